Source: an optimization exercise on an open RTL-to-GDS flow (aim: small area). Production flows keep margins and buffers that such runs may drop. The RTL was checked by simulation tests, not by an equivalence proof against the original design. Order is by start time. A run may have started before the one above it ended, and the first run may already hold edits. Not every run is shown, and edits may drop behaviour that the tests do not exercise. Power figures rest on the tool's default switching activity, not on a simulated workload.

File: run.sh
#!/bin/bash
# synth_recipe.tcl (not shown) runs the flow's synth.tcl, then flattens the netlist and writes it again
# the make line also repeats each setting of config.mk as NAME=value (left out here)
make -C /OpenROAD-flow-scripts/flow DESIGN_CONFIG=/design/flow/config.mk WORK_HOME=/design/flow/orfs CLKGATE_MAP_FILE= SYNTH_SCRIPT=/design/flow/synth_recipe.tcl finish
File: config.mk
export PLATFORM = sky130hd
export DESIGN_NAME = ocx_tlx_parse_mac
export DESIGN_NICKNAME = ocx_tlx_parse_mac
export VERILOG_FILES = /design/flow/design.v
export SDC_FILE = /design/flow/constraint.sdc
export NUM_CORES = 8
export LEC_CHECK = 0
export CAP_MARGIN = 20
export CORE_MARGIN = 2
export CORE_UTILIZATION = 40
export SLEW_MARGIN = 20
File: constraint.sdc
create_clock -name core_clock -period 10.0 [get_ports {tlx_clk}]
set_input_delay 2.0000 -clock core_clock [delete_from_list [all_inputs] [get_ports {tlx_clk}]]
set_output_delay 2.0000 -clock core_clock [all_outputs]
set_load 0.01 [all_outputs]
File: design.v
`timescale 1ns / 1ps
module ocx_tlx_flit_parser(
    input tlx_clk,
    input reset_n,
    input [511:0] dlx_tlx_flit,
    input dlx_tlx_flit_valid,
    input dlx_tlx_flit_crc_err,
    output [55:0] credit_return,
    output credit_return_v,
    output [167:0] pars_ctl_info,
    output pars_ctl_valid,
    output [511:0] pars_data_flit,
    output pars_data_valid,
    output template0_slot0_v,
    output [27:0] template0_slot0,
    output parser_inprog,
    output [7:0] bad_data_indicator,
    output bookend_flit_v,
    output ctl_flit_parsed,
    output ctl_flit_parse_end,
    output [5:0] ctl_template,
    output [3:0] run_length,
    output crc_error
    );
wire [511:0] flit_din;
wire [511:0] ctl_flit_din;
wire [511:0] data_flit_din;
wire [3:0]data_cnt_din;
wire [3:0]data_cnt_unverif_din;
wire [55:0] credit_buffer_din;
wire credit_flag_din;
wire data_nctl;
wire flit_valid_s1_din;
reg flit_valid_s1_dout;
wire flit_crc_s1_din;
reg flit_crc_s1_dout;
reg [511:0] flit_dout;
reg [511:0] ctl_flit_dout;
reg [511:0] data_flit_dout;
reg [3:0]data_cnt_dout;
reg [3:0]data_cnt_unverif_dout;  
reg [55:0] credit_buffer_dout;
reg credit_flag_dout;
wire flit_valid_s2_din;
reg flit_valid_s2_dout;
reg flit_valid_s2_clone_dout;
wire flit_valid_s3_din;
reg flit_valid_s3_dout;
wire flit_valid_s4_din;
reg flit_valid_s4_dout;
wire flit_valid_s5_din;
reg flit_valid_s5_dout;
wire flit_valid_s6_din;
reg flit_valid_s6_dout;
wire flit_valid_s7_din;
reg flit_valid_s7_dout;
wire flit_valid_s8_din;
reg flit_valid_s8_dout;
wire flit_valid_s9_din;
reg flit_valid_s9_dout;
wire [167:0] pars_ctl_info_t0_din;
reg  [167:0] pars_ctl_info_t0_dout;
wire [111:0] pars_ctl_info_t1_din;
reg  [111:0] pars_ctl_info_t1_dout;
wire [55:0] pars_ctl_info_t2_din;
reg  [55:0] pars_ctl_info_t2_dout;
wire [167:0] pars_ctl_info_t3_din;
reg  [167:0] pars_ctl_info_t3_dout;
wire [5:0] ctl_info_template_din;
reg  [5:0] ctl_info_template_dout;
wire [5:0] ctl_info_template_s1_din;
reg  [5:0] ctl_info_template_s1_dout;
wire parse_inprog;
wire data_flit_valid_din;
reg data_flit_valid_dout;
wire bookend_flit_valid_din;
reg bookend_flit_valid_dout;
wire [7:0] bdi_din;
reg [7:0] bdi_dout;
wire pars_ctl_valid_din;
reg pars_ctl_valid_dout;
wire parse_block_null;
reg true_bookend_dout;
wire true_bookend_din;
reg ctl_flit_parse_dout;
wire ctl_flit_parse_din;
reg ctl_flit_parse_end_dout;
wire ctl_flit_parse_end_din;
always @(posedge tlx_clk)
    begin
    if (!reset_n)
    begin
        credit_buffer_dout[55:0]   <= 56'b0;  
        flit_dout[511:0]           <= 512'b0;
        ctl_flit_dout[511:0]       <= 512'b0;
        data_flit_dout[511:0]      <= 512'b0;
        flit_valid_s1_dout         <= 1'b0;
        flit_crc_s1_dout           <= 1'b0;
        data_cnt_dout[3:0]         <= 4'b0;
        data_cnt_unverif_dout[3:0] <= 4'b0;
        credit_flag_dout           <= 1'b0;
        flit_valid_s2_dout         <= 1'b0;
        flit_valid_s2_clone_dout   <= 1'b0;
        flit_valid_s3_dout         <= 1'b0;
        flit_valid_s4_dout         <= 1'b0;
        flit_valid_s5_dout         <= 1'b0;
        flit_valid_s6_dout         <= 1'b0;
        flit_valid_s7_dout         <= 1'b0;
        flit_valid_s8_dout         <= 1'b0;
        flit_valid_s9_dout         <= 1'b0;
        pars_ctl_info_t0_dout      <= 168'b0;
        pars_ctl_info_t1_dout      <= 112'b0;
        pars_ctl_info_t2_dout      <= 56'b0;
        pars_ctl_info_t3_dout      <= 168'b0;
        ctl_info_template_dout     <= 6'b0;
        ctl_info_template_s1_dout     <= 6'b0;
        data_flit_valid_dout       <= 1'b0;
        bookend_flit_valid_dout    <= 1'b0;
        bdi_dout    <= 8'b0;
        pars_ctl_valid_dout <= 1'b0;
        true_bookend_dout <= 1'b0;
        ctl_flit_parse_dout <= 1'b0;
        ctl_flit_parse_end_dout <= 1'b0;
    end
    else
        begin
        credit_buffer_dout[55:0] <= credit_buffer_din[55:0];  
        flit_dout[511:0] <= flit_din[511:0];
        ctl_flit_dout[511:0] <= ctl_flit_din[511:0];
        data_flit_dout[511:0] <= data_flit_din[511:0];
        flit_valid_s1_dout <= flit_valid_s1_din;
        flit_crc_s1_dout <= flit_crc_s1_din;
        data_cnt_dout[3:0] <= data_cnt_din[3:0];
        data_cnt_unverif_dout[3:0] <= data_cnt_unverif_din[3:0];
        credit_flag_dout <= credit_flag_din;
        flit_valid_s2_dout <= flit_valid_s2_din;
        flit_valid_s2_clone_dout <= flit_valid_s2_din;
        flit_valid_s3_dout <= flit_valid_s3_din;
        flit_valid_s4_dout <= flit_valid_s4_din;
        flit_valid_s5_dout <= flit_valid_s5_din;
        flit_valid_s6_dout <= flit_valid_s6_din;
        flit_valid_s7_dout <= flit_valid_s7_din;
        flit_valid_s8_dout <= flit_valid_s8_din;
        flit_valid_s9_dout <= flit_valid_s9_din;
        pars_ctl_info_t0_dout <= pars_ctl_info_t0_din;
        pars_ctl_info_t1_dout <= pars_ctl_info_t1_din;
        pars_ctl_info_t2_dout <= pars_ctl_info_t2_din;
        pars_ctl_info_t3_dout <= pars_ctl_info_t3_din;
        ctl_info_template_dout <= ctl_info_template_din;
        ctl_info_template_s1_dout <= ctl_info_template_s1_din;
        data_flit_valid_dout <= data_flit_valid_din;
        bookend_flit_valid_dout <= bookend_flit_valid_din;
        bdi_dout <= bdi_din;
        pars_ctl_valid_dout <= pars_ctl_valid_din;
        true_bookend_dout <= true_bookend_din;
        ctl_flit_parse_dout <= ctl_flit_parse_din;
        ctl_flit_parse_end_dout <= ctl_flit_parse_end_din;
        end
    end
    assign flit_valid_s1_din = dlx_tlx_flit_valid & ~dlx_tlx_flit_crc_err;  
    assign flit_valid_s2_din = flit_valid_s1_dout & ~data_nctl & ~parse_block_null & (flit_dout[451:448] <= 4'h8) ; 
    assign flit_valid_s3_din = flit_valid_s2_dout & (ctl_info_template_dout != 6'b0);  
    assign flit_valid_s4_din = flit_valid_s3_dout; 
    assign flit_valid_s5_din = flit_valid_s4_dout & (ctl_info_template_dout != 6'b000011);  
    assign flit_valid_s6_din = flit_valid_s5_dout & (ctl_info_template_dout != 6'b000001);  
    assign flit_valid_s7_din = flit_valid_s6_dout;
    assign flit_valid_s8_din = flit_valid_s7_dout;
    assign flit_valid_s9_din = flit_valid_s8_dout;
    assign ctl_flit_parse_din = flit_valid_s2_clone_dout;
    assign ctl_flit_parsed = ctl_flit_parse_dout;
    assign ctl_flit_parse_end_din = (flit_valid_s2_dout & (ctl_info_template_dout == 6'b0)) | (flit_valid_s4_dout & (ctl_info_template_dout == 6'b000011)) | (flit_valid_s5_dout & (ctl_info_template_dout == 6'b000001)) | flit_valid_s9_dout;
    assign ctl_flit_parse_end = ctl_flit_parse_end_dout;
    assign flit_crc_s1_din = dlx_tlx_flit_crc_err; 
    assign flit_din[511:0] = (dlx_tlx_flit_valid && ~dlx_tlx_flit_crc_err) ? dlx_tlx_flit[511:0] : flit_dout[511:0];
    assign data_nctl = (data_cnt_unverif_dout != 4'b0) ;  
    assign data_cnt_unverif_din[3:0] =  (flit_crc_s1_dout) ? data_cnt_dout[3:0] :  
                                        (flit_valid_s1_dout && (data_cnt_unverif_dout == 4'b0)) ? flit_dout[451:448] :
                                        (flit_valid_s1_dout && (data_cnt_unverif_dout > 4'b0)) ? (data_cnt_unverif_dout[3:0] - 4'b0001) :  
                                        data_cnt_unverif_dout[3:0];      
    assign data_cnt_din[3:0] = (flit_valid_s1_dout && (~data_nctl)) ? flit_dout[451:448] : data_cnt_dout[3:0];  
    assign true_bookend_din = (data_nctl) ? 1'b1  : 
                              (bookend_flit_valid_dout) ? 1'b0 : true_bookend_dout;
    assign bookend_flit_valid_din = flit_valid_s1_dout & ~data_nctl; 
    assign bdi_din = flit_valid_s1_dout ? flit_dout[459:452] : bdi_dout;
    assign ctl_flit_din[511:0] = (flit_valid_s2_din) ? flit_dout : ctl_flit_dout;
    assign data_flit_din[511:0] = ((data_nctl) && flit_valid_s1_dout) ? flit_dout : data_flit_dout;
    assign data_flit_valid_din = (data_nctl & flit_valid_s1_dout);
    assign run_length[3:0] = ((~data_nctl) && flit_valid_s1_dout) ? flit_dout[451:448] : 4'b0;
    assign credit_flag_din = (flit_valid_s1_dout & ~data_nctl) ;  
    assign credit_buffer_din[55:0] = (flit_valid_s1_dout && ~data_nctl) ? flit_dout[55:0] : credit_buffer_dout[55:0];
    assign bad_data_indicator[7:0] = bookend_flit_valid_dout && true_bookend_dout ? bdi_dout : 8'h00;  
    assign crc_error = (flit_crc_s1_dout & (data_nctl | true_bookend_din));  
    assign bookend_flit_v = bookend_flit_valid_dout & true_bookend_dout;  
    assign parse_block_null = flit_valid_s3_din |flit_valid_s4_din |flit_valid_s5_din |flit_valid_s6_din |flit_valid_s7_din |flit_valid_s8_din |flit_valid_s9_din;
    assign parse_inprog = flit_valid_s2_dout|flit_valid_s3_dout|flit_valid_s4_dout|flit_valid_s5_dout|flit_valid_s6_dout|flit_valid_s7_dout|flit_valid_s8_dout|flit_valid_s9_dout;
    assign pars_ctl_info_t0_din[167:0] = (flit_valid_s2_dout) ? ctl_flit_dout[279:112] : pars_ctl_info_t0_dout;
    assign pars_ctl_info_t1_din[111:0] = (flit_valid_s2_dout) ? ctl_flit_dout[111:0] :  
                                         (flit_valid_s3_dout) ? ctl_flit_dout[223:112] :
                                         (flit_valid_s4_dout) ? ctl_flit_dout[335:224] :
                                         (flit_valid_s5_dout) ? ctl_flit_dout[447:336] : pars_ctl_info_t1_dout;
    assign pars_ctl_info_t2_din[55:0]  = (flit_valid_s2_dout) ? ctl_flit_dout[55:0] :
                                         (flit_valid_s3_dout) ? ctl_flit_dout[111:56] :
                                         (flit_valid_s4_dout) ? ctl_flit_dout[167:112] :
                                         (flit_valid_s5_dout) ? ctl_flit_dout[223:168] : 
                                         (flit_valid_s6_dout) ? ctl_flit_dout[279:224] :
                                         (flit_valid_s7_dout) ? ctl_flit_dout[335:280] :
                                         (flit_valid_s8_dout) ? ctl_flit_dout[391:336] :
                                         (flit_valid_s9_dout) ? ctl_flit_dout[447:392] : pars_ctl_info_t2_dout;
    assign pars_ctl_info_t3_din[167:0] = (flit_valid_s2_dout) ? {56'b0, ctl_flit_dout[111:0]} :
                                         (flit_valid_s3_dout) ? ctl_flit_dout[279:112] :
                                         (flit_valid_s4_dout) ? ctl_flit_dout[447:280] : pars_ctl_info_t3_dout;       
    assign ctl_info_template_din[5:0] = (flit_valid_s2_din) ? flit_dout[465:460] : ctl_info_template_dout;
    assign ctl_info_template_s1_din[5:0] = ctl_info_template_dout;
    assign pars_ctl_info = (ctl_info_template_s1_dout == 6'b000000) ? pars_ctl_info_t0_dout :
                           (ctl_info_template_s1_dout == 6'b000001) ? {56'b0,pars_ctl_info_t1_dout} :
                           (ctl_info_template_s1_dout == 6'b000010) ? {112'b0,pars_ctl_info_t2_dout} :
                           (ctl_info_template_s1_dout == 6'b000011) ? pars_ctl_info_t3_dout :
                           168'b0;
    assign ctl_template = ctl_info_template_s1_dout;                           
    assign pars_ctl_valid_din = parse_inprog;
    assign pars_ctl_valid = pars_ctl_valid_dout;
    assign credit_return = credit_buffer_dout;
    assign credit_return_v = credit_flag_dout & credit_buffer_dout[7:0] == 8'h01;  
    assign pars_data_flit = data_flit_dout;
    assign pars_data_valid = data_flit_valid_dout;
    assign parser_inprog = flit_valid_s3_dout|flit_valid_s4_dout|flit_valid_s5_dout|flit_valid_s6_dout|flit_valid_s7_dout|flit_valid_s8_dout|flit_valid_s9_dout;
    assign template0_slot0_v = flit_valid_s2_dout & (ctl_info_template_dout == 6'b0);
    assign template0_slot0[27:0] = ctl_flit_dout[27:0];  
endmodule
`timescale 1ns / 1ps
module ocx_tlx_data_arb(
    input tlx_clk,
    input reset_n,
    input crc_error,
    input bookend_flit_v,     
    output dcp0_data_v,
    output dcp1_data_v,
    output [511:0] dcp0_data,
    output [511:0] dcp1_data,
    output good_crc,
    output crc_flush_done,
    output crc_flush_inprog,
    output cfg_data_v,
    output cfg_data_cnt_v,
    output [31:0] cfg_data_bus,
    input  control_parsing_end, 
    input  control_parsing_start,   
    input [511:0] pars_data_flit,
    input pars_data_valid,
    input [3:0] run_length,
    input [1:0] data_arb_vc_v,
    input data_arb_cfg_hint,
    input [3:0] data_arb_cfg_offset,
    input [1:0] data_arb_flit_cnt
    );
wire [511:0] dcp1_data_wire;
wire [1:0] data_arb_vc_v_din;
reg  [1:0] data_arb_vc_v_dout;
wire [2:0] data_arb_flit_cnt_din;
reg  [2:0] data_arb_flit_cnt_dout;
wire [2:0] data_arb_flit_cnt_dout_m1;
wire [511:0] data_pipe0_din,data_pipe1_din,data_pipe2_din,data_pipe3_din,data_pipe4_din,data_pipe5_din,data_pipe6_din,data_pipe7_din, data_pipe8_din, data_pipe9_din;
reg  [511:0] data_pipe0_dout, data_pipe1_dout, data_pipe2_dout, data_pipe3_dout, data_pipe4_dout, data_pipe5_dout, data_pipe6_dout, data_pipe7_dout, data_pipe8_dout, data_pipe9_dout;
wire [3:0] shift_reg_value;
wire data_vc_v;
wire [9:0] pipe_v_din;
reg  [9:0] pipe_v_dout;
wire rd_stg4_v_clone_dcp0,rd_stg3_v_clone_dcp0,rd_stg5_v_clone_dcp0, rd_stg6_v_clone_dcp0, rd_stg9_v_clone_dcp0;
wire rd_stg4_v_clone_dcp1,rd_stg3_v_clone_dcp1,rd_stg5_v_clone_dcp1, rd_stg6_v_clone_dcp1, rd_stg9_v_clone_dcp1;
wire rd_stg4_v_clone_cfg,rd_stg3_v_clone_cfg,rd_stg5_v_clone_cfg, rd_stg6_v_clone_cfg, rd_stg9_v_clone_cfg;
wire vc_shift_decr,vc_shift_incr;
wire [3:0] vc_shift_minus1, vc_shift_plus;
wire [3:0] vc_shift_load_ptr_din;
reg  [3:0] vc_shift_load_ptr_dout, vc_shift_load_ptr_dout_clone_dcp1, vc_shift_load_ptr_dout_clone_dcp0,vc_shift_load_ptr_dout_clone_cfg;
wire [15:0] vc_shift_din;
reg  [15:0] vc_shift_dout;
wire [15:0] vc_shift_verified_din;
reg  [15:0] vc_shift_verified_dout;
wire [15:0] cfg_shift_din;
reg  [15:0] cfg_shift_dout;
wire [15:0] cfg_shift_verified_din;
reg  [15:0] cfg_shift_verified_dout;
wire bookend_flit_din;
reg  bookend_flit_dout;
wire [8:0] good_crc_shift_din;
reg  [8:0] good_crc_shift_dout;
wire crc_flush_inprog_din;
reg  crc_flush_inprog_dout;
wire crc_flush_done_wire;
reg  [3:0] run_length_hold_dout;
wire [3:0] run_length_hold_din;
wire crc_error_din;
reg  crc_error_dout;
wire ctl_flit_parse_done_din;
reg  ctl_flit_parse_done_dout;
reg  crc_error_s2_dout;
wire crc_error_s2_din;
reg  crc_error_s3_dout;
wire crc_error_s3_din;
reg  [3:0] vc_shift_verif_ptr_dout;
wire [3:0] vc_shift_verif_ptr_din;
reg  data_arb_cfg_hint_dout;
wire data_arb_cfg_hint_din;
reg  [1:0] cfg_offset_wr_ptr_dout;
wire [1:0] cfg_offset_wr_ptr_din;
wire cfg_offset_incr;
wire cfg_offset_decr;
wire cfg_offset_hold;
reg  [31:0] cfg_data_bus_reg;
reg [3:0] cfg_offset_shift0_dout;
wire [3:0] cfg_offset_shift0_din;
reg [3:0] cfg_offset_shift1_dout;
wire [3:0] cfg_offset_shift1_din;
reg [3:0] cfg_offset_shift2_dout;
wire [3:0] cfg_offset_shift2_din;
reg [3:0] cfg_offset_shift3_dout;
wire [3:0] cfg_offset_shift3_din;
reg [3:0] cfg_offset_verif_shift0_dout;
wire [3:0] cfg_offset_verif_shift0_din;
reg [3:0] cfg_offset_verif_shift1_dout;
wire [3:0] cfg_offset_verif_shift1_din;
reg [3:0] cfg_offset_verif_shift2_dout;
wire [3:0] cfg_offset_verif_shift2_din;
reg [3:0] cfg_offset_verif_shift3_dout;
wire [3:0] cfg_offset_verif_shift3_din;
wire cfg_shift;
wire cfg_wr;
wire cfg_data_v_din;
reg  cfg_data_v_dout;
wire [511:0] cfg_data_bus_din;
reg  [511:0] cfg_data_bus_dout;
wire [3:0] data_arb_cfg_offset_din;
reg  [3:0] data_arb_cfg_offset_dout;
wire cfg_data_v_s1_din;
reg  cfg_data_v_s1_dout;
wire [1:0] cfg_offset_verif_ptr_din;
reg  [1:0] cfg_offset_verif_ptr_dout;
wire crc_reset;
reg  [9:0] pipe_v_clone_dout;
reg  [9:0] pipe_v_clone_cfg_dout;
wire [19:0]  vc_shift_verified_shifted_temp;
wire [18:0]  vc_shifted_reg_value_temp_1;
wire [19:0]  vc_shifted_reg_value_temp_0;
wire [19:0]  cfg_shifted_reg_verified_temp;
parameter [15:0] vc0_mask = 16'hFF;
always @(posedge tlx_clk)  
    begin
        if(!reset_n)
        begin
            data_arb_cfg_hint_dout            <= 1'b0;
            cfg_shift_verified_dout           <= 16'b0;
            cfg_shift_dout                    <= 16'b0;                      
            data_arb_vc_v_dout[1:0]           <= 2'b0;
            data_arb_flit_cnt_dout            <= 3'b0;
            data_pipe0_dout[511:0]            <= 512'b0;
            data_pipe1_dout[511:0]            <= 512'b0;
            data_pipe2_dout[511:0]            <= 512'b0;
            data_pipe3_dout[511:0]            <= 512'b0;
            data_pipe4_dout[511:0]            <= 512'b0;
            data_pipe5_dout[511:0]            <= 512'b0;
            data_pipe6_dout[511:0]            <= 512'b0;
            data_pipe7_dout[511:0]            <= 512'b0;
            data_pipe8_dout[511:0]            <= 512'b0;
            data_pipe9_dout[511:0]            <= 512'b0;
            vc_shift_dout[15:0]               <= 16'b0;
            vc_shift_load_ptr_dout_clone_cfg[3:0] <= 4'b0;
            vc_shift_load_ptr_dout_clone_dcp1[3:0] <= 4'b0;
            vc_shift_load_ptr_dout_clone_dcp0[3:0] <= 4'b0;
            vc_shift_verified_dout[15:0]      <= 16'b0;
            vc_shift_load_ptr_dout[3:0]       <= 4'b0;
            pipe_v_dout[9:0]                  <= 10'b0;
            pipe_v_clone_dout[9:0]            <= 10'b0;
            pipe_v_clone_cfg_dout[9:0]        <= 10'b0;
            bookend_flit_dout                 <= 1'b0;
            good_crc_shift_dout               <= 9'b0;
            crc_flush_inprog_dout             <= 1'b0;
            run_length_hold_dout              <= 4'b0;
            crc_error_dout                    <= 1'b0;
            crc_error_s2_dout                 <= 1'b0;
            crc_error_s3_dout                 <= 1'b0;
            ctl_flit_parse_done_dout          <= 1'b0;
            vc_shift_verif_ptr_dout[3:0]      <= 4'b0;
            cfg_offset_wr_ptr_dout[1:0]       <= 2'b0;
            cfg_data_bus_reg[31:0]            <= 32'b0;
            cfg_offset_shift0_dout            <= 4'b0;
            cfg_offset_shift1_dout            <= 4'b0;
            cfg_offset_shift2_dout            <= 4'b0;
            cfg_offset_shift3_dout            <= 4'b0;
            cfg_offset_verif_shift0_dout            <= 4'b0;
            cfg_offset_verif_shift1_dout            <= 4'b0;
            cfg_offset_verif_shift2_dout            <= 4'b0;
            cfg_offset_verif_shift3_dout            <= 4'b0;            
            cfg_data_v_dout                   <= 1'b0;
            cfg_data_bus_dout[511:0]          <= 512'b0;
            data_arb_cfg_offset_dout[3:0]     <= 4'b0;
            cfg_data_v_s1_dout                <= 1'b0;
            cfg_offset_verif_ptr_dout         <= 2'b0;
        end
        else
        begin
            bookend_flit_dout      <= bookend_flit_din;
            data_arb_vc_v_dout     <= data_arb_vc_v_din;
            data_arb_flit_cnt_dout <= data_arb_flit_cnt_din;
            data_pipe0_dout[511:0] <= data_pipe0_din[511:0];
            data_pipe1_dout[511:0] <= data_pipe1_din[511:0];
            data_pipe2_dout[511:0] <= data_pipe2_din[511:0];
            data_pipe3_dout[511:0] <= data_pipe3_din[511:0];
            data_pipe4_dout[511:0] <= data_pipe4_din[511:0];
            data_pipe5_dout[511:0] <= data_pipe5_din[511:0];
            data_pipe6_dout[511:0] <= data_pipe6_din[511:0];
            data_pipe7_dout[511:0] <= data_pipe7_din[511:0];
            data_pipe8_dout[511:0] <= data_pipe8_din[511:0];
            data_pipe9_dout[511:0] <= data_pipe9_din[511:0];
            vc_shift_dout[15:0] <= vc_shift_din[15:0];
            vc_shift_verified_dout[15:0] <= vc_shift_verified_din[15:0];
            vc_shift_load_ptr_dout[3:0] <= vc_shift_load_ptr_din[3:0];
            vc_shift_load_ptr_dout_clone_cfg[3:0] <= vc_shift_load_ptr_din[3:0];
            vc_shift_load_ptr_dout_clone_dcp1[3:0] <= vc_shift_load_ptr_din[3:0];
            vc_shift_load_ptr_dout_clone_dcp0[3:0] <= vc_shift_load_ptr_din[3:0];
            pipe_v_dout[9:0] <= pipe_v_din[9:0];
            pipe_v_clone_dout[9:0] <= pipe_v_din[9:0];
            pipe_v_clone_cfg_dout[9:0] <= pipe_v_din[9:0];
            good_crc_shift_dout[8:0] <= good_crc_shift_din[8:0];
            crc_flush_inprog_dout <= crc_flush_inprog_din;
            run_length_hold_dout <= run_length_hold_din;
            crc_error_dout <= crc_error_din;
            crc_error_s2_dout <= crc_error_s2_din;
            crc_error_s3_dout <= crc_error_s3_din;
            ctl_flit_parse_done_dout <= ctl_flit_parse_done_din;
            vc_shift_verif_ptr_dout[3:0]  <= vc_shift_verif_ptr_din[3:0];
            cfg_shift_verified_dout[15:0]     <= cfg_shift_verified_din[15:0];
            cfg_shift_dout[15:0]              <= cfg_shift_din[15:0]; 
            data_arb_cfg_hint_dout            <= data_arb_cfg_hint_din;  
            cfg_offset_wr_ptr_dout            <= cfg_offset_wr_ptr_din;           
            cfg_offset_shift0_dout            <= cfg_offset_shift0_din;
            cfg_offset_shift1_dout            <= cfg_offset_shift1_din;
            cfg_offset_shift2_dout            <= cfg_offset_shift2_din;
            cfg_offset_shift3_dout            <= cfg_offset_shift3_din;
            cfg_offset_verif_shift0_dout            <= cfg_offset_verif_shift0_din;
            cfg_offset_verif_shift1_dout            <= cfg_offset_verif_shift1_din;
            cfg_offset_verif_shift2_dout            <= cfg_offset_verif_shift2_din;
            cfg_offset_verif_shift3_dout            <= cfg_offset_verif_shift3_din;
            cfg_data_v_dout                   <= cfg_data_v_din;
            cfg_data_bus_dout[511:0]          <= cfg_data_bus_din[511:0];
            data_arb_cfg_offset_dout[3:0]     <= data_arb_cfg_offset_din[3:0];
            cfg_data_v_s1_dout                <= cfg_data_v_s1_din;
            cfg_offset_verif_ptr_dout         <= cfg_offset_verif_ptr_din;
          case ( cfg_offset_shift0_dout[3:0] )        
            4'b0000:  cfg_data_bus_reg <= cfg_data_bus_dout[ 31:  0];
            4'b0001:  cfg_data_bus_reg <= cfg_data_bus_dout[ 63: 32];
            4'b0010:  cfg_data_bus_reg <= cfg_data_bus_dout[ 95: 64];
            4'b0011:  cfg_data_bus_reg <= cfg_data_bus_dout[127: 96];
            4'b0100:  cfg_data_bus_reg <= cfg_data_bus_dout[159:128];
            4'b0101:  cfg_data_bus_reg <= cfg_data_bus_dout[191:160];
            4'b0110:  cfg_data_bus_reg <= cfg_data_bus_dout[223:192];
            4'b0111:  cfg_data_bus_reg <= cfg_data_bus_dout[255:224];
            4'b1000:  cfg_data_bus_reg <= cfg_data_bus_dout[287:256];
            4'b1001:  cfg_data_bus_reg <= cfg_data_bus_dout[319:288];
            4'b1010:  cfg_data_bus_reg <= cfg_data_bus_dout[351:320];
            4'b1011:  cfg_data_bus_reg <= cfg_data_bus_dout[383:352];
            4'b1100:  cfg_data_bus_reg <= cfg_data_bus_dout[415:384];
            4'b1101:  cfg_data_bus_reg <= cfg_data_bus_dout[447:416];
            4'b1110:  cfg_data_bus_reg <= cfg_data_bus_dout[479:448];
            4'b1111:  cfg_data_bus_reg <= cfg_data_bus_dout[511:480];
            default:  cfg_data_bus_reg <= 32'hBADDBADD;     
          endcase                     
        end
    end   
wire unused_intentionally;
assign unused_intentionally = (| {pipe_v_clone_dout[2:0],
vc_shift_verified_shifted_temp[19:16],
vc_shifted_reg_value_temp_1[18:16],
vc_shifted_reg_value_temp_0[19:16],
cfg_shifted_reg_verified_temp[19:16],
cfg_offset_verif_shift2_dout[3:0],
cfg_offset_verif_shift3_dout[3:0],
pipe_v_clone_cfg_dout[2:0]} );
assign crc_error_din = crc_error;
assign crc_error_s2_din = crc_error_dout;
assign crc_error_s3_din = crc_error_s2_dout;
assign ctl_flit_parse_done_din = control_parsing_end ? 1'b1 :
                                 control_parsing_start ? 1'b0 : ctl_flit_parse_done_dout;
assign good_crc_shift_din = bookend_flit_v ? 9'b111111111 : good_crc_shift_dout <<< 1;   
assign crc_flush_inprog_din = (|(good_crc_shift_dout[8:0] & pipe_v_dout[9:1])) && crc_error_dout ? 1'b1 :
                             !(|(good_crc_shift_dout[8:0] & pipe_v_dout[9:1])) ? 1'b0 : crc_flush_inprog_dout;
assign crc_flush_done_wire = ~crc_flush_inprog_din & crc_flush_inprog_dout;  
assign pipe_v_din[0] = crc_error_dout ? 1'b0 : pars_data_valid;
assign pipe_v_din[1] = crc_error_dout && ~good_crc_shift_dout[0] ? 1'b0 : pipe_v_dout[0];
assign pipe_v_din[2] = crc_error_dout && ~good_crc_shift_dout[1] ? 1'b0 : pipe_v_dout[1];
assign pipe_v_din[3] = crc_error_dout && ~good_crc_shift_dout[2] ? 1'b0 : pipe_v_dout[2];
assign pipe_v_din[4] = crc_error_dout && ~good_crc_shift_dout[3] ? 1'b0 : (pipe_v_dout[3] & ~rd_stg3_v_clone_dcp1);
assign pipe_v_din[5] = crc_error_dout && ~good_crc_shift_dout[4] ? 1'b0 : (pipe_v_dout[4] & ~rd_stg4_v_clone_dcp1);
assign pipe_v_din[6] = crc_error_dout && ~good_crc_shift_dout[5] ? 1'b0 : (pipe_v_dout[5] & ~rd_stg5_v_clone_dcp1);
assign pipe_v_din[7] = crc_error_dout && ~good_crc_shift_dout[6] ? 1'b0 : (pipe_v_dout[6] & ~rd_stg6_v_clone_dcp1);
assign pipe_v_din[8] = crc_error_dout && ~good_crc_shift_dout[7] ? 1'b0 : pipe_v_dout[7];
assign pipe_v_din[9] = crc_error_dout && ~good_crc_shift_dout[8] ? 1'b0 : pipe_v_dout[8];
assign data_pipe0_din[511:0] = pars_data_flit[511:0];
assign data_pipe1_din[511:0] = data_pipe0_dout[511:0];
assign data_pipe2_din[511:0] = data_pipe1_dout[511:0];
assign data_pipe3_din[511:0] = data_pipe2_dout[511:0];
assign data_pipe4_din[511:0] = data_pipe3_dout[511:0];
assign data_pipe5_din[511:0] = data_pipe4_dout[511:0];
assign data_pipe6_din[511:0] = data_pipe5_dout[511:0];
assign data_pipe7_din[511:0] = data_pipe6_dout[511:0];
assign data_pipe8_din[511:0] = data_pipe7_dout[511:0];
assign data_pipe9_din[511:0] = data_pipe8_dout[511:0];
assign data_arb_vc_v_din = data_arb_vc_v;
assign data_arb_flit_cnt_din[2:0] = (data_arb_flit_cnt == 2'b01) ? 3'b001 :  
                                    (data_arb_flit_cnt == 2'b10) ? 3'b010 :  
                                    (data_arb_flit_cnt == 2'b11) ? 3'b100 : 3'b000;  
assign data_vc_v = |data_arb_vc_v_dout;
assign shift_reg_value[3:0] = (data_arb_flit_cnt_dout == 3'b001) ? 4'b0001 :  
                              (data_arb_flit_cnt_dout == 3'b010) ? 4'b0011 :  
                              (data_arb_flit_cnt_dout == 3'b100) ? 4'b1111 : 4'b0000;  
assign vc_shift_minus1[3:0] = vc_shift_load_ptr_dout[3:0] - 4'b0001;
assign data_arb_flit_cnt_dout_m1[2:0] = (data_arb_flit_cnt_dout[2:0] - 3'b001);
assign vc_shift_plus[3:0] = data_vc_v && (rd_stg4_v_clone_dcp0 || rd_stg3_v_clone_dcp1 || rd_stg5_v_clone_dcp1 || rd_stg6_v_clone_dcp1 || rd_stg9_v_clone_dcp1) ? {1'b0,data_arb_flit_cnt_dout_m1[2:0]} + vc_shift_load_ptr_dout[3:0] :  
                            data_vc_v ? {1'b0,data_arb_flit_cnt_dout[2:0]} + vc_shift_load_ptr_dout[3:0] : 4'b0;
assign vc_shift_incr = data_vc_v;
assign vc_shift_decr = (rd_stg4_v_clone_dcp1 | rd_stg3_v_clone_dcp1 | rd_stg5_v_clone_dcp1 | rd_stg6_v_clone_dcp1 | rd_stg9_v_clone_dcp1);        
assign run_length_hold_din = (run_length > 4'b0) ? run_length : run_length_hold_dout;     
assign vc_shift_verif_ptr_din[3:0] = control_parsing_start && data_vc_v ? {1'b0, data_arb_flit_cnt_dout}   :
                                     control_parsing_start ? 4'b0 :
                                     data_vc_v ? vc_shift_verif_ptr_dout + {1'b0,data_arb_flit_cnt_dout} : vc_shift_verif_ptr_dout;                          
assign vc_shift_load_ptr_din[3:0] = (ctl_flit_parse_done_dout && crc_error_s3_dout && ~(control_parsing_start || bookend_flit_v || crc_flush_inprog_dout)) ? run_length_hold_dout :
                                    vc_shift_incr ? vc_shift_plus :
                                    vc_shift_decr ? vc_shift_minus1 : vc_shift_load_ptr_dout;
assign vc_shift_verified_shifted_temp[19:0] = ({16'b0, shift_reg_value[3:0]} <<< vc_shift_verif_ptr_dout[3:0]);
assign vc_shift_verified_din[15:0] = control_parsing_start && data_arb_vc_v_dout[1] ? {12'b0,shift_reg_value} :
                                     control_parsing_start && data_arb_vc_v_dout[0] ? 16'b0 :
                                     data_arb_vc_v_dout[1] ? vc_shift_verified_dout[15:0] |  (vc_shift_verified_shifted_temp[15:0]) :
                                     data_arb_vc_v_dout[0] ? vc_shift_verified_dout[15:0] & ((vc_shift_verified_shifted_temp[15:0]) ^ vc0_mask) :
                                     vc_shift_verified_dout;
assign vc_shifted_reg_value_temp_1[18:0] = ({15'b0, shift_reg_value[3:0]} <<< (vc_shift_load_ptr_dout[3:0]-4'h1));
assign vc_shifted_reg_value_temp_0[19:0] = ({16'b0, shift_reg_value[3:0]} <<< vc_shift_load_ptr_dout[3:0]);
assign vc_shift_din[15:0] = (ctl_flit_parse_done_dout && crc_error_s3_dout && ~(control_parsing_start || crc_flush_inprog_dout)) ? vc_shift_verified_dout :
                            data_arb_vc_v_dout[1] && vc_shift_decr ? (vc_shift_dout[15:0] >> 1) |  (vc_shifted_reg_value_temp_1[15:0]) :
                            data_arb_vc_v_dout[0] && vc_shift_decr ? (vc_shift_dout[15:0] >> 1) & ((vc_shifted_reg_value_temp_1[15:0]) ^ vc0_mask) : 
                            data_arb_vc_v_dout[1] ? vc_shift_dout[15:0] |  (vc_shifted_reg_value_temp_0[15:0]) :
                            data_arb_vc_v_dout[0] ? vc_shift_dout[15:0] & ((vc_shifted_reg_value_temp_0[15:0]) ^ vc0_mask) : 
                            vc_shift_decr ? vc_shift_dout >> 1 : vc_shift_dout;
assign crc_reset = (ctl_flit_parse_done_dout & crc_error_s3_dout & ~(control_parsing_start | crc_flush_inprog_dout));
assign data_arb_cfg_hint_din = data_arb_cfg_hint;
assign cfg_shift_din[15:0] = (ctl_flit_parse_done_dout && crc_error_s3_dout && ~(control_parsing_start || crc_flush_inprog_dout)) ? cfg_shift_verified_dout :                            
                            data_arb_cfg_hint_dout && vc_shift_decr ? (cfg_shift_dout[15:0] >> 1) |  (vc_shifted_reg_value_temp_1[15:0]) :                             
                            data_arb_cfg_hint_dout ? cfg_shift_dout[15:0] | (vc_shifted_reg_value_temp_0[15:0]) :
                            |data_arb_vc_v_dout && vc_shift_decr    ? (cfg_shift_dout[15:0] >> 1) & ((vc_shifted_reg_value_temp_1[15:0]) ^ vc0_mask) :
                            |data_arb_vc_v_dout    ? cfg_shift_dout[15:0] & ((vc_shifted_reg_value_temp_0[15:0]) ^ vc0_mask) : 
                            vc_shift_decr ? cfg_shift_dout >> 1 : cfg_shift_dout;
assign cfg_shifted_reg_verified_temp[19:0] = ({16'b0, shift_reg_value[3:0]} <<< vc_shift_verif_ptr_dout[3:0]);
assign cfg_shift_verified_din[15:0] = control_parsing_start && data_arb_cfg_hint_dout ? {12'b0,shift_reg_value} :
                                   control_parsing_start && |data_arb_vc_v_dout ? 16'b0 :
                                   data_arb_cfg_hint_dout ? cfg_shift_verified_dout[15:0] |  (cfg_shifted_reg_verified_temp[15:0]) :
                                   |data_arb_vc_v_dout    ? cfg_shift_verified_dout[15:0] & ((cfg_shifted_reg_verified_temp[15:0]) ^ vc0_mask) :
                                   cfg_shift_verified_dout;
assign data_arb_cfg_offset_din = data_arb_cfg_offset;
assign cfg_offset_incr = data_arb_cfg_hint_dout;
assign cfg_offset_decr = cfg_data_v_dout;
assign cfg_offset_hold = data_arb_cfg_hint_dout & cfg_data_v_dout;
assign cfg_offset_wr_ptr_din[1:0] =  crc_reset ? cfg_offset_verif_ptr_dout:
                                     cfg_offset_hold ? cfg_offset_wr_ptr_dout:
                                     cfg_offset_incr ? cfg_offset_wr_ptr_dout + 2'b01:
                                     cfg_offset_decr ? cfg_offset_wr_ptr_dout - 2'b01: cfg_offset_wr_ptr_dout;
assign cfg_offset_verif_ptr_din[1:0] = control_parsing_start && cfg_offset_incr ? 2'b01:  
                                       cfg_offset_incr ? cfg_offset_verif_ptr_dout + 2'b01: 
                                       control_parsing_start ? 2'b00 : cfg_offset_verif_ptr_dout;                                     
assign cfg_shift = cfg_data_v_dout;
assign cfg_wr = data_arb_cfg_hint_dout;                                     
assign cfg_offset_shift0_din[3:0] = crc_reset ? cfg_offset_verif_shift0_dout :
                                    cfg_offset_hold && (cfg_offset_wr_ptr_dout - 2'b01 == 2'b00) ? data_arb_cfg_offset_dout:
                                    cfg_wr && (cfg_offset_wr_ptr_dout == 2'b00) ? data_arb_cfg_offset_dout :
                                    cfg_shift ? cfg_offset_shift1_dout : cfg_offset_shift0_dout;
assign cfg_offset_shift1_din[3:0] = crc_reset ? cfg_offset_verif_shift1_dout :
                                    cfg_offset_hold && (cfg_offset_wr_ptr_dout - 2'b01 == 2'b01) ? data_arb_cfg_offset_dout:
                                    cfg_wr && (cfg_offset_wr_ptr_dout == 2'b01) ? data_arb_cfg_offset_dout :
                                    cfg_shift ? cfg_offset_shift2_dout : cfg_offset_shift1_dout; 
assign cfg_offset_shift2_din[3:0] = crc_reset ? cfg_offset_verif_shift0_dout :
                                    cfg_offset_hold && (cfg_offset_wr_ptr_dout - 2'b01 == 2'b10) ? data_arb_cfg_offset_dout:
                                    cfg_wr && (cfg_offset_wr_ptr_dout == 2'b10) ? data_arb_cfg_offset_dout :
                                    cfg_shift ? cfg_offset_shift3_dout : cfg_offset_shift2_dout;
assign cfg_offset_shift3_din[3:0] = crc_reset ? cfg_offset_verif_shift0_dout :
                                    cfg_offset_hold && (cfg_offset_wr_ptr_dout - 2'b01 == 2'b11) ? data_arb_cfg_offset_dout:
                                    cfg_wr && (cfg_offset_wr_ptr_dout == 2'b11) ? data_arb_cfg_offset_dout :
                                    cfg_shift ? 4'h0 : cfg_offset_shift3_dout; 
assign cfg_offset_verif_shift0_din[3:0] = bookend_flit_v ? 4'h0 :
                                          cfg_wr && (cfg_offset_wr_ptr_dout == 2'b00) ? data_arb_cfg_offset_dout : cfg_offset_verif_shift0_dout;
assign cfg_offset_verif_shift1_din[3:0] = bookend_flit_v ? 4'h0 :
                                          cfg_wr && (cfg_offset_wr_ptr_dout == 2'b01) ? data_arb_cfg_offset_dout : cfg_offset_verif_shift1_dout;                                           
assign cfg_offset_verif_shift2_din[3:0] = bookend_flit_v ? 4'h0 :
                                          cfg_wr && (cfg_offset_wr_ptr_dout == 2'b10) ? data_arb_cfg_offset_dout : cfg_offset_verif_shift2_dout;
assign cfg_offset_verif_shift3_din[3:0] = bookend_flit_v ? 4'h0 :
                                          cfg_wr && (cfg_offset_wr_ptr_dout == 2'b11) ? data_arb_cfg_offset_dout :cfg_offset_verif_shift3_dout;                                                                                                                                      
assign rd_stg9_v_clone_dcp0 = pipe_v_dout[9] & (vc_shift_load_ptr_dout_clone_dcp0 > 4'b0);
assign rd_stg6_v_clone_dcp0 = pipe_v_dout[6] & ~(|pipe_v_dout[9:7]) & (vc_shift_load_ptr_dout_clone_dcp0 > 4'b0);
assign rd_stg5_v_clone_dcp0 = pipe_v_dout[5] & ~(|pipe_v_dout[9:6]) & (vc_shift_load_ptr_dout_clone_dcp0 > 4'b0);
assign rd_stg4_v_clone_dcp0 = pipe_v_dout[4] & ~(|pipe_v_dout[9:5]) & (vc_shift_load_ptr_dout_clone_dcp0 > 4'b0);
assign rd_stg3_v_clone_dcp0 = pipe_v_dout[3] & ~(|pipe_v_dout[9:4]) & (vc_shift_load_ptr_dout_clone_dcp0 > 4'b0);
assign rd_stg9_v_clone_dcp1 = pipe_v_clone_dout[9] & vc_shift_load_ptr_dout_clone_dcp1 > 4'b0;
assign rd_stg6_v_clone_dcp1 = pipe_v_clone_dout[6] & ~(|pipe_v_clone_dout[9:7]) & vc_shift_load_ptr_dout_clone_dcp1 > 4'b0;
assign rd_stg5_v_clone_dcp1 = pipe_v_clone_dout[5] & ~(|pipe_v_clone_dout[9:6]) & vc_shift_load_ptr_dout_clone_dcp1 > 4'b0;
assign rd_stg4_v_clone_dcp1 = pipe_v_clone_dout[4] & ~(|pipe_v_clone_dout[9:5]) & vc_shift_load_ptr_dout_clone_dcp1 > 4'b0;
assign rd_stg3_v_clone_dcp1 = pipe_v_clone_dout[3] & ~(|pipe_v_clone_dout[9:4]) & vc_shift_load_ptr_dout_clone_dcp1 > 4'b0;
assign rd_stg9_v_clone_cfg = pipe_v_clone_cfg_dout[9] & vc_shift_load_ptr_dout_clone_cfg > 4'b0;
assign rd_stg6_v_clone_cfg = pipe_v_clone_cfg_dout[6] & ~(|pipe_v_clone_cfg_dout[9:7]) & vc_shift_load_ptr_dout_clone_cfg > 4'b0;
assign rd_stg5_v_clone_cfg = pipe_v_clone_cfg_dout[5] & ~(|pipe_v_clone_cfg_dout[9:6]) & vc_shift_load_ptr_dout_clone_cfg > 4'b0;
assign rd_stg4_v_clone_cfg = pipe_v_clone_cfg_dout[4] & ~(|pipe_v_clone_cfg_dout[9:5]) & vc_shift_load_ptr_dout_clone_cfg > 4'b0;
assign rd_stg3_v_clone_cfg = pipe_v_clone_cfg_dout[3] & ~(|pipe_v_clone_cfg_dout[9:4]) & vc_shift_load_ptr_dout_clone_cfg > 4'b0;
assign dcp0_data_v = (rd_stg4_v_clone_dcp0 | rd_stg3_v_clone_dcp0 | rd_stg5_v_clone_dcp0 | rd_stg6_v_clone_dcp0 | rd_stg9_v_clone_dcp0) & ~vc_shift_dout[0];
assign dcp1_data_v = (rd_stg4_v_clone_dcp1 | rd_stg3_v_clone_dcp1 | rd_stg5_v_clone_dcp1 | rd_stg6_v_clone_dcp1 | rd_stg9_v_clone_dcp1) & (vc_shift_dout[0] & ~cfg_shift_dout[0]);
assign dcp0_data = (rd_stg9_v_clone_dcp0) ? data_pipe9_dout :
                   (rd_stg6_v_clone_dcp0) ? data_pipe6_dout :
                   (rd_stg5_v_clone_dcp0) ? data_pipe5_dout :
                   (rd_stg3_v_clone_dcp0) ? data_pipe3_dout :
                   (rd_stg4_v_clone_dcp0) ? data_pipe4_dout : 512'b0; 
assign dcp1_data_wire = (rd_stg9_v_clone_dcp1) ? data_pipe9_dout :
                   (rd_stg6_v_clone_dcp1) ? data_pipe6_dout :
                   (rd_stg5_v_clone_dcp1) ? data_pipe5_dout :
                   (rd_stg3_v_clone_dcp1) ? data_pipe3_dout :
                   (rd_stg4_v_clone_dcp1) ? data_pipe4_dout : 512'b0;
assign dcp1_data = dcp1_data_wire;
assign bookend_flit_din = (pars_data_valid || crc_error) ? 1'b0 :
                          (bookend_flit_v) ? 1'b1 : bookend_flit_dout;                            
assign good_crc = bookend_flit_dout | (|(good_crc_shift_dout[8:0] & pipe_v_dout[9:1]));  
assign crc_flush_done = crc_flush_done_wire;
assign crc_flush_inprog = crc_flush_inprog_din;    
assign cfg_data_v_din = (rd_stg4_v_clone_cfg | rd_stg3_v_clone_cfg | rd_stg5_v_clone_cfg | rd_stg6_v_clone_cfg | rd_stg9_v_clone_cfg) & (vc_shift_dout[0] & cfg_shift_dout[0]);
assign cfg_data_v_s1_din = cfg_data_v_dout & ~crc_reset;
assign cfg_data_v = cfg_data_v_s1_dout;                                       
assign cfg_data_bus_din = dcp1_data_wire;
assign cfg_data_bus = cfg_data_bus_reg;
assign cfg_data_cnt_v = cfg_data_v_din;  
endmodule
`timescale 1ns / 1ps
module ocx_tlx_ctl_fsm(
    input tlx_clk,
    input reset_n,
    input [55:0] credit_return,
    input credit_return_v,
    input [167:0] pars_ctl_info,
    input pars_ctl_valid,
    input ctl_flit_parsed,
    input ctl_flit_parse_end,
    output [55:0] ctl_vc0_bus,
    output [167:0] ctl_vc1_bus,
    output ctl_vc0_v,
    output ctl_vc1_v,
    output [3:0] rcv_xmt_credit_vcx0,
    output [3:0] rcv_xmt_credit_vcx3,
    output [5:0] rcv_xmt_credit_dcpx0,
    output [5:0] rcv_xmt_credit_dcpx3,
    output rcv_xmt_credit_tlx_v,
    output data_arb_cfg_hint,
    output bdi_cfg_hint,
    output [3:0] data_arb_cfg_offset,
    output cmd_credit_enable,
    output [1:0] data_arb_vc_v,
    output [1:0] data_bdi_vc_V,
    output data_hold_vc0,
    output data_hold_vc1,
    output control_parsing_end,
    output control_parsing_start,
    output [1:0] data_bdi_flit_cnt,
    output [1:0] data_arb_flit_cnt
    );
wire [55:0] credit_return_din;
reg  [55:0] credit_return_dout;
wire credit_return_v_din;
reg  credit_return_v_dout;
wire [167:0] pars_ctl_info_din;
reg  [167:0] pars_ctl_info_dout;
wire pars_ctl_valid_din;
reg  pars_ctl_valid_dout;
wire ctl_flit_parsed_din;
reg  ctl_flit_parsed_dout;
wire ctl_flit_parse_end_din;
reg  ctl_flit_parse_end_dout;
wire [1:0] data_arb_flit_cnt_din;
reg  [1:0] data_arb_flit_cnt_dout;
wire [1:0] data_arb_vc_v_din;
reg  [1:0] data_arb_vc_v_dout;
wire cfg_hint_din;
reg  cfg_hint_dout;
wire ctl_vc0_valid;
wire ctl_vc1_valid;
wire data_vc0_valid;
wire data_vc1_valid;
always @(posedge tlx_clk) 
    begin
        if(!reset_n)
        begin
        credit_return_dout <= 56'b0;
        credit_return_v_dout <= 1'b0;
        pars_ctl_valid_dout <= 1'b0;
        pars_ctl_info_dout <= 168'b0;
        ctl_flit_parsed_dout <= 1'b0;
        ctl_flit_parse_end_dout <= 1'b0;
        data_arb_vc_v_dout <= 2'b0;
        data_arb_flit_cnt_dout <= 2'b0;
        cfg_hint_dout <= 1'b0;
        end
        else
        begin
        credit_return_dout <= credit_return_din;
        credit_return_v_dout <= credit_return_v_din;
        pars_ctl_valid_dout <= pars_ctl_valid_din;
        pars_ctl_info_dout <= pars_ctl_info_din;
        ctl_flit_parsed_dout <= ctl_flit_parsed_din;
        ctl_flit_parse_end_dout <= ctl_flit_parse_end_din;
        data_arb_vc_v_dout <= data_arb_vc_v_din;
        data_arb_flit_cnt_dout <= data_arb_flit_cnt_din;
        cfg_hint_dout <= cfg_hint_din;
        end
    end   
assign credit_return_din[55:0] = credit_return_v ? credit_return[55:0] : credit_return_dout;
assign credit_return_v_din = credit_return_v;
assign pars_ctl_info_din[167:0] = pars_ctl_info[167:0];
assign pars_ctl_valid_din = pars_ctl_valid;
assign ctl_vc0_valid = ~(~pars_ctl_info_dout[1] & ~pars_ctl_info_dout[2] & ~pars_ctl_info_dout[3] & ~pars_ctl_info_dout[4])  
                    & (~pars_ctl_info_dout[7] & ~pars_ctl_info_dout[6] & ~pars_ctl_info_dout[5]) & pars_ctl_valid_dout;  
assign ctl_vc0_v = ctl_vc0_valid;  
assign ctl_vc0_bus[55:0] = pars_ctl_info_dout[55:0];                  
assign ctl_vc1_valid = (pars_ctl_info_dout[5] | pars_ctl_info_dout[7] | pars_ctl_info_dout[6]) & pars_ctl_valid_dout;  
assign ctl_vc1_v = ctl_vc1_valid;
assign ctl_vc1_bus[167:0] = pars_ctl_info_dout[167:0];
assign data_vc0_valid = ~(~pars_ctl_info[1] & ~pars_ctl_info[2] & ~pars_ctl_info[3] & ~pars_ctl_info[4])  
                       & (~pars_ctl_info[7] & ~pars_ctl_info[6] & ~pars_ctl_info[5]) & pars_ctl_valid;  
assign data_vc1_valid = (pars_ctl_info[5] | pars_ctl_info[7] | pars_ctl_info[6]) & pars_ctl_valid;  
assign data_arb_vc_v_din[0] = data_vc0_valid & ((pars_ctl_info[7:0] == 8'h04) | (pars_ctl_info[7:0] == 8'h06));
assign data_arb_vc_v_din[1] = data_vc1_valid & ((pars_ctl_info[7:0] == 8'h81) |
                                           (pars_ctl_info[7:0] == 8'h82) |
                                           (pars_ctl_info[7:0] == 8'h86) |
                                           (pars_ctl_info[7:0] == 8'hE1));
assign cfg_hint_din = data_vc1_valid & pars_ctl_info[7:0] == 8'hE1;                                           
assign data_arb_cfg_hint = cfg_hint_din;    
assign data_arb_cfg_offset[3:0] = pars_ctl_info[33:30];                                      
assign data_arb_vc_v[1:0] = data_arb_vc_v_din[1:0];  
assign data_bdi_vc_V[1:0] = data_arb_vc_v_dout[1:0]; 
assign bdi_cfg_hint = cfg_hint_dout;             
assign cmd_credit_enable = ctl_vc1_valid & ((pars_ctl_info_dout[7:0] != 8'hE1) | (pars_ctl_info_dout[7:0] != 8'hE0));                                          
assign data_hold_vc0 = ctl_vc0_valid & ((pars_ctl_info_dout[7:0] == 8'h04) | (pars_ctl_info_dout[7:0] == 8'h06));                                           
assign data_hold_vc1 = ctl_vc1_valid & ((pars_ctl_info_dout[7:0] == 8'h81) |
                       (pars_ctl_info_dout[7:0] == 8'h82) |
                       (pars_ctl_info_dout[7:0] == 8'h86) |
                       (pars_ctl_info_dout[7:0] == 8'hE1));                                           
assign data_arb_flit_cnt_din[1:0] = (data_vc0_valid && (pars_ctl_info[7:0] == 8'h04 || pars_ctl_info[7:0] == 8'h06)) ? pars_ctl_info[27:26] :  
                                (data_vc1_valid && pars_ctl_info[7:0] == 8'h81) ? pars_ctl_info[111:110] :  
                                (data_vc1_valid && (pars_ctl_info[7:0] == 8'h82 || pars_ctl_info[7:0] == 8'h86 || pars_ctl_info[7:0] == 8'hE1)) ? 2'b01 :  
                                2'b00;
assign data_arb_flit_cnt = data_arb_flit_cnt_din;
assign data_bdi_flit_cnt = data_arb_flit_cnt_dout;                                
assign ctl_flit_parsed_din = ctl_flit_parsed ? 1'b1 :
                             ctl_flit_parsed_dout && (ctl_vc0_valid || ctl_vc1_valid) ? 1'b0 : ctl_flit_parsed_dout; 
assign ctl_flit_parse_end_din = ctl_flit_parse_end;                                               
assign control_parsing_start = ctl_flit_parsed_dout & (ctl_vc0_valid | ctl_vc1_valid);  
assign control_parsing_end = ctl_flit_parse_end_dout;
assign rcv_xmt_credit_vcx0 = credit_return_dout[11:8];    
assign rcv_xmt_credit_vcx3 = credit_return_dout[23:20]; 
assign rcv_xmt_credit_dcpx0 = credit_return_dout[37:32];   
assign rcv_xmt_credit_dcpx3 = credit_return_dout[55:50];   
assign rcv_xmt_credit_tlx_v = credit_return_v_dout;
endmodule
`timescale 1ns / 1ps
module ocx_tlx_parse_mac(
    output fp_rcv_cmd_valid,
    output [167:0] fp_rcv_cmd_info,
    output fp_rcv_cmd_data_v,
    output [511:0] fp_rcv_cmd_data_bus,
    output fp_rcv_resp_valid,
    output [55:0] fp_rcv_resp_info,
    output fp_rcv_resp_data_v,
    output data_hold_vc0,
    output data_hold_vc1,
    output [7:0] bad_data_indicator,
    output good_crc,
    output crc_flush_done,
    output crc_flush_inprog,
    output crc_error,
    output bookend_flit_v,
    output [3:0] run_length,
    output [1:0] data_arb_vc_v,
    output [1:0] data_arb_flit_cnt,
    output control_parsing_start,
    output control_parsing_end,
    output [511:0] fp_rcv_resp_data_bus,
    output rcv_xmt_credit_tlx_v,
    output [3:0] rcv_xmt_credit_vcx0,
    output [3:0] rcv_xmt_credit_vcx3,
    output [5:0] rcv_xmt_credit_dcpx0,
    output [5:0] rcv_xmt_credit_dcpx3,
    output ctl_flit_start,
    output template0_slot0_v,
    output [27:0] template0_slot0,
    output parser_inprog,    
    output [5:0] ctl_template,
    output [167:0] pars_ctl_info,
    output pars_ctl_valid,
    output cfg_data_v,
    output cfg_data_cnt_v,
    output [31:0] cfg_data_bus,
    output cmd_credit_enable,
    output bdi_cfg_hint,
    input [511:0] dlx_tlx_flit,
    input dlx_tlx_flit_valid,
    input dlx_tlx_flit_crc_err,
    input reset_n,
    input tlx_clk
    );   
    wire [55:0] credit_return;
    wire credit_return_v;
    wire [167:0] pars_ctl_info_wire;
    wire pars_ctl_valid_wire;
    wire ctl_flit_parsed;
    wire [1:0] data_arb_vc_v_wire;
    wire [1:0] data_arb_flit_cnt_wire;
    wire [511:0] pars_data_flit;
    wire pars_data_valid;  
    wire crc_error_int;
    wire data_arb_cfg_hint;
    wire [3:0] data_arb_cfg_offset;
    wire ctl_flit_parse_end;
    wire bookend_flit_v_wire;
    wire [3:0] run_length_wire;
    wire control_parsing_start_wire;
    wire control_parsing_end_wire;
    assign crc_error = crc_error_int;
    assign ctl_flit_start = ctl_flit_parsed;
    assign pars_ctl_info = pars_ctl_info_wire;
    assign pars_ctl_valid = pars_ctl_valid_wire;
    ocx_tlx_flit_parser flit_parser(
        .tlx_clk            (tlx_clk),                   
        .reset_n            (reset_n),                   
        .dlx_tlx_flit       (dlx_tlx_flit),              
        .dlx_tlx_flit_valid (dlx_tlx_flit_valid),        
        .dlx_tlx_flit_crc_err (dlx_tlx_flit_crc_err),        
        .pars_ctl_info      (pars_ctl_info_wire),             
        .pars_ctl_valid     (pars_ctl_valid_wire),            
        .pars_data_flit     (pars_data_flit),            
        .pars_data_valid    (pars_data_valid),           
        .bad_data_indicator (bad_data_indicator),             
        .crc_error          (crc_error_int),         
        .bookend_flit_v     (bookend_flit_v_wire),            
        .run_length         (run_length_wire),            
        .parser_inprog      (parser_inprog),
        .template0_slot0    (template0_slot0),
        .template0_slot0_v  (template0_slot0_v),
        .ctl_flit_parsed    (ctl_flit_parsed),   
        .ctl_flit_parse_end (ctl_flit_parse_end),  
        .ctl_template       (ctl_template),   
        .credit_return      (credit_return),        
        .credit_return_v    (credit_return_v)     
        );      
    assign bookend_flit_v         = bookend_flit_v_wire;
    assign run_length             = run_length_wire;
    assign control_parsing_start  = control_parsing_start_wire;
    assign control_parsing_end    = control_parsing_end_wire;
    ocx_tlx_data_arb data_arb(
        .tlx_clk            (tlx_clk),                   
        .reset_n            (reset_n),                   
        .dcp0_data_v        (fp_rcv_resp_data_v),               
        .dcp1_data_v        (fp_rcv_cmd_data_v),               
        .dcp0_data          (fp_rcv_resp_data_bus),                 
        .dcp1_data          (fp_rcv_cmd_data_bus),                 
        .good_crc           (good_crc),                 
        .crc_flush_inprog   (crc_flush_inprog),
        .crc_flush_done     (crc_flush_done),
        .control_parsing_start  (control_parsing_start_wire),
        .control_parsing_end(control_parsing_end_wire),
        .data_arb_vc_v      (data_arb_vc_v_wire),           
        .data_arb_flit_cnt  (data_arb_flit_cnt_wire),           
        .pars_data_flit     (pars_data_flit),            
        .pars_data_valid    (pars_data_valid),           
        .bookend_flit_v     (bookend_flit_v_wire),            
        .run_length         (run_length_wire),            
        .data_arb_cfg_hint  (data_arb_cfg_hint),
        .data_arb_cfg_offset(data_arb_cfg_offset),
        .cfg_data_v         (cfg_data_v),
        .cfg_data_cnt_v     (cfg_data_cnt_v),
        .cfg_data_bus       (cfg_data_bus),
        .crc_error          (crc_error_int)
        );
    ocx_tlx_ctl_fsm control_fsm(
        .tlx_clk                (tlx_clk),               
        .reset_n                (reset_n),                   
        .credit_return          (credit_return),    
        .credit_return_v        (credit_return_v),  
        .pars_ctl_info          (pars_ctl_info_wire),         
        .pars_ctl_valid         (pars_ctl_valid_wire),        
        .data_hold_vc0          (data_hold_vc0),   
        .data_hold_vc1          (data_hold_vc1),   
        .data_arb_vc_v          (data_arb_vc_v_wire),           
        .data_arb_flit_cnt      (data_arb_flit_cnt_wire),           
        .data_bdi_vc_V          (data_arb_vc_v),           
        .data_bdi_flit_cnt      (data_arb_flit_cnt),           
        .data_arb_cfg_hint      (data_arb_cfg_hint),
        .data_arb_cfg_offset    (data_arb_cfg_offset),
        .bdi_cfg_hint           (bdi_cfg_hint),  
        .cmd_credit_enable      (cmd_credit_enable),     
        .ctl_flit_parsed        (ctl_flit_parsed), 
        .ctl_flit_parse_end     (ctl_flit_parse_end),
        .control_parsing_start  (control_parsing_start_wire),
        .control_parsing_end    (control_parsing_end_wire),
        .ctl_vc0_bus            (fp_rcv_resp_info),           
        .ctl_vc1_bus            (fp_rcv_cmd_info),           
        .ctl_vc0_v              (fp_rcv_resp_valid),             
        .ctl_vc1_v              (fp_rcv_cmd_valid),             
        .rcv_xmt_credit_vcx0    (rcv_xmt_credit_vcx0),   
        .rcv_xmt_credit_vcx3    (rcv_xmt_credit_vcx3),   
        .rcv_xmt_credit_dcpx0   (rcv_xmt_credit_dcpx0),  
        .rcv_xmt_credit_dcpx3   (rcv_xmt_credit_dcpx3),  
        .rcv_xmt_credit_tlx_v   (rcv_xmt_credit_tlx_v)   
        );
endmodule
==> summary.md, run 1 <==
| Metric | Value |
|---|---|
| Initial Utilization | 0.401 |
| Prevailing post-synth register cell | dfxtp_1 |
| Share of cells above drive strength 1 | 0.0700 |
| Final Max Tran Viols | 0 |
| Row count | 302 |
| Ys async rst share | 0 |
| Largest net degree at the start of global routing | 274 |
| Sw power | 14800 uW |
| CTS tree | yes |
| Layout area overhead | 20.0% |
| Slack of the critical path | 1.40 ns |
| GP Congestion | 0.995 |
| Mean routed wirelength per cell | 32.5 um |
| Layout Nets | 28604 |
| Final setup fails | 0 |
| Clk sinks | 8043 |
| Total die area | 683000 um^2 |
| Crit path time final | 8.60 ns |
| First DRT Iteration DRCs | 24224 |
| Peak supply drop | 0.000218 V |
| Area of the multi-input gates | 96700 um^2 |
| Synthesized area | 271000 um^2 |
| Internal | 51400 uW |
| Number of gates resized after CTS | 0 |
| Hold buffers post-CTS | 0 |
| Number of flops mapped to enable cells by yosys | 0 |
| Initial DRT Pass Iterations | 6 |
| Period utilization | 0.860 |
| Number of setup buffers added after CTS | 0 |
| Remaining global-route overflow | 0 |
| Die Width | 826 um |
| Via count | 204193 |
| RSZ-0062 raised after global routing | false |
| Antenna violation net count after detailed routing | 0 |
| Post-Route Skew | 0.0539 ns |
| Final hold slack | 0.402 ns |
| Yosys cell types | 84 |
| Worst hold path cell count | 1 |
| Register Area | 161000 um^2 |
| Status | finished clean |
| Layout fillers | 63546 |
| Worst-Skew Late Latency | 1.18 ns |
| Nature of the critical path endpoint | output pin |
| Sequential share of power | 0.490 |
| Ports | 2056 |
| CP cell instances | inv_1, ha_1, or3b_1, nand2b_4, nor3b_2, buf_12, buf_4, a21oi_1, o21ai_0, clkdlybuf4s50_1 |
| Post-Syn Nets | 28021 |
| Worst Tran Pin Value | 1.33 ns |
| CP peak stage delay | 1.01 ns |
| Pleak | 0.120 uW |
| Die height | 826 um |
| Slew margin rel. | 0.112 |
| Clock transition at path regs | 0.06 ns |
| Yosys warning count | 3 |
| Crit path max-delay cell type | o21ai_0 |
| Commonest cells after routing, fill and taps aside | 8027 x dfxtp_1, 5827 x and2_1, 3553 x nand2_1, 2180 x a21oi_1, 2054 x clkdlybuf4s50_1 |
| CTS buffer count | 817 |
| Hold crit path type | flop to flop |
| Hpwl dp | 935000 um |
| Logic pwr share | 0.021 |
| Fin. Hold Viols | 0 |
| Initial antenna violation count | 410 |
| First-pass GRT wire length | 1640000 um |
| Root Buffer | clkbuf_16 |
| Setup TNS | 0 ns |
| DR vias/cell | 5.28 |
| Syn_area_per_cell | 9.84 um^2 |
| Crit path max fanout | 42 |
| Max Cap Viol | 0 |
| Number of buffers added on ports | 2055 |
| #FFs+latches synth | 8043 |
| WL final | 1260000 um |
| H-tree lvl count | 6 |
| DRC violations left | 0 |
| Core area | 675000 um^2 |
| Most common cell after layout, fill and taps aside | dfxtp_1 |
| CP Data Arrival Time | 6.60 ns |
| R2R cell count | 10 |
| Clock power frac | 0.489 |
| Total GRT Usage | 0.351 |
| Crit Path Class | flop to output pin |
| Number of global-route vias before repair | 185241 |
| Maximum clock path buffer count | 4 |
| Critical Path RT | 8.00 ns |
| Max Clk Rate | 116 MHz |
| Register area share after synthesis | 0.595 |
| Post-place setup slack | 2.71 ns |
| CP Launch Type | flop |
| Sw Ratio | 0.223 |
| Synth Instances | 27487 |
| Cell Pwr Density | 204 nW/um^2 |
## final timing paths
check                                                   from                                          to  slack (ns)
min reg2reg          data_arb.data_pipe2_dout[61]$_SDFF_PN0_     data_arb.data_pipe3_dout[61]$_SDFF_PN0_        0.40
min                  data_arb.data_pipe2_dout[61]$_SDFF_PN0_     data_arb.data_pipe3_dout[61]$_SDFF_PN0_        0.40
max          data_arb.vc_shift_load_ptr_dout[1]$_SDFFE_PN0P_                    fp_rcv_resp_data_bus[18]        1.40
max reg2reg  data_arb.vc_shift_load_ptr_dout[1]$_SDFFE_PN0P_  data_arb.cfg_data_bus_dout[298]$_SDFF_PN0_        4.36
## synthesized netlist by cell type, drive strengths merged (9+ instances only)
| cell type | number | area [um^2] |
|---|---|---|
| clkbuf | 1810 | 6790 |
| inv | 255 | 960 |
| a22o | 94 | 823 |
| dfxtp | 8043 | 161000 |
| xnor2 | 10 | 87.6 |
| a211o | 16 | 140 |
| a211oi | 20 | 155 |
| o211ai | 74 | 569 |
| a221oi | 418 | 3660 |
| mux4 | 56 | 1260 |
| a221o | 369 | 3690 |
| nor2b | 445 | 2780 |
| a31oi | 164 | 1030 |
| buf | 826 | 5480 |
| o221a | 22 | 248 |
| mux2i | 495 | 4950 |
| a222oi | 28 | 280 |
| nor3b | 9 | 67.6 |
| nor2 | 603 | 2260 |
| ha | 16 | 200 |
| nand4 | 18 | 113 |
| mux2 | 129 | 1450 |
| nor3 | 403 | 2020 |
| o21ai | 804 | 4020 |
| nand2b | 17 | 106 |
| a21oi | 2180 | 10900 |
| a22oi | 395 | 2970 |
| and3 | 143 | 895 |
| o22ai | 11 | 68.8 |
| o31ai | 9 | 67.6 |
| and2 | 5832 | 36500 |
| nand3 | 74 | 375 |
| nand2 | 3555 | 13300 |
## cell families after synthesis
group	synth area share
xor gates and xnor gates	0.000453
and+or+nand+nor	0.218
buffers and inverters	0.0489
adders and majority gates	0.000888
AOI/OAI and AO/OA	0.109
muxes	0.0283
DFF	0.595
## critical path: cells and delay by family (launching register included)
kind / cells / cell delay [ns]
adder cells (fa/ha/maj): 1 / 0.39
buffers and inverters: 4 / 1.99
AND/OR/NAND/NOR: 3 / 1.01
AO/OA/AOI/OAI: 2 / 1.16
flip-flops: 1 / 0.75
## power by group through the flow
stage                     registers, uW  clock network [uW]  logic [uW]
after floorplan                   33000                   0         741
after global placement            33100                   0        1360
after detailed placement          33100                   0        1380
after CTS                         32400               32600        1380
after global routing              32400               34000        1480
final                             32400               32400        1400
## through the flow
stage                     power (uW)  instance area, um^2  instances   util
after floorplan                33700               271000      27487      -
after global placement         34500               294000      36212  0.435
after detailed placement       34500               294000      36218  0.435
after CTS                      66400               322000      37734  0.477
after global routing           67800               324000      38411  0.480
final                          66200               325000      38637  0.481
## cell type report
type | count | share of cell area
Antenna cell | 902 | 0.00695
Clock buffer | 1182 | 0.0738
Inverter | 257 | 0.00300
Timing Repair Buffer | 2400 | 0.0737
Tap cell | 8968 | 0.0346
Clock inverter | 334 | 0.0141
Multi-Input combinational cell | 16551 | 0.298
Sequential cell | 8043 | 0.496
## layer usage
metal,vias to the layer above,track usage,share of wire
met4,106,0.301,0.096
met5,-,0,0.00056
li1,92007,-,-
met1,99887,0.454,0.40
met3,2350,0.0750,0.084
met2,9843,0.499,0.42
==> run 2: changes to the inputs <==
==> design.v (replaced) <==
`timescale 1ns / 1ps
module ocx_tlx_flit_parser(
    input tlx_clk,
    input reset_n,
    input [511:0] dlx_tlx_flit,
    input dlx_tlx_flit_valid,
    input dlx_tlx_flit_crc_err,
    output [55:0] credit_return,
    output credit_return_v,
    output [167:0] pars_ctl_info,
    output pars_ctl_valid,
    output [511:0] pars_data_flit,
    output [10*512-1:0] pars_data_pipe,
    output pars_data_valid,
    output template0_slot0_v,
    output [27:0] template0_slot0,
    output parser_inprog,
    output [7:0] bad_data_indicator,
    output bookend_flit_v,
    output ctl_flit_parsed,
    output ctl_flit_parse_end,
    output [5:0] ctl_template,
    output [3:0] run_length,
    output crc_error
    );
reg  [511:0] flit_dout;           
reg  [511:0] data_flit_dout;      
reg  [10*512-1:0] data_pipe;      
reg  [27:0] ctl_slot0_dout;
reg  [167:0] pars_ctl_info_dout;
reg  flit_valid_s1_dout;
reg  flit_crc_s1_dout;
reg  [3:0] data_cnt_dout;
reg  [3:0] data_cnt_unverif_dout;
reg  flit_valid_s2_dout, flit_valid_s3_dout, flit_valid_s4_dout, flit_valid_s5_dout;
reg  flit_valid_s6_dout, flit_valid_s7_dout, flit_valid_s8_dout, flit_valid_s9_dout;
reg  [5:0] ctl_info_template_dout;
reg  [5:0] ctl_info_template_s1_dout;
reg  data_flit_valid_dout;
reg  bookend_flit_valid_dout;
reg  pars_ctl_valid_dout;
reg  true_bookend_dout;
reg  ctl_flit_parse_dout;
reg  ctl_flit_parse_end_dout;
wire data_nctl = (data_cnt_unverif_dout != 4'b0);  
wire [3:0] flit_rl = flit_dout[451:448];
wire [5:0] tmpl = ctl_info_template_dout;
wire ctl_v = flit_valid_s1_dout & ~data_nctl;
wire flit_valid_s3_din = flit_valid_s2_dout & (tmpl != 6'b0);  
wire flit_valid_s5_din = flit_valid_s4_dout & (tmpl != 6'b000011);  
wire flit_valid_s6_din = flit_valid_s5_dout & (tmpl != 6'b000001);  
wire parse_block_null = flit_valid_s3_din | flit_valid_s3_dout | flit_valid_s5_din | flit_valid_s6_din |
                        flit_valid_s6_dout | flit_valid_s7_dout | flit_valid_s8_dout;
wire flit_valid_s2_din = ctl_v & ~parse_block_null & (flit_rl <= 4'h8);
wire true_bookend_din = data_nctl ? 1'b1 : bookend_flit_valid_dout ? 1'b0 : true_bookend_dout;
wire [3:0] data_cnt_unverif_din = flit_crc_s1_dout ? data_cnt_dout :
                                  (flit_valid_s1_dout && !data_nctl) ? flit_rl :
                                  flit_valid_s1_dout ? data_cnt_unverif_dout - 4'b0001 :
                                  data_cnt_unverif_dout;
wire [511:0] pipe0 = data_pipe[0*512 +: 512];
wire [511:0] pipe1 = data_pipe[1*512 +: 512];
wire [511:0] pipe2 = data_pipe[2*512 +: 512];
wire [511:0] pipe3 = data_pipe[3*512 +: 512];
wire [511:0] pipe4 = data_pipe[4*512 +: 512];
wire [511:0] pipe5 = data_pipe[5*512 +: 512];
wire [511:0] pipe6 = data_pipe[6*512 +: 512];
reg [167:0] pars_ctl_info_din;
always @(*)
    begin
    pars_ctl_info_din = pars_ctl_info_dout;
    if (flit_valid_s2_dout)
        case (tmpl)
        6'd0:      pars_ctl_info_din = data_flit_dout[279:112];
        6'd1,6'd3: pars_ctl_info_din = {56'b0, data_flit_dout[111:0]};
        6'd2:      pars_ctl_info_din = {112'b0, data_flit_dout[55:0]};
        default:   pars_ctl_info_din = 168'b0;
        endcase
    else
        case (tmpl)
        6'd1: pars_ctl_info_din[111:0] = flit_valid_s3_dout ? pipe0[223:112] :
                                         flit_valid_s4_dout ? pipe1[335:224] :
                                         flit_valid_s5_dout ? pipe2[447:336] : pars_ctl_info_dout[111:0];
        6'd2: pars_ctl_info_din[55:0]  = flit_valid_s3_dout ? pipe0[111:56] :
                                         flit_valid_s4_dout ? pipe1[167:112] :
                                         flit_valid_s5_dout ? pipe2[223:168] :
                                         flit_valid_s6_dout ? pipe3[279:224] :
                                         flit_valid_s7_dout ? pipe4[335:280] :
                                         flit_valid_s8_dout ? pipe5[391:336] :
                                         flit_valid_s9_dout ? pipe6[447:392] : pars_ctl_info_dout[55:0];
        6'd3: pars_ctl_info_din        = flit_valid_s3_dout ? pipe0[279:112] :
                                         flit_valid_s4_dout ? pipe1[447:280] : pars_ctl_info_dout;
        default: ;
        endcase
    end
always @(posedge tlx_clk)
    begin
    flit_dout <= dlx_tlx_flit;
    data_flit_dout <= flit_dout;
    data_pipe <= {data_pipe[9*512-1:0], data_flit_dout};
    end
always @(posedge tlx_clk)
    begin
    if (!reset_n)
    begin
        ctl_slot0_dout          <= 28'b0;
        pars_ctl_info_dout      <= 168'b0;
        flit_valid_s1_dout      <= 1'b0;
        flit_crc_s1_dout        <= 1'b0;
        data_cnt_dout           <= 4'b0;
        data_cnt_unverif_dout   <= 4'b0;
        flit_valid_s2_dout      <= 1'b0;
        flit_valid_s3_dout      <= 1'b0;
        flit_valid_s4_dout      <= 1'b0;
        flit_valid_s5_dout      <= 1'b0;
        flit_valid_s6_dout      <= 1'b0;
        flit_valid_s7_dout      <= 1'b0;
        flit_valid_s8_dout      <= 1'b0;
        flit_valid_s9_dout      <= 1'b0;
        ctl_info_template_dout  <= 6'b0;
        ctl_info_template_s1_dout <= 6'b0;
        data_flit_valid_dout    <= 1'b0;
        bookend_flit_valid_dout <= 1'b0;
        pars_ctl_valid_dout     <= 1'b0;
        true_bookend_dout       <= 1'b0;
        ctl_flit_parse_dout     <= 1'b0;
        ctl_flit_parse_end_dout <= 1'b0;
    end
    else
    begin
        if (flit_valid_s2_din)
        begin
            ctl_slot0_dout <= flit_dout[27:0];
            ctl_info_template_dout <= flit_dout[465:460];
        end
        pars_ctl_info_dout      <= pars_ctl_info_din;
        flit_valid_s1_dout      <= dlx_tlx_flit_valid & ~dlx_tlx_flit_crc_err;
        flit_crc_s1_dout        <= dlx_tlx_flit_crc_err;
        if (ctl_v)
            data_cnt_dout       <= flit_rl;
        data_cnt_unverif_dout   <= data_cnt_unverif_din;
        flit_valid_s2_dout      <= flit_valid_s2_din;
        flit_valid_s3_dout      <= flit_valid_s3_din;
        flit_valid_s4_dout      <= flit_valid_s3_dout;
        flit_valid_s5_dout      <= flit_valid_s5_din;
        flit_valid_s6_dout      <= flit_valid_s6_din;
        flit_valid_s7_dout      <= flit_valid_s6_dout;
        flit_valid_s8_dout      <= flit_valid_s7_dout;
        flit_valid_s9_dout      <= flit_valid_s8_dout;
        ctl_info_template_s1_dout <= ctl_info_template_dout;
        data_flit_valid_dout    <= data_nctl & flit_valid_s1_dout;
        bookend_flit_valid_dout <= ctl_v;
        pars_ctl_valid_dout     <= flit_valid_s2_dout | flit_valid_s3_dout | flit_valid_s4_dout | flit_valid_s5_dout |
                                   flit_valid_s6_dout | flit_valid_s7_dout | flit_valid_s8_dout | flit_valid_s9_dout;
        true_bookend_dout       <= true_bookend_din;
        ctl_flit_parse_dout     <= flit_valid_s2_dout;
        ctl_flit_parse_end_dout <= (flit_valid_s2_dout & (tmpl == 6'b0)) | (flit_valid_s4_dout & (tmpl == 6'b000011)) |
                                   (flit_valid_s5_dout & (tmpl == 6'b000001)) | flit_valid_s9_dout;
    end
    end
assign ctl_flit_parsed = ctl_flit_parse_dout;
assign ctl_flit_parse_end = ctl_flit_parse_end_dout;
assign run_length = ctl_v ? flit_rl : 4'b0;
assign bad_data_indicator = (bookend_flit_valid_dout && true_bookend_dout) ? data_flit_dout[459:452] : 8'h00;  
assign crc_error = flit_crc_s1_dout & (data_nctl | true_bookend_din);  
assign bookend_flit_v = bookend_flit_valid_dout & true_bookend_dout;  
assign pars_ctl_info = pars_ctl_info_dout;
assign ctl_template = ctl_info_template_s1_dout;
assign pars_ctl_valid = pars_ctl_valid_dout;
assign credit_return = data_flit_dout[55:0];
assign credit_return_v = bookend_flit_valid_dout & data_flit_dout[7:0] == 8'h01;  
assign pars_data_flit = data_flit_dout;
assign pars_data_pipe = data_pipe;
assign pars_data_valid = data_flit_valid_dout;
assign parser_inprog = flit_valid_s3_dout|flit_valid_s4_dout|flit_valid_s5_dout|flit_valid_s6_dout|flit_valid_s7_dout|flit_valid_s8_dout|flit_valid_s9_dout;
assign template0_slot0_v = flit_valid_s2_dout & (tmpl == 6'b0);
assign template0_slot0 = ctl_slot0_dout;
endmodule
`timescale 1ns / 1ps
module ocx_tlx_data_arb(
    input tlx_clk,
    input reset_n,
    input crc_error,
    input bookend_flit_v,     
    output dcp0_data_v,
    output dcp1_data_v,
    output [511:0] dcp0_data,
    output [511:0] dcp1_data,
    output good_crc,
    output crc_flush_done,
    output crc_flush_inprog,
    output cfg_data_v,
    output cfg_data_cnt_v,
    output [31:0] cfg_data_bus,
    input  control_parsing_end,
    input  control_parsing_start,
    input [511:0] pars_data_flit,
    input [10*512-1:0] pars_data_pipe,  
    input pars_data_valid,
    input [3:0] run_length,
    input [1:0] data_arb_vc_v,
    input data_arb_cfg_hint,
    input [3:0] data_arb_cfg_offset,
    input [1:0] data_arb_flit_cnt
    );
parameter [15:0] vc0_mask = 16'hFF;
wire [10*512-1:0] data_pipe = pars_data_pipe;  
reg  [1:0] data_arb_vc_v_dout;
reg  [2:0] data_arb_flit_cnt_dout;
reg  [9:0] pipe_v_dout;
reg  [3:0] vc_shift_load_ptr_dout;
reg  [15:0] vc_shift_dout;
reg  [15:0] vc_shift_verified_dout;
reg  [15:0] cfg_shift_dout;
reg  [15:0] cfg_shift_verified_dout;
reg  bookend_flit_dout;
reg  [8:0] good_crc_shift_dout;
reg  crc_flush_inprog_dout;
reg  [3:0] run_length_hold_dout;
reg  crc_error_dout;
reg  crc_error_s2_dout;
reg  crc_error_s3_dout;
reg  ctl_flit_parse_done_dout;
reg  [3:0] vc_shift_verif_ptr_dout;
reg  data_arb_cfg_hint_dout;
reg  [1:0] cfg_offset_wr_ptr_dout;
reg  [1:0] cfg_offset_verif_ptr_dout;
reg  [3:0] cfg_offset_shift0_dout, cfg_offset_shift1_dout, cfg_offset_shift2_dout, cfg_offset_shift3_dout;
reg  [3:0] cfg_offset_verif_shift0_dout, cfg_offset_verif_shift1_dout;
reg  cfg_data_v_dout;
reg  cfg_data_v_s1_dout;
reg  [3:0] data_arb_cfg_offset_dout;
reg  [31:0] cfg_word_dout;
reg  [31:0] cfg_data_bus_reg;
wire [1:0] data_arb_vc_v_din;
wire [2:0] data_arb_flit_cnt_din;
wire [9:0] pipe_v_din;
wire [3:0] vc_shift_load_ptr_din;
wire [15:0] vc_shift_din, vc_shift_verified_din, cfg_shift_din, cfg_shift_verified_din;
wire bookend_flit_din;
wire [8:0] good_crc_shift_din;
wire crc_flush_inprog_din;
wire [3:0] run_length_hold_din;
wire ctl_flit_parse_done_din;
wire [3:0] vc_shift_verif_ptr_din;
wire [1:0] cfg_offset_wr_ptr_din;
wire [1:0] cfg_offset_verif_ptr_din;
wire [3:0] cfg_offset_shift0_din, cfg_offset_shift1_din, cfg_offset_shift2_din, cfg_offset_shift3_din;
wire [3:0] cfg_offset_verif_shift0_din, cfg_offset_verif_shift1_din;
wire cfg_data_v_din;
wire cfg_data_v_s1_din;
wire [511:0] dcp_data;
wire [31:0] cfg_word_din;
always @(posedge tlx_clk)
    begin
        if(!reset_n)
        begin
            data_arb_cfg_hint_dout       <= 1'b0;
            cfg_shift_verified_dout      <= 16'b0;
            cfg_shift_dout               <= 16'b0;
            data_arb_vc_v_dout           <= 2'b0;
            data_arb_flit_cnt_dout       <= 3'b0;
            vc_shift_dout                <= 16'b0;
            vc_shift_verified_dout       <= 16'b0;
            vc_shift_load_ptr_dout       <= 4'b0;
            pipe_v_dout                  <= 10'b0;
            bookend_flit_dout            <= 1'b0;
            good_crc_shift_dout          <= 9'b0;
            crc_flush_inprog_dout        <= 1'b0;
            run_length_hold_dout         <= 4'b0;
            crc_error_dout               <= 1'b0;
            crc_error_s2_dout            <= 1'b0;
            crc_error_s3_dout            <= 1'b0;
            ctl_flit_parse_done_dout     <= 1'b0;
            vc_shift_verif_ptr_dout      <= 4'b0;
            cfg_offset_wr_ptr_dout       <= 2'b0;
            cfg_offset_verif_ptr_dout    <= 2'b0;
            cfg_offset_shift0_dout       <= 4'b0;
            cfg_offset_shift1_dout       <= 4'b0;
            cfg_offset_shift2_dout       <= 4'b0;
            cfg_offset_shift3_dout       <= 4'b0;
            cfg_offset_verif_shift0_dout <= 4'b0;
            cfg_offset_verif_shift1_dout <= 4'b0;
            cfg_data_v_dout              <= 1'b0;
            cfg_data_v_s1_dout           <= 1'b0;
            data_arb_cfg_offset_dout     <= 4'b0;
            cfg_word_dout                <= 32'b0;
            cfg_data_bus_reg             <= 32'b0;
        end
        else
        begin
            data_arb_cfg_hint_dout       <= data_arb_cfg_hint;
            cfg_shift_verified_dout      <= cfg_shift_verified_din;
            cfg_shift_dout               <= cfg_shift_din;
            data_arb_vc_v_dout           <= data_arb_vc_v_din;
            data_arb_flit_cnt_dout       <= data_arb_flit_cnt_din;
            vc_shift_dout                <= vc_shift_din;
            vc_shift_verified_dout       <= vc_shift_verified_din;
            vc_shift_load_ptr_dout       <= vc_shift_load_ptr_din;
            pipe_v_dout                  <= pipe_v_din;
            bookend_flit_dout            <= bookend_flit_din;
            good_crc_shift_dout          <= good_crc_shift_din;
            crc_flush_inprog_dout        <= crc_flush_inprog_din;
            run_length_hold_dout         <= run_length_hold_din;
            crc_error_dout               <= crc_error;
            crc_error_s2_dout            <= crc_error_dout;
            crc_error_s3_dout            <= crc_error_s2_dout;
            ctl_flit_parse_done_dout     <= ctl_flit_parse_done_din;
            vc_shift_verif_ptr_dout      <= vc_shift_verif_ptr_din;
            cfg_offset_wr_ptr_dout       <= cfg_offset_wr_ptr_din;
            cfg_offset_verif_ptr_dout    <= cfg_offset_verif_ptr_din;
            cfg_offset_shift0_dout       <= cfg_offset_shift0_din;
            cfg_offset_shift1_dout       <= cfg_offset_shift1_din;
            cfg_offset_shift2_dout       <= cfg_offset_shift2_din;
            cfg_offset_shift3_dout       <= cfg_offset_shift3_din;
            cfg_offset_verif_shift0_dout <= cfg_offset_verif_shift0_din;
            cfg_offset_verif_shift1_dout <= cfg_offset_verif_shift1_din;
            cfg_data_v_dout              <= cfg_data_v_din;
            cfg_data_v_s1_dout           <= cfg_data_v_s1_din;
            data_arb_cfg_offset_dout     <= data_arb_cfg_offset;
            cfg_word_dout                <= cfg_word_din;
            cfg_data_bus_reg             <= cfg_word_dout;
        end
    end
assign ctl_flit_parse_done_din = control_parsing_end ? 1'b1 :
                                 control_parsing_start ? 1'b0 : ctl_flit_parse_done_dout;
assign good_crc_shift_din = bookend_flit_v ? 9'b111111111 : good_crc_shift_dout << 1;
wire good_pending = |(good_crc_shift_dout[8:0] & pipe_v_dout[9:1]);
assign crc_flush_inprog_din = good_pending && crc_error_dout ? 1'b1 :
                             !good_pending ? 1'b0 : crc_flush_inprog_dout;
wire ptr_nz = |vc_shift_load_ptr_dout;
wire rd_stg9 = pipe_v_dout[9] & ptr_nz;
wire rd_stg6 = pipe_v_dout[6] & ~(|pipe_v_dout[9:7]) & ptr_nz;
wire rd_stg5 = pipe_v_dout[5] & ~(|pipe_v_dout[9:6]) & ptr_nz;
wire rd_stg4 = pipe_v_dout[4] & ~(|pipe_v_dout[9:5]) & ptr_nz;
wire rd_stg3 = pipe_v_dout[3] & ~(|pipe_v_dout[9:4]) & ptr_nz;
wire rd_any  = rd_stg9 | rd_stg6 | rd_stg5 | rd_stg4 | rd_stg3;
assign pipe_v_din[0] = crc_error_dout ? 1'b0 : pars_data_valid;
assign pipe_v_din[1] = crc_error_dout && ~good_crc_shift_dout[0] ? 1'b0 : pipe_v_dout[0];
assign pipe_v_din[2] = crc_error_dout && ~good_crc_shift_dout[1] ? 1'b0 : pipe_v_dout[1];
assign pipe_v_din[3] = crc_error_dout && ~good_crc_shift_dout[2] ? 1'b0 : pipe_v_dout[2];
assign pipe_v_din[4] = crc_error_dout && ~good_crc_shift_dout[3] ? 1'b0 : (pipe_v_dout[3] & ~rd_stg3);
assign pipe_v_din[5] = crc_error_dout && ~good_crc_shift_dout[4] ? 1'b0 : (pipe_v_dout[4] & ~rd_stg4);
assign pipe_v_din[6] = crc_error_dout && ~good_crc_shift_dout[5] ? 1'b0 : (pipe_v_dout[5] & ~rd_stg5);
assign pipe_v_din[7] = crc_error_dout && ~good_crc_shift_dout[6] ? 1'b0 : (pipe_v_dout[6] & ~rd_stg6);
assign pipe_v_din[8] = crc_error_dout && ~good_crc_shift_dout[7] ? 1'b0 : pipe_v_dout[7];
assign pipe_v_din[9] = crc_error_dout && ~good_crc_shift_dout[8] ? 1'b0 : pipe_v_dout[8];
assign data_arb_vc_v_din = data_arb_vc_v;
assign data_arb_flit_cnt_din[2:0] = (data_arb_flit_cnt == 2'b01) ? 3'b001 :  
                                    (data_arb_flit_cnt == 2'b10) ? 3'b010 :  
                                    (data_arb_flit_cnt == 2'b11) ? 3'b100 : 3'b000;  
wire data_vc_v = |data_arb_vc_v_dout;
wire [3:0] shift_reg_value = (data_arb_flit_cnt_dout == 3'b001) ? 4'b0001 :  
                             (data_arb_flit_cnt_dout == 3'b010) ? 4'b0011 :  
                             (data_arb_flit_cnt_dout == 3'b100) ? 4'b1111 : 4'b0000;  
wire vc_shift_decr = rd_any;
wire [3:0] vc_shift_minus1 = vc_shift_load_ptr_dout - 4'b0001;
wire [2:0] data_arb_flit_cnt_dout_m1 = data_arb_flit_cnt_dout - 3'b001;
wire [3:0] vc_shift_plus = data_vc_v && rd_any ? {1'b0,data_arb_flit_cnt_dout_m1} + vc_shift_load_ptr_dout :
                           data_vc_v ? {1'b0,data_arb_flit_cnt_dout} + vc_shift_load_ptr_dout : 4'b0;
assign run_length_hold_din = (run_length > 4'b0) ? run_length : run_length_hold_dout;
wire crc_reset = ctl_flit_parse_done_dout & crc_error_s3_dout & ~(control_parsing_start | crc_flush_inprog_dout);
assign vc_shift_verif_ptr_din = control_parsing_start && data_vc_v ? {1'b0, data_arb_flit_cnt_dout} :
                                control_parsing_start ? 4'b0 :
                                data_vc_v ? vc_shift_verif_ptr_dout + {1'b0,data_arb_flit_cnt_dout} : vc_shift_verif_ptr_dout;
assign vc_shift_load_ptr_din = (ctl_flit_parse_done_dout && crc_error_s3_dout && ~(control_parsing_start || bookend_flit_v || crc_flush_inprog_dout)) ? run_length_hold_dout :
                               data_vc_v ? vc_shift_plus :
                               vc_shift_decr ? vc_shift_minus1 : vc_shift_load_ptr_dout;
wire [19:0] verif_shifted = {16'b0, shift_reg_value} << vc_shift_verif_ptr_dout;
wire [18:0] load_shifted_m1 = {15'b0, shift_reg_value} << (vc_shift_load_ptr_dout - 4'h1);
wire [19:0] load_shifted = {16'b0, shift_reg_value} << vc_shift_load_ptr_dout;
assign vc_shift_verified_din = control_parsing_start && data_arb_vc_v_dout[1] ? {12'b0,shift_reg_value} :
                               control_parsing_start && data_arb_vc_v_dout[0] ? 16'b0 :
                               data_arb_vc_v_dout[1] ? vc_shift_verified_dout |  verif_shifted[15:0] :
                               data_arb_vc_v_dout[0] ? vc_shift_verified_dout & (verif_shifted[15:0] ^ vc0_mask) :
                               vc_shift_verified_dout;
assign vc_shift_din = crc_reset ? vc_shift_verified_dout :
                      data_arb_vc_v_dout[1] && vc_shift_decr ? (vc_shift_dout >> 1) |  load_shifted_m1[15:0] :
                      data_arb_vc_v_dout[0] && vc_shift_decr ? (vc_shift_dout >> 1) & (load_shifted_m1[15:0] ^ vc0_mask) :
                      data_arb_vc_v_dout[1] ? vc_shift_dout |  load_shifted[15:0] :
                      data_arb_vc_v_dout[0] ? vc_shift_dout & (load_shifted[15:0] ^ vc0_mask) :
                      vc_shift_decr ? vc_shift_dout >> 1 : vc_shift_dout;
assign cfg_shift_din = crc_reset ? cfg_shift_verified_dout :
                       data_arb_cfg_hint_dout && vc_shift_decr ? (cfg_shift_dout >> 1) |  load_shifted_m1[15:0] :
                       data_arb_cfg_hint_dout ? cfg_shift_dout | load_shifted[15:0] :
                       data_vc_v && vc_shift_decr ? (cfg_shift_dout >> 1) & (load_shifted_m1[15:0] ^ vc0_mask) :
                       data_vc_v ? cfg_shift_dout & (load_shifted[15:0] ^ vc0_mask) :
                       vc_shift_decr ? cfg_shift_dout >> 1 : cfg_shift_dout;
assign cfg_shift_verified_din = control_parsing_start && data_arb_cfg_hint_dout ? {12'b0,shift_reg_value} :
                                control_parsing_start && data_vc_v ? 16'b0 :
                                data_arb_cfg_hint_dout ? cfg_shift_verified_dout |  verif_shifted[15:0] :
                                data_vc_v ? cfg_shift_verified_dout & (verif_shifted[15:0] ^ vc0_mask) :
                                cfg_shift_verified_dout;
wire cfg_offset_incr = data_arb_cfg_hint_dout;
wire cfg_offset_decr = cfg_data_v_dout;
wire cfg_offset_hold = data_arb_cfg_hint_dout & cfg_data_v_dout;
assign cfg_offset_wr_ptr_din =  crc_reset ? cfg_offset_verif_ptr_dout:
                                cfg_offset_hold ? cfg_offset_wr_ptr_dout:
                                cfg_offset_incr ? cfg_offset_wr_ptr_dout + 2'b01:
                                cfg_offset_decr ? cfg_offset_wr_ptr_dout - 2'b01: cfg_offset_wr_ptr_dout;
assign cfg_offset_verif_ptr_din = control_parsing_start && cfg_offset_incr ? 2'b01:  
                                  cfg_offset_incr ? cfg_offset_verif_ptr_dout + 2'b01:
                                  control_parsing_start ? 2'b00 : cfg_offset_verif_ptr_dout;
wire cfg_shift = cfg_data_v_dout;
wire cfg_wr = data_arb_cfg_hint_dout;
wire [1:0] wr_ptr_m1 = cfg_offset_wr_ptr_dout - 2'b01;
assign cfg_offset_shift0_din = crc_reset ? cfg_offset_verif_shift0_dout :
                               cfg_offset_hold && (wr_ptr_m1 == 2'b00) ? data_arb_cfg_offset_dout:
                               cfg_wr && (cfg_offset_wr_ptr_dout == 2'b00) ? data_arb_cfg_offset_dout :
                               cfg_shift ? cfg_offset_shift1_dout : cfg_offset_shift0_dout;
assign cfg_offset_shift1_din = crc_reset ? cfg_offset_verif_shift1_dout :
                               cfg_offset_hold && (wr_ptr_m1 == 2'b01) ? data_arb_cfg_offset_dout:
                               cfg_wr && (cfg_offset_wr_ptr_dout == 2'b01) ? data_arb_cfg_offset_dout :
                               cfg_shift ? cfg_offset_shift2_dout : cfg_offset_shift1_dout;
assign cfg_offset_shift2_din = crc_reset ? cfg_offset_verif_shift0_dout :
                               cfg_offset_hold && (wr_ptr_m1 == 2'b10) ? data_arb_cfg_offset_dout:
                               cfg_wr && (cfg_offset_wr_ptr_dout == 2'b10) ? data_arb_cfg_offset_dout :
                               cfg_shift ? cfg_offset_shift3_dout : cfg_offset_shift2_dout;
assign cfg_offset_shift3_din = crc_reset ? cfg_offset_verif_shift0_dout :
                               cfg_offset_hold && (wr_ptr_m1 == 2'b11) ? data_arb_cfg_offset_dout:
                               cfg_wr && (cfg_offset_wr_ptr_dout == 2'b11) ? data_arb_cfg_offset_dout :
                               cfg_shift ? 4'h0 : cfg_offset_shift3_dout;
assign cfg_offset_verif_shift0_din = bookend_flit_v ? 4'h0 :
                                     cfg_wr && (cfg_offset_wr_ptr_dout == 2'b00) ? data_arb_cfg_offset_dout : cfg_offset_verif_shift0_dout;
assign cfg_offset_verif_shift1_din = bookend_flit_v ? 4'h0 :
                                     cfg_wr && (cfg_offset_wr_ptr_dout == 2'b01) ? data_arb_cfg_offset_dout : cfg_offset_verif_shift1_dout;
assign dcp_data = ({512{rd_stg9}} & data_pipe[9*512 +: 512]) |
                  ({512{rd_stg6}} & data_pipe[6*512 +: 512]) |
                  ({512{rd_stg5}} & data_pipe[5*512 +: 512]) |
                  ({512{rd_stg4}} & data_pipe[4*512 +: 512]) |
                  ({512{rd_stg3}} & data_pipe[3*512 +: 512]);
assign dcp0_data_v = rd_any & ~vc_shift_dout[0];
assign dcp1_data_v = rd_any & (vc_shift_dout[0] & ~cfg_shift_dout[0]);
assign dcp0_data = dcp_data;
assign dcp1_data = dcp_data;
assign bookend_flit_din = (pars_data_valid || crc_error) ? 1'b0 :
                          (bookend_flit_v) ? 1'b1 : bookend_flit_dout;
assign good_crc = bookend_flit_dout | good_pending;
assign crc_flush_done = ~crc_flush_inprog_din & crc_flush_inprog_dout;  
assign crc_flush_inprog = crc_flush_inprog_din;
assign cfg_data_v_din = rd_any & (vc_shift_dout[0] & cfg_shift_dout[0]);
assign cfg_data_v_s1_din = cfg_data_v_dout & ~crc_reset;
assign cfg_data_v = cfg_data_v_s1_dout;
assign cfg_word_din = dcp_data[cfg_offset_shift0_din*32 +: 32];
assign cfg_data_bus = cfg_data_bus_reg;
assign cfg_data_cnt_v = cfg_data_v_din;  
endmodule
`timescale 1ns / 1ps
module ocx_tlx_ctl_fsm(
    input tlx_clk,
    input reset_n,
    input [55:0] credit_return,
    input credit_return_v,
    input [167:0] pars_ctl_info,
    input pars_ctl_valid,
    input ctl_flit_parsed,
    input ctl_flit_parse_end,
    output [55:0] ctl_vc0_bus,
    output [167:0] ctl_vc1_bus,
    output ctl_vc0_v,
    output ctl_vc1_v,
    output [3:0] rcv_xmt_credit_vcx0,
    output [3:0] rcv_xmt_credit_vcx3,
    output [5:0] rcv_xmt_credit_dcpx0,
    output [5:0] rcv_xmt_credit_dcpx3,
    output rcv_xmt_credit_tlx_v,
    output data_arb_cfg_hint,
    output bdi_cfg_hint,
    output [3:0] data_arb_cfg_offset,
    output cmd_credit_enable,
    output [1:0] data_arb_vc_v,
    output [1:0] data_bdi_vc_V,
    output data_hold_vc0,
    output data_hold_vc1,
    output control_parsing_end,
    output control_parsing_start,
    output [1:0] data_bdi_flit_cnt,
    output [1:0] data_arb_flit_cnt
    );
wire [55:0] credit_return_din;
reg  [55:0] credit_return_dout;
wire credit_return_v_din;
reg  credit_return_v_dout;
wire [167:0] pars_ctl_info_din;
reg  [167:0] pars_ctl_info_dout;
wire pars_ctl_valid_din;
reg  pars_ctl_valid_dout;
wire ctl_flit_parsed_din;
reg  ctl_flit_parsed_dout;
wire ctl_flit_parse_end_din;
reg  ctl_flit_parse_end_dout;
wire [1:0] data_arb_flit_cnt_din;
reg  [1:0] data_arb_flit_cnt_dout;
wire [1:0] data_arb_vc_v_din;
reg  [1:0] data_arb_vc_v_dout;
wire cfg_hint_din;
reg  cfg_hint_dout;
wire ctl_vc0_valid;
wire ctl_vc1_valid;
wire data_vc0_valid;
wire data_vc1_valid;
always @(posedge tlx_clk) 
    begin
        if(!reset_n)
        begin
        credit_return_dout <= 56'b0;
        credit_return_v_dout <= 1'b0;
        pars_ctl_valid_dout <= 1'b0;
        pars_ctl_info_dout <= 168'b0;
        ctl_flit_parsed_dout <= 1'b0;
        ctl_flit_parse_end_dout <= 1'b0;
        data_arb_vc_v_dout <= 2'b0;
        data_arb_flit_cnt_dout <= 2'b0;
        cfg_hint_dout <= 1'b0;
        end
        else
        begin
        credit_return_dout <= credit_return_din;
        credit_return_v_dout <= credit_return_v_din;
        pars_ctl_valid_dout <= pars_ctl_valid_din;
        pars_ctl_info_dout <= pars_ctl_info_din;
        ctl_flit_parsed_dout <= ctl_flit_parsed_din;
        ctl_flit_parse_end_dout <= ctl_flit_parse_end_din;
        data_arb_vc_v_dout <= data_arb_vc_v_din;
        data_arb_flit_cnt_dout <= data_arb_flit_cnt_din;
        cfg_hint_dout <= cfg_hint_din;
        end
    end   
assign credit_return_din[55:0] = credit_return_v ? credit_return[55:0] : credit_return_dout;
assign credit_return_v_din = credit_return_v;
assign pars_ctl_info_din[167:0] = pars_ctl_info[167:0];
assign pars_ctl_valid_din = pars_ctl_valid;
assign ctl_vc0_valid = ~(~pars_ctl_info_dout[1] & ~pars_ctl_info_dout[2] & ~pars_ctl_info_dout[3] & ~pars_ctl_info_dout[4])  
                    & (~pars_ctl_info_dout[7] & ~pars_ctl_info_dout[6] & ~pars_ctl_info_dout[5]) & pars_ctl_valid_dout;  
assign ctl_vc0_v = ctl_vc0_valid;  
assign ctl_vc0_bus[55:0] = pars_ctl_info_dout[55:0];                  
assign ctl_vc1_valid = (pars_ctl_info_dout[5] | pars_ctl_info_dout[7] | pars_ctl_info_dout[6]) & pars_ctl_valid_dout;  
assign ctl_vc1_v = ctl_vc1_valid;
assign ctl_vc1_bus[167:0] = pars_ctl_info_dout[167:0];
assign data_vc0_valid = ~(~pars_ctl_info[1] & ~pars_ctl_info[2] & ~pars_ctl_info[3] & ~pars_ctl_info[4])  
                       & (~pars_ctl_info[7] & ~pars_ctl_info[6] & ~pars_ctl_info[5]) & pars_ctl_valid;  
assign data_vc1_valid = (pars_ctl_info[5] | pars_ctl_info[7] | pars_ctl_info[6]) & pars_ctl_valid;  
assign data_arb_vc_v_din[0] = data_vc0_valid & ((pars_ctl_info[7:0] == 8'h04) | (pars_ctl_info[7:0] == 8'h06));
assign data_arb_vc_v_din[1] = data_vc1_valid & ((pars_ctl_info[7:0] == 8'h81) |
                                           (pars_ctl_info[7:0] == 8'h82) |
                                           (pars_ctl_info[7:0] == 8'h86) |
                                           (pars_ctl_info[7:0] == 8'hE1));
assign cfg_hint_din = data_vc1_valid & pars_ctl_info[7:0] == 8'hE1;                                           
assign data_arb_cfg_hint = cfg_hint_din;    
assign data_arb_cfg_offset[3:0] = pars_ctl_info[33:30];                                      
assign data_arb_vc_v[1:0] = data_arb_vc_v_din[1:0];  
assign data_bdi_vc_V[1:0] = data_arb_vc_v_dout[1:0]; 
assign bdi_cfg_hint = cfg_hint_dout;             
assign cmd_credit_enable = ctl_vc1_valid & ((pars_ctl_info_dout[7:0] != 8'hE1) | (pars_ctl_info_dout[7:0] != 8'hE0));                                          
assign data_hold_vc0 = ctl_vc0_valid & ((pars_ctl_info_dout[7:0] == 8'h04) | (pars_ctl_info_dout[7:0] == 8'h06));                                           
assign data_hold_vc1 = ctl_vc1_valid & ((pars_ctl_info_dout[7:0] == 8'h81) |
                       (pars_ctl_info_dout[7:0] == 8'h82) |
                       (pars_ctl_info_dout[7:0] == 8'h86) |
                       (pars_ctl_info_dout[7:0] == 8'hE1));                                           
assign data_arb_flit_cnt_din[1:0] = (data_vc0_valid && (pars_ctl_info[7:0] == 8'h04 || pars_ctl_info[7:0] == 8'h06)) ? pars_ctl_info[27:26] :  
                                (data_vc1_valid && pars_ctl_info[7:0] == 8'h81) ? pars_ctl_info[111:110] :  
                                (data_vc1_valid && (pars_ctl_info[7:0] == 8'h82 || pars_ctl_info[7:0] == 8'h86 || pars_ctl_info[7:0] == 8'hE1)) ? 2'b01 :  
                                2'b00;
assign data_arb_flit_cnt = data_arb_flit_cnt_din;
assign data_bdi_flit_cnt = data_arb_flit_cnt_dout;                                
assign ctl_flit_parsed_din = ctl_flit_parsed ? 1'b1 :
                             ctl_flit_parsed_dout && (ctl_vc0_valid || ctl_vc1_valid) ? 1'b0 : ctl_flit_parsed_dout; 
assign ctl_flit_parse_end_din = ctl_flit_parse_end;                                               
assign control_parsing_start = ctl_flit_parsed_dout & (ctl_vc0_valid | ctl_vc1_valid);  
assign control_parsing_end = ctl_flit_parse_end_dout;
assign rcv_xmt_credit_vcx0 = credit_return_dout[11:8];    
assign rcv_xmt_credit_vcx3 = credit_return_dout[23:20]; 
assign rcv_xmt_credit_dcpx0 = credit_return_dout[37:32];   
assign rcv_xmt_credit_dcpx3 = credit_return_dout[55:50];   
assign rcv_xmt_credit_tlx_v = credit_return_v_dout;
endmodule
`timescale 1ns / 1ps
module ocx_tlx_parse_mac(
    output fp_rcv_cmd_valid,
    output [167:0] fp_rcv_cmd_info,
    output fp_rcv_cmd_data_v,
    output [511:0] fp_rcv_cmd_data_bus,
    output fp_rcv_resp_valid,
    output [55:0] fp_rcv_resp_info,
    output fp_rcv_resp_data_v,
    output data_hold_vc0,
    output data_hold_vc1,
    output [7:0] bad_data_indicator,
    output good_crc,
    output crc_flush_done,
    output crc_flush_inprog,
    output crc_error,
    output bookend_flit_v,
    output [3:0] run_length,
    output [1:0] data_arb_vc_v,
    output [1:0] data_arb_flit_cnt,
    output control_parsing_start,
    output control_parsing_end,
    output [511:0] fp_rcv_resp_data_bus,
    output rcv_xmt_credit_tlx_v,
    output [3:0] rcv_xmt_credit_vcx0,
    output [3:0] rcv_xmt_credit_vcx3,
    output [5:0] rcv_xmt_credit_dcpx0,
    output [5:0] rcv_xmt_credit_dcpx3,
    output ctl_flit_start,
    output template0_slot0_v,
    output [27:0] template0_slot0,
    output parser_inprog,    
    output [5:0] ctl_template,
    output [167:0] pars_ctl_info,
    output pars_ctl_valid,
    output cfg_data_v,
    output cfg_data_cnt_v,
    output [31:0] cfg_data_bus,
    output cmd_credit_enable,
    output bdi_cfg_hint,
    input [511:0] dlx_tlx_flit,
    input dlx_tlx_flit_valid,
    input dlx_tlx_flit_crc_err,
    input reset_n,
    input tlx_clk
    );   
    wire [55:0] credit_return;
    wire credit_return_v;
    wire [167:0] pars_ctl_info_wire;
    wire pars_ctl_valid_wire;
    wire ctl_flit_parsed;
    wire [1:0] data_arb_vc_v_wire;
    wire [1:0] data_arb_flit_cnt_wire;
    wire [511:0] pars_data_flit;
    wire [10*512-1:0] pars_data_pipe;
    wire pars_data_valid;  
    wire crc_error_int;
    wire data_arb_cfg_hint;
    wire [3:0] data_arb_cfg_offset;
    wire ctl_flit_parse_end;
    wire bookend_flit_v_wire;
    wire [3:0] run_length_wire;
    wire control_parsing_start_wire;
    wire control_parsing_end_wire;
    assign crc_error = crc_error_int;
    assign ctl_flit_start = ctl_flit_parsed;
    assign pars_ctl_info = pars_ctl_info_wire;
    assign pars_ctl_valid = pars_ctl_valid_wire;
    ocx_tlx_flit_parser flit_parser(
        .tlx_clk            (tlx_clk),                   
        .reset_n            (reset_n),                   
        .dlx_tlx_flit       (dlx_tlx_flit),              
        .dlx_tlx_flit_valid (dlx_tlx_flit_valid),        
        .dlx_tlx_flit_crc_err (dlx_tlx_flit_crc_err),        
        .pars_ctl_info      (pars_ctl_info_wire),             
        .pars_ctl_valid     (pars_ctl_valid_wire),            
        .pars_data_flit     (pars_data_flit),            
        .pars_data_pipe     (pars_data_pipe),            
        .pars_data_valid    (pars_data_valid),           
        .bad_data_indicator (bad_data_indicator),             
        .crc_error          (crc_error_int),         
        .bookend_flit_v     (bookend_flit_v_wire),            
        .run_length         (run_length_wire),            
        .parser_inprog      (parser_inprog),
        .template0_slot0    (template0_slot0),
        .template0_slot0_v  (template0_slot0_v),
        .ctl_flit_parsed    (ctl_flit_parsed),   
        .ctl_flit_parse_end (ctl_flit_parse_end),  
        .ctl_template       (ctl_template),   
        .credit_return      (credit_return),        
        .credit_return_v    (credit_return_v)     
        );      
    assign bookend_flit_v         = bookend_flit_v_wire;
    assign run_length             = run_length_wire;
    assign control_parsing_start  = control_parsing_start_wire;
    assign control_parsing_end    = control_parsing_end_wire;
    ocx_tlx_data_arb data_arb(
        .tlx_clk            (tlx_clk),                   
        .reset_n            (reset_n),                   
        .dcp0_data_v        (fp_rcv_resp_data_v),               
        .dcp1_data_v        (fp_rcv_cmd_data_v),               
        .dcp0_data          (fp_rcv_resp_data_bus),                 
        .dcp1_data          (fp_rcv_cmd_data_bus),                 
        .good_crc           (good_crc),                 
        .crc_flush_inprog   (crc_flush_inprog),
        .crc_flush_done     (crc_flush_done),
        .control_parsing_start  (control_parsing_start_wire),
        .control_parsing_end(control_parsing_end_wire),
        .data_arb_vc_v      (data_arb_vc_v_wire),           
        .data_arb_flit_cnt  (data_arb_flit_cnt_wire),           
        .pars_data_flit     (pars_data_flit),            
        .pars_data_pipe     (pars_data_pipe),            
        .pars_data_valid    (pars_data_valid),           
        .bookend_flit_v     (bookend_flit_v_wire),            
        .run_length         (run_length_wire),            
        .data_arb_cfg_hint  (data_arb_cfg_hint),
        .data_arb_cfg_offset(data_arb_cfg_offset),
        .cfg_data_v         (cfg_data_v),
        .cfg_data_cnt_v     (cfg_data_cnt_v),
        .cfg_data_bus       (cfg_data_bus),
        .crc_error          (crc_error_int)
        );
    ocx_tlx_ctl_fsm control_fsm(
        .tlx_clk                (tlx_clk),               
        .reset_n                (reset_n),                   
        .credit_return          (credit_return),    
        .credit_return_v        (credit_return_v),  
        .pars_ctl_info          (pars_ctl_info_wire),         
        .pars_ctl_valid         (pars_ctl_valid_wire),        
        .data_hold_vc0          (data_hold_vc0),   
        .data_hold_vc1          (data_hold_vc1),   
        .data_arb_vc_v          (data_arb_vc_v_wire),           
        .data_arb_flit_cnt      (data_arb_flit_cnt_wire),           
        .data_bdi_vc_V          (data_arb_vc_v),           
        .data_bdi_flit_cnt      (data_arb_flit_cnt),           
        .data_arb_cfg_hint      (data_arb_cfg_hint),
        .data_arb_cfg_offset    (data_arb_cfg_offset),
        .bdi_cfg_hint           (bdi_cfg_hint),  
        .cmd_credit_enable      (cmd_credit_enable),     
        .ctl_flit_parsed        (ctl_flit_parsed), 
        .ctl_flit_parse_end     (ctl_flit_parse_end),
        .control_parsing_start  (control_parsing_start_wire),
        .control_parsing_end    (control_parsing_end_wire),
        .ctl_vc0_bus            (fp_rcv_resp_info),           
        .ctl_vc1_bus            (fp_rcv_cmd_info),           
        .ctl_vc0_v              (fp_rcv_resp_valid),             
        .ctl_vc1_v              (fp_rcv_cmd_valid),             
        .rcv_xmt_credit_vcx0    (rcv_xmt_credit_vcx0),   
        .rcv_xmt_credit_vcx3    (rcv_xmt_credit_vcx3),   
        .rcv_xmt_credit_dcpx0   (rcv_xmt_credit_dcpx0),  
        .rcv_xmt_credit_dcpx3   (rcv_xmt_credit_dcpx3),  
        .rcv_xmt_credit_tlx_v   (rcv_xmt_credit_tlx_v)   
        );
endmodule
==> run 2 against run 1 <==
  * Clock skew down 0.0045 ns
  * Via count down 41%
  * Still clean
  * Total power down 15%
  * Critical endpoint is now fp_rcv_resp_data_bus[366]
==> summary.md, run 2 <==
| Metric | Value |
|---|---|
| Hold path endpoint | flit_parser.data_pipe[4586]$_DFF_P_ |
| CP Launch Type | flop |
| Root Buffer | clkbuf_16 |
| Worst hold path cell count | 0 (-1) |
| CTS buffer count | 662 (-19%) |
| Die height | 674 um (-18%) |
| DRC violations left | 0 (unchanged) |
| Final setup fails | 0 (unchanged) |
| Setup TNS | 0 ns (unchanged) |
| Number of gates resized after CTS | 0 (unchanged) |
| Initial antenna violation count | 288 (-30%) |
| Remaining global-route overflow | 0 (unchanged) |
| Core area | 448000 um^2 (-34%) |
| Ports | 2056 (unchanged) |
| Layout area overhead | 26.0% |
| Most common cell after layout, fill and taps aside | dfxtp_1 |
| CP Launch Point | data_arb.vc_shift_load_ptr_dout[0]$_SDFFE_PN0P_ |
| Number of flops mapped to enable cells by yosys | 0 (unchanged) |
| Syn_area_per_cell | 12.9 um^2 (+31%) |
| GP Congestion | 0.984 (-1.1%) |
| Biggest regs | flit_parser.data_pipe (5120), flit_parser.data_flit_dout (512), flit_parser.flit_dout (512) |
| Main combinational cell family by area after synthesis | compound AO/OA/AOI/OAI gates |
| Layout fillers | 38960 (-39%) |
| Simple-Gate Fraction of Synth Area | 0.0496 (-0.168) |
| Crit path max fanout | 94 (+120%) |
| H-tree lvl count | 6 (unchanged) |
| Pleak | 0.0877 uW (-27%) |
| Max Cap Viol | 0 (unchanged) |
| Yosys cell types | 91 (+8.3%) |
| Initial Utilization | 0.401 (about the same) |
| Max Clk Rate | 119 MHz (+2.4%) |
| Nature of the critical path endpoint | output pin |
| Worst-Skew Late Latency | 1.10 ns (-0.08 ns) |
| Critical Path RT | 8.00 ns (about the same) |
| Ys async rst share | 0 (unchanged) |
| Synth top area share | 0.755 (+0.159) |
| Adder-cell share of the synthesized area | 0.00134 (+0.000449) |
| Number of setup buffers added after CTS | 0 (unchanged) |
| Synthesized area | 180000 um^2 (-34%) |
| Maximum clock path buffer count | 4 (unchanged) |
| Post-synthesis mux area share | 0.0238 (-0.00459) |
| Synth Instances | 13910 (-49%) |
| Crit Reg-Reg Endpoint | data_arb.cfg_word_dout[19]$_SDFF_PN0_ |
| Antenna violation net count after detailed routing | 0 (unchanged) |
| Clock transition at path regs | 0.07 ns (about the same) |
| Leading post-synthesis cells by cell area | dfxtp_1 75%, a22oi_1 2.7%, buf_4 2.5% |
| R2R cell count | 12 (+2) |
| Final Max Tran Viols | 0 (unchanged) |
| Total die area | 455000 um^2 (-33%) |
| Post-Route Skew | 0.0494 ns (-0.00449 ns) |
| Cell Pwr Density | 249 nW/um^2 (+22%) |
| Peak supply drop | 0.000198 V (-9.5%) |
| Final hold slack | 0.297 ns (-0.105 ns) |
| Register area share after synthesis | 0.755 (+0.159) |
| Period utilization | 0.840 (-0.0200) |
| FF-to-FF Start | control_fsm.pars_ctl_info_dout[5]$_SDFF_PN0_ |
| Row count | 246 (-19%) |
| Layout Nets | 16040 (-44%) |
| Area of the multi-input gates | 36800 um^2 (-62%) |
| Share of cells above drive strength 1 | 0.0985 (+0.0285) |
| First DRT Iteration DRCs | 16861 (-30%) |
| Post-Syn Nets | 14444 (-48%) |
| Reg-to-reg setup timing slack | 3.89 ns (-0.47 ns) |
| Status | finished clean |
| Commonest cells after routing, fill and taps aside | 6759 x dfxtp_1, 2054 x clkdlybuf4s50_1, 822 x nor2_1, 670 x clkbuf_16, 636 x a22oi_1 |
| Crit path time final | 8.40 ns (-0.200 ns) |
| DR vias/cell | 5.45 (+3.0%) |
| First-pass GRT wire length | 1110000 um (-32%) |
| Number of global-route vias before repair | 110532 (-40%) |
| Die Width | 674 um (-18%) |
| Number of buffers added on ports | 2055 (unchanged) |
| Hold path startpoint | flit_parser.data_pipe[4074]$_DFF_P_ |
| Hold crit path type | flop to flop |
| Slew margin rel. | 0.162 (+0.0499) |
| Number of flip-flops in the largest register | 5120 |
| CP Data Arrival Time | 6.40 ns (-0.20 ns) |
| Synth Area in XOR/XNOR | 0.000731 (+0.000278) |
| Synth top cells by count | 6771 x dfxtp_1, 829 x nor2_1, 689 x o21ai_0, 636 x a22oi_1, 597 x buf_4 |
| Worst Tran Pin Value | 1.25 ns (-0.0780 ns) |
| Fin. Hold Viols | 0 (unchanged) |
| Biggest register | flit_parser.data_pipe |
| #FFs+latches synth | 6771 (-16%) |
| Yosys warning count | 3 (unchanged) |
| Post-synth top area cell | dfxtp_1 |
| Hpwl dp | 682000 um (-27%) |
| Largest net degree at the start of global routing | 156 (-43%) |
| Hold buffers post-CTS | 0 (unchanged) |
| Total GRT Usage | 0.372 (+0.0203) |
| Initial DRT Pass Iterations | 10 (+4) |
| CTS tree | yes |
| RSZ-0062 raised after global routing | false |
| Prevailing post-synth register cell | dfxtp_1 |
| Register Area | 136000 um^2 (-16%) |
| Crit Path Class | flop to output pin |
| Mean routed wirelength per cell | 39.7 um (+22%) |
| Via count | 120531 (-41%) |
| Clk sinks | 6771 (-16%) |
| Dominant cell by count in the synthesized netlist | dfxtp_1 |
| Compound-cell area share of the yosys netlist | 0.126 (+0.0169) |
| WL final | 878000 um (-30%) |
==> run 2: critical path: stages (launching register included) <==
cell	delay, ns
dfxtp_1	0.72
inv_1	0.29
ha_1	0.38
nor3b_1	0.25
nor4b_4	0.62
buf_4	0.66
buf_12	0.52
nand2_1	0.11
nand3_1	0.66
clkdlybuf4s50_1	0.92
==> run 2: cell type report <==
cell class	instances	share of cell area
tap	5952	0.0329
antenna	143	0.00158
multi-input combinational	5673	0.162
timing repair buffer	2335	0.102
clock inverter	268	0.0167
inverter	63	0.00108
clock buffer	929	0.0848
sequential	6771	0.599
==> run 2: how the worst max path moves through the flow <==
stage / end / slack, ns
final: fp_rcv_resp_data_bus[366] / 1.60
after global routing: fp_rcv_resp_data_bus[366] / 1.66
after CTS: fp_rcv_resp_data_bus[366] / 1.72
after detailed placement: fp_rcv_resp_data_bus[366] / 2.93
after global placement: fp_rcv_resp_data_bus[388] / 2.90
after floorplan: fp_rcv_resp_data_bus[136] / 5.17
==> run 2: logic make-up (layout without fill, tap and decap cells) <==
| logic type | Yosys count | after routing |
|---|---|---|
| flops | 6771 | 6771 |
| compound gates | 3242 | 3242 |
| simple gates | 1991 | 1991 |
| buf+inv | 1466 | 3595 |
| mux | 407 | 407 |
| fa+ha+maj | 18 | 18 |
| xor+xnor | 15 | 15 |
| other cells | 0 | 143 |
==> run 2: report_power, final <==
| part | leakage (uW) | total [uW] | internal (uW) | switching [uW] |
|---|---|---|---|---|
| clock network | 0.0113 | 26100 | 15100 | 10900 |
| logic | 0.0195 | 910 | 402 | 508 |
| registers | 0.0569 | 29500 | 28300 | 1140 |
==> run 2: layer usage <==
| metal | vias to the layer above | share of wire | GRT usage |
|---|---|---|---|
| met3 | 1591 | 0.10 | 0.108 |
| met2 | 7550 | 0.42 | 0.539 |
| li1 | 51496 | - | - |
| met1 | 59748 | 0.40 | 0.482 |
| met4 | 146 | 0.076 | 0.243 |
| met5 | - | 0.0011 | 0.00383 |
==> run 2: metrics by stage <==
stage               total power (uW)  setup WS [ns]  std cells   util  area, um^2
CTS                            56600           1.72      21991  0.504      226000
floorplan                      29600           5.17      13910      -      180000
finish                         56500           1.60      22134  0.505      226000
detailed placement             30900           2.93      20794  0.453      203000
global placement               30900           2.90      20792  0.453      203000
global route                   57800           1.66      22040  0.505      226000
==> run 3: changes to the inputs <==
--- a/design.v
+++ b/design.v
@@ -8,6 +8,7 @@
     output [55:0] credit_return,
     output credit_return_v,
     output [167:0] pars_ctl_info,
+    output [167:0] pars_ctl_info_s1,
     output pars_ctl_valid,
     output [511:0] pars_data_flit,
     output [10*512-1:0] pars_data_pipe,
@@ -27,7 +28,8 @@
 reg  [511:0] data_flit_dout;      
 reg  [10*512-1:0] data_pipe;      
 reg  [27:0] ctl_slot0_dout;
-reg  [167:0] pars_ctl_info_dout;
+reg  [167:0] pars_ctl_info_s1_dout;  
+reg  parse_s3_done, parse_s4_done, parse_s5_done, parse_s6_done, parse_s7_done, parse_s8_done, parse_s9_done;
 reg  flit_valid_s1_dout;
 reg  flit_crc_s1_dout;
 reg  [3:0] data_cnt_dout;
@@ -57,6 +59,8 @@
                                   (flit_valid_s1_dout && !data_nctl) ? flit_rl :
                                   flit_valid_s1_dout ? data_cnt_unverif_dout - 4'b0001 :
                                   data_cnt_unverif_dout;
+wire [5:0] tmpl_s1 = ctl_info_template_s1_dout;
+wire parse_s2_done = ctl_flit_parse_dout;
 wire [511:0] pipe0 = data_pipe[0*512 +: 512];
 wire [511:0] pipe1 = data_pipe[1*512 +: 512];
 wire [511:0] pipe2 = data_pipe[2*512 +: 512];
@@ -64,34 +68,59 @@
 wire [511:0] pipe4 = data_pipe[4*512 +: 512];
 wire [511:0] pipe5 = data_pipe[5*512 +: 512];
 wire [511:0] pipe6 = data_pipe[6*512 +: 512];
-reg [167:0] pars_ctl_info_din;
-always @(*)
-    begin
-    pars_ctl_info_din = pars_ctl_info_dout;
-    if (flit_valid_s2_dout)
-        case (tmpl)
-        6'd0:      pars_ctl_info_din = data_flit_dout[279:112];
-        6'd1,6'd3: pars_ctl_info_din = {56'b0, data_flit_dout[111:0]};
-        6'd2:      pars_ctl_info_din = {112'b0, data_flit_dout[55:0]};
-        default:   pars_ctl_info_din = 168'b0;
-        endcase
-    else
-        case (tmpl)
-        6'd1: pars_ctl_info_din[111:0] = flit_valid_s3_dout ? pipe0[223:112] :
-                                         flit_valid_s4_dout ? pipe1[335:224] :
-                                         flit_valid_s5_dout ? pipe2[447:336] : pars_ctl_info_dout[111:0];
-        6'd2: pars_ctl_info_din[55:0]  = flit_valid_s3_dout ? pipe0[111:56] :
-                                         flit_valid_s4_dout ? pipe1[167:112] :
-                                         flit_valid_s5_dout ? pipe2[223:168] :
-                                         flit_valid_s6_dout ? pipe3[279:224] :
-                                         flit_valid_s7_dout ? pipe4[335:280] :
-                                         flit_valid_s8_dout ? pipe5[391:336] :
-                                         flit_valid_s9_dout ? pipe6[447:392] : pars_ctl_info_dout[55:0];
-        6'd3: pars_ctl_info_din        = flit_valid_s3_dout ? pipe0[279:112] :
-                                         flit_valid_s4_dout ? pipe1[447:280] : pars_ctl_info_dout;
-        default: ;
-        endcase
-    end
+wire [511:0] pipe7 = data_pipe[7*512 +: 512];
+wire t0 = (tmpl_s1 == 6'd0);
+wire t1 = (tmpl_s1 == 6'd1);
+wire t2 = (tmpl_s1 == 6'd2);
+wire t3 = (tmpl_s1 == 6'd3);
+wire ld_t0_2  = parse_s2_done & t0;
+wire ld_t13_2 = parse_s2_done & (t1 | t3);
+wire ld_t2_2  = parse_s2_done & t2;
+wire ld_t13_3 = parse_s3_done & (t1 | t3);
+wire ld_t1_4  = parse_s4_done & t1;
+wire ld_t1_5  = parse_s5_done & t1;
+wire ld_t2_3  = parse_s3_done & t2;
+wire ld_t2_4  = parse_s4_done & t2;
+wire ld_t2_5  = parse_s5_done & t2;
+wire ld_t2_6  = parse_s6_done & t2;
+wire ld_t2_7  = parse_s7_done & t2;
+wire ld_t2_8  = parse_s8_done & t2;
+wire ld_t2_9  = parse_s9_done & t2;
+wire ld_t3_3  = parse_s3_done & t3;
+wire ld_t3_4  = parse_s4_done & t3;
+wire ld_lo  = parse_s2_done | ((t1 | t3) & (parse_s3_done | parse_s4_done)) | ld_t1_5 |
+              (t2 & (parse_s3_done | parse_s4_done | parse_s5_done | parse_s6_done | parse_s7_done | parse_s8_done | parse_s9_done));
+wire ld_mid = parse_s2_done | ((t1 | t3) & (parse_s3_done | parse_s4_done)) | ld_t1_5;
+wire ld_hi  = parse_s2_done | ld_t3_3 | ld_t3_4;
+wire [167:0] pars_ctl_info_cur;
+assign pars_ctl_info_cur[55:0] =
+    ({56{ld_t0_2}}  & pipe0[167:112]) |
+    ({56{ld_t13_2 | ld_t2_2}} & pipe0[55:0]) |
+    ({56{ld_t13_3}} & pipe1[167:112]) |
+    ({56{ld_t1_4}}  & pipe2[279:224]) |
+    ({56{ld_t1_5}}  & pipe3[391:336]) |
+    ({56{ld_t2_3}}  & pipe1[111:56]) |
+    ({56{ld_t2_4}}  & pipe2[167:112]) |
+    ({56{ld_t2_5}}  & pipe3[223:168]) |
+    ({56{ld_t2_6}}  & pipe4[279:224]) |
+    ({56{ld_t2_7}}  & pipe5[335:280]) |
+    ({56{ld_t2_8}}  & pipe6[391:336]) |
+    ({56{ld_t2_9}}  & pipe7[447:392]) |
+    ({56{ld_t3_4}}  & pipe2[335:280]) |
+    ({56{~ld_lo}}   & pars_ctl_info_s1_dout[55:0]);
+assign pars_ctl_info_cur[111:56] =
+    ({56{ld_t0_2}}  & pipe0[223:168]) |
+    ({56{ld_t13_2}} & pipe0[111:56]) |
+    ({56{ld_t13_3}} & pipe1[223:168]) |
+    ({56{ld_t1_4}}  & pipe2[335:280]) |
+    ({56{ld_t1_5}}  & pipe3[447:392]) |
+    ({56{ld_t3_4}}  & pipe2[391:336]) |
+    ({56{~ld_mid}}  & pars_ctl_info_s1_dout[111:56]);
+assign pars_ctl_info_cur[167:112] =
+    ({56{ld_t0_2}}  & pipe0[279:224]) |
+    ({56{ld_t3_3}}  & pipe1[279:224]) |
+    ({56{ld_t3_4}}  & pipe2[447:392]) |
+    ({56{~ld_hi}}   & pars_ctl_info_s1_dout[167:112]);
 always @(posedge tlx_clk)
     begin
     flit_dout <= dlx_tlx_flit;
@@ -103,7 +132,8 @@
     if (!reset_n)
     begin
         ctl_slot0_dout          <= 28'b0;
-        pars_ctl_info_dout      <= 168'b0;
+        pars_ctl_info_s1_dout   <= 168'b0;
+        {parse_s3_done, parse_s4_done, parse_s5_done, parse_s6_done, parse_s7_done, parse_s8_done, parse_s9_done} <= 7'b0;
         flit_valid_s1_dout      <= 1'b0;
         flit_crc_s1_dout        <= 1'b0;
         data_cnt_dout           <= 4'b0;
@@ -132,7 +162,9 @@
             ctl_slot0_dout <= flit_dout[27:0];
             ctl_info_template_dout <= flit_dout[465:460];
         end
-        pars_ctl_info_dout      <= pars_ctl_info_din;
+        pars_ctl_info_s1_dout   <= pars_ctl_info_cur;
+        {parse_s3_done, parse_s4_done, parse_s5_done, parse_s6_done, parse_s7_done, parse_s8_done, parse_s9_done} <=
+            {flit_valid_s3_dout, flit_valid_s4_dout, flit_valid_s5_dout, flit_valid_s6_dout, flit_valid_s7_dout, flit_valid_s8_dout, flit_valid_s9_dout};
         flit_valid_s1_dout      <= dlx_tlx_flit_valid & ~dlx_tlx_flit_crc_err;
         flit_crc_s1_dout        <= dlx_tlx_flit_crc_err;
         if (ctl_v)
@@ -163,7 +195,8 @@
 assign bad_data_indicator = (bookend_flit_valid_dout && true_bookend_dout) ? data_flit_dout[459:452] : 8'h00;  
 assign crc_error = flit_crc_s1_dout & (data_nctl | true_bookend_din);  
 assign bookend_flit_v = bookend_flit_valid_dout & true_bookend_dout;  
-assign pars_ctl_info = pars_ctl_info_dout;
+assign pars_ctl_info = pars_ctl_info_cur;
+assign pars_ctl_info_s1 = pars_ctl_info_s1_dout;
 assign ctl_template = ctl_info_template_s1_dout;
 assign pars_ctl_valid = pars_ctl_valid_dout;
 assign credit_return = data_flit_dout[55:0];
@@ -451,6 +484,7 @@
     input [55:0] credit_return,
     input credit_return_v,
     input [167:0] pars_ctl_info,
+    input [167:0] pars_ctl_info_s1,  
     input pars_ctl_valid,
     input ctl_flit_parsed,
     input ctl_flit_parse_end,
@@ -480,8 +514,7 @@
 reg  [55:0] credit_return_dout;
 wire credit_return_v_din;
 reg  credit_return_v_dout;
-wire [167:0] pars_ctl_info_din;
-reg  [167:0] pars_ctl_info_dout;
+wire [167:0] pars_ctl_info_dout;
 wire pars_ctl_valid_din;
 reg  pars_ctl_valid_dout;
 wire ctl_flit_parsed_din;
@@ -505,7 +538,6 @@
         credit_return_dout <= 56'b0;
         credit_return_v_dout <= 1'b0;
         pars_ctl_valid_dout <= 1'b0;
-        pars_ctl_info_dout <= 168'b0;
         ctl_flit_parsed_dout <= 1'b0;
         ctl_flit_parse_end_dout <= 1'b0;
         data_arb_vc_v_dout <= 2'b0;
@@ -517,7 +549,6 @@
         credit_return_dout <= credit_return_din;
         credit_return_v_dout <= credit_return_v_din;
         pars_ctl_valid_dout <= pars_ctl_valid_din;
-        pars_ctl_info_dout <= pars_ctl_info_din;
         ctl_flit_parsed_dout <= ctl_flit_parsed_din;
         ctl_flit_parse_end_dout <= ctl_flit_parse_end_din;
         data_arb_vc_v_dout <= data_arb_vc_v_din;
@@ -527,7 +558,7 @@
     end   
 assign credit_return_din[55:0] = credit_return_v ? credit_return[55:0] : credit_return_dout;
 assign credit_return_v_din = credit_return_v;
-assign pars_ctl_info_din[167:0] = pars_ctl_info[167:0];
+assign pars_ctl_info_dout = pars_ctl_info_s1;
 assign pars_ctl_valid_din = pars_ctl_valid;
 assign ctl_vc0_valid = ~(~pars_ctl_info_dout[1] & ~pars_ctl_info_dout[2] & ~pars_ctl_info_dout[3] & ~pars_ctl_info_dout[4])  
                     & (~pars_ctl_info_dout[7] & ~pars_ctl_info_dout[6] & ~pars_ctl_info_dout[5]) & pars_ctl_valid_dout;  
@@ -622,6 +653,7 @@
     wire [55:0] credit_return;
     wire credit_return_v;
     wire [167:0] pars_ctl_info_wire;
+    wire [167:0] pars_ctl_info_s1;
     wire pars_ctl_valid_wire;
     wire ctl_flit_parsed;
     wire [1:0] data_arb_vc_v_wire;
@@ -648,6 +680,7 @@
         .dlx_tlx_flit_valid (dlx_tlx_flit_valid),        
         .dlx_tlx_flit_crc_err (dlx_tlx_flit_crc_err),        
         .pars_ctl_info      (pars_ctl_info_wire),             
+        .pars_ctl_info_s1   (pars_ctl_info_s1),             
         .pars_ctl_valid     (pars_ctl_valid_wire),            
         .pars_data_flit     (pars_data_flit),            
         .pars_data_pipe     (pars_data_pipe),            
@@ -701,6 +734,7 @@
         .credit_return          (credit_return),    
         .credit_return_v        (credit_return_v),  
         .pars_ctl_info          (pars_ctl_info_wire),         
+        .pars_ctl_info_s1       (pars_ctl_info_s1),         
         .pars_ctl_valid         (pars_ctl_valid_wire),        
         .data_hold_vc0          (data_hold_vc0),   
         .data_hold_vc1          (data_hold_vc1),   
==> flow/run.sh (new file) <==
#!/bin/bash
# The standard layout (standard.sh), with two changes passed to ORFS through
# its own variables:
#  - port buffers are sky130_fd_sc_hd__buf_1 instead of the cell buffer_ports
#    picks by default (every input and output port still gets its buffer);
#  - clock tree synthesis uses clkbuf_8 leaf buffers on clusters of at most 14
#    sinks within 60 um, and inserts no dummy loads.
# Synthesis, floorplan, power grid, tap cells, placement, routing and all
# repair steps are the standard flow's. make's full output goes to flow.log
# here; ORFS writes each step's log under orfs/logs.
set -euo pipefail
export BUFFER_PORTS_ARGS="-buffer_cell sky130_fd_sc_hd__buf_1"
export CTS_ARGS="-sink_clustering_enable -repair_clock_nets -dont_use_dummy_load -sink_clustering_size 14 -sink_clustering_max_diameter 60 -buf_list sky130_fd_sc_hd__clkbuf_8"
bash standard.sh > flow.log 2>&1
==> standard.sh (new file) <==
#!/bin/bash
# synth_recipe.tcl (not shown) runs the flow's synth.tcl, then flattens the netlist and writes it again
# the make line also repeats each setting of config.mk as NAME=value (left out here)
make -C /OpenROAD-flow-scripts/flow DESIGN_CONFIG=/design/flow/config.mk WORK_HOME=/design/flow/orfs CLKGATE_MAP_FILE= SYNTH_SCRIPT=/design/flow/synth_recipe.tcl "${@:-finish}"
removed: run.sh
==> run 3 against run 2 <==
  * Still clean on timing, DRC and antenna
  * Worst setup slack improved by 0.13 ns
  * Register-to-register slack got worse by 0.13 ns
  * Utilization decreased by 6.0 points
  * Sequential share of layout area increased by 11 points
  * Critical path depth unchanged
  * Sequential power decreased by 3%
  * Clock skew increased by 0.11 ns
  * Worst hold slack got worse by 0.074 ns
  * Flip-flop and latch count decreased by 165
  * Critical endpoint is now fp_rcv_resp_data_bus[274]
  * Highest routed layer unchanged
==> summary.md, run 3 <==
| Metric | Value |
|---|---|
| Status | finished clean |
| Critical Path RT | 8.00 ns (about the same) |
| DRC violations left | 0 (unchanged) |
| Initial Utilization | 0.401 (about the same) |
| GRT busiest layer | met2 |
| Register Area | 132000 um^2 (-2.5%) |
| Sw Ratio | 0.224 (+0.000920) |
| Cell Pwr Density | 227 nW/um^2 (-9.0%) |
| Dominant cell by count in the synthesized netlist | dfxtp_1 |
| Yosys warning count | 3 (unchanged) |
| Pleak | 0.0753 uW (-14%) |
| Worst hold path cell count | 0 (unchanged) |
| Yosys cell types | 80 (-12%) |
| Remaining global-route overflow | 0 (unchanged) |
| RSZ-0062 raised after global routing | false |
| Max Cap Viol | 0 (unchanged) |
| Finished Layout Cells | 19826 (-10%) |
| Period utilization | 0.826 (-0.0132) |
| Prevailing post-synth register cell | dfxtp_1 |
| Register area share after synthesis | 0.785 (+0.0305) |
| Synth top cells by count | 6606 x dfxtp_1, 955 x nand2_1, 792 x a22oi_1, 654 x a222oi_1, 574 x clkbuf_1 |
| Final setup fails | 0 (unchanged) |
| Post-synth top area cell | dfxtp_1 |
| Hpwl dp | 634000 um (-7.0%) |
| Hold crit path type | flop to flop |
| Clock transition at path regs | 0.09 ns (+0.02 ns) |
| DR vias/cell | 5.53 (+1.5%) |
| Synth top area share | 0.785 (+0.0305) |
| Crit path time final | 8.26 ns (-0.132 ns) |
| Number of buffers added on ports | 2055 (unchanged) |
| Sequential share of power | 0.673 (+0.151) |
| GP Congestion | 1.03 (+4.6%) |
| Clk sinks | 6606 (-2.4%) |
| CP Data Arrival Time | 6.26 ns (-0.14 ns) |
| Sw power | 9500 uW (-25%) |
| Met1 usage | 0.458 (-0.0235) |
| Ys async rst share | 0 (unchanged) |
| CP Launch Type | flop |
| Number of flops mapped to enable cells by yosys | 0 (unchanged) |
| Initial DRT Pass Iterations | 14 (+4) |
| Logic pwr share | 0.008 (-0.008) |
| Ports | 2056 (unchanged) |
| Peak supply drop | 0.000150 V (-24%) |
| Crit path max fanout | 93 (-1.1%) |
| Internal | 32900 uW (-25%) |
| Most common cell after layout, fill and taps aside | dfxtp_1 |
| Number of flip-flops in the largest register | 5120 (unchanged) |
| Commonest cells after routing, fill and taps aside | 6603 x dfxtp_1, 2044 x buf_1, 953 x nand2_1, 792 x a22oi_1, 654 x a222oi_1 |
| Via count | 109618 (-9.1%) |
| Clock power frac | 0.320 (-0.142) |
| Synth Instances | 12570 (-9.6%) |
| Max Clk Rate | 121 MHz (+1.6%) |
| Mean routed wirelength per cell | 40.9 um (+3.1%) |
| Row count | 238 (-3.3%) |
| Setup TNS | 0 ns (unchanged) |
| Final Max Tran Viols | 0 (unchanged) |
| Synthesized area | 168000 um^2 (-6.2%) |
| Crit Path Class | flop to output pin |
| Root Buffer | clkbuf_8 |
| Nature of the critical path endpoint | output pin |
| Area of the multi-input gates | 29900 um^2 (-19%) |
| Antenna violation net count after detailed routing | 0 (unchanged) |
| Syn_area_per_cell | 13.4 um^2 (+3.8%) |
| Biggest register | flit_parser.data_pipe |
| Number of gates resized after CTS | 0 (unchanged) |
| Layout area overhead | 11.0% |
| H-tree lvl count | 6 (unchanged) |
| Layout fillers | 38831 (-0.33%) |
| Worst-Skew Late Latency | 1.30 ns (+0.20 ns) |
| Number of global-route vias before repair | 99703 (-9.8%) |
| Total GRT Usage | 0.365 (-0.00658) |
| #FFs+latches synth | 6606 (-2.4%) |
| CTS buffer count | 583 (-12%) |
| Core area | 420000 um^2 (-6.3%) |
| Grt met2 use | 0.513 (-0.0251) |
| Met3 Use GR | 0.138 (+0.0301) |
| Die Width | 653 um (-3.1%) |
| Post-Syn Nets | 13104 (-9.3%) |
| Worst Tran Pin Value | 1.42 ns (+0.170 ns) |
| Die height | 653 um (-3.1%) |
| Fin. Hold Viols | 0 (unchanged) |
| Total power | 42400 uW (-25%) |
| Maximum clock path buffer count | 4 (unchanged) |
| Layout Nets | 14692 (-8.4%) |
| WL final | 811000 um (-7.7%) |
| Slew margin rel. | 0.0505 (-0.111) |
| First-pass GRT wire length | 1010000 um (-8.6%) |
| First DRT Iteration DRCs | 15951 (-5.4%) |
| Share of cells above drive strength 1 | 0.0627 (-0.0359) |
| CTS tree | yes |
| Leading post-synthesis cells by cell area | dfxtp_1 78%, a222oi_1 3.9%, a22oi_1 3.5% |
| Total die area | 426000 um^2 (-6.2%) |
| Placed Cells | 19093 (-8.2%) |
| R2R cell count | 14 (+2) |
| Post-Route Skew | 0.158 ns (+0.108 ns) |
| Hold buffers post-CTS | 0 (unchanged) |
| Largest net degree at the start of global routing | 140 (-10%) |
| Biggest regs | flit_parser.data_pipe (5120), flit_parser.data_flit_dout (512), flit_parser.flit_dout (512) |
| Number of setup buffers added after CTS | 0 (unchanged) |
| Initial antenna violation count | 175 (-39%) |
run 3: cell types whose count changed after synthesis, sizes merged, moves of 211 or more:
cell,previous run,this run
a222oi,260,654
o21ai,716,224
a211oi,405,22
buf,865,654
nor2,831,569
nand2,538,955
mux2i,360,43
run 3: path summary, 6_finish.rpt:
| kind | from | endpoint | slack (ns) |
|---|---|---|---|
| worst max-delay path | data_arb.vc_shift_load_ptr_dout[0]$_SDFFE_PN0P_ | fp_rcv_resp_data_bus[274] | 1.74 |
| worst min-delay path | flit_parser.data_pipe[1850]$_DFF_P_ | flit_parser.data_pipe[2362]$_DFF_P_ | 0.22 |
| worst max register to register | flit_parser.pars_ctl_info_s1_dout[5]$_SDFF_PN0_ | data_arb.cfg_word_dout[17]$_SDFF_PN0_ | 3.76 |
| worst min register to register | flit_parser.data_pipe[1850]$_DFF_P_ | flit_parser.data_pipe[2362]$_DFF_P_ | 0.22 |
run 3: worst max-delay path: stages, from the launching register on:
cell and delay (ns):
dfxtp_1 0.73, inv_1 0.21, ha_1 0.35, nor3b_1 0.27, nor4_4 0.59, buf_12 0.50, buf_4 0.70, a222oi_1 0.15
nand2_1 0.56, buf_1 0.68
run 3: power by group through the flow:
stage,logic (uW),clock network (uW),registers [uW]
2_1_floorplan,97.4,0,28600
3_3_place_gp,313,0,29100
3_5_place_dp,313,0,29100
4_1_cts,315,13700,28500
5_1_grt,331,14600,28600
6_report,319,13600,28500
run 3: final cells by class:
class | count | area share
diodes | 150 | 0.00201
clock buffers | 583 | 0.0429
inverters | 35 | 0.000743
well taps | 5520 | 0.0369
repair buffers | 2231 | 0.0502
multi-input cells | 4701 | 0.160
flip-flops and latches | 6606 | 0.707
run 3: layer usage:
layer / vias to the layer above / part of all wire
met1: 54445 / 0.39
met2: 7026 / 0.41
met3: 1500 / 0.12
met4: 81 / 0.084
li1: 46566 / -
met5: - / 0.00091
run 3: cell families (layout without fill, tap and decap cells):
family / count (synthesis) / after routing / synth area share
compound gates: 2529 / 2529 / 0.115
buf+inv: 1263 / 2849 / 0.0409
mux: 50 / 50 / 0.00302
xor+xnor: 15 / 15 / 0.000780
fa+ha+maj: 18 / 18 / 0.00143
other cells: 0 / 150 / 0
simple gates: 2089 / 2089 / 0.0537
flops: 6606 / 6606 / 0.785
run 3: metrics by stage:
step	setup WS, ns	util	area, um^2	hold WS (ns)
after detailed placement	3.26	0.425	179000	0.312
final	1.74	0.445	187000	0.222
after CTS	1.88	0.444	187000	0.246
after global routing	1.81	0.445	187000	0.233
after global placement	3.24	0.425	178000	0.310
after floorplan	4.98	-	168000	0.310
==> run 4: changes to the inputs <==
==> run.sh (new file) <==
#!/bin/bash
# synth_recipe.tcl (not shown) runs the flow's synth.tcl, then flattens the netlist and writes it again
# the make line also repeats each setting of config.mk as NAME=value (left out here)
make -C /OpenROAD-flow-scripts/flow DESIGN_CONFIG=/design/flow/config.mk WORK_HOME=/design/flow/orfs CLKGATE_MAP_FILE= SYNTH_SCRIPT=/design/flow/synth_recipe.tcl finish
--- a/config.mk
+++ b/config.mk
@@ -8,4 +8,7 @@
 export CAP_MARGIN = 20
 export CORE_MARGIN = 2
 export CORE_UTILIZATION = 40
+export CTS_BUF_LIST = sky130_fd_sc_hd__clkbuf_8
+export CTS_CLUSTER_DIAMETER = 60
+export CTS_CLUSTER_SIZE = 14
 export SLEW_MARGIN = 20
removed: flow/run.sh
removed: standard.sh
==> run 4 against run 3 <==
  * Still clean
  * Flip-flop and latch count did not move
  * Utilization grew 3.3 points
  * Critical path depth did not move
  * Design area is 7.5% higher
  * Worst setup slack got worse by 0.29 ns
  * Maximum frequency down 3.4%
  * Wire length rose by 0.91%
  * Register-to-register slack hardly changed
  * Clock power grew 7%
  * Global-route usage is 0.43 points higher
  * Critical endpoint is now fp_rcv_resp_data_bus[242]
  * Largest cell class unchanged
  * Largest power group unchanged
==> summary.md, run 4 <==
| Metric | Value |
|---|---|
| Biggest regs | flit_parser.data_pipe (5120), flit_parser.data_flit_dout (512), flit_parser.flit_dout (512) |
| Post-Route Skew | 0.108 ns (-0.0502 ns) |
| Initial Utilization | 0.401 (unchanged) |
| GRT busiest layer | met2 |
| Reg-to-reg setup timing slack | 3.76 ns (about the same) |
| Clock transition at path regs | 0.09 ns (about the same) |
| Met1 usage | 0.474 (+0.0159) |
| Die Width | 653 um (unchanged) |
| FF-to-FF Start | data_arb.vc_shift_load_ptr_dout[0]$_SDFFE_PN0P_ |
| Yosys cell types | 80 (unchanged) |
| Crit Reg-Reg Endpoint | data_arb.cfg_word_dout[18]$_SDFF_PN0_ |
| Leading post-synthesis cells by cell area | dfxtp_1 78%, a222oi_1 3.9%, a22oi_1 3.5% |
| Synth Instances | 12570 (unchanged) |
| Initial DRT Pass Iterations | 11 (-3) |
| Final setup fails | 0 (unchanged) |
| Worst-Skew Late Latency | 1.31 ns (about the same) |
| RSZ-0062 raised after global routing | false |
| Share of cells above drive strength 1 | 0.0696 (+0.00697) |
| Via count | 108725 (-0.81%) |
| Final Max Tran Viols | 0 (unchanged) |
| Fin. Hold Viols | 0 (unchanged) |
| Largest net degree at the start of global routing | 136 (-2.9%) |
| Synth top area share | 0.785 (unchanged) |
| Met3 Use GR | 0.114 (-0.0238) |
| Crit path time final | 8.56 ns (+0.293 ns) |
| Slew margin rel. | 0.0900 (+0.0395) |
| Number of gates resized after CTS | 0 (unchanged) |
| Die height | 653 um (unchanged) |
| H-tree lvl count | 6 (unchanged) |
| Hold crit path type | flop to flop |
| Yosys warning count | 3 (unchanged) |
| GP Congestion | 0.979 (-4.8%) |
| CP Data Arrival Time | 6.56 ns (+0.30 ns) |
| Maximum clock path buffer count | 4 (unchanged) |
| Hold buffers post-CTS | 0 (unchanged) |
| Crit Path Class | flop to output pin |
| Row count | 238 (unchanged) |
| Most common cell after layout, fill and taps aside | dfxtp_1 |
| Syn_area_per_cell | 13.4 um^2 (unchanged) |
| Layout area overhead | 19.3% |
| Remaining global-route overflow | 0 (unchanged) |
| Peak supply drop | 0.000162 V (+7.6%) |
| CTS buffer count | 572 (-1.9%) |
| CP peak stage delay | 0.93 ns (+0.20 ns) |
| Post-Syn Nets | 13104 (unchanged) |
| Number of flip-flops in the largest register | 5120 (unchanged) |
| Sequential share of power | 0.656 (-0.017) |
| Pleak | 0.0807 uW (+7.2%) |
| Crit path max-delay cell type | and3_4 |
| DR vias/cell | 5.46 (-1.2%) |
| Ys async rst share | 0 (unchanged) |
| Mean routed wirelength per cell | 41.1 um (+0.54%) |
| Clock power frac | 0.334 (+0.014) |
| CP Depth | 9 (unchanged) |
| Cell Pwr Density | 217 nW/um^2 (-4.5%) |
| Internal | 33600 uW (+2.0%) |
| Sw power | 9970 uW (+5.0%) |
| Hpwl dp | 642000 um (+1.3%) |
| Total die area | 426000 um^2 (unchanged) |
| Max Cap Viol | 0 (unchanged) |
| Critical path's top delay family | buffers and inverters |
| Period utilization | 0.856 (+0.0293) |
| Setup TNS | 0 ns (unchanged) |
| Number of setup buffers added after CTS | 0 (unchanged) |
| Core area | 420000 um^2 (unchanged) |
| Dominant cell by count in the synthesized netlist | dfxtp_1 |
| WL final | 818000 um (+0.91%) |
| Register area share after synthesis | 0.785 (unchanged) |
| Sw Ratio | 0.229 (+0.00507) |
| Biggest register | flit_parser.data_pipe |
| Number of global-route vias before repair | 100501 (+0.80%) |
| Total GRT Usage | 0.369 (+0.00429) |
| Total power | 43500 uW (+2.6%) |
| Synthesized area | 168000 um^2 (unchanged) |
| Worst Path Buf+Inv | 4 (unchanged) |
| Max Clk Rate | 117 MHz (-3.4%) |
| Post-synth top area cell | dfxtp_1 |
| Layout Nets | 14675 (-0.12%) |
| Synth top cells by count | 6606 x dfxtp_1, 955 x nand2_1, 792 x a22oi_1, 654 x a222oi_1, 574 x clkbuf_1 |
| Prevailing post-synth register cell | dfxtp_1 |
| Logic pwr share | 0.010 (+0.002) |
| Grt met2 use | 0.538 (+0.0243) |
| DRC violations left | 0 (unchanged) |
| Number of flops mapped to enable cells by yosys | 0 (unchanged) |
| Nature of the critical path endpoint | output pin |
| Critical Path RT | 8.00 ns (about the same) |
| Ports | 2056 (unchanged) |
| Status | finished clean |
| CP cell instances | inv_1, ha_1, or3b_2, and3_4, buf_12, buf_4, a222oi_1, nand2_1, clkdlybuf4s50_1 |
| Antenna violation net count after detailed routing | 0 (unchanged) |
| Number of buffers added on ports | 2055 (unchanged) |
| #FFs+latches synth | 6606 (unchanged) |
| Root Buffer | clkbuf_8 |
| CP Launch Type | flop |
| First DRT Iteration DRCs | 16546 (+3.7%) |
| Layout fillers | 37157 (-4.3%) |
| Crit path max fanout | 100 (+7.5%) |
| Initial antenna violation count | 170 (-2.9%) |
| Commonest cells after routing, fill and taps aside | 6604 x dfxtp_1, 2049 x clkdlybuf4s50_1, 953 x nand2_1, 792 x a22oi_1, 654 x a222oi_1 |
| Worst setup path endpoint | fp_rcv_resp_data_bus[242] |
| R2R cell count | 14 (unchanged) |
| CTS tree | yes |
| Worst Tran Pin Value | 1.36 ns (-0.0656 ns) |
| Clk sinks | 6606 (unchanged) |
| First-pass GRT wire length | 1030000 um (+1.2%) |
| CP Launch Point | data_arb.vc_shift_load_ptr_dout[0]$_SDFFE_PN0P_ |
run 4: layout make-up:
cell class                 instances  area, um^2  share of cell area
antenna                           89         223             0.00111
clock buffer                     595        8190              0.0408
timing repair buffer            2225       22100               0.110
inverter                          35         139            0.000691
clock inverter                   128        1210             0.00605
sequential                      6606      132000               0.658
multi-input combinational       4701       29900               0.149
tap                             5520        6910              0.0344
run 4: layer usage:
metal | up-vias | share of wire | wire length (um)
li1 | 46662 | - | -
met1 | 53834 | 0.40 | 326000
met2 | 6773 | 0.42 | 341000
met3 | 1388 | 0.11 | 86200
met4 | 68 | 0.078 | 64100
met5 | - | 0.00055 | 447
run 4: worst register-to-register path: stages, from the launching register on:
cell	delay, ns
dfxtp_1	0.72
inv_1	0.20
ha_1	0.35
or3b_2	0.31
and3_4	0.93
buf_12	0.46
buf_4	1.10
a222oi_1	0.23
nand2_1	0.38
nor2_1	0.15
a311oi_1	0.69
buf_4	0.28
a21oi_1	0.05
o22ai_1	0.19
a21o_1	0.10
run 4: cells by family after synthesis:
| kind of cell | share of synthesized area |
|---|---|
| DFF | 0.785 |
| AOI/OAI and AO/OA | 0.115 |
| and+or+nand+nor | 0.0537 |
| buffers and inverters | 0.0409 |
| muxes | 0.00302 |
| adders and majority gates | 0.00143 |
| xor gates and xnor gates | 0.000780 |
run 4: stage by stage:
step / area (um^2) / worst slack [ns] / std cells / hold WS [ns] / utilization
finish: 201000 / 1.44 / 19899 / 0.289 / 0.479
CTS: 201000 / 1.61 / 19810 / 0.296 / 0.478
detailed placement: 191000 / 3.02 / 19087 / 0.312 / 0.456
floorplan: 168000 / 4.98 / 12570 / 0.310 / -
global placement: 191000 / 3.08 / 19084 / 0.310 / 0.455
global route: 201000 / 1.43 / 19836 / 0.291 / 0.478
run 4: how the worst min path moves through the flow:
stage                                         from                                 endpoint  slack, ns  cells past startpoint
2_1_floorplan   flit_parser.flit_dout[100]$_DFF_P_  flit_parser.data_flit_dout[100]$_DFF_P_       0.31                      0
3_3_place_gp   flit_parser.data_pipe[4437]$_DFF_P_      flit_parser.data_pipe[4949]$_DFF_P_       0.31                      0
3_5_place_dp     flit_parser.flit_dout[28]$_DFF_P_   flit_parser.data_flit_dout[28]$_DFF_P_       0.31                      0
4_1_cts         flit_parser.data_pipe[327]$_DFF_P_       flit_parser.data_pipe[839]$_DFF_P_       0.30                      0
5_1_grt        flit_parser.data_pipe[4235]$_DFF_P_      flit_parser.data_pipe[4747]$_DFF_P_       0.29                      0
6_report        flit_parser.flit_dout[329]$_DFF_P_  flit_parser.data_flit_dout[329]$_DFF_P_       0.29                      0
run 4: power groups by stage:
stage / clock (uW) / sequential, uW / combinational (uW)
6_report: 14500 / 28500 / 452
5_1_grt: 15700 / 28600 / 468
4_1_cts: 14700 / 28500 / 449
3_5_place_dp: 0 / 29100 / 448
3_3_place_gp: 0 / 29100 / 446
2_1_floorplan: 0 / 28600 / 97.4
==> run 5: changes to the inputs <==
--- a/design.v
+++ b/design.v
@@ -29,7 +29,6 @@
 reg  [10*512-1:0] data_pipe;      
 reg  [27:0] ctl_slot0_dout;
 reg  [167:0] pars_ctl_info_s1_dout;  
-reg  parse_s3_done, parse_s4_done, parse_s5_done, parse_s6_done, parse_s7_done, parse_s8_done, parse_s9_done;
 reg  flit_valid_s1_dout;
 reg  flit_crc_s1_dout;
 reg  [3:0] data_cnt_dout;
@@ -76,21 +75,20 @@
 wire ld_t0_2  = parse_s2_done & t0;
 wire ld_t13_2 = parse_s2_done & (t1 | t3);
 wire ld_t2_2  = parse_s2_done & t2;
-wire ld_t13_3 = parse_s3_done & (t1 | t3);
-wire ld_t1_4  = parse_s4_done & t1;
-wire ld_t1_5  = parse_s5_done & t1;
-wire ld_t2_3  = parse_s3_done & t2;
-wire ld_t2_4  = parse_s4_done & t2;
-wire ld_t2_5  = parse_s5_done & t2;
-wire ld_t2_6  = parse_s6_done & t2;
-wire ld_t2_7  = parse_s7_done & t2;
-wire ld_t2_8  = parse_s8_done & t2;
-wire ld_t2_9  = parse_s9_done & t2;
-wire ld_t3_3  = parse_s3_done & t3;
-wire ld_t3_4  = parse_s4_done & t3;
-wire ld_lo  = parse_s2_done | ((t1 | t3) & (parse_s3_done | parse_s4_done)) | ld_t1_5 |
-              (t2 & (parse_s3_done | parse_s4_done | parse_s5_done | parse_s6_done | parse_s7_done | parse_s8_done | parse_s9_done));
-wire ld_mid = parse_s2_done | ((t1 | t3) & (parse_s3_done | parse_s4_done)) | ld_t1_5;
+wire ld_t13_3 = flit_valid_s4_dout & (t1 | t3);
+wire ld_t1_4  = flit_valid_s5_dout & t1;
+wire ld_t1_5  = ctl_flit_parse_end_dout & t1;
+wire ld_t2_3  = flit_valid_s4_dout & t2;
+wire ld_t2_4  = flit_valid_s5_dout & t2;
+wire ld_t2_5  = flit_valid_s6_dout & t2;
+wire ld_t2_6  = flit_valid_s7_dout & t2;
+wire ld_t2_7  = flit_valid_s8_dout & t2;
+wire ld_t2_8  = flit_valid_s9_dout & t2;
+wire ld_t2_9  = ctl_flit_parse_end_dout & t2;
+wire ld_t3_3  = flit_valid_s4_dout & t3;
+wire ld_t3_4  = ctl_flit_parse_end_dout & t3;
+wire ld_lo  = parse_s2_done | ld_t13_3 | ld_t1_4 | ld_t1_5 | ld_t3_4 | ld_t2_3 | ld_t2_4 | ld_t2_5 | ld_t2_6 | ld_t2_7 | ld_t2_8 | ld_t2_9;
+wire ld_mid = parse_s2_done | ld_t13_3 | ld_t1_4 | ld_t1_5 | ld_t3_4;
 wire ld_hi  = parse_s2_done | ld_t3_3 | ld_t3_4;
 wire [167:0] pars_ctl_info_cur;
 assign pars_ctl_info_cur[55:0] =
@@ -133,7 +131,6 @@
     begin
         ctl_slot0_dout          <= 28'b0;
         pars_ctl_info_s1_dout   <= 168'b0;
-        {parse_s3_done, parse_s4_done, parse_s5_done, parse_s6_done, parse_s7_done, parse_s8_done, parse_s9_done} <= 7'b0;
         flit_valid_s1_dout      <= 1'b0;
         flit_crc_s1_dout        <= 1'b0;
         data_cnt_dout           <= 4'b0;
@@ -163,8 +160,6 @@
             ctl_info_template_dout <= flit_dout[465:460];
         end
         pars_ctl_info_s1_dout   <= pars_ctl_info_cur;
-        {parse_s3_done, parse_s4_done, parse_s5_done, parse_s6_done, parse_s7_done, parse_s8_done, parse_s9_done} <=
-            {flit_valid_s3_dout, flit_valid_s4_dout, flit_valid_s5_dout, flit_valid_s6_dout, flit_valid_s7_dout, flit_valid_s8_dout, flit_valid_s9_dout};
         flit_valid_s1_dout      <= dlx_tlx_flit_valid & ~dlx_tlx_flit_crc_err;
         flit_crc_s1_dout        <= dlx_tlx_flit_crc_err;
         if (ctl_v)
@@ -473,7 +468,15 @@
 assign cfg_data_v_din = rd_any & (vc_shift_dout[0] & cfg_shift_dout[0]);
 assign cfg_data_v_s1_din = cfg_data_v_dout & ~crc_reset;
 assign cfg_data_v = cfg_data_v_s1_dout;
-assign cfg_word_din = dcp_data[cfg_offset_shift0_din*32 +: 32];
+reg [31:0] cfg_word_sel;
+integer w;
+always @(*)
+    begin
+    cfg_word_sel = 32'b0;
+    for (w = 0; w < 16; w = w + 1)
+        cfg_word_sel = cfg_word_sel | ({32{cfg_offset_shift0_din == w}} & dcp_data[w*32 +: 32]);
+    end
+assign cfg_word_din = cfg_word_sel;
 assign cfg_data_bus = cfg_data_bus_reg;
 assign cfg_data_cnt_v = cfg_data_v_din;  
 endmodule
==> flow/run.sh (new file) <==
#!/bin/bash
# The standard layout (standard.sh), with two changes passed to ORFS through
# its own variables:
#  - port buffers are sky130_fd_sc_hd__buf_1 instead of the cell buffer_ports
#    picks by default (every input and output port still gets its buffer);
#  - clock tree synthesis uses clkbuf_4 buffers, clusters of at most 8 sinks
#    within 40 um, and inserts no dummy loads.
# Synthesis, floorplan, power grid, tap cells, placement, routing and all
# repair steps are the standard flow's. make's full output goes to flow.log
# here; ORFS writes each step's log under orfs/logs.
set -euo pipefail
export BUFFER_PORTS_ARGS="-buffer_cell sky130_fd_sc_hd__buf_1"
export CTS_ARGS="-sink_clustering_enable -repair_clock_nets -dont_use_dummy_load -sink_clustering_size 8 -sink_clustering_max_diameter 40 -buf_list sky130_fd_sc_hd__clkbuf_4"
bash standard.sh > flow.log 2>&1
==> standard.sh (new file) <==
#!/bin/bash
# synth_recipe.tcl (not shown) runs the flow's synth.tcl, then flattens the netlist and writes it again
# the make line also repeats each setting of config.mk as NAME=value (left out here)
make -C /OpenROAD-flow-scripts/flow DESIGN_CONFIG=/design/flow/config.mk WORK_HOME=/design/flow/orfs CLKGATE_MAP_FILE= SYNTH_SCRIPT=/design/flow/synth_recipe.tcl "${@:-finish}"
--- a/config.mk
+++ b/config.mk
@@ -8,7 +8,4 @@
 export CAP_MARGIN = 20
 export CORE_MARGIN = 2
 export CORE_UTILIZATION = 40
-export CTS_BUF_LIST = sky130_fd_sc_hd__clkbuf_8
-export CTS_CLUSTER_DIAMETER = 60
-export CTS_CLUSTER_SIZE = 14
 export SLEW_MARGIN = 20
removed: run.sh
==> run 5 against run 4 <==
  * Utilization decreased by 3.4 points
  * Still clean on timing, DRC and antenna
  * Cell count decreased by 0.81%
  * Critical path depth decreased by 1
  * Critical endpoint is now pars_ctl_info[54]
  * Wire length increased by 5.9%
  * Clock skew increased by 0.13 ns
  * Worst setup slack got worse by 0.27 ns
==> summary.md, run 5 <==
| Metric | Value |
|---|---|
| Status | finished clean |
| Maximum clock path buffer count | 4 (unchanged) |
| Hold crit path type | flop to flop |
| Prevailing post-synth register cell | dfxtp_1 |
| Row count | 237 (-0.42%) |
| Placed cell areas | 178000 um^2 (-7.0%) |
| Layout fillers | 38714 (+4.2%) |
| Most common cell after layout, fill and taps aside | dfxtp_1 |
| Register area share after synthesis | 0.788 (+0.00292) |
| WL final | 866000 um (+5.9%) |
| Total die area | 425000 um^2 (-0.41%) |
| Synth top cells by count | 6603 x dfxtp_1, 856 x nand2_1, 770 x a22oi_1, 654 x a222oi_1, 569 x buf_4 |
| Clock transition at path regs | 0.10 ns (about the same) |
| Syn_area_per_cell | 13.9 um^2 (+3.8%) |
| Crit path max fanout | 35 (-65%) |
| Via count | 112919 (+3.9%) |
| Crit Path Class | flop to output pin |
| Leading post-synthesis cells by cell area | dfxtp_1 79%, a222oi_1 3.9%, a22oi_1 3.4% |
| First-pass GRT wire length | 1070000 um (+4.4%) |
| Synthesized area | 168000 um^2 (-0.42%) |
| Biggest regs | flit_parser.data_pipe (5120), flit_parser.data_flit_dout (512), flit_parser.flit_dout (512) |
| DRC violations left | 0 (unchanged) |
| Biggest register | flit_parser.data_pipe |
| Cell Pwr Density | 225 nW/um^2 (+3.9%) |
| Number of setup buffers added after CTS | 0 (unchanged) |
| CTS tree | yes |
| Nature of the critical path endpoint | output pin |
| Ports | 2056 (unchanged) |
| GP Congestion | 1.05 (+7.6%) |
| Initial antenna violation count | 207 (+22%) |
| Mean routed wirelength per cell | 43.9 um (+6.7%) |
| First DRT Iteration DRCs | 19663 (+19%) |
| Number of buffers added on ports | 2055 (unchanged) |
| Crit path max-delay cell type | nor2_4 |
| Largest net degree at the start of global routing | 116 (-15%) |
| Post-Syn Nets | 12593 (-3.9%) |
| Internal | 32000 uW (-4.7%) |
| CTS buffer count | 943 (+65%) |
| Initial DRT Pass Iterations | 11 (unchanged) |
| Final setup fails | 0 (unchanged) |
| Yosys warning count | 3 (unchanged) |
| Initial Utilization | 0.402 (+0.000873) |
| Number of gates resized after CTS | 0 (unchanged) |
| Number of flops mapped to enable cells by yosys | 0 (unchanged) |
| Period utilization | 0.883 (+0.0273) |
| Worst-Skew Late Latency | 1.83 ns (+0.52 ns) |
| Dominant cell by count in the synthesized netlist | dfxtp_1 |
| Critical Path RT | 8.00 ns (about the same) |
| Peak supply drop | 0.000135 V (-16%) |
| Root Buffer | clkbuf_4 |
| Worst Tran Pin Value | 1.30 ns (-0.0590 ns) |
| Share of cells above drive strength 1 | 0.0878 (+0.0182) |
| Post-Route Skew | 0.237 ns (+0.130 ns) |
| #FFs+latches synth | 6603 (-0.045%) |
| Antenna violation net count after detailed routing | 0 (unchanged) |
| Ys async rst share | 0 (unchanged) |
| CP cell instances | nor4b_2, nand2_1, nor2_4, buf_4, a221oi_1, and3_1, nand3_1, buf_1 |
| Crit path time final | 8.83 ns (+0.273 ns) |
| Placed Cells | 18610 (-2.5%) |
| Die height | 652 um (-0.21%) |
| Synth top area share | 0.788 (+0.00292) |
| Sw power | 9740 uW (-2.3%) |
| Pleak | 0.0741 uW (-8.2%) |
| Post-route cell area | 185000 um^2 (-7.7%) |
| CP Launch Type | flop |
| Post-synth top area cell | dfxtp_1 |
| Die Width | 652 um (-0.21%) |
| Core area | 417000 um^2 (-0.63%) |
| Sw Ratio | 0.233 (+0.00426) |
| Commonest cells after routing, fill and taps aside | 6597 x dfxtp_1, 2043 x buf_1, 945 x clkbuf_4, 856 x nand2_1, 770 x a22oi_1 |
| Setup TNS | 0 ns (unchanged) |
| Hpwl dp | 676000 um (+5.3%) |
| CP Data Arrival Time | 6.83 ns (+0.27 ns) |
| Clk sinks | 6603 (-0.045%) |
| Max Cap Viol | 0 (unchanged) |
| Slew margin rel. | 0.131 (+0.0415) |
| Final Max Tran Viols | 0 (unchanged) |
| Number of flip-flops in the largest register | 5120 (unchanged) |
| Layout area overhead | 10.5% |
| Logic pwr share | 0.008 (-0.002) |
| Layout Nets | 14593 (-0.56%) |
| Number of global-route vias before repair | 101168 (+0.66%) |
| Synth Instances | 12059 (-4.1%) |
| CP peak stage delay | 0.86 ns (-0.07 ns) |
| Max Clk Rate | 113 MHz (-3.1%) |
| DR vias/cell | 5.72 (+4.7%) |
| Remaining global-route overflow | 0 (unchanged) |
| H-tree lvl count | 6 (unchanged) |
| Yosys cell types | 82 (+2.5%) |
| Hold buffers post-CTS | 0 (unchanged) |
| Total GRT Usage | 0.392 (+0.0224) |
| Sequential share of power | 0.686 (+0.030) |
| RSZ-0062 raised after global routing | false |
| Finished Layout Cells | 19737 (-0.81%) |
| Clock power frac | 0.305 (-0.029) |
| Fin. Hold Viols | 0 (unchanged) |
[run 5: final timing paths]
| path | from | end | slack, ns | cells after the start |
|---|---|---|---|---|
| worst max register to register | flit_parser.pars_ctl_info_s1_dout[3]$_SDFF_PN0_ | data_arb.cfg_word_dout[31]$_SDFF_PN0_ | 3.71 | 13 |
| worst max-delay path | flit_parser.ctl_info_template_s1_dout[1]$_SDFF_PN0_ | pars_ctl_info[54] | 1.17 | 8 |
| worst min-delay path | flit_parser.data_pipe[1061]$_DFF_P_ | flit_parser.data_pipe[1573]$_DFF_P_ | 0.20 | 0 |
| worst min register to register | flit_parser.data_pipe[1061]$_DFF_P_ | flit_parser.data_pipe[1573]$_DFF_P_ | 0.20 | 0 |
[run 5: final cells by class]
type                       instances  area [um^2]  share of cell area
sequential                      6603       132000               0.713
multi-input combinational       4232        29100               0.157
timing repair buffer            2241         9550              0.0515
clock buffer                     943         7080              0.0382
tap                             5497         6880              0.0371
antenna                          183          458             0.00247
inverter                          38          150            0.000810
[run 5: critical path: cells and delay by family, from the launching register on]
family          cells  cell delay (ns)
compound gates      1             0.22
buf+inv             2             0.91
flops               1             0.80
simple gates        5             3.02
[run 5: per-stage QoR]
stage / util / setup slack (ns) / power, uW / hold WS [ns]
after floorplan: - / 5.13 / 28700 / 0.310
after global placement: 0.426 / 2.89 / 29500 / 0.309
after detailed placement: 0.426 / 2.65 / 29500 / 0.312
after CTS: 0.443 / 0.715 / 41800 / 0.117
after global routing: 0.444 / 1.33 / 43000 / 0.196
final: 0.444 / 1.17 / 41700 / 0.196
[run 5: logic make-up after synthesis]
kind of cell,count (synthesis),synth area share
fa+ha+maj,18,0.00143
buf+inv,1224,0.0403
mux,192,0.0115
flops,6603,0.788
compound gates,2293,0.110
simple gates,1713,0.0476
xor+xnor,16,0.000835
[run 5: power groups by stage]
| stage | Sequential, uW | Clock [uW] | Combinational (uW) |
|---|---|---|---|
| detailed placement | 29200 | 0 | 344 |
| global placement | 29200 | 0 | 344 |
| CTS | 28600 | 12800 | 345 |
| global route | 28700 | 13900 | 363 |
| floorplan | 28500 | 0 | 112 |
| finish | 28600 | 12700 | 352 |
[run 5: routing by layer]
layer	part of all wire	wire [um]	vias up	GRT usage
li1	-	-	46339	-
met1	0.38	329000	55789	0.487
met2	0.41	353000	8883	0.546
met3	0.13	116000	1820	0.168
met4	0.078	67800	88	0.269
met5	0.00080	690	-	0.00170

==> what the ideal ports hide <==
Ports are ideal in the flow. The routed layouts listed here were re-timed in OpenROAD. Step 1: set_driving_cell puts a clkbuf_16 on tlx_clk and a buf_2 on each other input, an assumption about the parent block. Step 2 moves the port delays by t, midway between the first and last clock arrival at a register: inputs arrive t later, outputs are due t later. That takes back most of the time a late clock gives input paths. a / b / c = ideal ports / drivers / drivers and shift; a / b = the first two.
run	t (ns)	setup slack, ns	worst setup path after step 2	clock arrival spread, ns	worst register clock-pin slew, ns
run 1	1.302	1.403 / 1.255 / 2.558	register to output	0.059 / 0.059	0.07 / 0.07
run 2	1.210	1.603 / 1.471 / 2.681	register to output	0.066 / 0.066	0.07 / 0.07
run 3	1.333	1.735 / 1.613 / 2.945	register to output	0.189 / 0.189	0.10 / 0.10
run 4	1.378	1.442 / 1.319 / 2.697	register to output	0.114 / 0.114	0.10 / 0.10
run 5	1.833	1.169 / 1.053 / 2.885	register to output	0.247 / 0.247	0.10 / 0.10
After both steps setup and hold are still met in every run listed.
